From an optimization exercise on the open Yosys and OpenROAD flow, aimed at small area; shortcuts taken in it are not production practice.
RTL that was checked went through simulation tests only; none was proved equivalent to the original.
The runs stand in the order in which they began. Some may have run side by side, so a run need not build on the results above it, and the first need not be the original design.
Not every run is shown, and edits may drop behaviour that the tests do not exercise.
No functional check of the RTL was part of runs 3 to 8.
The flow treats the clock pin as an ideal source, which a real chip does not have.
Power is estimated from default activity; no workload was simulated.

## design.v

```verilog
`timescale 1ns/1ps
`default_nettype none
module uart_fifo_tx
  #(
    parameter FIFO_DEPTH=16,
    parameter UART_CDIV=434
    )
   (
    input wire 	     clk,
    input wire 	     n_rst,
    input wire [7:0] data,
    input wire 	     n_wr,
    output wire      n_full,
    output wire      uart_tx
    );
   localparam N = FIFO_DEPTH;
   reg [8*N-1:0]     s;         
   reg [N-1:0] 	     v;         
   reg [7:0] 	     h;         
   reg 		     hv;        
   reg 		     held;      
   reg 		     sending;
   reg 		     tx_out;
   reg [8:0] 	     cnt;
   reg [3:0] 	     idx;
   wire 	     transit = held & ~hv;
   assign n_full = ~(&v) | transit;
   assign uart_tx = tx_out;
   wire 	     wr = ~n_wr & n_full;
   wire 	     take = ~held & (|v);
   wire [N:0] 	     rdy;
   assign rdy[N] = ~hv;
   genvar 	     i;
   generate
      for (i = 0; i < N; i = i + 1) begin : g_rdy
	 assign rdy[i] = ~v[i] | rdy[i+1];
      end
   endgenerate
   wire [8*N-1:0]    s_in = {s[8*N-9:0], data};
   wire [N-1:0]      v_in = {v[N-2:0], wr};
   integer 	     k;
   always @(posedge clk) begin
      for (k = 0; k < N; k = k + 1)
	if (rdy[k]) s[8*k +: 8] <= s_in[8*k +: 8];
      if (rdy[N]) h <= s[8*N-8 +: 8];
   end
   wire 	     bit_end = (cnt == UART_CDIV - 1);
   wire 	     release_h = sending & bit_end & (idx == 4'd7);
   always @(posedge clk, negedge n_rst) begin
      if (~n_rst) begin
	 v <= 0;
	 hv <= 1'b0;
	 held <= 1'b0;
	 sending <= 1'b0;
	 tx_out <= 1'b1;
      end
      else begin
	 for (k = 0; k < N; k = k + 1)
	   if (rdy[k]) v[k] <= v_in[k];
	 if (~hv) hv <= v[N-1];
	 else if (release_h) hv <= 1'b0;
	 if (take) held <= 1'b1;
	 else if (release_h) held <= 1'b0;
	 if (~sending) begin
	    if (take) begin
	       sending <= 1'b1;
	       tx_out <= 1'b0;
	    end
	 end
	 else if (bit_end) begin
	    case (idx)
	      4'd8: tx_out <= 1'b1;
	      4'd9: begin
		 if (held | take) tx_out <= 1'b0;
		 else sending <= 1'b0;
	      end
	      default: tx_out <= h[idx[2:0]];
	    endcase
	 end
      end
   end
   always @(posedge clk) begin
      if (~sending | bit_end) cnt <= 0;
      else cnt <= cnt + 1'b1;
      if (~sending | (bit_end & (idx == 4'd9))) idx <= 0;
      else if (bit_end) idx <= idx + 1'b1;
   end
endmodule
`default_nettype wire
```

## run.sh

```bash
#!/bin/bash
# synth_recipe.tcl (not shown) runs the flow's synth.tcl, then flattens the netlist and writes it again
# the make line also repeats each setting of config.mk as NAME=value (left out here)
make -C /OpenROAD-flow-scripts/flow DESIGN_CONFIG=/design/flow/config.mk WORK_HOME=/design/flow/orfs CLKGATE_MAP_FILE= SYNTH_SCRIPT=/design/flow/synth_recipe.tcl finish
```

## config.mk

```make
export PLATFORM = sky130hd
export DESIGN_NAME = uart_fifo_tx
export DESIGN_NICKNAME = uart_fifo_tx
export VERILOG_FILES = /design/flow/design.v
export SDC_FILE = /design/flow/constraint.sdc
export NUM_CORES = 4
export LEC_CHECK = 0
export CAP_MARGIN = 20
export CORE_MARGIN = 2
export CORE_UTILIZATION = 40
export SLEW_MARGIN = 20
```

## constraint.sdc

```tcl
create_clock -name core_clock -period 10.0 [get_ports {clk}]
set_input_delay 2.0000 -clock core_clock [delete_from_list [all_inputs] [get_ports {clk}]]
set_output_delay 2.0000 -clock core_clock [all_outputs]
set_load 0.01 [all_outputs]
```

==> results.sh, run 1 <==
export IMPL_outcome="finished clean"
export IMPL_cts_sinks=169
export IMPL_fin_nets=342
export IMPL_yosysSeqAreaShare_pct=85.6
export IMPL_multi_input_area_um2=748
export IMPL_via_per_inst=4.73
export IMPL_grt_total_usage_pct=10.9
export IMPL_ctsHoldBuffers=0
export IMPL_netlist_top_cell_by_area="edfxtp_1"
export IMPL_slew_viol_final=0
export IMPL_r2r_start="v[15]$_DFFE_PN0P_"
export IMPL_power_switching_mw=0.318
export IMPL_synth_edf_count=136
export IMPL_post_cts_buffers=0
export IMPL_cts_tree="done"
export IMPL_pin_count=13
export IMPL_dieArea_mm2=0.0151
export IMPL_post_cts_resized=0
export IMPL_synthTopCellsByArea="edfxtp_1, dfrtp_1, dfxtp_1"
export IMPL_coreArea_mm2=0.0138
export IMPL_cts_root_buf="clkbuf_16"
export IMPL_clock_power_share_pct=42.7
export IMPL_synth_top_area_share_pct=72.1
export IMPL_fillCellCount=1119
export IMPL_slew_headroom_pct=39.5
export IMPL_overflow=0
export IMPL_clock_skew_ns=0.00996
export IMPL_cts_buffers=17
export IMPL_synthDistinctLibCells=42
export IMPL_dieHeight_um=123
export IMPL_stdcell_count=519
export IMPL_period_needed_ns=4.10
export IMPL_hold_viol_final=0
export IMPL_ys_flop_type="edfxtp_1"
export IMPL_synth_nets=315
export IMPL_start_util_pct=40.9
export IMPL_register_area_mm2=0.00485
export IMPL_fmax_ghz=0.244
export IMPL_rsz0062_at_grt="false"
export IMPL_synth_area_mm2=0.00566
export IMPL_p_leak_nw=2.23
export IMPL_slowest_stage="clkdlybuf4s50_1"
export IMPL_post_route_period_util_pct=41.0
export IMPL_ys_seq_elements=169
export IMPL_r2r_slack_ns=7.73
export IMPL_grt_pass1_wl_mm=12.1
export IMPL_critPathCapture="n_full"
export IMPL_area_delta_synth_final_pct=15.9
export IMPL_portBuffers=12
export IMPL_ant_nets=0
export IMPL_drc=0
export IMPL_grt_antenna_before_repair=0
export IMPL_globalplace_congestion=0.755
export IMPL_critPathArrivalTime_ns=2.10
export IMPL_tns_ns=0
export IMPL_end_kind="primary output"
export IMPL_drtIter0Drc=176
export IMPL_h_tree_depth=4
export IMPL_p_int_mw=1.13
export IMPL_power_frac_comb_pct=2.8
export IMPL_startpoint="v[15]$_DFFE_PN0P_"
export IMPL_clk_insertion_delay_late_ns=0.42
export IMPL_drt_pre_antenna_iters=4
export IMPL_p_seq_share_pct=54.5
export IMPL_synthArstFlopShare_pct=11.8
export IMPL_powerDensity_mw_per_mm2=220
export IMPL_syn_area_per_cell_um2=18.9
export IMPL_switching_share_pct=22.0
export IMPL_ir_drop_uv=123
export IMPL_synthCells=299
export IMPL_crit_type="reg2out"
export IMPL_dpl_hpwl_mm=4.82
export IMPL_chipWidth_um=123
export IMPL_setup_ws_ns=5.90
export IMPL_tightest_slew_ns=0.904
export IMPL_grt_pass1_vias=2529
export IMPL_n_antenna_cell=0
export IMPL_yosys_top_cells_count="edfxtp_1, dfrtp_1, nor2_1"
export IMPL_required_ns=8.00
export IMPL_maxCapViolCount=0
export IMPL_path_clk_slew_ns=0.06
export IMPL_rows=43
export IMPL_wl_per_cell_um=13.6
export IMPL_reg2reg_depth=5
export IMPL_dp_slack_ns=6.35
export IMPL_cts_buffer_depth=2
export IMPL_finalSetupViolCount=0
export IMPL_critical_path_startpoint_type="flip-flop"
export IMPL_dp_cells=487
export IMPL_dr_total_vias=2457
export IMPL_critPathMaxFanout=6
export IMPL_grt_max_degree=21
export IMPL_ys_warn_count=1
export IMPL_routed_wirelength_mm=7.05
export IMPL_yosysMostFrequentCell="edfxtp_1"
export IMPL_crit_path_cell_trace="and4_1, o2111ai_1, or3_1, clkdlybuf4s50_1"
export IMPL_drive_gt1_share_pct=12.1
export IMPL_cpPeakStageDelay_ns=0.50
export IMPL_hp_class="reg2reg"
export IMPL_timing_rr_end="s[7]$_DFFE_PP_"
-- through the flow --
stage / total power [mW] / area, um2 / utilization, % / hold WS (ns)
after floorplan: 0.824 / 5660 / - / 0.400
after global placement: 0.842 / 5980 / 43.3 / 0.401
after detailed placement: 0.845 / 5980 / 43.3 / 0.405
after CTS: 1.47 / 6560 / 47.4 / 0.417
after global routing: 1.51 / 6560 / 47.4 / 0.420
final: 1.45 / 6560 / 47.4 / 0.417
-- sequential cells by signal, indices dropped and copies added, names as in the netlist --
register  flops
cnt           9
h             8
held          1
hv            1
idx           4
s           128
sending       1
tx_out        1
v            16
-- layout by cell type, fill, tap and decap left out, types with 4 or more instances in the layout --
master,count
inv_1,12
nand3_1,9
clkbuf_16,17
dfxtp_1,13
nor4_1,5
dfrtp_1,19
edfxtp_1,136
nand2b_1,9
xnor2_1,5
and4_1,4
nor2_1,16
nand2_1,14
clkdlybuf4s50_1,12
o21ai_0,5
ha_1,5
inv_6,6
-- worst max-delay path, delay by kind of cell (launching register included) --
family,cells,cell delay [ns]
and+or+nand+nor,2,0.63
buffers and inverters,1,0.50
DFF,1,0.43
AOI/OAI and AO/OA,1,0.12
-- power groups by stage --
stage,logic (mW),registers (mW),clock network (mW)
floorplan,0.0244,0.799,0
global placement,0.0401,0.802,0
detailed placement,0.0419,0.803,0
CTS,0.0419,0.788,0.637
global route,0.0465,0.791,0.670
finish,0.0404,0.788,0.617
-- cell type report --
| cell class | count | area share (%) |
|---|---|---|
| sequential | 169 | 73.9 |
| timing repair buffer | 12 | 1.83 |
| clock inverter | 15 | 2.29 |
| clock buffer | 17 | 6.48 |
| tap | 180 | 3.43 |
| inverter | 12 | 0.687 |
| multi-input combinational | 114 | 11.4 |
-- worst min path at each step --
stage / slack, ns / endpoint / cells past startpoint / start
after floorplan: 0.40 / h[0]$_DFFE_PN_ / 0 / s[120]$_DFFE_PP_
after global placement: 0.40 / h[2]$_DFFE_PN_ / 0 / s[122]$_DFFE_PP_
after detailed placement: 0.40 / s[126]$_DFFE_PP_ / 0 / s[118]$_DFFE_PP_
after CTS: 0.42 / s[107]$_DFFE_PP_ / 0 / s[99]$_DFFE_PP_
after global routing: 0.42 / s[79]$_DFFE_PP_ / 0 / s[71]$_DFFE_PP_
final: 0.42 / s[106]$_DFFE_PP_ / 0 / s[98]$_DFFE_PP_
-- cells by family (layout without fill, tap and decap cells) --
group                      count (synthesis)  in the layout  synth area share [%]
buffers and inverters                     16             56                  1.19
muxes                                      6              6                  1.35
AOI/OAI and AO/OA                         21             21                  2.61
and+or+nand+nor                           75             75                  7.07
xor gates and xnor gates                   7              7                  1.08
adders and majority gates                  5              5                  1.10
DFF                                      169            169                  85.6
-- routing by layer --
layer	vias to the layer above	part of all wire [%]	GRT usage, %	wire length [um]
li1	1191	-	-	-
met1	1216	42	12.1	2930
met2	40	52	18.3	3670
met3	10	4.8	4.43	338
met4	0	1.6	5.33	113
met5	-	0	0	0
==> inputs of run 2 (changes only) <==
--- a/config.mk
+++ b/config.mk
@@ -9,3 +9,4 @@
 export CORE_MARGIN = 2
 export CORE_UTILIZATION = 40
+export CTS_BUF_LIST = sky130_fd_sc_hd__clkbuf_8
 export SLEW_MARGIN = 20
==> results.sh, run 2 <==
export IMPL_grt_antenna_before_repair=0
export IMPL_grt_pass1_wl_mm=12.0
export IMPL_finalSetupViolCount=0
export IMPL_start_util_pct=40.9
export IMPL_r2r_start="v[15]$_DFFE_PN0P_"
export IMPL_n_antenna_cell=0
export IMPL_rsz0062_at_grt="false"
export IMPL_grt_max_degree=21
export IMPL_dr_total_vias=2460
export IMPL_synth_top_area_share_pct=72.1
export IMPL_post_cts_resized=0
export IMPL_post_route_period_util_pct=41.1
export IMPL_synthCells=299
export IMPL_maxCapViolCount=0
export IMPL_syn_area_per_cell_um2=18.9
export IMPL_stdcell_area_mm2=0.00637
export IMPL_hp_class="reg2reg"
export IMPL_worst_path_buf_inv=1
export IMPL_grt_pass1_vias=2497
export IMPL_drt_pre_antenna_iters=4
export IMPL_ys_warn_count=1
export IMPL_yosysSeqAreaShare_pct=85.6
export IMPL_ir_drop_uv=116
export IMPL_dieHeight_um=123
export IMPL_period_needed_ns=4.11
export IMPL_hold_viol_final=0
export IMPL_slew_headroom_pct=40.2
export IMPL_register_area_mm2=0.00485
export IMPL_routed_wirelength_mm=7.12
export IMPL_cts_sinks=169
export IMPL_multi_input_area_um2=748
export IMPL_synth_edf_count=136
export IMPL_cts_buffer_depth=2
export IMPL_end_kind="primary output"
export IMPL_hold_path_startpoint="s[101]$_DFFE_PP_"
export IMPL_mostFrequentLayoutCells="edfxtp_1, dfrtp_1, clkbuf_8"
export IMPL_globalplace_congestion=0.755
export IMPL_drive_gt1_share_pct=12.1
export IMPL_postPlaceCellArea_mm2=0.00598
export IMPL_grt_total_usage_pct=10.8
export IMPL_cts_buffers=17
export IMPL_critical_path_top_delay_family="simple AND/OR/NAND/NOR gates"
export IMPL_totalPowerFinal_mw=1.28
export IMPL_ys_flop_type="edfxtp_1"
export IMPL_critPathMaxFanout=6
export IMPL_rows=43
export IMPL_switching_share_pct=23.3
export IMPL_fillCellCount=1142
export IMPL_drc=0
export IMPL_synth_nets=315
export IMPL_largest_register_ffs=128
export IMPL_power_frac_comb_pct=3.2
export IMPL_area_delta_synth_final_pct=12.5
export IMPL_tns_ns=0
export IMPL_yosysMostFrequentCell="edfxtp_1"
export IMPL_critPathArrivalTime_ns=2.11
export IMPL_dieArea_mm2=0.0151
export IMPL_synthDistinctLibCells=42
export IMPL_yosys_top_cells_count="edfxtp_1, dfrtp_1, nor2_1"
export IMPL_wl_per_cell_um=13.7
export IMPL_fmax_ghz=0.243
export IMPL_netlist_top_cell_by_area="edfxtp_1"
export IMPL_coreArea_mm2=0.0138
export IMPL_clk_insertion_delay_late_ns=0.44
export IMPL_power_switching_mw=0.299
export IMPL_cts_root_buf="clkbuf_8"
export IMPL_synth_area_mm2=0.00566
export IMPL_slowest_stage="clkdlybuf4s50_1"
export IMPL_crit_type="reg2out"
export IMPL_required_ns=8.00
export IMPL_critical_path_startpoint_type="flip-flop"
export IMPL_tightest_slew_ns=0.894
export IMPL_p_seq_share_pct=61.5
export IMPL_synthArstFlopShare_pct=11.8
export IMPL_cts_tree="done"
export IMPL_outcome="finished clean"
export IMPL_portBuffers=12
export IMPL_crit_path_cell_trace="and4_1, o2111ai_1, or3_1, clkdlybuf4s50_1"
export IMPL_chipWidth_um=123
export IMPL_cpPeakStageDelay_ns=0.50
export IMPL_drtIter0Drc=191
export IMPL_clock_power_share_pct=35.3
export IMPL_largest_register="s"
export IMPL_reg_largest_list="s (128), v (16), cnt (9)"
export IMPL_ctsHoldBuffers=0
export IMPL_startpoint="v[15]$_DFFE_PN0P_"
export IMPL_clock_skew_ns=0.0206
export IMPL_slew_viol_final=0
export IMPL_dpl_hpwl_mm=4.82
export IMPL_p_int_mw=0.981
export IMPL_ant_nets=0
export IMPL_p_leak_nw=2.15
export IMPL_synthTopCellsByArea="edfxtp_1, dfrtp_1, dfxtp_1"
export IMPL_final_common_cell="edfxtp_1"
export IMPL_path_clk_slew_ns=0.10
export IMPL_ys_seq_elements=169
export IMPL_fin_nets=342
export IMPL_via_per_inst=4.74
export IMPL_powerDensity_mw_per_mm2=201
export IMPL_overflow=0
export IMPL_h_tree_depth=4
export IMPL_post_cts_buffers=0
export IMPL_pin_count=13
-- run 2: cell counts after synthesis --
No cell type changed its count.
-- run 2: path summary, 6_finish.rpt --
| check | cells past startpoint | slack, ns | end |
|---|---|---|---|
| min in group asynchronous | 1 | 2.06 | v[4]$_DFFE_PN0P_ |
| hold reg to reg | 0 | 0.42 | s[109]$_DFFE_PP_ |
| setup reg to reg | 5 | 7.74 | s[5]$_DFFE_PP_ |
| setup / recovery | 4 | 5.89 | n_full |
| max in group asynchronous | 1 | 7.38 | v[14]$_DFFE_PN0P_ |
| hold / removal | 0 | 0.42 | s[109]$_DFFE_PP_ |
-- run 2: metal layers --
layer / part of all wire, % / vias up / GRT usage (%)
li1: - / 1185 / -
met3: 3.7 / 7 / 4.01
met2: 52 / 37 / 18.2
met4: 1.6 / 0 / 5.33
met1: 43 / 1231 / 12.0
met5: 0 / - / 0
-- run 2: per-stage QoR --
step	utilization (%)	std cells	setup slack, ns	hold slack [ns]
2_1_floorplan	-	299	6.90	0.400
5_1_grt	46.1	519	5.71	0.423
6_report	46.1	519	5.89	0.419
4_1_cts	46.1	519	5.83	0.419
3_3_place_gp	43.3	487	6.36	0.401
3_5_place_dp	43.3	487	6.35	0.405
-- run 2: power groups by stage --
stage | sequential [mW] | clock [mW] | combinational (mW)
floorplan | 0.799 | 0 | 0.0244
global route | 0.791 | 0.500 | 0.0465
finish | 0.787 | 0.452 | 0.0404
CTS | 0.787 | 0.467 | 0.0419
detailed placement | 0.803 | 0 | 0.0419
global placement | 0.802 | 0 | 0.0401
-- run 2: cells by family (layout without fill, tap and decap cells) --
group                    count (synthesis)  count (layout)  synth area share (%)
AO/OA/AOI/OAI                           21              21                  2.61
multiplexers                             6               6                  1.35
adder cells (fa/ha/maj)                  5               5                  1.10
AND/OR/NAND/NOR                         75              75                  7.07
flip-flops                             169             169                  85.6
XOR/XNOR                                 7               7                  1.08
buffers and inverters                   16              56                  1.19
-- run 2: final cells by class --
class	count	share of cell area [%]
multi-input combinational	114	11.7
clock buffer	17	3.67
inverter	12	0.707
timing repair buffer	12	1.89
sequential	169	76.1
clock inverter	15	2.36
tap	180	3.54
==> inputs of run 3 (changes only) <==
--- a/design.v
+++ b/design.v
@@ -45,5 +45,6 @@
       if (rdy[N]) h <= s[8*N-8 +: 8];
    end
-   wire 	     bit_end = (cnt == UART_CDIV - 1);
+   localparam [8:0] CNT_LAST = 9'd182;
+   wire 	     bit_end = (cnt == CNT_LAST);
    wire 	     release_h = sending & bit_end & (idx == 4'd7);
    always @(posedge clk, negedge n_rst) begin
@@ -82,5 +83,5 @@
    always @(posedge clk) begin
       if (~sending | bit_end) cnt <= 0;
-      else cnt <= cnt + 1'b1;
+      else cnt <= {cnt[7:0], ~(cnt[8] ^ cnt[4])};
       if (~sending | (bit_end & (idx == 4'd9))) idx <= 0;
       else if (bit_end) idx <= idx + 1'b1;
--- a/config.mk
+++ b/config.mk
@@ -10,3 +10,4 @@
 export CORE_UTILIZATION = 40
 export CTS_BUF_LIST = sky130_fd_sc_hd__clkbuf_8
+export CTS_CLUSTER_SIZE = 20
 export SLEW_MARGIN = 20
==> results.sh, run 3 <==
export IMPL_r2r_start="hv$_DFF_PN0_"
export IMPL_grt_total_usage_pct=10.4
export IMPL_yosysSeqAreaShare_pct=87.0
export IMPL_syn_area_per_cell_um2=19.5
export IMPL_critical_path_startpoint_type="flip-flop"
export IMPL_wl_per_cell_um=13.9
export IMPL_ir_drop_uv=108
export IMPL_stdcell_area_mm2=0.00626
export IMPL_chipWidth_um=122
export IMPL_cts_buffers=17
export IMPL_dieHeight_um=122
export IMPL_area_delta_synth_final_pct=12.4
export IMPL_totalPowerFinal_mw=1.24
export IMPL_rsz0062_at_grt="false"
export IMPL_drtIter0Drc=197
export IMPL_crit_path_cell_trace="inv_1, a211oi_1, nand3_1, clkdlybuf4s50_1"
export IMPL_yosysMostFrequentCell="edfxtp_1"
export IMPL_startpoint="hv$_DFF_PN0_"
export IMPL_rows=43
export IMPL_globalplace_congestion=0.751
export IMPL_crit_type="reg2out"
export IMPL_outcome="finished clean"
export IMPL_mostFrequentLayoutCells="edfxtp_1, dfrtp_1, clkbuf_8"
export IMPL_cts_root_buf="clkbuf_8"
export IMPL_start_util_pct=40.6
export IMPL_stdcell_count=505
export IMPL_tightest_slew_ns=0.904
export IMPL_synth_top_area_share_pct=73.3
export IMPL_powerDensity_mw_per_mm2=198
export IMPL_critPathMaxFanout=10
export IMPL_maxCapViolCount=0
export IMPL_synthTopCellsByArea="edfxtp_1, dfrtp_1, dfxtp_1"
export IMPL_post_cts_resized=0
export IMPL_ant_nets=0
export IMPL_synthDistinctLibCells=40
export IMPL_pin_count=13
export IMPL_grt_pass1_vias=2355
export IMPL_synthArstFlopShare_pct=11.8
export IMPL_dieArea_mm2=0.0149
export IMPL_ctsHoldBuffers=0
export IMPL_dr_total_vias=2343
export IMPL_ys_seq_elements=169
export IMPL_slew_viol_final=0
export IMPL_grt_pass1_wl_mm=11.2
export IMPL_required_ns=8.00
export IMPL_tns_ns=0
export IMPL_dpl_hpwl_mm=4.59
export IMPL_coreArea_mm2=0.0137
export IMPL_cts_buffer_depth=2
export IMPL_yosys_top_cells_count="edfxtp_1, dfrtp_1, nand2_1"
export IMPL_cpPeakStageDelay_ns=0.51
export IMPL_via_per_inst=4.64
export IMPL_post_cts_buffers=0
export IMPL_netlist_top_cell_by_area="edfxtp_1"
export IMPL_portBuffers=12
export IMPL_post_route_period_util_pct=41.0
export IMPL_hold_viol_final=0
export IMPL_synth_area_mm2=0.00557
export IMPL_fmax_ghz=0.244
export IMPL_routed_wirelength_mm=7.00
export IMPL_ys_warn_count=1
export IMPL_whs_ns=0.420
export IMPL_synthCells=286
export IMPL_hold_path_startpoint="s[102]$_DFFE_PP_"
export IMPL_period_needed_ns=4.10
export IMPL_postPlaceCellArea_mm2=0.00589
export IMPL_grt_antenna_before_repair=0
export IMPL_fin_nets=326
export IMPL_clk_insertion_delay_late_ns=0.44
export IMPL_drive_gt1_share_pct=12.9
export IMPL_overflow=0
export IMPL_grt_max_degree=21
export IMPL_clock_skew_ns=0.00816
export IMPL_dp_cells=473
export IMPL_n_antenna_cell=0
export IMPL_synth_nets=300
export IMPL_h_tree_depth=4
export IMPL_slowest_stage="clkdlybuf4s50_1"
export IMPL_critPathArrivalTime_ns=2.10
export IMPL_p_leak_nw=2.13
export IMPL_largest_register_ffs=128
export IMPL_finalSetupViolCount=0
export IMPL_reg_largest_list="s (128), v (16), cnt (9)"
export IMPL_hp_class="reg2reg"
export IMPL_end_kind="primary output"
export IMPL_ys_flop_type="edfxtp_1"
export IMPL_drt_pre_antenna_iters=4
export IMPL_cts_tree="done"
export IMPL_largest_register="s"
export IMPL_final_common_cell="edfxtp_1"
export IMPL_slew_headroom_pct=39.6
export IMPL_drc=0
export IMPL_synth_edf_count=136
export IMPL_cts_sinks=169
export IMPL_path_clk_slew_ns=0.08
-- run 3: where the power goes --
part / internal (mW) / switching [mW]
Sequential: 0.766 / 0.00408
Combinational: 0.00936 / 0.0142
Clock: 0.201 / 0.245
Total: 0.976 / 0.263
-- run 3: worst paths after layout --
path,end,slack [ns],depth (start not counted)
worst max-delay path,n_full,5.90,4
worst min-delay path,s[110]$_DFFE_PP_,0.42,0
worst max register to register,s[30]$_DFFE_PP_,7.55,6
worst min register to register,s[110]$_DFFE_PP_,0.42,0
max in group asynchronous,sending$_DFF_PN0_,7.38,1
min in group asynchronous,v[4]$_DFFE_PN0P_,2.06,1
-- run 3: logic make-up (layout without fill, tap and decap cells) --
| group | after synthesis | after routing | share of synthesized area (%) |
|---|---|---|---|
| AO/OA/AOI/OAI | 17 | 17 | 2.13 |
| XOR/XNOR | 1 | 1 | 0.157 |
| adder cells (fa/ha/maj) | 3 | 3 | 0.674 |
| buffers and inverters | 15 | 54 | 1.17 |
| flip-flops | 169 | 169 | 87.0 |
| multiplexers | 4 | 4 | 0.966 |
| AND/OR/NAND/NOR | 77 | 77 | 7.91 |
-- run 3: critical path: cells and delay by family (launching register included) --
family / cells / cell delay [ns]
buffers and inverters: 2 / 0.73
DFF: 1 / 0.45
AOI/OAI and AO/OA: 1 / 0.34
and+or+nand+nor: 1 / 0.14
-- run 3: metrics by stage --
| step | utilization, % | setup slack [ns] |
|---|---|---|
| global placement | 42.9 | 6.42 |
| global route | 45.6 | 5.79 |
| CTS | 45.6 | 5.88 |
| finish | 45.6 | 5.90 |
| floorplan | - | 7.04 |
| detailed placement | 42.9 | 6.40 |
-- run 3: metal layers --
layer  global-route usage, %  vias up  part of all wire (%)
met5                       0        -                     0
met4                    7.11        0                   2.5
met3                    3.37       15                   3.3
met2                    16.7       33                    51
met1                    12.0     1165                    43
li1                        -     1130                     -
-- run 3: cell type report --
class,instances,area (um2)
sequential,169,4850
fill,1201,7460
timing repair buffer,12,120
tap,180,225
inverter,10,37.5
multi-input combinational,102,659
clock inverter,15,139
clock buffer,17,234
==> inputs of run 4 (changes only) <==
--- a/config.mk
+++ b/config.mk
@@ -9,5 +9,4 @@
 export CORE_MARGIN = 2
 export CORE_UTILIZATION = 40
-export CTS_BUF_LIST = sky130_fd_sc_hd__clkbuf_8
-export CTS_CLUSTER_SIZE = 20
+export CTS_BUF_LIST = sky130_fd_sc_hd__clkbuf_2 sky130_fd_sc_hd__clkbuf_4 sky130_fd_sc_hd__clkbuf_8 sky130_fd_sc_hd__clkbuf_16
 export SLEW_MARGIN = 20
==> results.sh, run 4 <==
export IMPL_outcome="finished clean"
export IMPL_clk_insertion_delay_late_ns=0.42
export IMPL_post_route_util_pct=47.0
export IMPL_area_delta_synth_final_pct=15.8
export IMPL_cts_tree="done"
export IMPL_p_seq_share_pct=54.9
export IMPL_required_ns=8.00
export IMPL_p_int_mw=1.12
export IMPL_largest_register="s"
export IMPL_setup_ws_ns=5.95
export IMPL_portBuffers=12
export IMPL_dr_total_vias=2351
export IMPL_ys_warn_count=1
export IMPL_cts_root_buf="clkbuf_16"
export IMPL_grt_max_degree=21
export IMPL_power_switching_mw=0.283
export IMPL_yosysSeqAreaShare_pct=87.0
export IMPL_switching_share_pct=20.1
export IMPL_reg_largest_list="s (128), v (16), cnt (9)"
export IMPL_ant_nets=0
export IMPL_drive_gt1_share_pct=12.9
export IMPL_synthDistinctLibCells=40
export IMPL_yosysMostFrequentCell="edfxtp_1"
export IMPL_tns_ns=0
export IMPL_path_clk_slew_ns=0.06
export IMPL_coreArea_mm2=0.0137
export IMPL_rows=43
export IMPL_power_frac_comb_pct=1.6
export IMPL_synthTopCellsByArea="edfxtp_1, dfrtp_1, dfxtp_1"
export IMPL_drt_met1_wl_mm=3.04
export IMPL_slew_viol_final=0
export IMPL_ir_drop_uv=140
export IMPL_ys_flop_type="edfxtp_1"
export IMPL_maxCapViolCount=0
export IMPL_drc=0
export IMPL_muxShareOfSynthArea_pct=0.966
export IMPL_cts_sinks=169
export IMPL_clock_skew_ns=0.00641
export IMPL_period_needed_ns=4.05
export IMPL_synthArstFlopShare_pct=11.8
export IMPL_drtIter0Drc=191
export IMPL_critical_path_startpoint_type="flip-flop"
export IMPL_stdcell_area_mm2=0.00645
export IMPL_register_area_mm2=0.00485
export IMPL_powerDensity_mw_per_mm2=218
export IMPL_overflow=0
export IMPL_whs_ns=0.415
export IMPL_globalplace_congestion=0.751
export IMPL_via_per_inst=4.66
export IMPL_rsz0062_at_grt="false"
export IMPL_synth_top_area_share_pct=73.3
export IMPL_synthCells=286
export IMPL_synth_edf_count=136
export IMPL_post_cts_buffers=0
export IMPL_crit_type="reg2out"
export IMPL_synthAdderAreaFrac_pct=0.674
export IMPL_wl_per_cell_um=13.8
export IMPL_yosys_area_share_simple_pct=7.91
export IMPL_cts_buffer_depth=2
export IMPL_grt_pass1_vias=2338
export IMPL_totalPowerFinal_mw=1.41
export IMPL_ys_seq_elements=169
export IMPL_cts_buffers=17
export IMPL_clock_power_share_pct=43.5
export IMPL_fmax_ghz=0.247
export IMPL_p_leak_nw=2.22
export IMPL_hold_viol_final=0
export IMPL_stdcell_count=505
export IMPL_critPathMaxFanout=10
export IMPL_dieArea_mm2=0.0149
export IMPL_critPathArrivalTime_ns=2.05
export IMPL_dieHeight_um=122
export IMPL_n_antenna_cell=0
export IMPL_multi_input_area_um2=659
export IMPL_postPlaceCellArea_mm2=0.00589
export IMPL_hp_class="reg2reg"
export IMPL_grt_antenna_before_repair=0
export IMPL_grt_total_usage_pct=10.4
export IMPL_fillCellCount=1167
export IMPL_h_tree_depth=4
export IMPL_drt_pre_antenna_iters=4
export IMPL_mostFrequentLayoutCells="edfxtp_1, dfrtp_1, clkbuf_16"
export IMPL_end_kind="primary output"
export IMPL_post_cts_resized=0
export IMPL_final_common_cell="edfxtp_1"
export IMPL_routed_wirelength_mm=6.96
export IMPL_finalSetupViolCount=0
export IMPL_netlist_top_cell_by_area="edfxtp_1"
export IMPL_post_route_period_util_pct=40.5
export IMPL_yosys_top_cells_count="edfxtp_1, dfrtp_1, nand2_1"
export IMPL_dp_cells=473
export IMPL_fin_nets=326
export IMPL_wl_met2_mm=3.50
export IMPL_synth_xor_area_share_pct=0.157
export IMPL_synth_nets=300
export IMPL_routed_top_layer="met4"
export IMPL_syn_area_per_cell_um2=19.5
export IMPL_chipWidth_um=122
export IMPL_dp_slack_ns=6.40
export IMPL_met3_length_um=300
export IMPL_dpl_hpwl_mm=4.59
export IMPL_grt_pass1_wl_mm=11.2
export IMPL_ctsHoldBuffers=0
export IMPL_largest_register_ffs=128
export IMPL_pin_count=13
export IMPL_tightest_slew_ns=0.904
export IMPL_synth_area_mm2=0.00557
export IMPL_synth_compound_area_share_pct=2.13
export IMPL_slew_headroom_pct=39.6
export IMPL_start_util_pct=40.6
export IMPL_synth_top_family_by_area="simple AND/OR/NAND/NOR gates"
[run 4: cell types whose count changed in the layout (fill, tap and decap cells not counted)]
| cell | change |
|---|---|
| clkbuf_16 | +17 |
| clkbuf_8 | -17 |
[run 4: cell families after synthesis]
kind of cell | after synthesis
xor gates and xnor gates | 1
buffers and inverters | 15
AOI/OAI and AO/OA | 17
muxes | 4
and+or+nand+nor | 77
adders and majority gates | 3
DFF | 169
[run 4: critical path: stages, from the launching register on]
cell and delay, ns:
dfrtp_1 0.44, inv_1 0.22, a211oi_1 0.34, nand3_1 0.14, clkdlybuf4s50_1 0.51
[run 4: final timing paths]
check / depth (start not counted) / end / slack (ns) / from
max in group asynchronous: 1 / sending$_DFF_PN0_ / 7.35 / n_rst
hold / removal: 0 / s[126]$_DFFE_PP_ / 0.41 / s[118]$_DFFE_PP_
min in group asynchronous: 1 / v[4]$_DFFE_PN0P_ / 2.09 / n_rst
setup / recovery: 4 / n_full / 5.95 / hv$_DFF_PN0_
setup reg to reg: 6 / s[30]$_DFFE_PP_ / 7.57 / hv$_DFF_PN0_
hold reg to reg: 0 / s[126]$_DFFE_PP_ / 0.41 / s[118]$_DFFE_PP_
[run 4: routing by layer]
metal | vias up | GRT usage (%)
li1 | 1130 | -
met1 | 1176 | 12.2
met2 | 35 | 16.3
met3 | 10 | 4.35
met4 | 0 | 5.60
met5 | - | 0
[run 4: layout make-up]
cell class / count / share of cell area [%]
sequential: 169 / 75.1
clock inverter: 15 / 2.15
clock buffer: 17 / 6.59
inverter: 10 / 0.582
timing repair buffer: 12 / 1.86
tap: 180 / 3.49
multi-input combinational: 102 / 10.2
[run 4: power groups by stage]
stage | registers (mW) | logic [mW] | clock network [mW]
after global routing | 0.772 | 0.0258 | 0.655
after global placement | 0.785 | 0.0242 | 0
after CTS | 0.771 | 0.0243 | 0.631
final | 0.771 | 0.0232 | 0.611
after floorplan | 0.784 | 0.0103 | 0
after detailed placement | 0.786 | 0.0243 | 0
==> inputs of run 5 (changes only) <==
==> flow/run.sh (new file) <==
#!/bin/bash
# The standard layout (standard.sh) with two changes:
# - clock tree synthesis without dummy load cells;
# - port buffers of the smallest buffer cell.
set -euo pipefail
export CTS_ARGS="-sink_clustering_enable -repair_clock_nets -dont_use_dummy_load -buf_list sky130_fd_sc_hd__clkbuf_8"
export BUFFER_PORTS_ARGS="-buffer_cell sky130_fd_sc_hd__buf_1"
bash standard.sh finish > standard.log 2>&1
==> standard.sh (new file) <==
#!/bin/bash
# synth_recipe.tcl (not shown) runs the flow's synth.tcl, then flattens the netlist and writes it again
# the make line also repeats each setting of config.mk as NAME=value (left out here)
make -C /OpenROAD-flow-scripts/flow DESIGN_CONFIG=/design/flow/config.mk WORK_HOME=/design/flow/orfs CLKGATE_MAP_FILE= SYNTH_SCRIPT=/design/flow/synth_recipe.tcl "${@:-finish}"
--- a/config.mk
+++ b/config.mk
@@ -9,4 +9,4 @@
 export CORE_MARGIN = 2
 export CORE_UTILIZATION = 40
-export CTS_BUF_LIST = sky130_fd_sc_hd__clkbuf_2 sky130_fd_sc_hd__clkbuf_4 sky130_fd_sc_hd__clkbuf_8 sky130_fd_sc_hd__clkbuf_16
+export CTS_BUF_LIST = sky130_fd_sc_hd__clkbuf_8
 export SLEW_MARGIN = 20
removed: run.sh
==> results.sh, run 5 <==
export IMPL_outcome="finished clean"
export IMPL_path_clk_slew_ns=0.07
export IMPL_wl_per_cell_um=13.8
export IMPL_drc=0
export IMPL_via_per_inst=4.75
export IMPL_synthCells=286
export IMPL_synthDistinctLibCells=40
export IMPL_yosysMostFrequentCell="edfxtp_1"
export IMPL_coreArea_mm2=0.0137
export IMPL_synthTopCellsByArea="edfxtp_1, dfrtp_1, dfxtp_1"
export IMPL_start_util_pct=40.6
export IMPL_cts_sinks=169
export IMPL_synth_top_area_share_pct=73.3
export IMPL_required_ns=8.00
export IMPL_critical_path_startpoint_type="flip-flop"
export IMPL_drt_pre_antenna_iters=4
export IMPL_grt_max_degree=21
export IMPL_end_kind="primary output"
export IMPL_crit_type="reg2out"
export IMPL_synth_area_mm2=0.00557
export IMPL_post_cts_resized=0
export IMPL_grt_antenna_before_repair=0
export IMPL_ctsHoldBuffers=0
export IMPL_p_leak_nw=2.03
export IMPL_ys_warn_count=1
export IMPL_switching_share_pct=18.6
export IMPL_slew_viol_final=0
export IMPL_dr_total_vias=2327
export IMPL_post_route_period_util_pct=36.5
export IMPL_cts_buffer_depth=2
export IMPL_grt_total_usage_pct=10.3
export IMPL_h_tree_depth=4
export IMPL_p_int_mw=0.921
export IMPL_rows=43
export IMPL_synth_edf_count=136
export IMPL_clock_skew_ns=0.0195
export IMPL_p_seq_share_pct=68.1
export IMPL_clock_power_share_pct=30.3
export IMPL_clk_insertion_delay_late_ns=0.44
export IMPL_tightest_slew_ns=0.490
export IMPL_post_cts_buffers=0
export IMPL_dpl_hpwl_mm=4.53
export IMPL_finalSetupViolCount=0
export IMPL_yosys_top_cells_count="edfxtp_1, dfrtp_1, nand2_1"
export IMPL_routed_wirelength_mm=6.75
export IMPL_fmax_ghz=0.274
export IMPL_globalplace_congestion=0.739
export IMPL_powerDensity_mw_per_mm2=187
export IMPL_stdcell_count=490
export IMPL_power_switching_mw=0.211
export IMPL_ys_seq_elements=169
export IMPL_drive_gt1_share_pct=9.35
export IMPL_area_delta_synth_final_pct=8.58
export IMPL_chipWidth_um=122
export IMPL_n_antenna_cell=0
export IMPL_period_needed_ns=3.65
export IMPL_dieArea_mm2=0.0149
export IMPL_fin_nets=326
export IMPL_grt_pass1_vias=2384
export IMPL_dieHeight_um=122
export IMPL_synth_nets=300
export IMPL_hp_class="reg2reg"
export IMPL_pin_count=13
export IMPL_tns_ns=0
export IMPL_cts_tree="done"
export IMPL_grt_pass1_wl_mm=11.1
export IMPL_slew_headroom_pct=67.3
export IMPL_ir_drop_uv=115
export IMPL_netlist_top_cell_by_area="edfxtp_1"
export IMPL_largest_register_ffs=128
export IMPL_dp_cells=473
export IMPL_critPathArrivalTime_ns=1.65
export IMPL_reg_largest_list="s (128), v (16), cnt (9)"
export IMPL_cts_buffers=17
export IMPL_hold_viol_final=0
export IMPL_totalPowerFinal_mw=1.13
export IMPL_final_common_cell="edfxtp_1"
export IMPL_overflow=0
export IMPL_mostFrequentLayoutCells="edfxtp_1, dfrtp_1, clkbuf_8"
export IMPL_rsz0062_at_grt="false"
export IMPL_critPathMaxFanout=10
export IMPL_ant_nets=0
export IMPL_syn_area_per_cell_um2=19.5
export IMPL_yosysSeqAreaShare_pct=87.0
export IMPL_maxCapViolCount=0
export IMPL_cts_root_buf="clkbuf_8"
export IMPL_largest_register="s"
export IMPL_fillCellCount=1193
export IMPL_power_frac_comb_pct=1.6
export IMPL_ys_flop_type="edfxtp_1"
export IMPL_drtIter0Drc=203
export IMPL_portBuffers=12
export IMPL_synthArstFlopShare_pct=11.8
==> run 5: cell counts after synthesis <==
Identical to the previous run, type by type.
==> run 5: layout make-up <==
| type | count | area [um2] | share of cell area, % |
|---|---|---|---|
| flip-flops and latches | 169 | 4850 | 80.1 |
| multi-input cells | 102 | 659 | 10.9 |
| clock buffers | 17 | 234 | 3.87 |
| well taps | 180 | 225 | 3.72 |
| repair buffers | 12 | 46.3 | 0.765 |
| inverters | 10 | 37.5 | 0.621 |
==> run 5: through the flow <==
stage | instance area, um2 | hold WS, ns | worst slack, ns | utilization (%)
global route | 6050 | 0.402 | 6.17 | 44.1
detailed placement | 5810 | 0.405 | 6.79 | 42.4
floorplan | 5570 | 0.400 | 7.04 | -
finish | 6050 | 0.407 | 6.35 | 44.1
global placement | 5810 | 0.401 | 6.81 | 42.4
CTS | 6050 | 0.406 | 6.29 | 44.1
==> run 5: power by group through the flow <==
stage / clock [mW] / sequential [mW] / combinational, mW
final: 0.343 / 0.771 / 0.0182
after detailed placement: 0 / 0.786 / 0.0190
after global routing: 0.385 / 0.772 / 0.0206
after CTS: 0.359 / 0.771 / 0.0191
after floorplan: 0 / 0.784 / 0.0103
after global placement: 0 / 0.786 / 0.0189
==> run 5: logic make-up (layout without fill, tap and decap cells) <==
group	after synthesis	in the layout	share of synthesized area [%]
multiplexers	4	4	0.966
adder cells (fa/ha/maj)	3	3	0.674
buffers and inverters	15	39	1.17
AO/OA/AOI/OAI	17	17	2.13
XOR/XNOR	1	1	0.157
flip-flops	169	169	87.0
AND/OR/NAND/NOR	77	77	7.91
==> run 5: per-layer routing <==
metal  global-route usage (%)  vias to the layer above  share of wire (%)
met5                        0                        -                  0
met4                     5.96                        0                2.1
met3                     4.40                       14                3.2
met2                     16.2                       29                 50
met1                     11.6                     1169                 45
li1                         -                     1115                  -
==> run 5: final timing paths <==
path                                       start  cells past startpoint  slack [ns]            endpoint
worst max-delay path                hv$_DFF_PN0_                      4        6.35              n_full
worst min-delay path            s[115]$_DFFE_PP_                      0        0.41    s[123]$_DFFE_PP_
worst max register to register      hv$_DFF_PN0_                      6        7.66     s[30]$_DFFE_PP_
worst min register to register  s[115]$_DFFE_PP_                      0        0.41    s[123]$_DFFE_PP_
max in group asynchronous                  n_rst                      1        8.12  tx_out$_DFFE_PN1P_
min in group asynchronous                  n_rst                      1        1.52    v[4]$_DFFE_PN0P_
==> run 5: critical path, stage by stage (launching register included) <==
cell	delay (ns)
dfrtp_1	0.42
inv_1	0.22
a211oi_1	0.31
nand3_1	0.13
buf_1	0.15
==> inputs of run 6 (changes only) <==
==> flow/run.sh (replaced) <==
#!/bin/bash
# The standard layout (standard.sh) with two changes:
# - clock tree synthesis without dummy load cells;
# - port buffers of the smallest buffer cell.
set -euo pipefail
export CTS_ARGS="-sink_clustering_enable -repair_clock_nets -dont_use_dummy_load -sink_clustering_size 24 -sink_clustering_max_diameter 200 -buf_list sky130_fd_sc_hd__clkbuf_8"
export BUFFER_PORTS_ARGS="-buffer_cell sky130_fd_sc_hd__buf_1"
bash standard.sh finish > standard.log 2>&1
==> results.sh, run 6 <==
export IMPL_outcome="finished clean"
export IMPL_cts_tree="done"
export IMPL_rows=43
export IMPL_cts_root_buf="clkbuf_8"
export IMPL_worst_path_buf_inv=2
export IMPL_overflow=0
export IMPL_register_area_mm2=0.00485
export IMPL_ys_warn_count=1
export IMPL_ant_nets=0
export IMPL_tns_ns=0
export IMPL_tightest_slew_ns=0.490
export IMPL_slowest_stage="dfrtp_1"
export IMPL_drtIter0Drc=203
export IMPL_post_cts_buffers=0
export IMPL_grtUsageMet1_pct=11.6
export IMPL_postPlaceCellArea_mm2=0.00581
export IMPL_stdcell_area_mm2=0.00605
export IMPL_end_kind="primary output"
export IMPL_via_per_inst=4.75
export IMPL_dieHeight_um=122
export IMPL_ys_seq_elements=169
export IMPL_post_route_util_pct=44.1
export IMPL_hp_class="reg2reg"
export IMPL_ir_drop_uv=115
export IMPL_totalPowerFinal_mw=1.13
export IMPL_dpl_hpwl_mm=4.53
export IMPL_synthArstFlopShare_pct=11.8
export IMPL_grt_pass1_wl_mm=11.1
export IMPL_cpPeakStageDelay_ns=0.42
export IMPL_routed_wirelength_mm=6.75
export IMPL_synthCells=286
export IMPL_reg_largest_list="s (128), v (16), cnt (9)"
export IMPL_yosys_top_cells_count="edfxtp_1, dfrtp_1, nand2_1"
export IMPL_cts_buffers=17
export IMPL_ctsHoldBuffers=0
export IMPL_post_route_period_util_pct=36.5
export IMPL_synth_area_mm2=0.00557
export IMPL_slew_viol_final=0
export IMPL_cts_sinks=169
export IMPL_critical_path_top_delay_family="flip-flops"
export IMPL_chipWidth_um=122
export IMPL_clock_skew_ns=0.0195
export IMPL_area_delta_synth_final_pct=8.58
export IMPL_grt_total_usage_pct=10.3
export IMPL_fin_nets=326
export IMPL_n_antenna_cell=0
export IMPL_mostFrequentLayoutCells="edfxtp_1, dfrtp_1, clkbuf_8"
export IMPL_post_cts_resized=0
export IMPL_pin_count=13
export IMPL_syn_area_per_cell_um2=19.5
export IMPL_slew_headroom_pct=67.3
export IMPL_grt_pass1_vias=2384
export IMPL_portBuffers=12
export IMPL_netlist_top_cell_by_area="edfxtp_1"
export IMPL_dieArea_mm2=0.0149
export IMPL_finalSetupViolCount=0
export IMPL_largest_register_ffs=128
export IMPL_final_common_cell="edfxtp_1"
export IMPL_grtUsageMet2_pct=16.2
export IMPL_synthDistinctLibCells=40
export IMPL_drc=0
export IMPL_fillCellCount=1193
export IMPL_hold_viol_final=0
export IMPL_wl_per_cell_um=13.8
export IMPL_grt_antenna_before_repair=0
export IMPL_p_leak_nw=2.03
export IMPL_crit_type="reg2out"
export IMPL_fmax_ghz=0.274
export IMPL_cts_buffer_depth=2
export IMPL_h_tree_depth=4
export IMPL_yosysSeqAreaShare_pct=87.0
export IMPL_whs_ns=0.407
export IMPL_period_needed_ns=3.65
export IMPL_powerDensity_mw_per_mm2=187
export IMPL_grt_busiest_layer="met2"
export IMPL_path_clk_slew_ns=0.07
export IMPL_start_util_pct=40.6
export IMPL_gr_usage_met3_pct=4.40
export IMPL_rsz0062_at_grt="false"
export IMPL_coreArea_mm2=0.0137
export IMPL_synth_top_area_share_pct=73.3
export IMPL_synth_nets=300
export IMPL_grt_max_degree=21
export IMPL_drive_gt1_share_pct=9.35
export IMPL_crit_path_cell_trace="inv_1, a211oi_1, nand3_1, buf_1"
export IMPL_drt_pre_antenna_iters=4
export IMPL_globalplace_congestion=0.739
export IMPL_ys_flop_type="edfxtp_1"
export IMPL_multi_input_area_um2=659
export IMPL_yosysMostFrequentCell="edfxtp_1"
export IMPL_dr_total_vias=2327
export IMPL_synthTopCellsByArea="edfxtp_1, dfrtp_1, dfxtp_1"
export IMPL_required_ns=8.00
export IMPL_critPathMaxFanout=10
export IMPL_synth_edf_count=136
export IMPL_critical_path_startpoint_type="flip-flop"
export IMPL_critPathArrivalTime_ns=1.65
export IMPL_largest_register="s"
export IMPL_clk_insertion_delay_late_ns=0.44
export IMPL_maxCapViolCount=0
==> run 6: path summary, 6_finish.rpt <==
| path | startpoint | endpoint | slack [ns] | depth (start not counted) |
|---|---|---|---|---|
| min | s[115]$_DFFE_PP_ | s[123]$_DFFE_PP_ | 0.41 | 0 |
| min in group asynchronous | n_rst | v[4]$_DFFE_PN0P_ | 1.52 | 1 |
| min reg2reg | s[115]$_DFFE_PP_ | s[123]$_DFFE_PP_ | 0.41 | 0 |
| max reg2reg | hv$_DFF_PN0_ | s[30]$_DFFE_PP_ | 7.66 | 6 |
| max in group asynchronous | n_rst | tx_out$_DFFE_PN1P_ | 8.12 | 1 |
| max | hv$_DFF_PN0_ | n_full | 6.35 | 4 |
==> run 6: power by group <==
| group | total, mW | internal [mW] | switching [mW] |
|---|---|---|---|
| Clock | 0.343 | 0.150 | 0.193 |
| Combinational | 0.0182 | 0.00450 | 0.0137 |
| Sequential | 0.771 | 0.767 | 0.00429 |
==> run 6: area by class of cell <==
type / instances / share of cell area [%]
Clock buffer: 17 / 3.87
Inverter: 10 / 0.621
Multi-Input combinational cell: 102 / 10.9
Sequential cell: 169 / 80.1
Tap cell: 180 / 3.72
Timing Repair Buffer: 12 / 0.765
==> run 6: cell families (layout without fill, tap and decap cells) <==
family,after synthesis,count (layout),share of synthesized area [%]
xor+xnor,1,1,0.157
fa+ha+maj,3,3,0.674
buf+inv,15,39,1.17
simple gates,77,77,7.91
flops,169,169,87.0
mux,4,4,0.966
compound gates,17,17,2.13
==> run 6: per-stage QoR <==
step	setup WS [ns]	instances
3_3_place_gp	6.81	473
4_1_cts	6.29	490
3_5_place_dp	6.79	473
6_report	6.35	490
5_1_grt	6.17	490
2_1_floorplan	7.04	286
==> run 6: worst reg2reg max path, cell delays in order, from the launching register on <==
cell     delay (ns)
dfrtp_1        0.42
inv_1          0.22
nor2_1         0.24
inv_1          0.24
nor3_2         0.24
and3_1         0.30
nand3_1        0.34
==> run 6: per-layer routing <==
metal,share of wire [%],routed length (um),up-vias
met2,50,3360,29
li1,-,-,1115
met1,45,3040,1169
met4,2.1,139,0
met5,0,0,-
met3,3.2,214,14
==> inputs of run 7 (changes only) <==
==> flow/run.sh (replaced) <==
#!/bin/bash
# The standard layout (standard.sh) with two changes:
# - clock tree synthesis without dummy load cells;
# - port buffers of the smallest buffer cell.
set -euo pipefail
export CTS_ARGS="-sink_clustering_enable -repair_clock_nets -dont_use_dummy_load -root_buf sky130_fd_sc_hd__clkbuf_8 -buf_list {sky130_fd_sc_hd__clkbuf_4 sky130_fd_sc_hd__clkbuf_8}"
export BUFFER_PORTS_ARGS="-buffer_cell sky130_fd_sc_hd__buf_1"
bash standard.sh finish > standard.log 2>&1
==> results.sh, run 7 <==
export IMPL_outcome="finished clean"
export IMPL_hp_class="reg2reg"
export IMPL_fmax_ghz=0.274
export IMPL_slew_headroom_pct=67.3
export IMPL_end_kind="primary output"
export IMPL_overflow=0
export IMPL_drive_gt1_share_pct=9.35
export IMPL_netlist_top_cell_by_area="edfxtp_1"
export IMPL_grt_pass1_wl_mm=11.1
export IMPL_drc=0
export IMPL_grt_total_usage_pct=10.3
export IMPL_critPathMaxFanout=10
export IMPL_cts_root_buf="clkbuf_8"
export IMPL_rows=43
export IMPL_whs_ns=0.407
export IMPL_yosysMostFrequentCell="edfxtp_1"
export IMPL_hold_viol_final=0
export IMPL_ys_flop_type="edfxtp_1"
export IMPL_grt_antenna_before_repair=0
export IMPL_h_tree_depth=4
export IMPL_grt_pass1_vias=2384
export IMPL_slew_viol_final=0
export IMPL_setup_ws_ns=6.35
export IMPL_crit_type="reg2out"
export IMPL_synthTopCellsByArea="edfxtp_1, dfrtp_1, dfxtp_1"
export IMPL_clk_insertion_delay_late_ns=0.44
export IMPL_ys_seq_elements=169
export IMPL_cts_buffer_depth=2
export IMPL_dieArea_mm2=0.0149
export IMPL_coreArea_mm2=0.0137
export IMPL_fin_nets=326
export IMPL_synthDistinctLibCells=40
export IMPL_largest_register_ffs=128
export IMPL_largest_register="s"
export IMPL_stdcell_count=490
export IMPL_cpPeakStageDelay_ns=0.42
export IMPL_dp_slack_ns=6.79
export IMPL_postPlaceCellArea_mm2=0.00581
export IMPL_path_clk_slew_ns=0.07
export IMPL_mostFrequentLayoutCells="edfxtp_1, dfrtp_1, clkbuf_8"
export IMPL_synthCells=286
export IMPL_rsz0062_at_grt="false"
export IMPL_reg_largest_list="s (128), v (16), cnt (9)"
export IMPL_start_util_pct=40.6
export IMPL_cts_sinks=169
export IMPL_slowest_stage="dfrtp_1"
export IMPL_ir_drop_uv=115
export IMPL_via_per_inst=4.75
export IMPL_globalplace_congestion=0.739
export IMPL_cts_buffers=17
export IMPL_maxCapViolCount=0
export IMPL_stdcell_area_mm2=0.00605
export IMPL_tightest_slew_ns=0.490
export IMPL_dpl_hpwl_mm=4.53
export IMPL_n_antenna_cell=0
export IMPL_required_ns=8.00
export IMPL_post_route_util_pct=44.1
export IMPL_chipWidth_um=122
export IMPL_critPathArrivalTime_ns=1.65
export IMPL_totalPowerFinal_mw=1.13
export IMPL_clock_skew_ns=0.0195
export IMPL_tns_ns=0
export IMPL_post_cts_buffers=0
export IMPL_synth_area_mm2=0.00557
export IMPL_routed_wirelength_mm=6.75
export IMPL_drt_pre_antenna_iters=4
export IMPL_yosysSeqAreaShare_pct=87.0
export IMPL_reg2reg_depth=6
export IMPL_final_common_cell="edfxtp_1"
export IMPL_area_delta_synth_final_pct=8.58
export IMPL_dieHeight_um=122
export IMPL_critical_path_startpoint_type="flip-flop"
export IMPL_fillCellCount=1193
export IMPL_syn_area_per_cell_um2=19.5
export IMPL_synthArstFlopShare_pct=11.8
export IMPL_portBuffers=12
export IMPL_finalSetupViolCount=0
export IMPL_synth_edf_count=136
export IMPL_wl_per_cell_um=13.8
export IMPL_dr_total_vias=2327
export IMPL_post_route_period_util_pct=36.5
export IMPL_p_leak_nw=2.03
export IMPL_grt_max_degree=21
export IMPL_yosys_top_cells_count="edfxtp_1, dfrtp_1, nand2_1"
export IMPL_dp_cells=473
export IMPL_ant_nets=0
export IMPL_whs_path_depth=0
export IMPL_crit_path_cell_trace="inv_1, a211oi_1, nand3_1, buf_1"
export IMPL_synth_top_area_share_pct=73.3
export IMPL_pin_count=13
export IMPL_synth_nets=300
export IMPL_powerDensity_mw_per_mm2=187
export IMPL_post_cts_resized=0
export IMPL_cts_tree="done"
export IMPL_ctsHoldBuffers=0
export IMPL_ys_warn_count=1
export IMPL_period_needed_ns=3.65
export IMPL_drtIter0Drc=203
==> run 7: cell counts after synthesis <==
Identical to the previous run, type by type.
==> run 7: cell families after synthesis <==
group	Yosys count	share of synthesized area, %
AO/OA/AOI/OAI	17	2.13
XOR/XNOR	1	0.157
adder cells (fa/ha/maj)	3	0.674
buffers and inverters	15	1.17
flip-flops	169	87.0
multiplexers	4	0.966
AND/OR/NAND/NOR	77	7.91
==> run 7: worst max-delay path, delay by kind of cell (launching register included) <==
| kind | cells | cell delay, ns |
|---|---|---|
| compound gates | 1 | 0.31 |
| buf+inv | 2 | 0.37 |
| flops | 1 | 0.42 |
| simple gates | 1 | 0.13 |
==> run 7: area by class of cell <==
class / instances / area [um2] / area share (%)
inverter: 10 / 37.5 / 0.621
sequential: 169 / 4850 / 80.1
timing repair buffer: 12 / 46.3 / 0.765
clock buffer: 17 / 234 / 3.87
multi-input combinational: 102 / 659 / 10.9
tap: 180 / 225 / 3.72
==> run 7: worst paths after layout <==
check / startpoint / slack [ns] / to
setup reg to reg: hv$_DFF_PN0_ / 7.66 / s[30]$_DFFE_PP_
min in group asynchronous: n_rst / 1.52 / v[4]$_DFFE_PN0P_
setup / recovery: hv$_DFF_PN0_ / 6.35 / n_full
hold reg to reg: s[115]$_DFFE_PP_ / 0.41 / s[123]$_DFFE_PP_
hold / removal: s[115]$_DFFE_PP_ / 0.41 / s[123]$_DFFE_PP_
max in group asynchronous: n_rst / 8.12 / tx_out$_DFFE_PN1P_
==> run 7: layer usage <==
layer | track usage (%) | share of wire, %
met1 | 11.6 | 45
met5 | 0 | 0
met3 | 4.40 | 3.2
met4 | 5.96 | 2.1
met2 | 16.2 | 50
==> run 7: power breakdown <==
group | switching, mW | total, mW | internal (mW)
combinational | 0.0137 | 0.0182 | 0.00450
sequential | 0.00429 | 0.771 | 0.767
clock | 0.193 | 0.343 | 0.150
total | 0.211 | 1.13 | 0.921
==> inputs of run 8 (changes only) <==
==> flow/run.sh (replaced) <==
#!/bin/bash
# The standard layout (standard.sh) with these changes:
# - clock tree synthesis without dummy load cells, with clkbuf_4 leaf buffers
#   under a clkbuf_16 root; leaf buffers with a large fanout become clkbuf_8
#   (flow/post_cts.tcl);
# - port buffers of the smallest buffer cell.
set -euo pipefail
here=$(pwd)
export CTS_ARGS="-sink_clustering_enable -repair_clock_nets -dont_use_dummy_load -root_buf sky130_fd_sc_hd__clkbuf_16 -buf_list sky130_fd_sc_hd__clkbuf_4"
export POST_CTS_TCL="$here/flow/post_cts.tcl"
export CLK_UPSIZE_FANOUT=13
export BUFFER_PORTS_ARGS="-buffer_cell sky130_fd_sc_hd__buf_1"
bash standard.sh finish > standard.log 2>&1
==> flow/post_cts.tcl (new file) <==
# After clock tree synthesis: a clkbuf_4 that drives many clock pins becomes a
# clkbuf_8, so every flip-flop clock pin keeps a fast edge.
set n_up 0
foreach inst [[ord::get_db_block] getInsts] {
  if { [[$inst getMaster] getName] ne "sky130_fd_sc_hd__clkbuf_4" } { continue }
  set net [[$inst findITerm X] getNet]
  if { $net eq "NULL" } { continue }
  set fanout [expr { [llength [$net getITerms]] - 1 }]
  if { $fanout >= $::env(CLK_UPSIZE_FANOUT) } {
    replace_cell [$inst getName] sky130_fd_sc_hd__clkbuf_8
    incr n_up
  }
}
puts "post_cts: upsized $n_up clock buffers"
if { $n_up > 0 } {
  detailed_placement
  check_placement -verbose
}
==> results.sh, run 8 <==
export IMPL_dieHeight_um=122
export IMPL_synthTopCellsByArea="edfxtp_1, dfrtp_1, dfxtp_1"
export IMPL_final_common_cell="edfxtp_1"
export IMPL_critPathArrivalTime_ns=1.58
export IMPL_dp_slack_ns=6.79
export IMPL_synth_edf_count=136
export IMPL_start_util_pct=40.6
export IMPL_via_per_inst=4.76
export IMPL_netlist_top_cell_by_area="edfxtp_1"
export IMPL_rows=43
export IMPL_fillCellCount=1206
export IMPL_tns_ns=0
export IMPL_register_area_mm2=0.00485
export IMPL_clock_power_share_pct=26.8
export IMPL_power_frac_comb_pct=1.7
export IMPL_ys_seq_elements=169
export IMPL_grt_total_usage_pct=10.3
export IMPL_grt_antenna_before_repair=0
export IMPL_ant_nets=0
export IMPL_slew_headroom_pct=67.4
export IMPL_synthCells=286
export IMPL_n_antenna_cell=0
export IMPL_p_leak_nw=2.00
export IMPL_pin_count=13
export IMPL_wl_per_cell_um=13.8
export IMPL_ys_warn_count=1
export IMPL_coreArea_mm2=0.0137
export IMPL_drive_gt1_share_pct=9.35
export IMPL_power_switching_mw=0.200
export IMPL_hold_viol_final=0
export IMPL_p_int_mw=0.877
export IMPL_setup_ws_ns=6.42
export IMPL_hp_class="reg2reg"
export IMPL_dpl_hpwl_mm=4.53
export IMPL_tightest_slew_ns=0.489
export IMPL_required_ns=8.00
export IMPL_multi_input_area_um2=659
export IMPL_largest_register_ffs=128
export IMPL_drt_pre_antenna_iters=4
export IMPL_path_clk_slew_ns=0.11
export IMPL_p_seq_share_pct=71.5
export IMPL_crit_type="reg2out"
export IMPL_grt_pass1_wl_mm=11.2
export IMPL_routed_wirelength_mm=6.77
export IMPL_reg_largest_list="s (128), v (16), cnt (9)"
export IMPL_synth_top_area_share_pct=73.3
export IMPL_ir_drop_uv=116
export IMPL_critical_path_startpoint_type="flip-flop"
export IMPL_yosysMostFrequentCell="edfxtp_1"
export IMPL_area_delta_synth_final_pct=7.32
export IMPL_cts_sinks=169
export IMPL_finalSetupViolCount=0
export IMPL_cts_tree="done"
export IMPL_overflow=0
export IMPL_ys_flop_type="edfxtp_1"
export IMPL_drtIter0Drc=177
export IMPL_synthDistinctLibCells=40
export IMPL_powerDensity_mw_per_mm2=180
export IMPL_outcome="finished clean"
export IMPL_globalplace_congestion=0.739
export IMPL_switching_share_pct=18.6
export IMPL_portBuffers=12
export IMPL_synth_area_mm2=0.00557
export IMPL_grt_pass1_vias=2364
export IMPL_critPathMaxFanout=10
export IMPL_chipWidth_um=122
export IMPL_dieArea_mm2=0.0149
export IMPL_clk_insertion_delay_late_ns=0.37
export IMPL_slew_viol_final=0
export IMPL_syn_area_per_cell_um2=19.5
export IMPL_grt_max_degree=21
export IMPL_period_needed_ns=3.58
export IMPL_fin_nets=326
export IMPL_clock_skew_ns=0.0278
export IMPL_fmax_ghz=0.279
export IMPL_post_route_period_util_pct=35.8
export IMPL_rsz0062_at_grt="false"
export IMPL_mostFrequentLayoutCells="edfxtp_1, dfrtp_1, nand2_1"
export IMPL_synthArstFlopShare_pct=11.8
export IMPL_yosysSeqAreaShare_pct=87.0
export IMPL_synth_nets=300
export IMPL_maxCapViolCount=0
export IMPL_dr_total_vias=2333
export IMPL_end_kind="primary output"
export IMPL_yosys_top_cells_count="edfxtp_1, dfrtp_1, nand2_1"
export IMPL_largest_register="s"
export IMPL_drc=0
-- run 8: metal layers --
layer | share of wire, % | global-route usage [%]
met2 | 49 | 16.4
met3 | 3.8 | 4.07
met1 | 44 | 11.7
met5 | 0 | 0
met4 | 2.6 | 6.03
-- run 8: cell type report --
cell class	count	area share, %
well taps	180	3.77
repair buffers	12	0.774
inverters	10	0.628
flip-flops and latches	169	81.1
clock buffers	17	2.74
multi-input cells	102	11.0
-- run 8: worst paths after layout --
check,to,slack [ns],depth (start not counted),start
worst max-delay path,n_full,6.42,4,hv$_DFF_PN0_
worst min-delay path,s[123]$_DFFE_PP_,0.40,0,s[115]$_DFFE_PP_
worst max register to register,s[25]$_DFFE_PP_,7.65,6,hv$_DFF_PN0_
worst min register to register,s[123]$_DFFE_PP_,0.40,0,s[115]$_DFFE_PP_
max in group asynchronous,tx_out$_DFFE_PN1P_,8.05,1,n_rst
min in group asynchronous,v[4]$_DFFE_PN0P_,1.57,1,n_rst
-- run 8: cells by family after synthesis --
logic type	share of synthesized area [%]
flops	87.0
xor+xnor	0.157
mux	0.966
compound gates	2.13
fa+ha+maj	0.674
simple gates	7.91
buf+inv	1.17
-- run 8: stage by stage --
step	cells	utilization (%)	area, um2	power [mW]	hold WS [ns]
2_1_floorplan	286	-	5570	0.795	0.400
3_3_place_gp	473	42.4	5810	0.804	0.401
3_5_place_dp	473	42.4	5810	0.805	0.405
6_report	490	43.6	5980	1.08	0.403
5_1_grt	490	43.6	5980	1.12	0.394
-- run 8: power groups by stage --
stage | logic (mW) | clock network (mW) | registers [mW]
final | 0.0182 | 0.288 | 0.770
after global routing | 0.0206 | 0.330 | 0.772
after detailed placement | 0.0190 | 0 | 0.786
after global placement | 0.0189 | 0 | 0.786
after floorplan | 0.0103 | 0 | 0.784
-- run 8: worst max-delay path, cell delays in order (launching register included) --
cell      delay, ns
dfrtp_1        0.43
inv_1          0.22
a211oi_1       0.31
nand3_1        0.13
buf_1          0.15
==> inputs of run 9 (changes only) <==
--- a/design.v
+++ b/design.v
@@ -46,6 +46,6 @@
    end
    localparam [8:0] CNT_LAST = 9'd182;
-   wire 	     bit_end = (cnt == CNT_LAST);
-   wire 	     release_h = sending & bit_end & (idx == 4'd7);
+   wire 	     bit_end = sending & (cnt == CNT_LAST);
+   wire 	     release_h = bit_end & (idx == 4'd7);
    always @(posedge clk, negedge n_rst) begin
       if (~n_rst) begin
@@ -55,8 +55,10 @@
 	 sending <= 1'b0;
 	 tx_out <= 1'b1;
+	 idx <= 0;
       end
       else begin
 	 for (k = 0; k < N; k = k + 1)
 	   if (rdy[k]) v[k] <= v_in[k];
+	 if (bit_end) idx <= (idx == 4'd9) ? 4'd0 : idx + 1'b1;
 	 if (~hv) hv <= v[N-1];
 	 else if (release_h) hv <= 1'b0;
@@ -84,6 +86,4 @@
       if (~sending | bit_end) cnt <= 0;
       else cnt <= {cnt[7:0], ~(cnt[8] ^ cnt[4])};
-      if (~sending | (bit_end & (idx == 4'd9))) idx <= 0;
-      else if (bit_end) idx <= idx + 1'b1;
    end
 endmodule
==> results.sh, run 9 <==
export IMPL_cpPeakStageDelay_ns=0.43
export IMPL_chipWidth_um=122
export IMPL_synth_nets=282
export IMPL_slew_headroom_pct=67.4
export IMPL_drt_pre_antenna_iters=4
export IMPL_ys_flop_type="edfxtp_1"
export IMPL_drc=0
export IMPL_p_int_mw=0.925
export IMPL_ys_warn_count=1
export IMPL_ir_drop_uv=107
export IMPL_dp_cells=460
export IMPL_grt_antenna_before_repair=0
export IMPL_synthCells=271
export IMPL_dr_total_vias=2222
export IMPL_portBuffers=12
export IMPL_reg_largest_list="s (128), v (16), cnt (9)"
export IMPL_netlist_top_cell_by_area="edfxtp_1"
export IMPL_register_area_mm2=0.00487
export IMPL_post_route_util_pct=43.6
export IMPL_grt_total_usage_pct=9.68
export IMPL_crit_type="reg2out"
export IMPL_globalplace_congestion=0.740
export IMPL_grt_pass1_vias=2229
export IMPL_fillCellCount=1192
export IMPL_area_delta_synth_final_pct=7.63
export IMPL_switching_share_pct=19.5
export IMPL_synthDistinctLibCells=41
export IMPL_wl_per_cell_um=13.4
export IMPL_drive_gt1_share_pct=11.4
export IMPL_p_seq_share_pct=70.2
export IMPL_fmax_ghz=0.272
export IMPL_stdcell_area_mm2=0.00598
export IMPL_power_switching_mw=0.224
export IMPL_drtIter0Drc=248
export IMPL_p_leak_nw=2.00
export IMPL_required_ns=8.00
export IMPL_syn_area_per_cell_um2=20.5
export IMPL_crit_path_cell_trace="and4_1, o2111ai_1, or3_1, buf_1"
export IMPL_start_util_pct=40.5
export IMPL_largest_register_ffs=128
export IMPL_tightest_slew_ns=0.488
export IMPL_synth_edf_count=136
export IMPL_end_kind="primary output"
export IMPL_clk_insertion_delay_late_ns=0.35
export IMPL_dpl_hpwl_mm=4.39
export IMPL_fin_nets=310
export IMPL_power_frac_comb_pct=4.4
export IMPL_routed_wirelength_mm=6.37
export IMPL_post_route_period_util_pct=36.7
export IMPL_postPlaceCellArea_mm2=0.00581
export IMPL_slowest_stage="dfrtp_1"
export IMPL_rows=43
export IMPL_r2r_slack_ns=7.77
export IMPL_yosysMostFrequentCell="edfxtp_1"
export IMPL_path_clk_slew_ns=0.09
export IMPL_ys_seq_elements=169
export IMPL_rsz0062_at_grt="false"
export IMPL_powerDensity_mw_per_mm2=192
export IMPL_clock_power_share_pct=25.4
export IMPL_slew_viol_final=0
export IMPL_synthArstFlopShare_pct=14.2
export IMPL_cts_sinks=169
export IMPL_multi_input_area_um2=633
export IMPL_ant_nets=0
export IMPL_pin_count=13
export IMPL_critPathMaxFanout=6
export IMPL_overflow=0
export IMPL_coreArea_mm2=0.0137
export IMPL_synth_top_area_share_pct=73.5
export IMPL_final_common_cell="edfxtp_1"
export IMPL_stdcell_count=477
export IMPL_critical_path_startpoint_type="flip-flop"
export IMPL_finalSetupViolCount=0
export IMPL_yosysSeqAreaShare_pct=87.6
export IMPL_grt_max_degree=25
export IMPL_via_per_inst=4.66
export IMPL_outcome="finished clean"
export IMPL_yosys_top_cells_count="edfxtp_1, dfrtp_1, and2_1"
export IMPL_hold_viol_final=0
export IMPL_tns_ns=0
export IMPL_dieArea_mm2=0.0148
export IMPL_whs_ns=0.401
export IMPL_period_needed_ns=3.67
export IMPL_mostFrequentLayoutCells="edfxtp_1, dfrtp_1, and2_1, clkbuf_4, buf_1"
export IMPL_critPathArrivalTime_ns=1.67
export IMPL_synthTopCellsByArea="edfxtp_1, dfrtp_1, dfxtp_1"
export IMPL_largest_register="s"
export IMPL_maxCapViolCount=0
export IMPL_grt_pass1_wl_mm=10.6
export IMPL_n_antenna_cell=0
export IMPL_cts_tree="done"
export IMPL_hp_class="reg2reg"
export IMPL_dieHeight_um=122
export IMPL_clock_skew_ns=0.0234
export IMPL_synth_area_mm2=0.00556
[run 9: changes by cell type in the layout (fill, tap and decap cells not counted), moves of 4 or more]
cell / previous run / this run
and2_1: 4 / 12
and3_1: 7 / 2
nand2_1: 14 / 10
dfxtp_1: 13 / 9
dfrtp_1: 19 / 23
a21oi_1: 5 / 0
[run 9: per-layer routing]
| layer | vias to the layer above | global-route usage (%) | wire [um] |
|---|---|---|---|
| met5 | - | 0 | 0 |
| met3 | 5 | 4.92 | 281 |
| met1 | 1109 | 11.1 | 2730 |
| met4 | 0 | 3.45 | 72 |
| li1 | 1072 | - | - |
| met2 | 36 | 15.6 | 3280 |
[run 9: layout make-up]
cell class              count  share of cell area, %
multi-input cells          89                   10.6
well taps                 180                   3.77
clock buffers              17                   2.85
repair buffers             13                  0.879
inverters                   9                  0.565
flip-flops and latches    169                   81.4
[run 9: final timing paths]
path,startpoint,cells past startpoint,endpoint
min in group asynchronous,n_rst,2,idx[2]$_DFFE_PN0P_
min,s[108]$_DFFE_PP_,0,s[116]$_DFFE_PP_
max in group asynchronous,n_rst,2,tx_out$_DFFE_PN1P_
max reg2reg,v[15]$_DFFE_PN0P_,5,s[3]$_DFFE_PP_
max,v[15]$_DFFE_PN0P_,4,n_full
min reg2reg,s[108]$_DFFE_PP_,0,s[116]$_DFFE_PP_
[run 9: logic make-up after synthesis]
logic type	after synthesis	share of synthesized area, %
AND/OR/NAND/NOR	67	7.45
buffers and inverters	13	1.04
AO/OA/AOI/OAI	14	2.00
XOR/XNOR	3	0.473
multiplexers	5	1.46
flip-flops	169	87.6
[run 9: power groups by stage]
stage | sequential, mW | clock, mW | combinational (mW)
2_1_floorplan | 0.815 | 0 | 0.0414
3_3_place_gp | 0.822 | 0 | 0.0509
3_5_place_dp | 0.823 | 0 | 0.0515
5_1_grt | 0.811 | 0.337 | 0.0572
6_report | 0.807 | 0.292 | 0.0500
[run 9: stage by stage]
stage	power [mW]	setup WS (ns)
2_1_floorplan	0.856	6.90
5_1_grt	1.21	6.20
6_report	1.15	6.33
3_3_place_gp	0.873	6.71
3_5_place_dp	0.875	6.71
[run 9: worst max-delay path, delay by kind of cell, from the launching register on]
| kind | cells | cell delay [ns] |
|---|---|---|
| buf+inv | 1 | 0.14 |
| compound gates | 1 | 0.12 |
| flops | 1 | 0.43 |
| simple gates | 2 | 0.64 |
==> inputs of run 10 (changes only) <==
--- a/design.v
+++ b/design.v
@@ -45,7 +45,11 @@
       if (rdy[N]) h <= s[8*N-8 +: 8];
    end
-   localparam [8:0] CNT_LAST = 9'd182;
-   wire 	     bit_end = sending & (cnt == CNT_LAST);
-   wire 	     release_h = bit_end & (idx == 4'd7);
+   localparam [8:0] CNT_LAST = 9'd19;
+   wire 	     bit_end = sending & (cnt[8:4] == CNT_LAST[8:4])
+		       & (cnt[2:0] == CNT_LAST[2:0]);
+   wire 	     idx_7 = ~idx[3] & (&idx[2:0]);
+   wire 	     idx_8 = idx[3] & ~idx[0];
+   wire 	     idx_9 = idx[3] & idx[0];
+   wire 	     release_h = bit_end & idx_7;
    always @(posedge clk, negedge n_rst) begin
       if (~n_rst) begin
@@ -60,5 +64,5 @@
 	 for (k = 0; k < N; k = k + 1)
 	   if (rdy[k]) v[k] <= v_in[k];
-	 if (bit_end) idx <= (idx == 4'd9) ? 4'd0 : idx + 1'b1;
+	 if (bit_end) idx <= idx_9 ? 4'd0 : idx + 1'b1;
 	 if (~hv) hv <= v[N-1];
 	 else if (release_h) hv <= 1'b0;
@@ -72,12 +76,8 @@
 	 end
 	 else if (bit_end) begin
-	    case (idx)
-	      4'd8: tx_out <= 1'b1;
-	      4'd9: begin
-		 if (held | take) tx_out <= 1'b0;
-		 else sending <= 1'b0;
-	      end
-	      default: tx_out <= h[idx[2:0]];
-	    endcase
+	    if (~idx[3]) tx_out <= h[idx[2:0]];
+	    else if (idx_8) tx_out <= 1'b1;
+	    else if (held | take) tx_out <= 1'b0;
+	    else sending <= 1'b0;
 	 end
       end
@@ -85,5 +85,5 @@
    always @(posedge clk) begin
       if (~sending | bit_end) cnt <= 0;
-      else cnt <= {cnt[7:0], ~(cnt[8] ^ cnt[4])};
+      else cnt <= {cnt[7:0], ~(cnt[8] ^ cnt[1])};
    end
 endmodule
--- a/flow/run.sh
+++ b/flow/run.sh
@@ -7,5 +7,5 @@
 set -euo pipefail
 here=$(pwd)
-export CTS_ARGS="-sink_clustering_enable -repair_clock_nets -dont_use_dummy_load -root_buf sky130_fd_sc_hd__clkbuf_16 -buf_list sky130_fd_sc_hd__clkbuf_4"
+export CTS_ARGS="-sink_clustering_enable -repair_clock_nets -dont_use_dummy_load -root_buf sky130_fd_sc_hd__clkbuf_8 -buf_list sky130_fd_sc_hd__clkbuf_4"
 export POST_CTS_TCL="$here/flow/post_cts.tcl"
 export CLK_UPSIZE_FANOUT=13
==> results.sh, run 10 <==
export IMPL_dieArea_mm2=0.0147
export IMPL_end_kind="primary output"
export IMPL_rows=42
export IMPL_dieHeight_um=121
export IMPL_wl_per_cell_um=14.2
export IMPL_coreArea_mm2=0.0133
export IMPL_reg2reg_depth=5
export IMPL_drc=0
export IMPL_slew_viol_final=0
export IMPL_synthCells=272
export IMPL_stdcell_count=473
export IMPL_reg_largest_list="s (128), v (16), cnt (9)"
export IMPL_finalSetupViolCount=0
export IMPL_slew_headroom_pct=65.8
export IMPL_required_ns=8.00
export IMPL_critPathArrivalTime_ns=1.73
export IMPL_largest_register_ffs=128
export IMPL_outcome="finished clean"
export IMPL_grt_total_usage_pct=9.89
export IMPL_routed_wirelength_mm=6.71
export IMPL_start_util_pct=41.2
export IMPL_drive_gt1_share_pct=8.08
export IMPL_grt_max_degree=25
export IMPL_netlist_top_cell_by_area="edfxtp_1"
export IMPL_yosysMostFrequentCell="edfxtp_1"
export IMPL_cts_sinks=169
export IMPL_startpoint="v[15]$_DFFE_PN0P_"
export IMPL_maxCapViolCount=0
export IMPL_overflow=0
export IMPL_tns_ns=0
export IMPL_ant_nets=0
export IMPL_clk_insertion_delay_late_ns=0.42
export IMPL_via_per_inst=4.79
export IMPL_crit_type="reg2out"
export IMPL_yosysSeqAreaShare_pct=88.5
export IMPL_grt_pass1_vias=2260
export IMPL_period_needed_ns=3.73
export IMPL_postPlaceCellArea_mm2=0.00575
export IMPL_yosys_top_cells_count="edfxtp_1, dfrtp_1, nand2_1"
export IMPL_pin_count=13
export IMPL_area_delta_synth_final_pct=7.37
export IMPL_synthArstFlopShare_pct=14.2
export IMPL_chipWidth_um=121
export IMPL_dr_total_vias=2265
export IMPL_dp_cells=456
export IMPL_post_route_period_util_pct=37.3
export IMPL_critPathCapture="n_full"
export IMPL_p_leak_nw=1.97
export IMPL_synthDistinctLibCells=39
export IMPL_r2r_slack_ns=7.74
export IMPL_dpl_hpwl_mm=4.43
export IMPL_rsz0062_at_grt="false"
export IMPL_stdcell_area_mm2=0.00591
export IMPL_synthTopCellsByArea="edfxtp_1, dfrtp_1, dfxtp_1"
export IMPL_powerDensity_mw_per_mm2=188
export IMPL_grt_pass1_wl_mm=10.7
export IMPL_grt_antenna_before_repair=0
export IMPL_hp_class="reg2reg"
export IMPL_fmax_ghz=0.268
export IMPL_synth_area_mm2=0.00550
export IMPL_fin_nets=312
export IMPL_synth_edf_count=136
export IMPL_critical_path_startpoint_type="flip-flop"
export IMPL_tightest_slew_ns=0.511
export IMPL_syn_area_per_cell_um2=20.2
export IMPL_final_common_cell="edfxtp_1"
export IMPL_ys_warn_count=1
export IMPL_path_clk_slew_ns=0.10
export IMPL_drt_pre_antenna_iters=5
export IMPL_ys_flop_type="edfxtp_1"
export IMPL_clock_skew_ns=0.0303
export IMPL_synth_nets=285
export IMPL_cts_tree="done"
export IMPL_drtIter0Drc=275
export IMPL_n_antenna_cell=0
export IMPL_ir_drop_uv=152
export IMPL_synth_top_area_share_pct=74.2
export IMPL_mostFrequentLayoutCells="edfxtp_1, dfrtp_1, nand2_1"
export IMPL_timing_rr_end="s[4]$_DFFE_PP_"
export IMPL_hold_viol_final=0
export IMPL_r2r_start="v[15]$_DFFE_PN0P_"
export IMPL_critPathMaxFanout=6
export IMPL_largest_register="s"
export IMPL_ys_seq_elements=169
export IMPL_portBuffers=12
export IMPL_globalplace_congestion=0.733
==> run 10: cell count changes after synthesis, sizes merged, moves of 3 or more <==
| cell | delta |
|---|---|
| nand2 | +5 |
| and2 | -7 |
| nand3 | -3 |
| and3 | +4 |
| a21oi | +3 |
==> run 10: worst min-delay path by stage <==
stage / startpoint / endpoint / slack [ns] / cells after the start
final: s[85]$_DFFE_PP_ / s[93]$_DFFE_PP_ / 0.40 / 0
after global routing: s[85]$_DFFE_PP_ / s[93]$_DFFE_PP_ / 0.41 / 0
after detailed placement: s[33]$_DFFE_PP_ / s[41]$_DFFE_PP_ / 0.40 / 0
after global placement: s[70]$_DFFE_PP_ / s[78]$_DFFE_PP_ / 0.40 / 0
after floorplan: s[120]$_DFFE_PP_ / h[0]$_DFFE_PN_ / 0.40 / 0
==> run 10: per-layer routing <==
metal,global-route usage (%),vias up,wire length [um]
met5,0,-,0
met4,4.74,0,97
met3,4.09,10,222
met2,16.1,32,3370
met1,11.4,1143,3020
li1,-,1080,-
==> run 10: power breakdown <==
part           leakage, nW  switching [mW]  internal (mW)
Clock               0.0886           0.185         0.0964
Combinational        0.350          0.0200         0.0175
Sequential            1.53          0.0148          0.775
==> run 10: final cells by class <==
type,count,area [um2]
Clock buffer,17,153
Fill cell,1179,7440
Inverter,8,30.0
Multi-Input combinational cell,90,584
Sequential cell,169,4870
Tap cell,176,220
Timing Repair Buffer,13,52.6
==> run 10: kinds of logic (layout without fill, tap and decap cells) <==
logic type / Yosys count / count (layout) / share of synthesized area (%)
DFF: 169 / 169 / 88.5
AOI/OAI and AO/OA: 20 / 20 / 2.66
adders and majority gates: 2 / 2 / 0.455
xor gates and xnor gates: 2 / 2 / 0.319
muxes: 3 / 3 / 0.773
and+or+nand+nor: 63 / 63 / 6.41
buffers and inverters: 13 / 38 / 0.910
==> run 10: per-stage QoR <==
step / utilization (%) / hold slack [ns] / setup WS (ns) / power (mW)
detailed placement: 43.1 / 0.405 / 6.70 / 0.844
global route: 44.2 / 0.409 / 6.15 / 1.16
floorplan: - / 0.400 / 6.90 / 0.828
global placement: 43.1 / 0.401 / 6.71 / 0.843
finish: 44.2 / 0.398 / 6.27 / 1.11
==> run 10: worst max-delay path: stages, from the launching register on <==
cell and delay, ns:
dfrtp_1 0.43, and4_1 0.28, o2111ai_1 0.13, or3_1 0.35, buf_1 0.14
==> inputs of run 11 (changes only) <==
--- a/flow/run.sh
+++ b/flow/run.sh
@@ -7,5 +7,5 @@
 set -euo pipefail
 here=$(pwd)
-export CTS_ARGS="-sink_clustering_enable -repair_clock_nets -dont_use_dummy_load -root_buf sky130_fd_sc_hd__clkbuf_8 -buf_list sky130_fd_sc_hd__clkbuf_4"
+export CTS_ARGS="-sink_clustering_enable -repair_clock_nets -dont_use_dummy_load -root_buf sky130_fd_sc_hd__clkbuf_16 -buf_list sky130_fd_sc_hd__clkbuf_4"
 export POST_CTS_TCL="$here/flow/post_cts.tcl"
 export CLK_UPSIZE_FANOUT=13
==> results.sh, run 11 <==
export IMPL_path_clk_slew_ns=0.10
export IMPL_synth_top_area_share_pct=74.2
export IMPL_outcome="finished clean"
export IMPL_powerDensity_mw_per_mm2=189
export IMPL_final_common_cell="edfxtp_1"
export IMPL_reg_largest_list="s (128), v (16), cnt (9)"
export IMPL_largest_register="s"
export IMPL_ir_drop_uv=152
export IMPL_synthArstFlopShare_pct=14.2
export IMPL_grt_total_usage_pct=9.86
export IMPL_coreArea_mm2=0.0133
export IMPL_ys_flop_type="edfxtp_1"
export IMPL_cpPeakStageDelay_ns=0.43
export IMPL_dpl_hpwl_mm=4.43
export IMPL_overflow=0
export IMPL_drt_pre_antenna_iters=4
export IMPL_synth_area_mm2=0.00550
export IMPL_totalPowerFinal_mw=1.12
export IMPL_wl_per_cell_um=14.2
export IMPL_globalplace_congestion=0.733
export IMPL_mostFrequentLayoutCells="edfxtp_1, dfrtp_1, nand2_1"
export IMPL_routed_wirelength_mm=6.70
export IMPL_fmax_ghz=0.272
export IMPL_fin_nets=312
export IMPL_syn_area_per_cell_um2=20.2
export IMPL_slew_headroom_pct=65.4
export IMPL_synth_top_family_by_area="simple AND/OR/NAND/NOR gates"
export IMPL_portBuffers=12
export IMPL_synthAdderAreaFrac_pct=0.455
export IMPL_post_route_period_util_pct=36.8
export IMPL_synth_edf_count=136
export IMPL_p_leak_nw=1.97
export IMPL_dr_total_vias=2283
export IMPL_netlist_top_cell_by_area="edfxtp_1"
export IMPL_drive_gt1_share_pct=8.08
export IMPL_pin_count=13
export IMPL_tightest_slew_ns=0.518
export IMPL_ant_nets=0
export IMPL_tns_ns=0
export IMPL_largest_register_ffs=128
export IMPL_clock_skew_ns=0.0276
export IMPL_drc=0
export IMPL_grt_pass1_wl_mm=10.7
export IMPL_yosys_top_cells_count="edfxtp_1, dfrtp_1, nand2_1"
export IMPL_synth_xor_area_share_pct=0.318
export IMPL_period_needed_ns=3.68
export IMPL_chipWidth_um=121
export IMPL_finalSetupViolCount=0
export IMPL_yosys_area_share_simple_pct=6.41
export IMPL_clk_insertion_delay_late_ns=0.36
export IMPL_maxCapViolCount=0
export IMPL_cts_tree="done"
export IMPL_synthTopCellsByArea="edfxtp_1, dfrtp_1, dfxtp_1"
export IMPL_muxShareOfSynthArea_pct=0.773
export IMPL_ys_seq_elements=169
export IMPL_hp_class="reg2reg"
export IMPL_required_ns=8.00
export IMPL_dieHeight_um=121
export IMPL_crit_type="reg2out"
export IMPL_grt_pass1_vias=2260
export IMPL_drtIter0Drc=272
export IMPL_worst_path_buf_inv=1
export IMPL_critPathMaxFanout=6
export IMPL_cts_sinks=169
export IMPL_dieArea_mm2=0.0147
export IMPL_grt_antenna_before_repair=0
export IMPL_slew_viol_final=0
export IMPL_slowest_stage="dfrtp_1"
export IMPL_synthDistinctLibCells=39
export IMPL_area_delta_synth_final_pct=7.57
export IMPL_grt_max_degree=25
export IMPL_end_kind="primary output"
export IMPL_critical_path_startpoint_type="flip-flop"
export IMPL_rows=42
export IMPL_yosysSeqAreaShare_pct=88.5
export IMPL_ys_warn_count=1
export IMPL_post_route_util_pct=44.3
export IMPL_synth_nets=285
export IMPL_synthCells=272
export IMPL_n_antenna_cell=0
export IMPL_via_per_inst=4.83
export IMPL_rsz0062_at_grt="false"
export IMPL_hold_viol_final=0
export IMPL_critPathArrivalTime_ns=1.68
export IMPL_yosysMostFrequentCell="edfxtp_1"
export IMPL_critical_path_top_delay_family="simple AND/OR/NAND/NOR gates"
export IMPL_start_util_pct=41.2
export IMPL_synth_compound_area_share_pct=2.66
export IMPL_crit_path_cell_trace="and4_1, o2111ai_1, or3_1, buf_1"
[run 11: cell families after synthesis]
logic type / after synthesis
AOI/OAI and AO/OA: 20
and+or+nand+nor: 63
adders and majority gates: 2
muxes: 3
buffers and inverters: 13
DFF: 169
xor gates and xnor gates: 2
[run 11: cell type report]
type,count,area (um2)
clock buffer,17,164
multi-input combinational,90,584
inverter,8,30.0
fill,1179,7430
sequential,169,4870
tap,176,220
timing repair buffer,13,52.6
[run 11: per-layer routing]
layer	global-route usage (%)	part of all wire, %	routed length [um]	up-vias
met5	0	0	0	-
met4	4.74	1.4	97	0
met3	3.95	3.8	252	9
met2	16.1	50	3350	42
met1	11.4	45	3000	1149
li1	-	-	-	1083
[run 11: final timing paths]
| kind | start | slack [ns] | to | cells past startpoint |
|---|---|---|---|---|
| worst max-delay path | v[15]$_DFFE_PN0P_ | 6.32 | n_full | 4 |
| worst min-delay path | s[85]$_DFFE_PP_ | 0.40 | s[93]$_DFFE_PP_ | 0 |
| worst max register to register | v[15]$_DFFE_PN0P_ | 7.74 | s[4]$_DFFE_PP_ | 5 |
| worst min register to register | s[85]$_DFFE_PP_ | 0.40 | s[93]$_DFFE_PP_ | 0 |
| max in group asynchronous | n_rst | 8.12 | tx_out$_DFFE_PN1P_ | 2 |
| min in group asynchronous | n_rst | 1.59 | idx[3]$_DFFE_PN0P_ | 2 |
[run 11: power by group]
part           total [mW]  leakage, nW  switching [mW]  internal, mW
Sequential          0.790         1.53          0.0149         0.775
Clock               0.290       0.0937           0.184         0.106
Combinational      0.0375        0.350          0.0200        0.0175
[run 11: per-stage QoR]
| step | instance area [um2] | hold slack (ns) | std cells | worst slack, ns |
|---|---|---|---|---|
| 6_report | 5920 | 0.399 | 473 | 6.32 |
| 5_1_grt | 5920 | 0.409 | 473 | 6.22 |
| 3_3_place_gp | 5750 | 0.401 | 456 | 6.71 |
| 2_1_floorplan | 5500 | 0.400 | 272 | 6.90 |
| 3_5_place_dp | 5750 | 0.405 | 456 | 6.70 |
==> inputs of run 12 (changes only) <==
==> flow/run.sh (replaced) <==
#!/bin/bash
# The standard layout (standard.sh) with these changes:
# - clock tree synthesis without dummy load cells, with clkbuf_4 leaf buffers
#   under a clkbuf_16 root; each clock buffer is then resized to the smallest clkbuf that keeps
#   its clock pins' slew low
#   (flow/post_cts.tcl);
# - port buffers of the smallest buffer cell.
set -euo pipefail
here=$(pwd)
export CTS_ARGS="-sink_clustering_enable -repair_clock_nets -dont_use_dummy_load -root_buf sky130_fd_sc_hd__clkbuf_8 -buf_list sky130_fd_sc_hd__clkbuf_4"
export POST_CTS_TCL="$here/flow/post_cts.tcl"
export CLK_SLEW_TARGET=0.100
export BUFFER_PORTS_ARGS="-buffer_cell sky130_fd_sc_hd__buf_1"
bash standard.sh finish > standard.log 2>&1
==> flow/post_cts.tcl (replaced) <==
# After clock tree synthesis: give each clock buffer the smallest clkbuf size
# that keeps the slew at every clock pin it drives within CLK_SLEW_TARGET (ns),
# as estimated from the placement, so every flip-flop clock pin keeps a fast
# edge.
set sizes {sky130_fd_sc_hd__clkbuf_1 sky130_fd_sc_hd__clkbuf_2 sky130_fd_sc_hd__clkbuf_4
  sky130_fd_sc_hd__clkbuf_8 sky130_fd_sc_hd__clkbuf_16}
set target $::env(CLK_SLEW_TARGET)

proc sink_slew { inst } {
  set net [[$inst findITerm X] getNet]
  set worst 0.0
  foreach it [$net getITerms] {
    if { [$it isOutputSignal] } { continue }
    set pin [get_pins [[$it getInst] getName]/[[$it getMTerm] getName]]
    set s [get_property $pin slew_max]
    if { $s > $worst } { set worst $s }
  }
  return $worst
}

set bufs {}
foreach inst [[ord::get_db_block] getInsts] {
  if { [string match sky130_fd_sc_hd__clkbuf_* [[$inst getMaster] getName]] } {
    set net [[$inst findITerm X] getNet]
    if { $net ne "NULL" && [$net getSigType] eq "CLOCK" } { lappend bufs $inst }
  }
}
estimate_parasitics -placement
# leaves first (buffers that drive no buffer), then the rest
set leaves {}
set upper {}
foreach inst $bufs {
  set drives_buf 0
  foreach it [[[$inst findITerm X] getNet] getITerms] {
    if { [string match sky130_fd_sc_hd__clkbuf_* [[[$it getInst] getMaster] getName]] && ![$it isOutputSignal] } {
      set drives_buf 1
    }
  }
  if { $drives_buf } { lappend upper $inst } else { lappend leaves $inst }
}
foreach inst [concat $leaves $upper] {
  set name [$inst getName]
  set orig [[$inst getMaster] getName]
  set chosen ""
  foreach m $sizes {
    replace_cell $name $m
    estimate_parasitics -placement
    if { [sink_slew $inst] <= $target } { set chosen $m; break }
  }
  if { $chosen eq "" } { set chosen [lindex $sizes end] }
  replace_cell $name $chosen
  puts "post_cts: $name $orig -> $chosen"
}
estimate_parasitics -placement
detailed_placement
check_placement -verbose
==> results.sh, run 12 <==
export IMPL_critical_path_startpoint_type="flip-flop"
export IMPL_ys_seq_elements=169
export IMPL_fmax_ghz=0.271
export IMPL_synth_top_area_share_pct=74.2
export IMPL_tightest_slew_ns=0.513
export IMPL_grt_total_usage_pct=9.95
export IMPL_slew_viol_final=0
export IMPL_reg2reg_depth=5
export IMPL_dieHeight_um=121
export IMPL_hp_class="reg2reg"
export IMPL_grt_pass1_vias=2259
export IMPL_finalSetupViolCount=0
export IMPL_ir_drop_uv=168
export IMPL_fillCellCount=1168
export IMPL_syn_area_per_cell_um2=20.2
export IMPL_grt_pass1_wl_mm=10.7
export IMPL_cpPeakStageDelay_ns=0.43
export IMPL_synthCells=272
export IMPL_grt_max_degree=25
export IMPL_post_route_period_util_pct=36.9
export IMPL_drc=0
export IMPL_postPlaceCellArea_mm2=0.00575
export IMPL_overflow=0
export IMPL_n_antenna_cell=0
export IMPL_ys_warn_count=1
export IMPL_rsz0062_at_grt="false"
export IMPL_whs_path_depth=0
export IMPL_rows=42
export IMPL_largest_register_ffs=128
export IMPL_synth_nets=285
export IMPL_mostFrequentLayoutCells="edfxtp_1, dfrtp_1, nand2_1"
export IMPL_dieArea_mm2=0.0147
export IMPL_pin_count=13
export IMPL_reg_largest_list="s (128), v (16), cnt (9)"
export IMPL_path_clk_slew_ns=0.09
export IMPL_slew_headroom_pct=65.7
export IMPL_crit_cells=4
export IMPL_drive_gt1_share_pct=8.08
export IMPL_critical_path_top_delay_family="simple AND/OR/NAND/NOR gates"
export IMPL_dp_cells=456
export IMPL_end_kind="primary output"
export IMPL_dr_total_vias=2277
export IMPL_clk_insertion_delay_late_ns=0.37
export IMPL_final_common_cell="edfxtp_1"
export IMPL_critPathMaxFanout=6
export IMPL_netlist_top_cell_by_area="edfxtp_1"
export IMPL_synth_area_mm2=0.00550
export IMPL_clock_skew_ns=0.0304
export IMPL_drtIter0Drc=239
export IMPL_ant_nets=0
export IMPL_cts_sinks=169
export IMPL_dpl_hpwl_mm=4.43
export IMPL_synth_edf_count=136
export IMPL_yosysMostFrequentCell="edfxtp_1"
export IMPL_drt_pre_antenna_iters=4
export IMPL_start_util_pct=41.2
export IMPL_largest_register="s"
export IMPL_grt_antenna_before_repair=0
export IMPL_chipWidth_um=121
export IMPL_stdcell_count=473
export IMPL_slowest_stage="dfrtp_1"
export IMPL_hold_viol_final=0
export IMPL_synthTopCellsByArea="edfxtp_1, dfrtp_1, dfxtp_1"
export IMPL_portBuffers=12
export IMPL_powerDensity_mw_per_mm2=194
export IMPL_tns_ns=0
export IMPL_required_ns=8.00
export IMPL_yosysSeqAreaShare_pct=88.5
export IMPL_synthArstFlopShare_pct=14.2
export IMPL_critPathArrivalTime_ns=1.69
export IMPL_fin_nets=312
export IMPL_setup_ws_ns=6.31
export IMPL_coreArea_mm2=0.0133
export IMPL_cts_tree="done"
export IMPL_crit_type="reg2out"
export IMPL_via_per_inst=4.81
export IMPL_maxCapViolCount=0
export IMPL_area_delta_synth_final_pct=8.48
export IMPL_period_needed_ns=3.69
export IMPL_worst_path_buf_inv=1
export IMPL_stdcell_area_mm2=0.00597
export IMPL_globalplace_congestion=0.733
export IMPL_wl_per_cell_um=14.1
export IMPL_outcome="finished clean"
export IMPL_dp_slack_ns=6.70
export IMPL_yosys_top_cells_count="edfxtp_1, dfrtp_1, nand2_1"
export IMPL_totalPowerFinal_mw=1.15
export IMPL_crit_path_cell_trace="and4_1, o2111ai_1, or3_1, buf_1"
export IMPL_synthDistinctLibCells=39
export IMPL_ys_flop_type="edfxtp_1"
export IMPL_routed_wirelength_mm=6.69
export IMPL_p_leak_nw=2.00
run 12: cell counts after synthesis:
No cell type changed its count.
run 12: final cells by class:
class	instances	area [um2]	share of cell area, %
Multi-Input combinational cell	90	584	9.79
Sequential cell	169	4870	81.5
Timing Repair Buffer	13	52.6	0.881
Clock buffer	17	214	3.59
Tap cell	176	220	3.69
Inverter	8	30.0	0.503
run 12: report_power, final:
group / leakage [nW] / internal, mW / switching, mW
sequential: 1.53 / 0.775 / 0.0148
combinational: 0.350 / 0.0175 / 0.0200
clock: 0.114 / 0.140 / 0.187
run 12: per-stage QoR:
step	hold WS, ns	util [%]
floorplan	0.400	-
global placement	0.401	43.1
detailed placement	0.405	43.1
global route	0.409	44.7
finish	0.401	44.7
run 12: layer usage:
metal  vias to the layer above  GRT usage [%]  part of all wire, %  wire length [um]
met3                         8           5.22                  4.3               290
met5                         -              0                    0                 0
met1                      1146           11.4                   45              3000
met4                         0           3.45                 0.97                65
li1                       1082              -                    -                 -
met2                        41           16.0                   50              3330
run 12: worst reg2reg max path, delay by kind of cell (launching register included):
family	cells	cell delay [ns]
and+or+nand+nor	4	1.24
DFF	1	0.43
buffers and inverters	1	0.20
run 12: worst paths after layout:
check | end | slack (ns) | start
min in group asynchronous | held$_DFFE_PN0P_ | 1.60 | n_rst
worst max-delay path | n_full | 6.31 | v[15]$_DFFE_PN0P_
worst max register to register | s[1]$_DFFE_PP_ | 7.73 | v[15]$_DFFE_PN0P_
worst min register to register | s[86]$_DFFE_PP_ | 0.40 | s[78]$_DFFE_PP_
worst min-delay path | s[86]$_DFFE_PP_ | 0.40 | s[78]$_DFFE_PP_
max in group asynchronous | tx_out$_DFFE_PN1P_ | 8.09 | n_rst
run 12: logic make-up after synthesis:
kind of cell / after synthesis / synth area share (%)
simple gates: 63 / 6.41
fa+ha+maj: 2 / 0.455
mux: 3 / 0.773
buf+inv: 13 / 0.910
flops: 169 / 88.5
compound gates: 20 / 2.66
xor+xnor: 2 / 0.319
==> inputs of run 13 (changes only) <==
--- a/flow/run.sh
+++ b/flow/run.sh
@@ -10,5 +10,5 @@
 export CTS_ARGS="-sink_clustering_enable -repair_clock_nets -dont_use_dummy_load -root_buf sky130_fd_sc_hd__clkbuf_8 -buf_list sky130_fd_sc_hd__clkbuf_4"
 export POST_CTS_TCL="$here/flow/post_cts.tcl"
-export CLK_SLEW_TARGET=0.100
+export CLK_SLEW_TARGET=0.115
 export BUFFER_PORTS_ARGS="-buffer_cell sky130_fd_sc_hd__buf_1"
 bash standard.sh finish > standard.log 2>&1
==> results.sh, run 13 <==
export IMPL_outcome="finished clean"
export IMPL_dp_cells=456
export IMPL_coreArea_mm2=0.0133
export IMPL_power_frac_comb_pct=3.3
export IMPL_grt_pass1_wl_mm=10.7
export IMPL_synth_area_mm2=0.00550
export IMPL_dr_total_vias=2279
export IMPL_synth_xor_area_share_pct=0.318
export IMPL_r2r_slack_ns=7.73
export IMPL_hp_class="reg2reg"
export IMPL_critPathArrivalTime_ns=1.69
export IMPL_synthArstFlopShare_pct=14.2
export IMPL_muxShareOfSynthArea_pct=0.773
export IMPL_crit_type="reg2out"
export IMPL_cpPeakStageDelay_ns=0.43
export IMPL_reg_largest_list="s (128), v (16), cnt (9)"
export IMPL_startpoint="v[15]$_DFFE_PN0P_"
export IMPL_wl_per_cell_um=14.2
export IMPL_ys_seq_elements=169
export IMPL_clk_insertion_delay_late_ns=0.36
export IMPL_dieArea_mm2=0.0147
export IMPL_start_util_pct=41.2
export IMPL_syn_area_per_cell_um2=20.2
export IMPL_yosys_area_share_simple_pct=6.41
export IMPL_rsz0062_at_grt="false"
export IMPL_fillCellCount=1175
export IMPL_finalSetupViolCount=0
export IMPL_stdcell_count=473
export IMPL_critical_path_top_delay_family="simple AND/OR/NAND/NOR gates"
export IMPL_clock_skew_ns=0.0277
export IMPL_synthTopCellsByArea="edfxtp_1, dfrtp_1, dfxtp_1"
export IMPL_synth_top_family_by_area="simple AND/OR/NAND/NOR gates"
export IMPL_grt_max_degree=25
export IMPL_synth_compound_area_share_pct=2.66
export IMPL_globalplace_congestion=0.733
export IMPL_final_common_cell="edfxtp_1"
export IMPL_drive_gt1_share_pct=8.08
export IMPL_maxCapViolCount=0
export IMPL_fin_nets=312
export IMPL_area_delta_synth_final_pct=7.76
export IMPL_synthCells=272
export IMPL_largest_register="s"
export IMPL_dieHeight_um=121
export IMPL_p_seq_share_pct=70.2
export IMPL_tns_ns=0
export IMPL_ir_drop_uv=167
export IMPL_synth_edf_count=136
export IMPL_via_per_inst=4.82
export IMPL_drtIter0Drc=258
export IMPL_yosysSeqAreaShare_pct=88.5
export IMPL_fmax_ghz=0.271
export IMPL_crit_path_cell_trace="and4_1, o2111ai_1, or3_1, buf_1"
export IMPL_p_int_mw=0.905
export IMPL_largest_register_ffs=128
export IMPL_synth_top_area_share_pct=74.2
export IMPL_worst_path_buf_inv=1
export IMPL_grt_pass1_vias=2254
export IMPL_post_route_period_util_pct=36.9
export IMPL_ys_flop_type="edfxtp_1"
export IMPL_mostFrequentLayoutCells="edfxtp_1, dfrtp_1, nand2_1"
export IMPL_overflow=0
export IMPL_pin_count=13
export IMPL_powerDensity_mw_per_mm2=190
export IMPL_synthDistinctLibCells=39
export IMPL_cts_sinks=169
export IMPL_netlist_top_cell_by_area="edfxtp_1"
export IMPL_yosys_top_cells_count="edfxtp_1, dfrtp_1, nand2_1"
export IMPL_cts_tree="done"
export IMPL_grt_total_usage_pct=9.90
export IMPL_dp_slack_ns=6.70
export IMPL_hold_viol_final=0
export IMPL_period_needed_ns=3.69
export IMPL_n_antenna_cell=0
export IMPL_ant_nets=0
export IMPL_required_ns=8.00
export IMPL_slew_viol_final=0
export IMPL_power_switching_mw=0.220
export IMPL_clock_power_share_pct=26.5
export IMPL_path_clk_slew_ns=0.09
export IMPL_rows=42
export IMPL_hold_path_startpoint="s[85]$_DFFE_PP_"
export IMPL_chipWidth_um=121
export IMPL_p_leak_nw=1.98
export IMPL_critPathMaxFanout=6
export IMPL_synth_nets=285
export IMPL_end_kind="primary output"
export IMPL_critical_path_startpoint_type="flip-flop"
export IMPL_dpl_hpwl_mm=4.43
export IMPL_setup_ws_ns=6.31
export IMPL_drc=0
export IMPL_portBuffers=12
export IMPL_synthAdderAreaFrac_pct=0.455
export IMPL_routed_wirelength_mm=6.70
export IMPL_slowest_stage="dfrtp_1"
export IMPL_yosysMostFrequentCell="edfxtp_1"
export IMPL_r2r_start="v[15]$_DFFE_PN0P_"
export IMPL_switching_share_pct=19.5
export IMPL_grt_antenna_before_repair=0
export IMPL_tightest_slew_ns=0.514
export IMPL_ys_warn_count=1
export IMPL_drt_pre_antenna_iters=4
export IMPL_slew_headroom_pct=65.6
-- run 13: changes by cell type in the layout (fill, tap and decap cells not counted) --
| cell | delta |
|---|---|
| clkbuf_2 | +1 |
| clkbuf_4 | +5 |
| clkbuf_8 | -6 |
-- run 13: area by class of cell --
class / count / area [um2] / area share, %
clock buffers: 17 / 174 / 2.93
multi-input cells: 90 / 584 / 9.86
repair buffers: 13 / 52.6 / 0.887
flip-flops and latches: 169 / 4870 / 82.1
well taps: 176 / 220 / 3.72
inverters: 8 / 30.0 / 0.507
-- run 13: worst reg2reg max path, stage by stage, from the launching register on --
cell and delay, ns:
dfrtp_1 0.43, and4_1 0.29, and4_1 0.26, inv_1 0.20, nor2_1 0.30, nand3_1 0.40
-- run 13: logic make-up after synthesis --
group / after synthesis
flip-flops: 169
AND/OR/NAND/NOR: 63
AO/OA/AOI/OAI: 20
buffers and inverters: 13
multiplexers: 3
XOR/XNOR: 2
adder cells (fa/ha/maj): 2
-- run 13: worst paths after layout --
kind                                      endpoint  cells past startpoint
worst max-delay path                        n_full                      4
worst min-delay path               s[93]$_DFFE_PP_                      0
worst max register to register      s[6]$_DFFE_PP_                      5
worst min register to register     s[93]$_DFFE_PP_                      0
max in group asynchronous       tx_out$_DFFE_PN1P_                      2
min in group asynchronous        v[11]$_DFFE_PN0P_                      2
-- run 13: per-stage QoR --
step | utilization (%) | hold slack (ns) | total power [mW] | cell area [um2]
2_1_floorplan | - | 0.400 | 0.828 | 5500
3_3_place_gp | 43.1 | 0.401 | 0.843 | 5750
3_5_place_dp | 43.1 | 0.405 | 0.844 | 5750
5_1_grt | 44.4 | 0.410 | 1.17 | 5930
6_report | 44.4 | 0.401 | 1.12 | 5930
-- run 13: layer usage --
layer	vias up	wire [um]	GRT usage, %
met5	-	0	0
met2	43	3340	16.0
li1	1083	-	-
met1	1144	2970	11.4
met3	9	284	4.09
met4	0	97	4.74
-- run 13: power by group through the flow --
stage / Clock [mW] / Combinational (mW) / Sequential [mW]
3_3_place_gp: 0 / 0.0379 / 0.805
3_5_place_dp: 0 / 0.0387 / 0.805
5_1_grt: 0.339 / 0.0428 / 0.793
2_1_floorplan: 0 / 0.0278 / 0.800
6_report: 0.298 / 0.0374 / 0.790
==> inputs of run 14 (changes only) <==
--- a/flow/run.sh
+++ b/flow/run.sh
@@ -10,5 +10,5 @@
 export CTS_ARGS="-sink_clustering_enable -repair_clock_nets -dont_use_dummy_load -root_buf sky130_fd_sc_hd__clkbuf_8 -buf_list sky130_fd_sc_hd__clkbuf_4"
 export POST_CTS_TCL="$here/flow/post_cts.tcl"
-export CLK_SLEW_TARGET=0.115
+export CLK_SLEW_TARGET=0.120
 export BUFFER_PORTS_ARGS="-buffer_cell sky130_fd_sc_hd__buf_1"
 bash standard.sh finish > standard.log 2>&1
--- a/flow/post_cts.tcl
+++ b/flow/post_cts.tcl
@@ -1,3 +1,3 @@
-# After clock tree synthesis: give each clock buffer the smallest clkbuf size
+# After clock tree synthesis: give each leaf clock buffer the smallest clkbuf size
 # that keeps the slew at every clock pin it drives within CLK_SLEW_TARGET (ns),
 # as estimated from the placement, so every flip-flop clock pin keeps a fast
@@ -27,5 +27,5 @@
 }
 estimate_parasitics -placement
-# leaves first (buffers that drive no buffer), then the rest
+# leaves: buffers that drive no buffer
 set leaves {}
 set upper {}
@@ -39,5 +39,5 @@
   if { $drives_buf } { lappend upper $inst } else { lappend leaves $inst }
 }
-foreach inst [concat $leaves $upper] {
+foreach inst $leaves {
   set name [$inst getName]
   set orig [[$inst getMaster] getName]
==> results.sh, run 14 <==
export IMPL_outcome="finished clean"
export IMPL_postPlaceCellArea_mm2=0.00575
export IMPL_dieHeight_um=121
export IMPL_post_route_period_util_pct=37.3
export IMPL_maxCapViolCount=0
export IMPL_synth_top_family_by_area="simple AND/OR/NAND/NOR gates"
export IMPL_end_kind="primary output"
export IMPL_drt_pre_antenna_iters=5
export IMPL_reg_largest_list="s (128), v (16), cnt (9)"
export IMPL_area_delta_synth_final_pct=7.28
export IMPL_slew_viol_final=0
export IMPL_p_seq_share_pct=71.5
export IMPL_cts_tree="done"
export IMPL_clock_power_share_pct=25.1
export IMPL_power_frac_comb_pct=3.4
export IMPL_yosys_area_share_simple_pct=6.41
export IMPL_path_clk_slew_ns=0.10
export IMPL_fillCellCount=1179
export IMPL_critPathMaxFanout=6
export IMPL_slew_headroom_pct=65.8
export IMPL_synthDistinctLibCells=39
export IMPL_largest_register_ffs=128
export IMPL_yosys_top_cells_count="edfxtp_1, dfrtp_1, nand2_1"
export IMPL_ant_nets=0
export IMPL_pin_count=13
export IMPL_totalPowerFinal_mw=1.10
export IMPL_dpl_hpwl_mm=4.43
export IMPL_n_antenna_cell=0
export IMPL_tightest_slew_ns=0.511
export IMPL_synth_compound_area_share_pct=2.66
export IMPL_post_route_util_pct=44.2
export IMPL_wl_per_cell_um=14.2
export IMPL_fin_nets=312
export IMPL_crit_type="reg2out"
export IMPL_grt_pass1_vias=2260
export IMPL_powerDensity_mw_per_mm2=187
export IMPL_power_switching_mw=0.220
export IMPL_ys_warn_count=1
export IMPL_hold_viol_final=0
export IMPL_stdcell_count=473
export IMPL_ys_flop_type="edfxtp_1"
export IMPL_globalplace_congestion=0.733
export IMPL_synth_edf_count=136
export IMPL_grt_pass1_wl_mm=10.7
export IMPL_rsz0062_at_grt="false"
export IMPL_dp_cells=456
export IMPL_synthAdderAreaFrac_pct=0.455
export IMPL_coreArea_mm2=0.0133
export IMPL_chipWidth_um=121
export IMPL_synthTopCellsByArea="edfxtp_1, dfrtp_1, dfxtp_1"
export IMPL_cts_sinks=169
export IMPL_dr_total_vias=2265
export IMPL_grt_max_degree=25
export IMPL_grt_antenna_before_repair=0
export IMPL_tns_ns=0
export IMPL_period_needed_ns=3.73
export IMPL_critPathArrivalTime_ns=1.73
export IMPL_stdcell_area_mm2=0.00590
export IMPL_synthCells=272
export IMPL_synth_nets=285
export IMPL_slowest_stage="dfrtp_1"
export IMPL_synth_xor_area_share_pct=0.318
export IMPL_grt_total_usage_pct=9.89
export IMPL_overflow=0
export IMPL_hp_class="reg2reg"
export IMPL_required_ns=8.00
export IMPL_yosysSeqAreaShare_pct=88.5
export IMPL_portBuffers=12
export IMPL_routed_wirelength_mm=6.71
export IMPL_drive_gt1_share_pct=8.08
export IMPL_fmax_ghz=0.268
export IMPL_synth_area_mm2=0.00550
export IMPL_synth_top_area_share_pct=74.2
export IMPL_dieArea_mm2=0.0147
export IMPL_ir_drop_uv=152
export IMPL_drc=0
export IMPL_rows=42
export IMPL_final_common_cell="edfxtp_1"
export IMPL_mostFrequentLayoutCells="edfxtp_1, dfrtp_1, nand2_1"
export IMPL_crit_path_cell_trace="and4_1, o2111ai_1, or3_1, buf_1"
export IMPL_clock_skew_ns=0.0324
export IMPL_ys_seq_elements=169
export IMPL_syn_area_per_cell_um2=20.2
export IMPL_cpPeakStageDelay_ns=0.43
export IMPL_muxShareOfSynthArea_pct=0.773
export IMPL_drtIter0Drc=275
export IMPL_via_per_inst=4.79
export IMPL_yosysMostFrequentCell="edfxtp_1"
export IMPL_largest_register="s"
export IMPL_synthArstFlopShare_pct=14.2
export IMPL_finalSetupViolCount=0
export IMPL_start_util_pct=41.2
export IMPL_switching_share_pct=19.9
export IMPL_p_leak_nw=1.97
export IMPL_p_int_mw=0.885
export IMPL_netlist_top_cell_by_area="edfxtp_1"
export IMPL_clk_insertion_delay_late_ns=0.42
export IMPL_critical_path_startpoint_type="flip-flop"
==> run 14: final timing paths <==
kind,from,end,slack [ns],cells after the start
min in group asynchronous,n_rst,idx[3]$_DFFE_PN0P_,1.53,2
max,v[15]$_DFFE_PN0P_,n_full,6.27,4
max in group asynchronous,n_rst,tx_out$_DFFE_PN1P_,8.17,2
min,s[85]$_DFFE_PP_,s[93]$_DFFE_PP_,0.40,0
min reg2reg,s[85]$_DFFE_PP_,s[93]$_DFFE_PP_,0.40,0
max reg2reg,v[15]$_DFFE_PN0P_,s[4]$_DFFE_PP_,7.74,5
==> run 14: routing by layer <==
metal / up-vias / GRT usage (%) / part of all wire (%)
li1: 1080 / - / -
met1: 1143 / 11.4 / 45
met2: 32 / 16.1 / 50
met3: 10 / 4.09 / 3.3
met4: 0 / 4.74 / 1.4
met5: - / 0 / 0
==> run 14: power groups by stage <==
stage | registers, mW | logic, mW | clock network (mW)
final | 0.790 | 0.0374 | 0.277
after global placement | 0.805 | 0.0379 | 0
after global routing | 0.793 | 0.0428 | 0.317
after detailed placement | 0.805 | 0.0387 | 0
after floorplan | 0.800 | 0.0278 | 0
==> run 14: cell families after synthesis <==
family	Yosys count
multiplexers	3
buffers and inverters	13
flip-flops	169
AO/OA/AOI/OAI	20
AND/OR/NAND/NOR	63
XOR/XNOR	2
adder cells (fa/ha/maj)	2
==> run 14: critical path, delay by kind of cell (launching register included) <==
family | cells | cell delay (ns)
flops | 1 | 0.43
buf+inv | 1 | 0.14
compound gates | 1 | 0.13
simple gates | 2 | 0.63
==> run 14: final cells by class <==
cell class / instances / area [um2] / area share, %
inverters: 8 / 30.0 / 0.509
flip-flops and latches: 169 / 4870 / 82.5
clock buffers: 17 / 148 / 2.50
repair buffers: 13 / 52.6 / 0.891
well taps: 176 / 220 / 3.73
multi-input cells: 90 / 584 / 9.90
==> run 14: through the flow <==
| step | setup WS, ns | hold slack (ns) |
|---|---|---|
| detailed placement | 6.70 | 0.405 |
| finish | 6.27 | 0.398 |
| global route | 6.15 | 0.409 |
| global placement | 6.71 | 0.401 |
| floorplan | 6.90 | 0.400 |
==> inputs of run 15 (changes only) <==
--- a/flow/run.sh
+++ b/flow/run.sh
@@ -10,5 +10,5 @@
 export CTS_ARGS="-sink_clustering_enable -repair_clock_nets -dont_use_dummy_load -root_buf sky130_fd_sc_hd__clkbuf_8 -buf_list sky130_fd_sc_hd__clkbuf_4"
 export POST_CTS_TCL="$here/flow/post_cts.tcl"
-export CLK_SLEW_TARGET=0.120
+export CLK_SLEW_TARGET=0.125
 export BUFFER_PORTS_ARGS="-buffer_cell sky130_fd_sc_hd__buf_1"
 bash standard.sh finish > standard.log 2>&1
==> results.sh, run 15 <==
export IMPL_fillCellCount=1178
export IMPL_yosys_area_share_simple_pct=6.41
export IMPL_synth_nets=285
export IMPL_p_leak_nw=1.97
export IMPL_period_needed_ns=3.73
export IMPL_yosysMostFrequentCell="edfxtp_1"
export IMPL_largest_register="s"
export IMPL_hold_viol_final=0
export IMPL_ant_nets=0
export IMPL_required_ns=8.00
export IMPL_netlist_top_cell_by_area="edfxtp_1"
export IMPL_synth_xor_area_share_pct=0.318
export IMPL_end_kind="primary output"
export IMPL_clk_insertion_delay_late_ns=0.42
export IMPL_largest_register_ffs=128
export IMPL_critPathArrivalTime_ns=1.73
export IMPL_globalplace_congestion=0.733
export IMPL_ys_seq_elements=169
export IMPL_path_clk_slew_ns=0.12
export IMPL_drive_gt1_share_pct=8.08
export IMPL_via_per_inst=4.79
export IMPL_synthArstFlopShare_pct=14.2
export IMPL_rsz0062_at_grt="false"
export IMPL_fin_nets=312
export IMPL_finalSetupViolCount=0
export IMPL_pin_count=13
export IMPL_routed_wirelength_mm=6.71
export IMPL_cts_sinks=169
export IMPL_critPathMaxFanout=6
export IMPL_synthTopCellsByArea="edfxtp_1, dfrtp_1, dfxtp_1"
export IMPL_grt_max_degree=25
export IMPL_ys_flop_type="edfxtp_1"
export IMPL_slowest_stage="dfrtp_1"
export IMPL_drtIter0Drc=275
export IMPL_fmax_ghz=0.268
export IMPL_crit_type="reg2out"
export IMPL_grt_total_usage_pct=9.89
export IMPL_synthCells=272
export IMPL_wl_per_cell_um=14.2
export IMPL_setup_ws_ns=6.27
export IMPL_area_delta_synth_final_pct=7.17
export IMPL_chipWidth_um=121
export IMPL_mostFrequentLayoutCells="edfxtp_1, dfrtp_1, nand2_1"
export IMPL_drt_pre_antenna_iters=5
export IMPL_dr_total_vias=2265
export IMPL_grt_pass1_wl_mm=10.7
export IMPL_final_common_cell="edfxtp_1"
export IMPL_synth_area_mm2=0.00550
export IMPL_crit_path_cell_trace="and4_1, o2111ai_1, or3_1, buf_1"
export IMPL_dieArea_mm2=0.0147
export IMPL_synthAdderAreaFrac_pct=0.455
export IMPL_slew_viol_final=0
export IMPL_reg_largest_list="s (128), v (16), cnt (9)"
export IMPL_ir_drop_uv=152
export IMPL_dpl_hpwl_mm=4.43
export IMPL_slew_headroom_pct=65.8
export IMPL_synth_top_family_by_area="simple AND/OR/NAND/NOR gates"
export IMPL_maxCapViolCount=0
export IMPL_critical_path_startpoint_type="flip-flop"
export IMPL_dp_slack_ns=6.70
export IMPL_coreArea_mm2=0.0133
export IMPL_powerDensity_mw_per_mm2=187
export IMPL_tns_ns=0
export IMPL_drc=0
export IMPL_yosys_top_cells_count="edfxtp_1, dfrtp_1, nand2_1"
export IMPL_synth_compound_area_share_pct=2.66
export IMPL_syn_area_per_cell_um2=20.2
export IMPL_grt_pass1_vias=2260
export IMPL_overflow=0
export IMPL_cts_tree="done"
export IMPL_synthDistinctLibCells=39
export IMPL_tightest_slew_ns=0.511
export IMPL_grt_antenna_before_repair=0
export IMPL_rows=42
export IMPL_synth_top_area_share_pct=74.2
export IMPL_start_util_pct=41.2
export IMPL_ys_warn_count=1
export IMPL_totalPowerFinal_mw=1.10
export IMPL_outcome="finished clean"
export IMPL_dieHeight_um=121
export IMPL_cpPeakStageDelay_ns=0.43
export IMPL_synth_edf_count=136
export IMPL_yosysSeqAreaShare_pct=88.5
export IMPL_portBuffers=12
export IMPL_post_route_period_util_pct=37.3
export IMPL_hp_class="reg2reg"
export IMPL_n_antenna_cell=0
export IMPL_clock_skew_ns=0.0372
export IMPL_muxShareOfSynthArea_pct=0.773
-- run 15: changes by cell type in the layout (fill, tap and decap cells not counted) --
cell,previous run,this run
clkbuf_8,4,3
clkbuf_4,11,12
-- run 15: final cells by class --
class | instances | area, um2 | area share, %
repair buffers | 13 | 52.6 | 0.892
flip-flops and latches | 169 | 4870 | 82.6
clock buffers | 17 | 141 | 2.40
inverters | 8 | 30.0 | 0.509
multi-input cells | 90 | 584 | 9.91
well taps | 176 | 220 | 3.74
-- run 15: path summary, 6_finish.rpt --
kind | slack [ns] | to | from | cells after the start
min | 0.39 | s[53]$_DFFE_PP_ | s[45]$_DFFE_PP_ | 0
min reg2reg | 0.39 | s[53]$_DFFE_PP_ | s[45]$_DFFE_PP_ | 0
min in group asynchronous | 1.54 | idx[3]$_DFFE_PN0P_ | n_rst | 2
max | 6.27 | n_full | v[15]$_DFFE_PN0P_ | 4
max reg2reg | 7.74 | s[4]$_DFFE_PP_ | v[15]$_DFFE_PN0P_ | 5
max in group asynchronous | 8.17 | tx_out$_DFFE_PN1P_ | n_rst | 2
-- run 15: power breakdown --
group	switching, mW	leakage (nW)	internal [mW]	total (mW)
registers	0.0148	1.53	0.775	0.790
clock network	0.184	0.0851	0.0883	0.272
logic	0.0200	0.350	0.0175	0.0374
total	0.219	1.97	0.881	1.10
-- run 15: cells by family (layout without fill, tap and decap cells) --
logic type | after synthesis | in the layout
mux | 3 | 3
buf+inv | 13 | 38
simple gates | 63 | 63
fa+ha+maj | 2 | 2
flops | 169 | 169
xor+xnor | 2 | 2
compound gates | 20 | 20
-- run 15: worst max-delay path, delay by kind of cell, from the launching register on --
family | cells | cell delay (ns)
AOI/OAI and AO/OA | 1 | 0.13
DFF | 1 | 0.43
buffers and inverters | 1 | 0.14
and+or+nand+nor | 2 | 0.63
-- run 15: per-layer routing --
| layer | vias to the layer above | global-route usage (%) | part of all wire (%) |
|---|---|---|---|
| li1 | 1080 | - | - |
| met1 | 1143 | 11.4 | 45 |
| met2 | 32 | 16.1 | 50 |
| met3 | 10 | 4.09 | 3.3 |
| met4 | 0 | 4.74 | 1.4 |
| met5 | - | 0 | 0 |
-- run 15: metrics by stage --
stage                     instance area, um2  cells  utilization, %  hold slack [ns]
final                                   5890    473            44.2            0.393
after floorplan                         5500    272               -            0.400
after global routing                    5890    473            44.2            0.404
after global placement                  5750    456            43.1            0.401
after detailed placement                5750    456            43.1            0.405
==> inputs of run 16 (changes only) <==
--- a/config.mk
+++ b/config.mk
@@ -10,3 +10,4 @@
 export CORE_UTILIZATION = 40
 export CTS_BUF_LIST = sky130_fd_sc_hd__clkbuf_8
+export GPL_TIMING_DRIVEN = 0
 export SLEW_MARGIN = 20
==> results.sh, run 16 <==
export IMPL_critPathArrivalTime_ns=1.77
export IMPL_maxCapViolCount=0
export IMPL_syn_area_per_cell_um2=20.2
export IMPL_drt_pre_antenna_iters=4
export IMPL_grt_total_usage_pct=9.75
export IMPL_end_kind="primary output"
export IMPL_stdcell_count=477
export IMPL_dr_total_vias=2254
export IMPL_grt_max_degree=25
export IMPL_crit_path_cell_trace="and4_1, o2111ai_1, or3_1, buf_1"
export IMPL_drive_gt1_share_pct=8.31
export IMPL_grt_antenna_before_repair=0
export IMPL_synth_area_mm2=0.00550
export IMPL_fmax_ghz=0.265
export IMPL_drc=0
export IMPL_powerDensity_mw_per_mm2=185
export IMPL_drtIter0Drc=149
export IMPL_synthCells=272
export IMPL_outcome="finished clean"
export IMPL_rows=42
export IMPL_yosysMostFrequentCell="edfxtp_1"
export IMPL_mostFrequentLayoutCells="edfxtp_1, dfrtp_1, nand2_1"
export IMPL_portBuffers=12
export IMPL_critical_path_startpoint_type="flip-flop"
export IMPL_n_antenna_cell=0
export IMPL_routed_wirelength_mm=6.31
export IMPL_p_leak_nw=1.97
export IMPL_grt_pass1_vias=2272
export IMPL_largest_register="s"
export IMPL_synth_top_area_share_pct=74.2
export IMPL_fin_nets=316
export IMPL_netlist_top_cell_by_area="edfxtp_1"
export IMPL_tightest_slew_ns=0.558
export IMPL_setup_ws_ns=6.23
export IMPL_synth_edf_count=136
export IMPL_cpPeakStageDelay_ns=0.45
export IMPL_start_util_pct=41.2
export IMPL_slowest_stage="dfrtp_1"
export IMPL_synthTopCellsByArea="edfxtp_1, dfrtp_1, dfxtp_1"
export IMPL_wl_per_cell_um=13.2
export IMPL_yosys_top_cells_count="edfxtp_1, dfrtp_1, nand2_1"
export IMPL_reg_largest_list="s (128), v (16), cnt (9)"
export IMPL_largest_register_ffs=128
export IMPL_hp_class="reg2reg"
export IMPL_synth_nets=285
export IMPL_slew_headroom_pct=62.4
export IMPL_worst_path_buf_inv=1
export IMPL_globalplace_congestion=0.707
export IMPL_ys_flop_type="edfxtp_1"
export IMPL_dp_slack_ns=6.69
export IMPL_dieHeight_um=121
export IMPL_dp_cells=460
export IMPL_postPlaceCellArea_mm2=0.00577
export IMPL_tns_ns=0
export IMPL_required_ns=8.00
export IMPL_clk_insertion_delay_late_ns=0.40
export IMPL_critPathMaxFanout=6
export IMPL_slew_viol_final=0
export IMPL_dieArea_mm2=0.0147
export IMPL_whs_ns=0.406
export IMPL_synthDistinctLibCells=39
export IMPL_totalPowerFinal_mw=1.09
export IMPL_yosysSeqAreaShare_pct=88.5
export IMPL_ant_nets=0
export IMPL_post_route_util_pct=44.2
export IMPL_final_common_cell="edfxtp_1"
export IMPL_cts_tree="done"
export IMPL_path_clk_slew_ns=0.10
export IMPL_overflow=0
export IMPL_chipWidth_um=121
export IMPL_via_per_inst=4.73
export IMPL_pin_count=13
export IMPL_grt_pass1_wl_mm=10.7
export IMPL_ir_drop_uv=120
export IMPL_critical_path_top_delay_family="simple AND/OR/NAND/NOR gates"
export IMPL_ys_seq_elements=169
export IMPL_crit_type="reg2out"
export IMPL_cts_sinks=169
export IMPL_dpl_hpwl_mm=4.33
export IMPL_synthArstFlopShare_pct=14.2
export IMPL_ys_warn_count=1
export IMPL_post_route_period_util_pct=37.7
export IMPL_clock_skew_ns=0.0300
export IMPL_area_delta_synth_final_pct=7.35
export IMPL_period_needed_ns=3.77
export IMPL_hold_viol_final=0
export IMPL_coreArea_mm2=0.0133
export IMPL_finalSetupViolCount=0
export IMPL_rsz0062_at_grt="false"
export IMPL_stdcell_area_mm2=0.00590
run 16: layout make-up:
cell class                      count  area (um2)
Multi-Input combinational cell     90         584
Clock buffer                       17         138
Tap cell                          176         220
Sequential cell                   169        4870
Inverter                            8        30.0
Buffer                              5        20.0
Timing Repair Buffer               12        46.3
Fill cell                        1163        7440
run 16: final timing paths:
kind / start / slack [ns] / end / cells past startpoint
max in group asynchronous: n_rst / 8.04 / v[5]$_DFFE_PN0P_ / 1
min reg2reg: s[105]$_DFFE_PP_ / 0.41 / s[113]$_DFFE_PP_ / 0
min: s[105]$_DFFE_PP_ / 0.41 / s[113]$_DFFE_PP_ / 0
max: v[15]$_DFFE_PN0P_ / 6.23 / n_full / 4
min in group asynchronous: n_rst / 1.57 / idx[1]$_DFFE_PN0P_ / 1
max reg2reg: v[15]$_DFFE_PN0P_ / 7.69 / s[2]$_DFFE_PP_ / 5
run 16: logic make-up (layout without fill, tap and decap cells):
logic type,Yosys count,in the layout,share of synthesized area (%)
flip-flops,169,169,88.5
AND/OR/NAND/NOR,63,63,6.41
AO/OA/AOI/OAI,20,20,2.66
adder cells (fa/ha/maj),2,2,0.455
buffers and inverters,13,42,0.910
XOR/XNOR,2,2,0.319
multiplexers,3,3,0.773
run 16: per-layer routing:
metal | vias to the layer above | global-route usage [%] | share of wire [%]
li1 | 1093 | - | -
met1 | 1109 | 11.1 | 43
met2 | 46 | 15.9 | 51
met3 | 6 | 4.09 | 4.7
met4 | 0 | 4.53 | 1.0
met5 | - | 0 | 0
run 16: where the power goes:
group / total, mW / switching, mW / internal [mW]
clock: 0.263 / 0.177 / 0.0860
sequential: 0.790 / 0.0152 / 0.775
combinational: 0.0372 / 0.0197 / 0.0175
run 16: worst reg2reg max path, delay by kind of cell (launching register included):
kind,cells,cell delay [ns]
buf+inv,1,0.18
flops,1,0.45
simple gates,4,1.33
==> inputs of run 17 (changes only) <==
--- a/config.mk
+++ b/config.mk
@@ -6,8 +6,7 @@
 export NUM_CORES = 4
 export LEC_CHECK = 0
-export CAP_MARGIN = 20
+export CAP_MARGIN = 0
 export CORE_MARGIN = 2
 export CORE_UTILIZATION = 40
 export CTS_BUF_LIST = sky130_fd_sc_hd__clkbuf_8
-export GPL_TIMING_DRIVEN = 0
-export SLEW_MARGIN = 20
+export SLEW_MARGIN = 0
==> results.sh, run 17 <==
export IMPL_ir_drop_uv=152
export IMPL_tightest_slew_ns=0.511
export IMPL_hp_class="reg2reg"
export IMPL_worst_path_buf_inv=1
export IMPL_yosysMostFrequentCell="edfxtp_1"
export IMPL_area_delta_synth_final_pct=7.17
export IMPL_globalplace_congestion=0.733
export IMPL_critical_path_startpoint_type="flip-flop"
export IMPL_ys_flop_type="edfxtp_1"
export IMPL_grt_busiest_layer="met2"
export IMPL_drive_gt1_share_pct=8.08
export IMPL_outcome="finished clean"
export IMPL_fillCellCount=1178
export IMPL_syn_area_per_cell_um2=20.2
export IMPL_drt_pre_antenna_iters=5
export IMPL_reg2reg_depth=5
export IMPL_grt_pass1_wl_mm=10.7
export IMPL_fin_nets=312
export IMPL_synthTopCellsByArea="edfxtp_1, dfrtp_1, dfxtp_1"
export IMPL_synth_edf_count=136
export IMPL_rsz0062_at_grt="false"
export IMPL_overflow=0
export IMPL_gr_usage_met3_pct=4.09
export IMPL_crit_type="reg2out"
export IMPL_drc=0
export IMPL_synth_area_mm2=0.00550
export IMPL_grt_max_degree=25
export IMPL_period_needed_ns=3.73
export IMPL_clk_insertion_delay_late_ns=0.42
export IMPL_post_route_period_util_pct=37.3
export IMPL_n_antenna_cell=0
export IMPL_critPathMaxFanout=6
export IMPL_path_clk_slew_ns=0.12
export IMPL_synth_nets=285
export IMPL_synthCells=272
export IMPL_maxCapViolCount=0
export IMPL_cpPeakStageDelay_ns=0.43
export IMPL_synthDistinctLibCells=39
export IMPL_chipWidth_um=121
export IMPL_dpl_hpwl_mm=4.43
export IMPL_synthArstFlopShare_pct=14.2
export IMPL_coreArea_mm2=0.0133
export IMPL_totalPowerFinal_mw=1.10
export IMPL_crit_cells=4
export IMPL_multi_input_area_um2=584
export IMPL_slowest_stage="dfrtp_1"
export IMPL_cts_tree="done"
export IMPL_grt_pass1_vias=2260
export IMPL_hold_viol_final=0
export IMPL_whs_ns=0.393
export IMPL_rows=42
export IMPL_reg_largest_list="s (128), v (16), cnt (9)"
export IMPL_drtIter0Drc=275
export IMPL_ys_seq_elements=169
export IMPL_netlist_top_cell_by_area="edfxtp_1"
export IMPL_cts_sinks=169
export IMPL_dr_total_vias=2265
export IMPL_slew_viol_final=0
export IMPL_clock_skew_ns=0.0372
export IMPL_portBuffers=12
export IMPL_dieArea_mm2=0.0147
export IMPL_critical_path_top_delay_family="simple AND/OR/NAND/NOR gates"
export IMPL_largest_register_ffs=128
export IMPL_critPathArrivalTime_ns=1.73
export IMPL_whs_path_depth=0
export IMPL_final_common_cell="edfxtp_1"
export IMPL_p_leak_nw=1.97
export IMPL_ant_nets=0
export IMPL_start_util_pct=41.2
export IMPL_mostFrequentLayoutCells="edfxtp_1, dfrtp_1, nand2_1"
export IMPL_crit_path_cell_trace="and4_1, o2111ai_1, or3_1, buf_1"
export IMPL_dieHeight_um=121
export IMPL_yosysSeqAreaShare_pct=88.5
export IMPL_tns_ns=0
export IMPL_ys_warn_count=1
export IMPL_grt_total_usage_pct=9.89
export IMPL_yosys_top_cells_count="edfxtp_1, dfrtp_1, nand2_1"
export IMPL_powerDensity_mw_per_mm2=187
export IMPL_grtUsageMet1_pct=11.4
export IMPL_finalSetupViolCount=0
export IMPL_synth_top_area_share_pct=74.2
export IMPL_register_area_mm2=0.00487
export IMPL_fmax_ghz=0.268
export IMPL_pin_count=13
export IMPL_wl_per_cell_um=14.2
export IMPL_via_per_inst=4.79
export IMPL_largest_register="s"
export IMPL_slew_headroom_pct=65.8
export IMPL_routed_wirelength_mm=6.71
export IMPL_end_kind="primary output"
export IMPL_grtUsageMet2_pct=16.1
export IMPL_grt_antenna_before_repair=0
export IMPL_required_ns=8.00
-- run 17: cell type report --
class                   count  share of cell area, %
multi-input cells          90                   9.91
repair buffers             13                  0.892
inverters                   8                  0.509
flip-flops and latches    169                   82.6
clock buffers              17                   2.40
well taps                 176                   3.74
-- run 17: metal layers --
layer	wire length, um	up-vias
li1	-	1080
met1	3020	1143
met2	3370	32
met3	222	10
met4	97	0
met5	0	-
-- run 17: stage by stage --
step | cell area (um2) | instances | utilization, % | setup slack, ns
final | 5890 | 473 | 44.2 | 6.27
after floorplan | 5500 | 272 | - | 6.90
after global routing | 5890 | 473 | 44.2 | 6.16
after detailed placement | 5750 | 456 | 43.1 | 6.70
after global placement | 5750 | 456 | 43.1 | 6.71
-- run 17: cell families (layout without fill, tap and decap cells) --
group / count (synthesis) / in the layout / share of synthesized area (%)
flops: 169 / 169 / 88.5
simple gates: 63 / 63 / 6.41
compound gates: 20 / 20 / 2.66
buf+inv: 13 / 38 / 0.910
mux: 3 / 3 / 0.773
fa+ha+maj: 2 / 2 / 0.455
xor+xnor: 2 / 2 / 0.319
-- run 17: power breakdown --
part,leakage [nW],total (mW),switching [mW],internal (mW)
Clock,0.0851,0.272,0.184,0.0883
Sequential,1.53,0.790,0.0148,0.775
Combinational,0.350,0.0374,0.0200,0.0175
-- run 17: worst paths after layout --
| kind | slack [ns] | startpoint | endpoint |
|---|---|---|---|
| setup / recovery | 6.27 | v[15]$_DFFE_PN0P_ | n_full |
| hold / removal | 0.39 | s[45]$_DFFE_PP_ | s[53]$_DFFE_PP_ |
| setup reg to reg | 7.74 | v[15]$_DFFE_PN0P_ | s[4]$_DFFE_PP_ |
| hold reg to reg | 0.39 | s[45]$_DFFE_PP_ | s[53]$_DFFE_PP_ |
| max in group asynchronous | 8.17 | n_rst | tx_out$_DFFE_PN1P_ |
| min in group asynchronous | 1.54 | n_rst | idx[3]$_DFFE_PN0P_ |
==> inputs of run 18 (changes only) <==
--- a/flow/run.sh
+++ b/flow/run.sh
@@ -11,4 +11,5 @@
 export POST_CTS_TCL="$here/flow/post_cts.tcl"
 export CLK_SLEW_TARGET=0.125
+export RECOVER_POWER=100
 export BUFFER_PORTS_ARGS="-buffer_cell sky130_fd_sc_hd__buf_1"
 bash standard.sh finish > standard.log 2>&1
--- a/config.mk
+++ b/config.mk
@@ -6,7 +6,7 @@
 export NUM_CORES = 4
 export LEC_CHECK = 0
-export CAP_MARGIN = 0
+export CAP_MARGIN = 20
 export CORE_MARGIN = 2
 export CORE_UTILIZATION = 40
 export CTS_BUF_LIST = sky130_fd_sc_hd__clkbuf_8
-export SLEW_MARGIN = 0
+export SLEW_MARGIN = 20
==> results.sh, run 18 <==
export IMPL_outcome="finished clean"
export IMPL_crit_cells=4
export IMPL_synthTopCellsByArea="edfxtp_1, dfrtp_1, dfxtp_1"
export IMPL_synthAdderAreaFrac_pct=0.455
export IMPL_drt_pre_antenna_iters=5
export IMPL_fillCellCount=1180
export IMPL_cts_sinks=169
export IMPL_powerDensity_mw_per_mm2=187
export IMPL_yosys_area_share_simple_pct=6.41
export IMPL_stdcell_count=473
export IMPL_synth_edf_count=136
export IMPL_cpPeakStageDelay_ns=0.43
export IMPL_ir_drop_uv=152
export IMPL_fin_nets=312
export IMPL_dpl_hpwl_mm=4.43
export IMPL_synthArstFlopShare_pct=14.2
export IMPL_slowest_stage="dfrtp_1"
export IMPL_globalplace_congestion=0.733
export IMPL_final_common_cell="edfxtp_1"
export IMPL_p_leak_nw=1.96
export IMPL_via_per_inst=4.79
export IMPL_synth_top_area_share_pct=74.2
export IMPL_reg_largest_list="s (128), v (16), cnt (9)"
export IMPL_whs_path_depth=0
export IMPL_synth_nets=285
export IMPL_slew_viol_final=0
export IMPL_register_area_mm2=0.00487
export IMPL_mostFrequentLayoutCells="edfxtp_1, dfrtp_1, nand2_1"
export IMPL_rows=42
export IMPL_worst_path_buf_inv=1
export IMPL_gr_usage_met3_pct=4.09
export IMPL_critical_path_top_delay_family="simple AND/OR/NAND/NOR gates"
export IMPL_hold_viol_final=0
export IMPL_end_kind="primary output"
export IMPL_fmax_ghz=0.268
export IMPL_n_antenna_cell=0
export IMPL_yosysMostFrequentCell="edfxtp_1"
export IMPL_grt_pass1_wl_mm=10.7
export IMPL_wl_per_cell_um=14.2
export IMPL_portBuffers=12
export IMPL_rsz0062_at_grt="false"
export IMPL_crit_path_cell_trace="and4_1, o2111ai_1, or3_1, buf_1"
export IMPL_start_util_pct=41.2
export IMPL_grt_pass1_vias=2260
export IMPL_reg2reg_depth=5
export IMPL_pin_count=13
export IMPL_grt_busiest_layer="met2"
export IMPL_ys_warn_count=1
export IMPL_tns_ns=0
export IMPL_whs_ns=0.393
export IMPL_ant_nets=0
export IMPL_chipWidth_um=121
export IMPL_netlist_top_cell_by_area="edfxtp_1"
export IMPL_crit_type="reg2out"
export IMPL_stdcell_area_mm2=0.00589
export IMPL_dieArea_mm2=0.0147
export IMPL_hp_class="reg2reg"
export IMPL_drive_gt1_share_pct=7.74
export IMPL_drc=0
export IMPL_finalSetupViolCount=0
export IMPL_post_route_period_util_pct=37.3
export IMPL_ys_seq_elements=169
export IMPL_ys_flop_type="edfxtp_1"
export IMPL_muxShareOfSynthArea_pct=0.773
export IMPL_routed_wirelength_mm=6.71
export IMPL_critPathArrivalTime_ns=1.73
export IMPL_postPlaceCellArea_mm2=0.00575
export IMPL_dp_cells=456
export IMPL_syn_area_per_cell_um2=20.2
export IMPL_clock_skew_ns=0.0372
export IMPL_yosysSeqAreaShare_pct=88.5
export IMPL_slew_headroom_pct=14.8
export IMPL_grtUsageMet1_pct=11.4
export IMPL_synthCells=272
export IMPL_clk_insertion_delay_late_ns=0.42
export IMPL_tightest_slew_ns=1.28
export IMPL_coreArea_mm2=0.0133
export IMPL_grtUsageMet2_pct=16.1
export IMPL_maxCapViolCount=0
export IMPL_overflow=0
export IMPL_required_ns=8.00
export IMPL_critPathMaxFanout=6
export IMPL_grt_total_usage_pct=9.89
export IMPL_cts_tree="done"
export IMPL_synth_xor_area_share_pct=0.318
export IMPL_period_needed_ns=3.73
export IMPL_synth_top_family_by_area="simple AND/OR/NAND/NOR gates"
export IMPL_critical_path_startpoint_type="flip-flop"
export IMPL_dieHeight_um=121
export IMPL_largest_register="s"
export IMPL_synth_area_mm2=0.00550
export IMPL_synth_compound_area_share_pct=2.66
export IMPL_area_delta_synth_final_pct=7.10
export IMPL_multi_input_area_um2=584
export IMPL_grt_antenna_before_repair=0
export IMPL_largest_register_ffs=128
export IMPL_drtIter0Drc=275
export IMPL_synthDistinctLibCells=39
export IMPL_yosys_top_cells_count="edfxtp_1, dfrtp_1, nand2_1"
export IMPL_dr_total_vias=2265
export IMPL_path_clk_slew_ns=0.12
export IMPL_grt_max_degree=25
## run 18: cell type report
type | instances | share of cell area [%]
clock buffers | 17 | 2.40
inverters | 8 | 0.510
multi-input cells | 90 | 9.92
flip-flops and latches | 169 | 82.6
well taps | 176 | 3.74
repair buffers | 13 | 0.828
## run 18: worst reg2reg max path, stage by stage (launching register included)
cell and delay (ns):
dfrtp_1 0.43, and4_1 0.28, and4_1 0.26, inv_1 0.20, nor2_1 0.30, nand3_1 0.40
## run 18: cells by family after synthesis
group / after synthesis
AOI/OAI and AO/OA: 20
xor gates and xnor gates: 2
adders and majority gates: 2
buffers and inverters: 13
DFF: 169
muxes: 3
and+or+nand+nor: 63
## run 18: power by group
| group | leakage, nW | internal [mW] | switching (mW) |
|---|---|---|---|
| Combinational | 0.345 | 0.0173 | 0.0200 |
| Clock | 0.0851 | 0.0883 | 0.184 |
| Sequential | 1.53 | 0.775 | 0.0148 |
| Total | 1.96 | 0.881 | 0.219 |
## run 18: metrics by stage
| step | utilization (%) | total power [mW] | setup slack, ns |
|---|---|---|---|
| detailed placement | 43.1 | 0.844 | 6.70 |
| finish | 44.1 | 1.10 | 6.27 |
| global route | 44.1 | 1.15 | 6.16 |
| floorplan | - | 0.828 | 6.90 |
| global placement | 43.1 | 0.843 | 6.71 |
## run 18: routing by layer
layer	part of all wire, %	vias to the layer above	wire, um
li1	-	1080	-
met1	45	1141	3020
met2	50	34	3360
met3	3.4	10	227
met4	1.4	0	97
met5	0	-	0
## run 18: path summary, 6_finish.rpt
kind / start / endpoint / slack [ns]
min in group asynchronous: n_rst / idx[3]$_DFFE_PN0P_ / 1.91
max: v[15]$_DFFE_PN0P_ / n_full / 6.27
max reg2reg: v[15]$_DFFE_PN0P_ / s[4]$_DFFE_PP_ / 7.74
max in group asynchronous: n_rst / v[1]$_DFFE_PN0P_ / 7.30
min: s[45]$_DFFE_PP_ / s[53]$_DFFE_PP_ / 0.39
min reg2reg: s[45]$_DFFE_PP_ / s[53]$_DFFE_PP_ / 0.39
==> inputs of run 19 (changes only) <==
--- a/flow/run.sh
+++ b/flow/run.sh
@@ -2,8 +2,12 @@
 # The standard layout (standard.sh) with these changes:
 # - clock tree synthesis without dummy load cells, with clkbuf_4 leaf buffers
-#   under a clkbuf_16 root; each clock buffer is then resized to the smallest clkbuf that keeps
-#   its clock pins' slew low
-#   (flow/post_cts.tcl);
+#   under a clkbuf_8 root; each leaf buffer is then resized to the smallest
+#   clkbuf that keeps the estimated slew at its clock pins within
+#   CLK_SLEW_TARGET ns (flow/post_cts.tcl);
+# - power recovery after global routing, which downsizes cells off the
+#   critical paths;
 # - port buffers of the smallest buffer cell.
+# Each ORFS step writes its full log under orfs/logs/; make's own output goes
+# to standard.log.
 set -euo pipefail
 here=$(pwd)
==> results.sh, run 19 <==
export IMPL_netlist_top_cell_by_area="edfxtp_1"
export IMPL_ys_seq_elements=169
export IMPL_outcome="finished clean"
export IMPL_syn_area_per_cell_um2=20.2
export IMPL_slew_viol_final=0
export IMPL_cts_sinks=169
export IMPL_tns_ns=0
export IMPL_finalSetupViolCount=0
export IMPL_drive_gt1_share_pct=7.74
export IMPL_p_seq_share_pct=71.8
export IMPL_crit_path_cell_trace="and4_1, o2111ai_1, or3_1, buf_1"
export IMPL_synthDistinctLibCells=39
export IMPL_drc=0
export IMPL_power_frac_comb_pct=3.4
export IMPL_rows=42
export IMPL_end_kind="primary output"
export IMPL_fmax_ghz=0.268
export IMPL_via_per_inst=4.79
export IMPL_critical_path_startpoint_type="flip-flop"
export IMPL_drtIter0Drc=275
export IMPL_grt_pass1_wl_mm=10.7
export IMPL_slowest_stage="dfrtp_1"
export IMPL_grt_antenna_before_repair=0
export IMPL_rsz0062_at_grt="false"
export IMPL_switching_share_pct=19.9
export IMPL_yosys_top_cells_count="edfxtp_1, dfrtp_1, nand2_1"
export IMPL_fin_nets=312
export IMPL_tightest_slew_ns=1.28
export IMPL_yosysSeqAreaShare_pct=88.5
export IMPL_final_common_cell="edfxtp_1"
export IMPL_fillCellCount=1180
export IMPL_n_antenna_cell=0
export IMPL_pin_count=13
export IMPL_postPlaceCellArea_mm2=0.00575
export IMPL_critPathArrivalTime_ns=1.73
export IMPL_dpl_hpwl_mm=4.43
export IMPL_grt_total_usage_pct=9.89
export IMPL_required_ns=8.00
export IMPL_p_int_mw=0.881
export IMPL_hold_viol_final=0
export IMPL_dr_total_vias=2265
export IMPL_wl_per_cell_um=14.2
export IMPL_synth_nets=285
export IMPL_post_route_period_util_pct=37.3
export IMPL_maxCapViolCount=0
export IMPL_routed_wirelength_mm=6.71
export IMPL_dieHeight_um=121
export IMPL_slew_headroom_pct=14.8
export IMPL_p_leak_nw=1.96
export IMPL_hp_class="reg2reg"
export IMPL_coreArea_mm2=0.0133
export IMPL_clock_skew_ns=0.0372
export IMPL_synthCells=272
export IMPL_path_clk_slew_ns=0.12
export IMPL_synthTopCellsByArea="edfxtp_1, dfrtp_1, dfxtp_1"
export IMPL_area_delta_synth_final_pct=7.10
export IMPL_ys_flop_type="edfxtp_1"
export IMPL_yosysMostFrequentCell="edfxtp_1"
export IMPL_totalPowerFinal_mw=1.10
export IMPL_largest_register="s"
export IMPL_power_switching_mw=0.219
export IMPL_start_util_pct=41.2
export IMPL_chipWidth_um=121
export IMPL_register_area_mm2=0.00487
export IMPL_synth_edf_count=136
export IMPL_overflow=0
export IMPL_largest_register_ffs=128
export IMPL_ant_nets=0
export IMPL_stdcell_count=473
export IMPL_period_needed_ns=3.73
export IMPL_mostFrequentLayoutCells="edfxtp_1, dfrtp_1, nand2_1"
export IMPL_ys_warn_count=1
export IMPL_powerDensity_mw_per_mm2=187
export IMPL_dieArea_mm2=0.0147
export IMPL_grt_pass1_vias=2260
export IMPL_clk_insertion_delay_late_ns=0.42
export IMPL_portBuffers=12
export IMPL_reg_largest_list="s (128), v (16), cnt (9)"
export IMPL_ir_drop_uv=152
export IMPL_cpPeakStageDelay_ns=0.43
export IMPL_dp_cells=456
export IMPL_critPathMaxFanout=6
export IMPL_grt_max_degree=25
export IMPL_cts_tree="done"
export IMPL_multi_input_area_um2=584
export IMPL_synth_area_mm2=0.00550
export IMPL_globalplace_congestion=0.733
export IMPL_crit_type="reg2out"
export IMPL_stdcell_area_mm2=0.00589
export IMPL_synth_top_area_share_pct=74.2
export IMPL_synthArstFlopShare_pct=14.2
export IMPL_drt_pre_antenna_iters=5
export IMPL_clock_power_share_pct=24.8
## run 19: cell counts after synthesis
No cell type changed its count.
## run 19: per-stage QoR
stage	setup WS, ns	hold slack [ns]	utilization [%]
after floorplan	6.90	0.400	-
after global placement	6.71	0.401	43.1
after detailed placement	6.70	0.405	43.1
after global routing	6.16	0.404	44.1
final	6.27	0.393	44.1
## run 19: kinds of logic after synthesis
group	Yosys count	synth area share, %
flip-flops	169	88.5
AND/OR/NAND/NOR	63	6.41
AO/OA/AOI/OAI	20	2.66
buffers and inverters	13	0.910
multiplexers	3	0.773
XOR/XNOR	2	0.319
adder cells (fa/ha/maj)	2	0.455
## run 19: cell type report
type	count	share of cell area, %
flip-flops and latches	169	82.6
well taps	176	3.74
inverters	8	0.510
repair buffers	13	0.828
clock buffers	17	2.40
multi-input cells	90	9.92
## run 19: path summary, 6_finish.rpt
check	start	to	slack, ns	cells past startpoint
setup / recovery	v[15]$_DFFE_PN0P_	n_full	6.27	4
hold / removal	s[45]$_DFFE_PP_	s[53]$_DFFE_PP_	0.39	0
min in group asynchronous	n_rst	idx[3]$_DFFE_PN0P_	1.91	2
hold reg to reg	s[45]$_DFFE_PP_	s[53]$_DFFE_PP_	0.39	0
max in group asynchronous	n_rst	v[1]$_DFFE_PN0P_	7.30	2
setup reg to reg	v[15]$_DFFE_PN0P_	s[4]$_DFFE_PP_	7.74	5
## run 19: routing by layer
layer	part of all wire (%)	global-route usage, %
met4	1.4	4.74
met2	50	16.1
met1	45	11.4
met3	3.4	4.09
met5	0	0
## run 19: worst max-delay path: cells and delay by family (launching register included)
kind,cells,cell delay [ns]
AOI/OAI and AO/OA,1,0.13
DFF,1,0.43
buffers and inverters,1,0.14
and+or+nand+nor,2,0.63
## run 19: power by group through the flow
stage / Clock (mW) / Combinational, mW / Sequential, mW
floorplan: 0 / 0.0278 / 0.800
global route: 0.312 / 0.0426 / 0.793
detailed placement: 0 / 0.0387 / 0.805
global placement: 0 / 0.0379 / 0.805
finish: 0.272 / 0.0372 / 0.790

re-timing with driven ports:
How much do the figures lean on ideal ports? The routed layouts below were timed once more, with nothing changed but the port constraints.
Step 1, drivers: a clkbuf_16 drives clk and a buf_2 each remaining input, both assumed.
Step 2 adds t to the input delays and takes it off the output delays; t is the mean of the earliest and latest rising clock arrival at the registers after step 1. Input paths then give back, and output paths get back, about the clock's delay inside the block.
a / b / c = no drivers / after step 1 / after step 2; a / b = the first two.
run	t (ns)	setup WS [ns]	hold slack, ns
run 1	0.450	5.903 / 5.867 / 6.317	0.417 / 0.417 / 0.417
run 2	0.470	5.886 / 5.849 / 6.318	0.419 / 0.419 / 0.419
run 3	0.471	5.900 / 5.867 / 6.338	0.420 / 0.420 / 0.420
run 4	0.450	5.946 / 5.909 / 6.359	0.415 / 0.415 / 0.415
run 5	0.460	6.351 / 6.318 / 6.778	0.407 / 0.407 / 0.407
run 6	0.460	6.351 / 6.318 / 6.778	0.407 / 0.407 / 0.407
run 7	0.460	6.351 / 6.318 / 6.778	0.407 / 0.407 / 0.407
run 8	0.391	6.416 / 6.378 / 6.769	0.403 / 0.403 / 0.403
run 9	0.376	6.325 / 6.288 / 6.664	0.401 / 0.401 / 0.401
run 10	0.430	6.267 / 6.236 / 6.666	0.398 / 0.398 / 0.398
run 11	0.383	6.318 / 6.282 / 6.665	0.399 / 0.399 / 0.399
run 12	0.388	6.307 / 6.271 / 6.659	0.401 / 0.401 / 0.401
run 13	0.380	6.313 / 6.278 / 6.657	0.401 / 0.401 / 0.401
run 14	0.431	6.267 / 6.236 / 6.667	0.398 / 0.398 / 0.398
run 15	0.430	6.270 / 6.239 / 6.669	0.393 / 0.393 / 0.393
run 16	0.417	6.229 / 6.199 / 6.616	0.406 / 0.406 / 0.406
run 17	0.430	6.270 / 6.239 / 6.669	0.393 / 0.393 / 0.393
run 18	0.430	6.270 / 6.239 / 6.669	0.393 / 0.393 / 0.393
run 19	0.430	6.270 / 6.239 / 6.669	0.393 / 0.393 / 0.393
After both steps setup and hold are still met in every run listed.
